This design comes from an exercise in tuning for small area on the open sky130 flow, not from production work.
RTL that was checked went through simulation tests only; none was proved equivalent to the original.
Runs are listed by start time; runs that overlapped did not see each other's results, and the first one shown may already differ from the original design.
The series may have gaps, and a smaller design here may also do less where the tests do not look.
Function not checked in runs 4, 5, 15 and 16: the RTL went through the layout flow alone.
No driver is modelled on the clock port, so clocking that relies on it looks cheaper here than on a real chip.

==> flow/design.v <==
`default_nettype	none
module	debouncer(i_clk, i_rst, i_in, o_debounced, o_debug);
	parameter	NIN=16+5, LGWAIT=17;
	input	wire			i_clk;
	input	wire			i_rst;
	input	wire	[(NIN-1):0]	i_in;
	output	reg	[(NIN-1):0]	o_debounced;
	output	wire	[30:0]		o_debug;
	reg			different, ztimer;
	reg	[(NIN-1):0]	r_in, q_in, r_last;
	reg	[(LGWAIT-1):0]	timer;
	always @(posedge i_clk)
		if (i_rst)
			q_in <= 0;
		else
			q_in <= i_in;
	always @(posedge i_clk)
		if (i_rst)
			r_in <= 0;
		else
			r_in <= q_in;
	always @(posedge i_clk)
		if (i_rst)
			r_last <= 0;
		else
			r_last <= r_in;
	always @(posedge i_clk)
		if (i_rst)
		begin
			ztimer <= 1'b1;
			timer  <= 0;
		end else if ((ztimer)&&(different))
		begin
			timer  <= {(LGWAIT) {1'b1} };
			ztimer <= 1'b0;
		end else if (!ztimer)
		begin
			timer  <= timer - 1'b1;
			ztimer <= (timer[(LGWAIT-1):1] == 0);
		end else begin
			ztimer <= 1'b1;
			timer  <= 0;
		end
	always @(posedge i_clk)
		if (i_rst)
			different <= 1'b0;
		else
			different <= ((different)&&(!ztimer))||(r_in != o_debounced);
	always @(posedge i_clk)
		if (i_rst)
			o_debounced <= { (NIN) {1'b0} };
		else if (ztimer)
			o_debounced <= r_last;
	reg	trigger;
	always @(posedge i_clk)
		if (i_rst)
			trigger <= 1'b0;
		else
			trigger <= (!ztimer)&&(!different)&&(!(|i_in))
				&&(timer[(LGWAIT-1):2]==0)&&(timer[1]);
	wire	[30:0]	debug;
	assign	debug[30] = ztimer;
	assign	debug[29] = trigger;
	assign	debug[28] = 1'b0;
	generate
	if (NIN >= 14)
	begin
		assign debug[27:14] = o_debounced[13:0];
		assign debug[13: 0] = r_in[13:0];
	end else begin
		assign	debug[27 :(14+NIN)] = 0;
		assign	debug[(14+NIN-1):14] = o_debounced;
		assign	debug[13 :NIN] = 0;
		assign	debug[(NIN-1):0] = r_in;
	end endgenerate
	assign	o_debug = debug;
endmodule
`default_nettype wire
`timescale 1ns / 1ps
module Clock_Generator (
    input clk,   
    input rst,   
    input btnU,  
    input btnC,  
    input btnD,  
    output reg slow_clk,  
    output reg reset
);
    logic btnU_debounced;
    logic btnC_debounced;
    logic btnD_debounced;
    logic prev_btnU_debounced;
    logic prev_btnC_debounced;
    logic prev_btnD_debounced;
    debouncer # (.NIN(1), .LGWAIT(3)) debouncer_inst1
    (
        .i_clk(clk),
        .i_rst(rst),
        .i_in(btnU),
        .o_debounced(btnU_debounced),
        .o_debug()
    );
    debouncer # (.NIN(1), .LGWAIT(3)) debouncer_inst2
    (
        .i_clk(clk),
        .i_rst(rst),
        .i_in(btnC),
        .o_debounced(btnC_debounced),
        .o_debug()
    );
    debouncer # (.NIN(1), .LGWAIT(3)) debouncer_inst3
    (
        .i_clk(clk),
        .i_rst(rst),
        .i_in(btnD),
        .o_debounced(btnD_debounced),
        .o_debug()
    );
    parameter [31:0] speed_1 = 7, speed_2 = 3, speed_3 = 1, speed_4 = 0;
    logic [31:0] speed_selection;
    logic [1:0] i;
    logic [31:0] counter;
    always @ (*) begin
        case (i)
            2'd0: speed_selection = speed_1;
            2'd1: speed_selection = speed_2;
            2'd2: speed_selection = speed_3;
            default: speed_selection = speed_4;
        endcase
    end
    logic pause;
    always @ (posedge clk) begin
        if (rst) begin
            pause = 1'b0;
            i <= 2'd0;
            counter <= 32'd0;
            slow_clk <= 1'b0;
            reset <= 1'b0;
            prev_btnU_debounced <= 1'b0;
            prev_btnC_debounced <= 1'b0;
            prev_btnD_debounced <= 1'b0;
        end else begin
            if (btnC_debounced && !prev_btnC_debounced) begin  
                pause = ~pause;
            end
            if (!pause && btnU_debounced && !prev_btnU_debounced) begin  
                i <= i + 1'd1;  
                if (i == 2'd3) begin
                    i <= 2'd0;
                end
            end
            if (!pause && (counter >= speed_selection)) begin  
                counter <= 32'd0;
                slow_clk <= ~slow_clk;
            end else if (!pause) begin
                counter <= counter + 1;
            end else begin
                counter <= counter;
            end
            if (btnD_debounced && !prev_btnD_debounced) begin  
                i <= 2'd0;
                counter <= 32'd0;
                reset <= 1'b1;
            end else begin
                reset <= 1'b0;
            end
            prev_btnU_debounced <= btnU_debounced;
            prev_btnC_debounced <= btnC_debounced;
            prev_btnD_debounced <= btnD_debounced;
        end
    end
endmodule
`timescale 1ns / 1ps
module Counter(
    input clk,  
    input rst,  
    input slow_clk,  
    input reset,  
    output [31:0] data  
);
    logic [3:0] a0, a1;                            
    logic [3:0] b2, b3;                           
    logic [3:0] b4, b5;                           
    logic [3:0] b6, b7;                           
    logic prev_slow_clk;
    always @ (posedge clk) begin
        if (rst || reset) begin
            a0 <= 4'd0;
            a1 <= 4'd0;
            b2 <= 4'd0;
            b3 <= 4'd0;
            b4 <= 4'd0;
            b5 <= 4'd0;
            b6 <= 4'd0;
            b7 <= 4'd0;
        end else if (slow_clk && !prev_slow_clk) begin
            if (a0 == 4'd9) begin
                a0 <= 4'd0;
                a1 <= a1 + 1'd1;
            end else begin
                a0 <= a0 + 1'd1;  
            end
            if (a1 == 4'd9 && a0 == 4'd9) begin
                a1 <= 4'd0;
                b2 <= b2 + 1'd1;
            end
            if (b2 == 4'd9 && a1 == 4'd9 && a0 == 4'd9) begin
                b2 <= 4'd0;
                b3 <= b3 + 1'd1;
            end
            if (b3 == 4'd5 && b2 == 4'd9 && a1 == 4'd9 && a0 == 4'd9) begin
                b3 <= 4'd0;
                b4 <= b4 + 1'd1;
            end
            if (b4 == 4'd9 && b3 == 4'd5 && b2 == 4'd9 && a1 == 4'd9 && a0 == 4'd9) begin
                b4 <= 4'd0;
                b5 <= b5 + 1'd1;
            end
            if (b5 == 4'd5 && b4 == 4'd9 && b3 == 4'd5 && b2 == 4'd9 && a1 == 4'd9 && a0 == 4'd9) begin
                b5 <= 4'd0;
                b6 <= b6 + 1'd1;
            end
            if (b6 == 4'd9 && b5 == 4'd5 && b4 == 4'd9 && b3 == 4'd5 && b2 == 4'd9 && a1 == 4'd9 && a0 == 4'd9) begin
                b6 <= 4'd0;
                b7 <= b7 + 1'd1;
            end
            if (b7 == 4'd9 && b6 == 4'd9 && b5 == 4'd5 && b4 == 4'd9 && b3 == 4'd5 && b2 == 4'd9 && a1 == 4'd9 && a0 == 4'd9) begin
                b7 <= 4'd0;
            end
        end
        if (rst)
            prev_slow_clk <= 1'b0;
        else
            prev_slow_clk <= slow_clk;  
    end
    assign data = {b7, b6, b5, b4, b3, b2, a1, a0};
endmodule
`default_nettype wire
`timescale 1ns / 1ps
module Seven_Seg(
    input clk,   
    input rst,   
    input [31:0] data,    
    output reg [7:0] anode,  
    output reg dp,   
    output reg [6:0] cathode  
    );
    reg [7:0] enable;    
    reg [3:0] data_disp;  
    reg [16:0] count_fast;           
    reg seven_seg_enable;            
     always @(posedge clk) begin
         if (rst) begin
            count_fast <= 17'b0;
            seven_seg_enable <= 1'b0;
         end else begin
         count_fast <= count_fast+1;     
         if(count_fast == 17'd100) begin   
            seven_seg_enable <= 1'b1;    
            count_fast <= 17'b0;     
         end
         else seven_seg_enable <= 0;     
         end
     end
     always @(posedge clk) begin
         if (rst) begin
            anode <= 8'hFF;   
            enable <= 8'b00000001;    
         end else if(seven_seg_enable) begin  
            enable <= (enable == 8'h80)? 8'h01 : (enable << 1);  
            anode <= ~enable;    
         end
     end
      always @ (*) begin                       
        case (anode)     
            8'b11111110 : begin
                data_disp = data[3:0];
                dp = 1'b1;
            end
            8'b11111101 : begin 
                data_disp = data[7:4];
                dp = 1'b1;
            end
            8'b11111011 : begin 
                data_disp = data[11:8];
                dp = 1'b0;   
            end
            8'b11110111 : begin  
                data_disp = data[15:12];
                dp = 1'b1; 
            end
            8'b11101111 : begin
                data_disp = data[19:16];
                dp = 1'b0;   
            end
            8'b11011111 : begin  
                data_disp = data[23:20];
                dp = 1'b1;
            end
            8'b10111111 : begin 
                data_disp = data[27:24];
                dp = 1'b0;   
            end
            8'b01111111 : begin  
                data_disp = data[31:28];
                dp = 1'b1;
            end
            default : begin
                data_disp = 4'h0;
                dp = 1'b1;
            end
        endcase 
        case (data_disp)  
            4'h0 : cathode = 7'b1000000; 
            4'h1 : cathode = 7'b1111001;
            4'h2 : cathode = 7'b0100100;
            4'h3 : cathode = 7'b0110000;
            4'h4 : cathode = 7'b0011001;
            4'h5 : cathode = 7'b0010010;
            4'h6 : cathode = 7'b0000010;
            4'h7 : cathode = 7'b1111000;
            4'h8 : cathode = 7'b0000000;
            4'h9 : cathode = 7'b0010000;
            4'hA : cathode = 7'b0001000;
            4'hB : cathode = 7'b0000011;
            4'hC : cathode = 7'b1000110;
            4'hD : cathode = 7'b0100001;
            4'hE : cathode = 7'b0000110;
            4'hF : cathode = 7'b0001110;
         endcase
    end 
endmodule
`default_nettype wire
`timescale 1ns / 1ps
module Top(
    input clk,  			 
    input rst,               
    input btnU,              
    input btnC, 			 
    input btnD,              
    output dp,  			 
    output [7:0]SevenSegAn, 		 
    output [6:0]SevenSegCat  	 
);
    wire slow_clk;
    wire reset;
    Clock_Generator Clock_Generator_inst(.clk(clk), .rst(rst), .btnU(btnU), .btnC(btnC), .btnD(btnD), .slow_clk(slow_clk), .reset(reset));
    wire [31:0] data;    
    Counter Counter_inst(.clk(clk), .rst(rst), .slow_clk(slow_clk), .reset(reset), .data(data));
    Seven_Seg Seven_Seg_inst(.clk(clk), .rst(rst), .data(data), .anode(SevenSegAn), .dp(dp), .cathode(SevenSegCat));
endmodule
==> flow/run.sh <==
#!/bin/bash
# synth_recipe.tcl (not shown) runs the flow's synth.tcl, then flattens the netlist and writes it again
# the make line also repeats each setting of config.mk as NAME=value (left out here)
make -C /OpenROAD-flow-scripts/flow DESIGN_CONFIG=/design/flow/config.mk WORK_HOME=/design/flow/orfs CLKGATE_MAP_FILE= SYNTH_SCRIPT=/design/flow/synth_recipe.tcl finish
==> flow/config.mk <==
export PLATFORM = sky130hd
export DESIGN_NAME = Top
export DESIGN_NICKNAME = Top
export VERILOG_FILES = /design/flow/design.v
export SDC_FILE = /design/flow/constraint.sdc
export NUM_CORES = 4
export LEC_CHECK = 0
export CAP_MARGIN = 20
export CORE_MARGIN = 2
export CORE_UTILIZATION = 40
export SLEW_MARGIN = 20
==> flow/constraint.sdc <==
create_clock -name core_clock -period 10.0 [get_ports {clk}]
set_input_delay 2.0000 -clock core_clock [delete_from_list [all_inputs] [get_ports {clk}]]
set_output_delay 2.0000 -clock core_clock [all_outputs]
set_load 0.01 [all_outputs]
==> reports/qor.yml, run 1 <==
run_status:
  outcome: "no timing/DRC/antenna violations"
timing:
  fmax_mhz: 198
  rsz0062_at_grt: "false"
  fin_tns_setup_ns: 0
  skew_ns: 0.00577
  hold_viol_final: 0
  worst_slew_pin_slew_ns: 0.944
  period_needed_ns: 5.05
  slew_headroom_pct: 36.5
  drv_slew: 0
  setup_viol_count_final: 0
  timing.final.crit_share_pct: 50.5
clock_network:
  numCtsBuffers: 17
  clock_latency_ns: 0.42
  path_clk_slew_ns: 0.06
  cts_max_path_buffers: 2
  cts_root_buf: "clkbuf_16"
  cts_tree: "done"
  cts_hold_buf: 0
  cts.sinks: 134
  htree_levels: 4
  cts_resized: 0
  cts_setup_buffers: 0
logic_synthesis:
  synth_cells: 735
  synth.distinct_cells: 58
  yosysWarnings: 4
  synth_nets: 774
  synth_top_area_share_pct: 42.1
  avgSynthCellArea_um2: 8.67
  synth.area.top_cells: "dfxtp_1 (42%), ha_1 (6.7%), nor2_1 (6.4%)"
  synth_flop_cell: "dfxtp_1"
  synth.top_cells.by_count: "dfxtp_1 (134), nor2_1 (108), a21oi_1 (49)"
  async_flop_share_pct: 0
  synthesis.area_mm2: 0.00637
  synth_edf_count: 0
  yosysMostFrequentCell: "dfxtp_1"
  yosysSeqAreaShare_pct: 42.1
  ys_ff_latch: 134
  yosys.area.top_type: "dfxtp_1"
layout:
  syn_to_final_growth_pct: 14.2
  drive_gt1_share_pct: 6.47
  register_area_mm2: 0.00268
  fillers: 1511
  multiInputGateArea_mm2: 0.00340
  insertedDiodeCount: 0
  finalNetCount: 783
  design_area_mm2: 0.00728
job:
  maxCapViolCount: 0
die:
  io_pins: 21
  start_util_pct: 40.6
  fp.dieW_um: 130
  core_mm2: 0.0157
  die_y_um: 130
  die_area_mm2: 0.0170
  rows: 46
global_routing:
  met2_usage_pct: 27.2
  grtUsageTotal_pct: 16.1
  busiest_layer: "met2"
  grt_overflow: 0
  grt_max_degree: 52
  global_route.usage.met1_pct: 19.3
  grt_pass1_wl_mm: 21.8
  antenna_found_initial: 0
  grt_pass1_vias: 4723
  met3_usage_pct: 4.76
critical_path:
  crit_type: "flip-flop to output pin"
  crit_fanout: 15
  worstSetupStartpointType: "flip-flop"
  r2r_setup_slack_ns: 7.54
  cp.required_ns: 8.00
  worst_setup_path_end_kind: "output pin"
  cp_slowest_cell: "clkdlybuf4s50_1"
  cp_cell_sequence: "nand2_1 > or3_1 > nor2b_1 > a211o_1 > mux2i_1 > a21o_1 > clkdlybuf4s50_1"
  cp.arrival_ns: 3.05
  slowest_delay_ns: 0.53
worst_hold_path:
  hp-class: "flip-flop to flip-flop"
placed_design:
  place.gp.congestion: 0.922
  place_hpwl_mm: 8.84
  port_buffers: 20
  post_dp_cell_area_mm2: 0.00669
routing:
  wl_mm: 12.7
  vias: 5084
  firstDrtPassIters: 5
  wire_per_inst_um: 13.1
  drtIter0Drc: 300
  via_per_inst: 5.23
  drc: 0
  antenna_left: 0
[sequential cells by signal (all words and copies together) (netlist names), 2 cells and up]
| name | cells |
|---|---|
| Counter_inst.a1 | 4 |
| Counter_inst.b3 | 4 |
| Counter_inst.b4 | 4 |
| Seven_Seg_inst.anode | 8 |
| Counter_inst.b2 | 4 |
| Counter_inst.b7 | 4 |
| Seven_Seg_inst.count_fast | 17 |
| Counter_inst.a0 | 4 |
| Clock_Generator_inst.debouncer_inst1.timer | 3 |
| Counter_inst.b5 | 4 |
| Clock_Generator_inst.debouncer_inst2.timer | 3 |
| Clock_Generator_inst.debouncer_inst3.timer | 3 |
| Counter_inst.b6 | 4 |
| Seven_Seg_inst.enable | 8 |
| Clock_Generator_inst.counter | 32 |
| Clock_Generator_inst.i | 2 |
[stage by stage]
step                utilization, %  setup slack [ns]  hold slack (ns)  std cells
floorplan                        -              5.96            0.414        735
global route                  46.3              4.75            0.453        973
CTS                           46.3              4.97            0.439        973
finish                        46.3              4.95            0.436        973
global placement              42.6              5.50            0.423        941
detailed placement            42.6              5.43            0.426        941
[metal layers]
metal / up-vias / part of all wire [%]
met3: 14 / 4.0
met5: - / 0
met1: 2421 / 46
met4: 0 / 1.4
met2: 77 / 48
li1: 2572 / -
[cell type report]
cell class,instances,share of cell area [%]
Tap cell,216,3.71
Multi-Input combinational cell,535,46.8
Inverter,35,1.80
Timing Repair Buffer,21,2.78
Clock inverter,14,2.06
Clock buffer,18,6.03
Sequential cell,134,36.8
[worst max-delay path: cells and delay by family (launching register included)]
kind | cells | cell delay, ns
buf+inv | 1 | 0.53
flops | 1 | 0.38
compound gates | 2 | 0.66
simple gates | 3 | 0.81
mux | 1 | 0.26
[cells in the final DEF, fill, tap and decap left out, types with 6 or more instances in the layout]
cell type and instances:
dfxtp_1 134, nor2_1 108, a21oi_1 49, nand2_1 41
inv_1 35, ha_1 34, nor2b_1 28, nand2b_1 23
mux2i_1 20, o21ai_0 20, nor3_1 19, xnor2_1 19
xor2_1 19, clkdlybuf4s50_1 19, nand3_1 17, clkbuf_16 17
or3_1 16, a22oi_1 15, nand4_1 13, nor4_1 12
o22ai_1 10, a31oi_1 7, and3b_1 6
[path summary, 6_finish.rpt]
kind                                        startpoint                                   endpoint  depth (start not counted)
max                            Seven_Seg_inst.anode[2]                             SevenSegCat[4]                          7
min          Clock_Generator_inst.debouncer_inst1.q_in  Clock_Generator_inst.debouncer_inst1.r_in                          1
max reg2reg                         Counter_inst.a1[0]                         Counter_inst.b4[0]                          6
min reg2reg  Clock_Generator_inst.debouncer_inst1.q_in  Clock_Generator_inst.debouncer_inst1.r_in                          1
[cell families after synthesis]
family                     synth area share, %
and+or+nand+nor                           25.8
DFF                                       42.1
AOI/OAI and AO/OA                         12.6
buffers and inverters                     4.50
xor gates and xnor gates                  5.22
adders and majority gates                 6.67
muxes                                     3.14
Power of run 1 is not shown: the default activity estimate is doubtful for this run.
==> run 2, diff against run 1 <==
==> flow/design.v (replaced) <==
`default_nettype none
module debouncer(
    input  wire i_clk,
    input  wire i_rst,
    input  wire i_in,
    output wire o_rise
);
    reg q_in, r_in, r_last, different, o_deb, prev;
    reg [2:0] timer;
    wire ztimer = (timer == 3'd0);
    always @(posedge i_clk)
        if (i_rst) begin
            q_in <= 1'b0;
            r_in <= 1'b0;
            r_last <= 1'b0;
            different <= 1'b0;
            o_deb <= 1'b0;
            prev <= 1'b0;
            timer <= 3'd0;
        end else begin
            q_in <= i_in;
            r_in <= q_in;
            r_last <= r_in;
            timer <= ztimer ? {3{different}} : timer - 3'd1;
            different <= (different & ~ztimer) | (r_in ^ o_deb);
            if (ztimer)
                o_deb <= r_last;
            prev <= o_deb;
        end
    assign o_rise = o_deb & ~prev;
endmodule
`default_nettype wire
`default_nettype wire
module Clock_Generator (
    input  clk,
    input  rst,
    input  btnU,
    input  btnC,
    input  btnD,
    output reg tick,
    output reg reset
);
    wire eU, eC, eD;
    debouncer dU (.i_clk(clk), .i_rst(rst), .i_in(btnU), .o_rise(eU));
    debouncer dC (.i_clk(clk), .i_rst(rst), .i_in(btnC), .o_rise(eC));
    debouncer dD (.i_clk(clk), .i_rst(rst), .i_in(btnD), .o_rise(eD));
    reg pause;
    reg [1:0] i;
    reg [2:0] counter;
    reg slow_clk;
    wire pause_n = pause ^ eC;
    reg  ge;
    always @(*) begin
        case (i)
            2'd0: ge = (counter == 3'd7);
            2'd1: ge = (counter >= 3'd3);
            2'd2: ge = (counter != 3'd0);
            default: ge = 1'b1;
        endcase
    end
    wire toggle = ~pause_n & ge;
    always @(posedge clk) begin
        if (rst) begin
            pause <= 1'b0;
            i <= 2'd0;
            counter <= 3'd0;
            slow_clk <= 1'b0;
            tick <= 1'b0;
            reset <= 1'b0;
        end else begin
            pause <= pause_n;
            if (eD)
                i <= 2'd0;
            else if (~pause_n & eU)
                i <= i + 2'd1;
            if (eD | toggle)
                counter <= 3'd0;
            else if (~pause_n)
                counter <= counter + 3'd1;
            if (toggle)
                slow_clk <= ~slow_clk;
            tick <= toggle & ~slow_clk;
            reset <= eD;
        end
    end
endmodule
module Counter(
    input clk,
    input rst,
    input tick,
    input reset,
    output [31:0] data
);
    reg [3:0] a0, a1, b2, b4, b6, b7;
    reg [2:0] b3, b5;
    wire c0 = tick;
    wire c1 = c0 & (a0 == 4'd9);
    wire c2 = c1 & (a1 == 4'd9);
    wire c3 = c2 & (b2 == 4'd9);
    wire c4 = c3 & (b3 == 3'd5);
    wire c5 = c4 & (b4 == 4'd9);
    wire c6 = c5 & (b5 == 3'd5);
    wire c7 = c6 & (b6 == 4'd9);
    always @(posedge clk) begin
        if (rst | reset) begin
            a0 <= 4'd0; a1 <= 4'd0; b2 <= 4'd0; b3 <= 3'd0;
            b4 <= 4'd0; b5 <= 3'd0; b6 <= 4'd0; b7 <= 4'd0;
        end else begin
            if (c0) a0 <= (a0 == 4'd9) ? 4'd0 : a0 + 4'd1;
            if (c1) a1 <= (a1 == 4'd9) ? 4'd0 : a1 + 4'd1;
            if (c2) b2 <= (b2 == 4'd9) ? 4'd0 : b2 + 4'd1;
            if (c3) b3 <= (b3 == 3'd5) ? 3'd0 : b3 + 3'd1;
            if (c4) b4 <= (b4 == 4'd9) ? 4'd0 : b4 + 4'd1;
            if (c5) b5 <= (b5 == 3'd5) ? 3'd0 : b5 + 3'd1;
            if (c6) b6 <= (b6 == 4'd9) ? 4'd0 : b6 + 4'd1;
            if (c7) b7 <= (b7 == 4'd9) ? 4'd0 : b7 + 4'd1;
        end
    end
    assign data = {b7, b6, 1'b0, b5, b4, 1'b0, b3, b2, a1, a0};
endmodule
`default_nettype wire
module Seven_Seg(
    input clk,
    input rst,
    input [31:0] data,
    output [7:0] anode,
    output dp,
    output reg [6:0] cathode
);
    reg [6:0] lfsr;
    reg       step;    
    reg [2:0] idx;     
    reg       valid;   
    wire wrap = (lfsr == 7'd22);    
    always @(posedge clk) begin
        if (rst) begin
            lfsr <= 7'd0;
            step <= 1'b0;
            idx <= 3'd7;
            valid <= 1'b0;
        end else begin
            lfsr <= wrap ? 7'd0 : {lfsr[5:0], ~(lfsr[6] ^ lfsr[5])};
            step <= wrap;
            if (step) begin
                idx <= idx + 3'd1;
                valid <= 1'b1;
            end
        end
    end
    wire [7:0] sel = valid ? (8'd1 << idx) : 8'd0;
    assign anode = ~sel;
    assign dp = ~(sel[2] | sel[4] | sel[6]);
    wire [3:0] d = ({4{sel[0]}} & data[3:0])   | ({4{sel[1]}} & data[7:4])
                 | ({4{sel[2]}} & data[11:8])  | ({4{sel[3]}} & data[15:12])
                 | ({4{sel[4]}} & data[19:16]) | ({4{sel[5]}} & data[23:20])
                 | ({4{sel[6]}} & data[27:24]) | ({4{sel[7]}} & data[31:28]);
    always @(*) begin
        case (d)
            4'h0: cathode = 7'b1000000;
            4'h1: cathode = 7'b1111001;
            4'h2: cathode = 7'b0100100;
            4'h3: cathode = 7'b0110000;
            4'h4: cathode = 7'b0011001;
            4'h5: cathode = 7'b0010010;
            4'h6: cathode = 7'b0000010;
            4'h7: cathode = 7'b1111000;
            4'h8: cathode = 7'b0000000;
            4'h9: cathode = 7'b0010000;
            4'hA: cathode = 7'b0001000;
            4'hB: cathode = 7'b0000011;
            4'hC: cathode = 7'b1000110;
            4'hD: cathode = 7'b0100001;
            4'hE: cathode = 7'b0000110;
            default: cathode = 7'b0001110;
        endcase
    end
endmodule
`default_nettype wire
`timescale 1ns / 1ps
module Top(
    input clk,
    input rst,
    input btnU,
    input btnC,
    input btnD,
    output dp,
    output [7:0] SevenSegAn,
    output [6:0] SevenSegCat
);
    wire tick, reset;
    Clock_Generator Clock_Generator_inst(.clk(clk), .rst(rst), .btnU(btnU), .btnC(btnC), .btnD(btnD), .tick(tick), .reset(reset));
    wire [31:0] data;
    Counter Counter_inst(.clk(clk), .rst(rst), .tick(tick), .reset(reset), .data(data));
    Seven_Seg Seven_Seg_inst(.clk(clk), .rst(rst), .data(data), .anode(SevenSegAn), .dp(dp), .cathode(SevenSegCat));
endmodule
==> run 2 against run 1 <==
  * Still clean
  * Sequential cell count fell by 56
  * Global-route usage fell by 0.72 points
  * Register-to-register slack improved by 0.52 ns
  * Largest cell class unchanged
==> reports/qor.yml, run 2 <==
layout:
  layout_commonest_cell: "dfxtp_1"
  drive_gt1_share_pct: 5.32  # -1.2 points
  register_area_mm2: 0.00156  # -42%
  insertedDiodeCount: 0  # unchanged
  largest_reg_flops: 7  # -78%
  multiInputGateArea_mm2: 0.00215  # -37%
  top_register: "Seven_Seg_inst.lfsr"
  fillers: 993  # -34%
  final_cell_mix: "dfxtp_1 (78), nor2_1 (44), nor2b_1 (29), ha_1 (26), a21oi_1 (24)"
  finalNetCount: 477  # -39%
  syn_to_final_growth_pct: 12.3
die:
  fp.dieW_um: 103  # -21%
  rows: 36  # -22%
  die_area_mm2: 0.0106  # -38%
  io_pins: 21  # unchanged
  core_mm2: 0.00964  # -39%
  die_y_um: 103  # -21%
  start_util_pct: 40.5  # -0.078 points
routing:
  firstDrtPassIters: 5  # unchanged
  drc: 0  # unchanged
  vias: 2939  # -42%
  antenna_left: 0  # unchanged
  wl_mm: 7.52  # -41%
  wire_per_inst_um: 12.9  # -1.4%
  via_per_inst: 5.03  # -3.7%
  drtIter0Drc: 146  # -51%
logic_synthesis:
  avgSynthCellArea_um2: 9.01  # +3.9%
  ys_ff_latch: 78  # -42%
  synth_nets: 464  # -40%
  synth_cells: 433  # -41%
  synth.area.top_cells: "dfxtp_1 (40%), ha_1 (8.3%), mux2i_1 (5.4%)"
  synthesis.area_mm2: 0.00390  # -39%
  yosys.area.top_type: "dfxtp_1"
  synth_edf_count: 0  # unchanged
  async_flop_share_pct: 0  # unchanged
  synth.top_cells.by_count: "dfxtp_1 (78), nor2_1 (44), nor2b_1 (29)"
  yosysSeqAreaShare_pct: 40.0  # -2.1 points
  synth.distinct_cells: 57  # -1.7%
  synth_top_area_share_pct: 40.0  # -2.1 points
  synth_flop_cell: "dfxtp_1"
  yosysMostFrequentCell: "dfxtp_1"
  yosysWarnings: 4  # unchanged
placed_design:
  place_hpwl_mm: 5.28  # -40%
  port_buffers: 20  # unchanged
  place.gp.congestion: 0.895  # -2.9%
clock_network:
  cts_tree: "done"
  cts_setup_buffers: 0  # unchanged
  cts_max_path_buffers: 2  # unchanged
  cts.sinks: 78  # -42%
  cts_resized: 0  # unchanged
  numCtsBuffers: 9  # -8
  cts_hold_buf: 0  # unchanged
  htree_levels: 3  # -1
  cts_root_buf: "clkbuf_8"
  path_clk_slew_ns: 0.09  # +0.03 ns
  clock_latency_ns: 0.35  # -0.07 ns
worst_hold_path:
  worst_hold_path.endpoint: "Clock_Generator_inst.dD.timer[0]"
  hp-class: "flip-flop to flip-flop"
  min_path_cells: 1  # unchanged
  worstHoldStart: "Clock_Generator_inst.dD.timer[0]"
critical_path:
  r2r-end: "Counter_inst.b6[3]"
  cp_cell_sequence: "inv_1 > ha_1 > a22oi_1 > o21ai_0 > o21ai_1 > inv_1 > ha_1 > o31ai_1 > clkdlybuf4s50_1"
  cp_slowest_cell: "dfxtp_1"
  crit_fanout: 16  # +1
  slowest_delay_ns: 0.71  # +0.18 ns
  worstSetupStartpointType: "flip-flop"
  worst_setup_path_end_kind: "output pin"
  r2r-start: "Counter_inst.a0[0]"
  cp.required_ns: 8.00  # about the same
  reg2reg_depth: 5  # -1
  crit_type: "flip-flop to output pin"
  cp.arrival_ns: 3.45  # +0.40 ns
  r2r_setup_slack_ns: 8.06  # +0.52 ns
timing:
  worst_slew_pin_slew_ns: 0.963  # +0.0190 ns
  skew_ns: 0.00906  # +0.00329 ns
  period_needed_ns: 5.45  # +0.399 ns
  rsz0062_at_grt: "false"
  setup_viol_count_final: 0  # unchanged
  fmax_mhz: 184  # -7.3%
  fin_tns_setup_ns: 0  # unchanged
  hold_viol_final: 0  # unchanged
  timing.final.crit_share_pct: 54.5  # +4.0 points
  slew_headroom_pct: 35.8  # -0.68 points
  drv_slew: 0  # unchanged
global_routing:
  antenna_found_initial: 0  # unchanged
  met3_usage_pct: 4.07  # -0.69 points
  met2_usage_pct: 25.8  # -1.3 points
  grt_pass1_wl_mm: 12.7  # -42%
  grt_max_degree: 37  # -29%
  busiest_layer: "met2"
  grt_overflow: 0  # unchanged
  grt_pass1_vias: 2779  # -41%
  grtUsageTotal_pct: 15.4  # -0.72 points
  global_route.usage.met1_pct: 19.1  # -0.25 points
run_status:
  outcome: "no timing/DRC/antenna violations"
job:
  maxCapViolCount: 0  # unchanged
[run 2: worst max path at each step]
stage	start	end	slack [ns]	cells after the start
detailed placement	Seven_Seg_inst.idx[2]	SevenSegCat[2]	4.96	9
floorplan	Seven_Seg_inst.idx[0]	SevenSegCat[2]	5.86	9
finish	Seven_Seg_inst.idx[2]	SevenSegCat[2]	4.55	9
global placement	Seven_Seg_inst.idx[2]	SevenSegCat[2]	5.10	9
global route	Seven_Seg_inst.idx[2]	SevenSegCat[2]	4.25	9
CTS	Seven_Seg_inst.idx[2]	SevenSegCat[2]	4.57	9
[run 2: final cells by class]
type                    instances  area share, %
flip-flops and latches         78           35.6
clock buffers                   9           2.83
well taps                     133           3.80
repair buffers                 21           4.74
clock inverters                 7           1.86
inverters                      23           1.97
multi-input cells             313           49.2
[run 2: worst max-delay path: cells and delay by family, from the launching register on]
| kind | cells | cell delay [ns] |
|---|---|---|
| fa+ha+maj | 2 | 0.55 |
| compound gates | 4 | 0.98 |
| flops | 1 | 0.71 |
| buf+inv | 3 | 0.85 |
[run 2: stage by stage]
stage,util (%),setup slack (ns),cell area (um2),std cells,hold slack (ns)
finish,45.5,4.55,4380,584,0.433
global route,45.5,4.25,4380,584,0.462
CTS,45.5,4.57,4380,584,0.439
detailed placement,43.3,4.96,4180,568,0.426
global placement,43.3,5.10,4180,568,0.420
floorplan,-,5.86,3900,433,0.408
[run 2: layer usage]
metal | wire [um] | vias up
met5 | 0 | -
met4 | 119 | 0
met3 | 318 | 9
met2 | 3500 | 42
met1 | 3580 | 1368
li1 | - | 1520
[run 2: cells by family (layout without fill, tap and decap cells)]
logic type,after synthesis,in the layout,share of synthesized area [%]
compound gates,70,70,11.6
fa+ha+maj,26,26,8.34
xor+xnor,24,24,5.39
mux,21,21,5.39
flops,78,78,40.0
simple gates,172,172,24.5
buf+inv,42,60,4.78
Power of run 2 is not shown: the default activity estimate is doubtful for this run.
==> run 3, diff against run 2 <==
==> flow/flow/run.sh (new file) <==
#!/bin/bash
# Own layout flow: the standard synthesis, then an area re-mapping of its
# combinational logic (registers untouched), then the standard layout steps
# with small port buffers and a clock tree without dummy loads.
set -euo pipefail
W=$(pwd)
F=$W/flow
R=$W/orfs/results/$FLOW_PLATFORM/Top/base
YOSYS=${YOSYS_EXE:-$(command -v yosys || echo /OpenROAD-flow-scripts/tools/install/yosys/bin/yosys)}

bash standard.sh synth > $W/standard_synth.log 2>&1

cp $R/1_2_yosys.v $W/standard_synth_netlist.v
REMAP_LIB=$FLOW_HOME/platforms/sky130hd/lib/sky130_fd_sc_hd__tt_025C_1v80.lib \
REMAP_IN=$W/standard_synth_netlist.v REMAP_OUT=$W/remapped.v REMAP_ABC=$F/abc.script \
  $YOSYS -c $F/remap.tcl > $W/remap.log 2>&1
cp $W/remapped.v $R/1_2_yosys.v
rm -f $R/1_synth.odb

export BUFFER_PORTS_ARGS="-buffer_cell sky130_fd_sc_hd__buf_1"
export CTS_ARGS="-sink_clustering_enable -repair_clock_nets -dont_use_dummy_load"
bash standard.sh > $W/standard_layout.log 2>&1
==> flow/flow/abc.script (new file) <==
strash
dch
map -a
topo
==> flow/flow/remap.tcl (new file) <==
# Re-map the combinational logic of the standard synthesis netlist for area.
# The flip-flops stay as they are: same instances, names and cell types.
set lib $::env(REMAP_LIB)
yosys read_liberty -ignore_miss_func $lib
yosys blackbox sky130_fd_sc_hd__dfxtp_1
yosys read_verilog $::env(REMAP_IN)
yosys hierarchy -top $::env(FLOW_TOP)
yosys flatten
yosys opt_clean -purge
yosys abc -liberty $lib -dont_use *lpflow* -dont_use *probe* -script $::env(REMAP_ABC)
yosys opt_clean -purge
yosys hilomap -singleton -hicell sky130_fd_sc_hd__conb_1 HI -locell sky130_fd_sc_hd__conb_1 LO
yosys splitnets
yosys opt_clean -purge
yosys stat -liberty $lib
yosys write_verilog -noattr -nohex -nodec $::env(REMAP_OUT)
==> flow/standard.sh (new file) <==
#!/bin/bash
# synth_recipe.tcl (not shown) runs the flow's synth.tcl, then flattens the netlist and writes it again
# the make line also repeats each setting of config.mk as NAME=value (left out here)
make -C /OpenROAD-flow-scripts/flow DESIGN_CONFIG=/design/flow/config.mk WORK_HOME=/design/flow/orfs CLKGATE_MAP_FILE= SYNTH_SCRIPT=/design/flow/synth_recipe.tcl "${@:-finish}"
removed: flow/run.sh
==> run 3 against run 2 <==
  * Still clean on timing, DRC and antenna
  * Non-clock buffer count unchanged
  * Global-route usage rose by 1.3 points
  * Final area down 19%
  * Setup slack better by 0.33 ns
  * First-iteration DRC count down 29%
  * Die area is 17% lower
  * Fmax increased by 6.4%
  * Cell count is 3.3% lower
  * Worst hold slack worse by 0.045 ns
  * Utilization increased by 0.34 points
  * Critical path type unchanged
  * Critical endpoint is now SevenSegCat[3]
==> reports/qor.yml, run 3 <==
critical_path:
  slowest_delay_ns: 0.38  # -0.33 ns
  worstSetupStartpointType: "flip-flop"
  r2r_setup_slack_ns: 7.10  # -0.96 ns
  cp.required_ns: 8.00  # about the same
  r2r-end: "Counter_inst.b7[2]"
  cp_slowest_cell: "dfxtp_1"
  reg2reg_depth: 12  # +7
  cp.arrival_ns: 3.12  # -0.33 ns
  crit_type: "flip-flop to output pin"
  crit_fanout: 5  # -11
  cpMostUsedCell: "clkinv_1"
  cp_cell_sequence: "clkinv_1 > nor2_1 > clkinv_1 > o21ai_0 > a21oi_1 > a32oi_1 > clkinv_1 > nor2_1 > clkinv_1 > nor3_1 > o21ai_0 > o311ai_0 > buf_1"
  r2r-start: "Counter_inst.a0[3]"
  worst_setup_path_end_kind: "output pin"
  worst-path-buf-inv: 5  # +2
  cp_top_family: "buffers and inverters"
clock_network:
  path_clk_slew_ns: 0.08  # about the same
  cts_setup_buffers: 0  # unchanged
  cts_tree: "done"
  numCtsBuffers: 9  # unchanged
  clock_latency_ns: 0.34  # about the same
  cts_resized: 0  # unchanged
  cts_root_buf: "clkbuf_8"
  cts_hold_buf: 0  # unchanged
  cts.sinks: 78  # unchanged
  cts_max_path_buffers: 2  # unchanged
  htree_levels: 3  # unchanged
layout:
  layout_commonest_cell: "nor2_1"
  finalNetCount: 470  # -1.5%
  syn_to_final_growth_pct: 10.4
  drive_gt1_share_pct: 3.02  # -2.3 points
  largest_reg_flops: 7  # unchanged
  top_register: "Seven_Seg_inst.lfsr"
  final_cell_mix: "nor2_1 (85), dfxtp_1 (78), clkinv_1 (76), nand2_1 (41), a21oi_1 (38)"
  insertedDiodeCount: 0  # unchanged
global_routing:
  grt_pass1_vias: 2557  # -8.0%
  grt_max_degree: 30  # -19%
  grt_overflow: 0  # unchanged
  grtUsageTotal_pct: 16.7  # +1.3 points
  antenna_found_initial: 0  # unchanged
  grt_pass1_wl_mm: 11.7  # -8.0%
routing:
  antenna_left: 0  # unchanged
  via_per_inst: 4.99  # -0.89%
  wire_per_inst_um: 11.7  # -8.7%
  firstDrtPassIters: 4  # -1
  wl_mm: 6.64  # -12%
  drtIter0Drc: 104  # -29%
  vias: 2818  # -4.1%
  drc: 0  # unchanged
logic_synthesis:
  synthesis.area_mm2: 0.00322  # -17%
  avgSynthCellArea_um2: 7.44  # -17%
  synth_cells: 433  # unchanged
  synth_nets: 438  # -5.6%
  yosysWarnings: 4  # unchanged
die:
  fp.dieW_um: 93.8  # -8.8%
  io_pins: 21  # unchanged
  start_util_pct: 41.5  # +1.0 points
  rows: 32  # -11%
  die_y_um: 93.8  # -8.8%
  core_mm2: 0.00777  # -19%
  die_area_mm2: 0.00879  # -17%
timing:
  fmax_mhz: 195  # +6.4%
  skew_ns: 0.0300  # +0.0209 ns
  worst_slew_pin_slew_ns: 0.680  # -0.283 ns
  timing.final.crit_share_pct: 51.2  # -3.3 points
  hold_viol_final: 0  # unchanged
  slew_headroom_pct: 54.5  # +19 points
  worst_slack_ns: 4.88  # +0.328 ns
  drv_slew: 0  # unchanged
  setup_viol_count_final: 0  # unchanged
  rsz0062_at_grt: "false"
  fin_tns_setup_ns: 0  # unchanged
  period_needed_ns: 5.12  # -0.328 ns
placed_design:
  place_hpwl_mm: 4.97  # -6.0%
  post-place-ws_ns: 5.30  # +0.339 ns
  place.gp.congestion: 0.927  # +3.5%
  port_buffers: 20  # unchanged
worst_hold_path:
  min_path_cells: 2  # +1
  worst_hold_path.endpoint: "Clock_Generator_inst.dD.r_in"
  hp-class: "flip-flop to flip-flop"
  worstHoldStart: "Clock_Generator_inst.dD.q_in"
run_status:
  outcome: "no timing/DRC/antenna violations"
job:
  maxCapViolCount: 0  # unchanged
[run 3: cell types whose count changed in the layout (fill, tap and decap cells not counted), moves of 8 or more]
cell	previous run	this run
ha_1	26	0
clkinv_1	0	76
o21ai_0	11	32
nor2b_1	29	0
nor3_1	5	15
nor2_1	44	85
xor2_1	16	5
nand2_1	23	41
mux2i_1	21	0
a21oi_1	24	38
buf_1	0	20
nor4_1	0	8
clkdlybuf4s50_1	20	0
inv_1	23	0
[run 3: metal layers]
| layer | wire (um) | global-route usage (%) | part of all wire [%] |
|---|---|---|---|
| met5 | 0 | 0 | 0 |
| met3 | 308 | 3.13 | 4.6 |
| met2 | 2830 | 25.2 | 43 |
| met4 | 155 | 9.06 | 2.3 |
| met1 | 3350 | 22.5 | 50 |
[run 3: worst max path at each step]
stage	start	endpoint	slack, ns	depth (start not counted)
2_1_floorplan	Seven_Seg_inst.idx[0]	SevenSegCat[3]	5.73	12
4_1_cts	Seven_Seg_inst.idx[0]	SevenSegCat[3]	4.94	13
5_1_grt	Seven_Seg_inst.idx[0]	SevenSegCat[3]	4.60	13
3_5_place_dp	Seven_Seg_inst.idx[0]	SevenSegCat[3]	5.30	13
3_3_place_gp	Seven_Seg_inst.idx[0]	SevenSegCat[3]	5.50	13
6_report	Seven_Seg_inst.idx[0]	SevenSegCat[3]	4.88	13
[run 3: layout make-up]
cell class | instances | area (um2)
flip-flops and latches | 78 | 1560
well taps | 102 | 128
inverters | 76 | 285
multi-input cells | 279 | 1380
repair buffers | 21 | 82.6
clock buffers | 9 | 124
fillers | 804 | 4210
[run 3: worst register-to-register path, stage by stage (launching register included)]
cell	delay, ns
dfxtp_1	0.34
clkinv_1	0.11
nor3_1	0.27
nand3_1	0.16
clkinv_1	0.13
nand3_1	0.16
nor2_1	0.22
nand2_1	0.16
nor4_1	0.50
nand4_1	0.26
nor2_1	0.27
o21ai_0	0.11
a21oi_1	0.14
[run 3: metrics by stage]
| stage | hold WS [ns] | area (um2) | std cells | util (%) |
|---|---|---|---|---|
| floorplan | 0.383 | 3220 | 433 | - |
| global placement | 0.385 | 3430 | 556 | 44.2 |
| detailed placement | 0.390 | 3430 | 556 | 44.2 |
| CTS | 0.386 | 3560 | 565 | 45.8 |
| global route | 0.402 | 3560 | 565 | 45.8 |
| finish | 0.388 | 3560 | 565 | 45.8 |
Power of run 3 is not shown: the default activity estimate is doubtful for this run.
==> run 4, diff against run 3 <==
--- a/flow/design.v
+++ b/flow/design.v
@@ -166,12 +166,12 @@
             4'h7: cathode = 7'b1111000;
             4'h8: cathode = 7'b0000000;
             4'h9: cathode = 7'b0010000;
-            4'hA: cathode = 7'b0001000;
-            4'hB: cathode = 7'b0000011;
-            4'hC: cathode = 7'b1000110;
-            4'hD: cathode = 7'b0100001;
-            4'hE: cathode = 7'b0000110;
-            default: cathode = 7'b0001110;
+            4'hA: cathode = 7'b0100100;
+            4'hB: cathode = 7'b0110000;
+            4'hC: cathode = 7'b0011001;
+            4'hD: cathode = 7'b0010010;
+            4'hE: cathode = 7'b0000010;
+            default: cathode = 7'b1111000;
         endcase
     end
 endmodule
--- a/flow/flow/run.sh
+++ b/flow/flow/run.sh
@@ -18,5 +18,5 @@
 rm -f $R/1_synth.odb
 
 export BUFFER_PORTS_ARGS="-buffer_cell sky130_fd_sc_hd__buf_1"
-export CTS_ARGS="-sink_clustering_enable -repair_clock_nets -dont_use_dummy_load"
+export CTS_ARGS="$(cat $F/cts_args.txt)"
 bash standard.sh > $W/standard_layout.log 2>&1
==> flow/flow/abc.script (replaced) <==
strash
&get -n
&deepsyn -T 30
&put
dch -f
&get -n
&nf -a -R 1000
&put
topo
==> flow/flow/cts_args.txt (new file) <==
-sink_clustering_enable -repair_clock_nets -dont_use_dummy_load -buf_list sky130_fd_sc_hd__clkbuf_8 -root_buf sky130_fd_sc_hd__clkbuf_8 -sink_clustering_size 30 -sink_clustering_max_diameter 100 -sink_clustering_levels 1
==> run 4 against run 3 <==
  * Still clean on timing, DRC and antenna
  * Cell count decreased by 16%
  * Global-route usage fell by 2.5 points
  * Sequential share of layout area is 2.5 points higher
  * Utilization rose by 0.40 points
  * Fmax rose by 11%
  * Wire length decreased by 17%
  * Clock skew decreased by 0.0012 ns
  * Clock-buffer cell count unchanged
==> reports/qor.yml, run 4 <==
run_status:
  outcome: "no timing/DRC/antenna violations"
layout:
  drive_gt1_share_pct: 2.94  # -0.083 points
  layout_commonest_cell: "dfxtp_1"
  finalNetCount: 381  # -19%
  register_area_mm2: 0.00156  # unchanged
  multiInputGateArea_mm2: 0.00145  # +5.0%
  final_cell_mix: "dfxtp_1 (78), nor2_1 (44), nor3_1 (29), nand2_1 (27), a21oi_1 (24)"
  final_cells: 473  # -16%
  top_register: "Seven_Seg_inst.lfsr"
  fillers: 745  # -7.3%
  syn_to_final_growth_pct: 11.1
  insertedDiodeCount: 0  # unchanged
  largest_reg_flops: 7  # unchanged
placed_design:
  place_hpwl_mm: 4.00  # -20%
  port_buffers: 20  # unchanged
  place.gp.congestion: 0.875  # -5.5%
  dpl.cell_count: 463  # -17%
global_routing:
  grt_overflow: 0  # unchanged
  grt_pass1_wl_mm: 9.54  # -18%
  antenna_found_initial: 0  # unchanged
  grtUsageTotal_pct: 14.2  # -2.5 points
  grt_max_degree: 45  # +50%
  grt_pass1_vias: 2140  # -16%
timing:
  hold_viol_final: 0  # unchanged
  fin_tns_setup_ns: 0  # unchanged
  slew_headroom_pct: 45.5  # -9.0 points
  period_needed_ns: 4.60  # -0.517 ns
  skew_ns: 0.0287  # -0.00121 ns
  rsz0062_at_grt: "false"
  fmax_mhz: 217  # +11%
  timing.final.crit_share_pct: 46.0  # -5.2 points
  setup_viol_count_final: 0  # unchanged
  worst_slew_pin_slew_ns: 0.817  # +0.137 ns
  drv_slew: 0  # unchanged
routing:
  wire_per_inst_um: 11.6  # -1.2%
  vias: 2318  # -18%
  met3WireLength_um: 249  # -19%
  wl_mm: 5.49  # -17%
  wl_met1_mm: 2.73  # -18%
  via_per_inst: 4.90  # -1.7%
  drc: 0  # unchanged
  top_layer: "met4"
  firstDrtPassIters: 4  # unchanged
  antenna_left: 0  # unchanged
  drtIter0Drc: 85  # -18%
  dr_wl_met2_mm: 2.47  # -12%
critical_path:
  crit_fanout: 7  # +2
  worst_setup_path_end_kind: "flip-flop"
  cp.arrival_ns: 4.81  # +1.69 ns
  crit_type: "flip-flop to flip-flop"
  cp.required_ns: 10.21  # +2.21 ns
  worstSetupStartpointType: "flip-flop"
logic_synthesis:
  avgSynthCellArea_um2: 8.82  # +18%
  yosysWarnings: 4  # unchanged
  synthesis.area_mm2: 0.00303  # -5.9%
  synth_nets: 349  # -20%
  synth_cells: 344  # -21%
clock_network:
  clock_latency_ns: 0.35  # about the same
  cts_tree: "done"
  cts_root_buf: "clkbuf_8"
  cts_hold_buf: 0  # unchanged
  cts_resized: 0  # unchanged
  cts_max_path_buffers: 2  # unchanged
  htree_levels: 3  # unchanged
  path_clk_slew_ns: 0.09  # about the same
  cts_setup_buffers: 0  # unchanged
  cts.sinks: 78  # unchanged
  numCtsBuffers: 9  # unchanged
die:
  die_area_mm2: 0.00829  # -5.7%
  die_y_um: 91.1  # -2.9%
  rows: 31  # -3.1%
  core_mm2: 0.00729  # -6.1%
  fp.dieW_um: 91.1  # -2.9%
  io_pins: 21  # unchanged
  start_util_pct: 41.6  # +0.097 points
job:
  maxCapViolCount: 0  # unchanged
worst_hold_path:
  hp-class: "flip-flop to flip-flop"
==> run 4: path summary, 6_finish.rpt <==
| kind | from | endpoint | slack (ns) | cells past startpoint |
|---|---|---|---|---|
| max | Clock_Generator_inst.tick | Counter_inst.b7[1] | 5.40 | 22 |
| min | Clock_Generator_inst.dD.prev | Clock_Generator_inst.reset | 0.44 | 1 |
| max reg2reg | Clock_Generator_inst.tick | Counter_inst.b7[1] | 5.40 | 22 |
| min reg2reg | Clock_Generator_inst.dD.prev | Clock_Generator_inst.reset | 0.44 | 1 |
==> run 4: metrics by stage <==
stage	worst slack, ns	hold WS (ns)	cell area, um2	utilization, %
global route	4.75	0.450	3370	46.2
floorplan	5.99	0.389	3030	-
CTS	5.42	0.441	3360	46.0
global placement	5.63	0.408	3230	44.3
detailed placement	5.45	0.404	3230	44.3
finish	5.40	0.437	3370	46.2
==> run 4: routing by layer <==
| layer | vias to the layer above | track usage (%) |
|---|---|---|
| met1 | 1023 | 18.1 |
| met4 | 0 | 4.04 |
| met3 | 2 | 5.56 |
| met2 | 40 | 22.5 |
| li1 | 1253 | - |
| met5 | - | 0 |
==> run 4: final cells by class <==
cell class,instances,area share (%)
tap,99,3.68
inverter,7,0.780
clock buffer,9,3.68
multi-input combinational,259,42.9
sequential,78,46.4
timing repair buffer,21,2.60
==> run 4: critical path, cell delays in order, from the launching register on <==
cell,delay [ns]
dfxtp_1,0.34
and3_1,0.23
nor3_1,0.27
and2_0,0.30
a21oi_1,0.12
and2_0,0.23
nand3_1,0.12
nor2_1,0.09
nor3_1,0.28
and2_0,0.28
nand2_1,0.10
nor2_1,0.13
and2_0,0.30
a21oi_1,0.14
and3_1,0.26
nand2_1,0.10
nor2_1,0.05
and2_0,0.24
a21oi_1,0.20
and2_0,0.24
nand2_1,0.14
o21ai_0,0.25
nor2_1,0.07
Power of run 4 is not shown: the default activity estimate is doubtful for this run.
==> run 5, diff against run 4 <==
==> flow/flow/cts_args.txt (replaced) <==
-sink_clustering_enable -repair_clock_nets -dont_use_dummy_load -buf_list sky130_fd_sc_hd__clkbuf_4 -root_buf sky130_fd_sc_hd__clkbuf_8
==> run 5 against run 4 <==
  * Fmax unchanged
  * Setup slack did not move
  * Worst hold slack did not move
  * Sequential cell count unchanged
  * Sequential share of layout area is the same
  * Clock skew unchanged
  * Cell count unchanged
  * Wire length stayed put
  * Largest cell class unchanged
==> reports/qor.yml, run 5 <==
worst_hold_path:
  hp-class: "flip-flop to flip-flop"
  worstHoldStart: "Clock_Generator_inst.dD.prev"
  min_path_cells: 1  # unchanged
  worst_hold_path.endpoint: "Clock_Generator_inst.reset"
die:
  die_area_mm2: 0.00829  # unchanged
  rows: 31  # unchanged
  fp.dieW_um: 91.1  # unchanged
  io_pins: 21  # unchanged
  core_mm2: 0.00729  # unchanged
  start_util_pct: 41.6  # unchanged
  die_y_um: 91.1  # unchanged
clock_network:
  path_clk_slew_ns: 0.09  # about the same
  clock_latency_ns: 0.35  # about the same
  cts.sinks: 78  # unchanged
  cts_root_buf: "clkbuf_8"
  cts_max_path_buffers: 2  # unchanged
  cts_setup_buffers: 0  # unchanged
  numCtsBuffers: 9  # unchanged
  cts_resized: 0  # unchanged
  htree_levels: 3  # unchanged
  cts_tree: "done"
  cts_hold_buf: 0  # unchanged
logic_synthesis:
  synth_nets: 349  # unchanged
  synthesis.area_mm2: 0.00303  # unchanged
  synth_cells: 344  # unchanged
  avgSynthCellArea_um2: 8.82  # unchanged
  yosysWarnings: 4  # unchanged
layout:
  register_area_mm2: 0.00156  # unchanged
  top_register: "Seven_Seg_inst.lfsr"
  fillers: 745  # unchanged
  finalNetCount: 381  # unchanged
  largest_reg_flops: 7  # unchanged
  multiInputGateArea_mm2: 0.00145  # unchanged
  drive_gt1_share_pct: 2.94  # unchanged
  layout_commonest_cell: "dfxtp_1"
  insertedDiodeCount: 0  # unchanged
  syn_to_final_growth_pct: 11.1  # unchanged
  final_cell_mix: "dfxtp_1 (78), nor2_1 (44), nor3_1 (29), nand2_1 (27), a21oi_1 (24)"
routing:
  drtIter0Drc: 85  # unchanged
  drc: 0  # unchanged
  firstDrtPassIters: 4  # unchanged
  wire_per_inst_um: 11.6  # unchanged
  vias: 2318  # unchanged
  via_per_inst: 4.90  # unchanged
  antenna_left: 0  # unchanged
  wl_mm: 5.49  # unchanged
critical_path:
  r2r_setup_slack_ns: 5.40  # about the same
  worst-path-buf-inv: 0  # unchanged
  worst_setup_path_end_kind: "flip-flop"
  r2r-end: "Counter_inst.b7[1]"
  cp_top_family: "simple AND/OR/NAND/NOR gates"
  r2r-start: "Clock_Generator_inst.tick"
  cp.arrival_ns: 4.81  # about the same
  cp_slowest_cell: "dfxtp_1"
  crit_fanout: 7  # unchanged
  slowest_delay_ns: 0.34  # about the same
  worstSetupStartpointType: "flip-flop"
  cpMostUsedCell: "and2_0"
  crit_type: "flip-flop to flip-flop"
  cp_cell_sequence: "and3_1 > nor3_1 > and2_0 > a21oi_1 > and2_0 > nand3_1 > nor2_1 > nor3_1 > and2_0 > nand2_1 > nor2_1 > and2_0 > a21oi_1 > and3_1 > nand2_1 > nor2_1 > and2_0 > a21oi_1 > and2_0 > nand2_1 > o21ai_0 > nor2_1"
  reg2reg_depth: 22  # unchanged
  cp.required_ns: 10.21  # about the same
global_routing:
  grt_pass1_wl_mm: 9.54  # unchanged
  grt_max_degree: 45  # unchanged
  grt_pass1_vias: 2140  # unchanged
  antenna_found_initial: 0  # unchanged
  grtUsageTotal_pct: 14.2  # unchanged
  grt_overflow: 0  # unchanged
placed_design:
  place_hpwl_mm: 4.00  # unchanged
  post-place-ws_ns: 5.45  # unchanged
  port_buffers: 20  # unchanged
  place.gp.congestion: 0.875  # unchanged
timing:
  rsz0062_at_grt: "false"
  whs_ns: 0.437  # unchanged
  period_needed_ns: 4.60  # unchanged
  setup_viol_count_final: 0  # unchanged
  skew_ns: 0.0287  # unchanged
  fin_tns_setup_ns: 0  # unchanged
  slew_headroom_pct: 45.5  # unchanged
  worst_slack_ns: 5.40  # unchanged
  hold_viol_final: 0  # unchanged
  worst_slew_pin_slew_ns: 0.817  # unchanged
  timing.final.crit_share_pct: 46.0  # unchanged
  drv_slew: 0  # unchanged
  fmax_mhz: 217  # unchanged
run_status:
  outcome: "no timing/DRC/antenna violations"
job:
  maxCapViolCount: 0  # unchanged
run 5: how the worst max path moves through the flow:
| stage | end | depth (start not counted) | start |
|---|---|---|---|
| after floorplan | Counter_inst.b7[1] | 22 | Clock_Generator_inst.tick |
| after global placement | Counter_inst.b7[1] | 22 | Clock_Generator_inst.tick |
| after detailed placement | Counter_inst.b7[1] | 22 | Counter_inst.a0[0] |
| after CTS | Counter_inst.b7[1] | 22 | Clock_Generator_inst.tick |
| after global routing | Counter_inst.b7[1] | 22 | Counter_inst.a0[0] |
| final | Counter_inst.b7[1] | 22 | Clock_Generator_inst.tick |
run 5: per-layer routing:
| metal | part of all wire [%] | up-vias | global-route usage [%] | routed length [um] |
|---|---|---|---|---|
| li1 | - | 1253 | - | - |
| met3 | 4.5 | 2 | 5.56 | 249 |
| met1 | 50 | 1023 | 18.1 | 2730 |
| met4 | 0.56 | 0 | 4.04 | 31 |
| met2 | 45 | 40 | 22.5 | 2470 |
| met5 | 0 | - | 0 | 0 |
run 5: stage by stage:
| stage | cells | util (%) | area, um2 |
|---|---|---|---|
| after global routing | 473 | 46.2 | 3370 |
| after CTS | 472 | 46.0 | 3360 |
| after detailed placement | 463 | 44.3 | 3230 |
| final | 473 | 46.2 | 3370 |
| after floorplan | 344 | - | 3030 |
| after global placement | 463 | 44.3 | 3230 |
run 5: layout make-up:
type | instances | share of cell area (%)
inverter | 7 | 0.780
clock buffer | 9 | 3.68
timing repair buffer | 21 | 2.60
sequential | 78 | 46.4
multi-input combinational | 259 | 42.9
tap | 99 | 3.68
Power of run 5 is not shown: the default activity estimate is doubtful for this run.
==> run 6, diff against run 5 <==
--- a/flow/design.v
+++ b/flow/design.v
@@ -5,7 +5,7 @@
     input  wire i_in,
     output wire o_rise
 );
-    reg q_in, r_in, r_last, different, o_deb, prev;
+    reg q_in, r_in, r_last, different, o_deb;
     reg [2:0] timer;
     wire ztimer = (timer == 3'd0);
     always @(posedge i_clk)
@@ -15,7 +15,6 @@
             r_last <= 1'b0;
             different <= 1'b0;
             o_deb <= 1'b0;
-            prev <= 1'b0;
             timer <= 3'd0;
         end else begin
             q_in <= i_in;
@@ -25,9 +24,8 @@
             different <= (different & ~ztimer) | (r_in ^ o_deb);
             if (ztimer)
                 o_deb <= r_last;
-            prev <= o_deb;
         end
-    assign o_rise = o_deb & ~prev;
+    assign o_rise = o_deb & (timer == 3'd7) & ~(different ^ r_last);
 endmodule
 `default_nettype wire
 `default_nettype wire
==> flow/flow/cts_args.txt (replaced) <==
-sink_clustering_enable -repair_clock_nets -dont_use_dummy_load -buf_list sky130_fd_sc_hd__clkbuf_4 -root_buf sky130_fd_sc_hd__clkbuf_16
==> run 6 against run 5 <==
  * First-iteration DRC count increased by 4.7%
  * Synthesized cell count grew 0.29%
  * Final area rose by 1.7%
  * Setup slack worse by 0.079 ns
  * Non-clock buffer count down 1
  * Sequential cell count fell by 3
  * Clock skew shrank 0.016 ns
  * Largest cell class unchanged
  * Register-to-register slack improved by 0.34 ns
  * Die area shrank 1.0%
  * Via count increased by 3.9%
==> reports/qor.yml, run 6 <==
run_status:
  outcome: "no timing/DRC/antenna violations"
critical_path:
  r2r-end: "Counter_inst.b7[3]"
  worstSetupStartpointType: "flip-flop"
  crit_fanout: 11  # +4
  r2r_setup_slack_ns: 5.74  # +0.34 ns
  crit_type: "flip-flop to output pin"
  cp.required_ns: 8.00  # -2.21 ns
  cp.arrival_ns: 2.68  # -2.13 ns
  r2r-start: "Counter_inst.a0[0]"
  worst_setup_path_end_kind: "output pin"
  reg2reg_depth: 21  # -4.5%
clock_network:
  cts_hold_buf: 0  # unchanged
  clock_latency_ns: 0.32  # -0.03 ns
  cts_tree: "done"
  cts_max_path_buffers: 2  # unchanged
  htree_levels: 3  # unchanged
  path_clk_slew_ns: 0.06  # -0.03 ns
  cts.sinks: 75  # -3.8%
  numCtsBuffers: 9  # unchanged
  cts_resized: 0  # unchanged
  cts_root_buf: "clkbuf_16"
  cts_setup_buffers: 0  # unchanged
placed_design:
  place.gp.congestion: 0.826  # -5.6%
  port_buffers: 20  # unchanged
  place_hpwl_mm: 4.07  # +1.8%
worst_hold_path:
  worstHoldStart: "Clock_Generator_inst.dD.q_in"
  hp-class: "flip-flop to flip-flop"
  worst_hold_path.endpoint: "Clock_Generator_inst.dD.r_in"
  min_path_cells: 1  # unchanged
die:
  die_area_mm2: 0.00821  # -1.0%
  die_y_um: 90.6  # -0.52%
  core_mm2: 0.00725  # -0.53%
  fp.dieW_um: 90.6  # -0.52%
  rows: 31  # unchanged
  io_pins: 21  # unchanged
  start_util_pct: 41.4  # -0.23 points
routing:
  wire_per_inst_um: 12.0  # +3.7%
  via_per_inst: 5.09  # +3.9%
  wl_mm: 5.69  # +3.7%
  firstDrtPassIters: 4  # unchanged
  vias: 2409  # +3.9%
  drtIter0Drc: 89  # +4.7%
  drc: 0  # unchanged
  antenna_left: 0  # unchanged
global_routing:
  met2_usage_pct: 23.4  # +0.91 points
  global_route.usage.met1_pct: 18.1  # -0.048 points
  grt_pass1_vias: 2198  # +2.7%
  grt_pass1_wl_mm: 9.78  # +2.5%
  grt_overflow: 0  # unchanged
  met3_usage_pct: 5.09  # -0.47 points
  grt_max_degree: 43  # -4.4%
  busiest_layer: "met2"
  antenna_found_initial: 0  # unchanged
  grtUsageTotal_pct: 14.5  # +0.25 points
layout:
  layout_commonest_cell: "dfxtp_1"
  syn_to_final_growth_pct: 14.2
  final_cell_mix: "dfxtp_1 (75), nor2_1 (45), nand2_1 (40), a21oi_1 (26), nor3_1 (25)"
  top_register: "Seven_Seg_inst.lfsr"
  finalNetCount: 381  # unchanged
  fillers: 733  # -1.6%
  drive_gt1_share_pct: 2.67  # -0.27 points
  insertedDiodeCount: 0  # unchanged
  register_area_mm2: 0.00150  # -3.8%
  multiInputGateArea_mm2: 0.00148  # +2.4%
  largest_reg_flops: 7  # unchanged
timing:
  timing.final.crit_share_pct: 46.8  # +0.79 points
  skew_ns: 0.0132  # -0.0155 ns
  period_needed_ns: 4.68  # +0.0793 ns
  rsz0062_at_grt: "false"
  drv_slew: 0  # unchanged
  setup_viol_count_final: 0  # unchanged
  fmax_mhz: 214  # -1.7%
  hold_viol_final: 0  # unchanged
  slew_headroom_pct: 37.0  # -8.6 points
  fin_tns_setup_ns: 0  # unchanged
  worst_slew_pin_slew_ns: 0.946  # +0.128 ns
logic_synthesis:
  avgSynthCellArea_um2: 8.70  # -1.4%
  synth_nets: 350  # +0.29%
  yosysWarnings: 4  # unchanged
  synthesis.area_mm2: 0.00300  # -1.1%
  synth_cells: 345  # +0.29%
job:
  maxCapViolCount: 0  # unchanged
[run 6: cell type report]
class / instances / share of cell area, %
sequential: 75 / 43.8
multi-input combinational: 265 / 43.2
clock buffer: 9 / 6.57
tap: 99 / 3.62
timing repair buffer: 20 / 2.23
inverter: 5 / 0.548
[run 6: per-stage QoR]
stage                     setup slack (ns)  hold slack [ns]  util, %  cells  area (um2)
after floorplan                       5.97            0.405        -    345        3000
after global placement                5.65            0.423     44.1    464        3200
after detailed placement              5.70            0.423     44.1    464        3200
after CTS                             5.36            0.437     47.2    473        3430
after global routing                  5.07            0.468     47.2    473        3430
final                                 5.32            0.436     47.2    473        3430
[run 6: worst max-delay path by stage]
stage	from	endpoint	slack, ns	depth (start not counted)
floorplan	Seven_Seg_inst.idx[0]	SevenSegCat[0]	5.97	7
finish	Seven_Seg_inst.idx[1]	SevenSegCat[0]	5.32	8
CTS	Seven_Seg_inst.idx[1]	SevenSegCat[0]	5.36	8
global route	Counter_inst.a0[0]	Counter_inst.b7[3]	5.07	21
detailed placement	Seven_Seg_inst.valid	SevenSegCat[0]	5.70	8
global placement	Seven_Seg_inst.idx[1]	SevenSegCat[0]	5.65	8
[run 6: layer usage]
layer  vias to the layer above  wire [um]
li1                       1274          -
met3                         6        240
met4                         0         69
met1                      1089       2850
met2                        40       2540
met5                         -          0
[run 6: critical path: stages, from the launching register on]
cell     delay (ns)
dfxtp_1        0.53
nor2b_1        0.56
a22oi_1        0.17
nand2_1        0.11
a22o_1         0.23
xor2_1         0.23
mux2i_1        0.24
nor2b_1        0.14
buf_1          0.16
Power of run 6 is not shown: the default activity estimate is doubtful for this run.
==> run 7, diff against run 6 <==
==> flow/flow/cts_args.txt (replaced) <==
-sink_clustering_enable -repair_clock_nets -dont_use_dummy_load -buf_list {sky130_fd_sc_hd__clkbuf_4 sky130_fd_sc_hd__clkbuf_8}
==> run 7 against run 6 <==
  * Wire length down 1.6%
  * Synthesized cell count unchanged
  * Global-route usage down 0.10 points
  * Final area down 3.0%
  * Via count down 0.50%
  * Synthesized area unchanged
  * Worst hold slack better by 0.0017 ns
  * Sequential share of layout area up 1.3 points
  * Register-to-register slack about the same
  * Still clean
  * Sequential cell count unchanged
==> reports/qor.yml, run 7 <==
die:
  start_util_pct: 41.4  # unchanged
  io_pins: 21  # unchanged
  core_mm2: 0.00725  # unchanged
  die_area_mm2: 0.00821  # unchanged
  die_y_um: 90.6  # unchanged
  rows: 31  # unchanged
  fp.dieW_um: 90.6  # unchanged
routing:
  wire_per_inst_um: 11.8  # -1.6%
  drc: 0  # unchanged
  via_per_inst: 5.07  # -0.50%
  drtIter0Drc: 98  # +10%
  firstDrtPassIters: 4  # unchanged
  vias: 2397  # -0.50%
  antenna_left: 0  # unchanged
  wl_mm: 5.60  # -1.6%
critical_path:
  r2r-end: "Counter_inst.b7[3]"
  reg2reg_depth: 21  # unchanged
  r2r_setup_slack_ns: 5.75  # about the same
  worst_setup_path_end_kind: "output pin"
  crit_start: "Seven_Seg_inst.idx[1]"
  crit_type: "flip-flop to output pin"
  worstSetupStartpointType: "flip-flop"
  cp_cell_sequence: "nor2b_1 > a22oi_1 > nand2_1 > a22o_1 > xor2_1 > mux2i_1 > nor2b_1 > buf_1"
  slowest_delay_ns: 0.56  # about the same
  cp.arrival_ns: 2.68  # about the same
  cp.required_ns: 8.00  # about the same
  cp_slowest_cell: "nor2b_1"
  r2r-start: "Counter_inst.a0[0]"
  crit_fanout: 11  # unchanged
  crit_end: "SevenSegCat[0]"
  cpMostUsedCell: "nor2b_1"
run_status:
  outcome: "no timing/DRC/antenna violations"
clock_network:
  cts_hold_buf: 0  # unchanged
  cts_resized: 0  # unchanged
  cts_max_path_buffers: 2  # unchanged
  path_clk_slew_ns: 0.07  # about the same
  clock_latency_ns: 0.33  # about the same
  cts_setup_buffers: 0  # unchanged
  htree_levels: 3  # unchanged
  cts_root_buf: "clkbuf_8"
  numCtsBuffers: 9  # unchanged
  cts.sinks: 75  # unchanged
  cts_tree: "done"
placed_design:
  place.gp.congestion: 0.826  # unchanged
  post_dp_cell_area_mm2: 0.00320  # unchanged
  place_hpwl_mm: 4.07  # unchanged
  port_buffers: 20  # unchanged
layout:
  post-route-util_pct: 45.8  # -1.4 points
  largest_reg_flops: 7  # unchanged
  layout_commonest_cell: "dfxtp_1"
  design_area_mm2: 0.00332  # -3.0%
  final_cell_mix: "dfxtp_1 (75), nor2_1 (45), nand2_1 (40), a21oi_1 (26), nor3_1 (25)"
  finalNetCount: 381  # unchanged
  drive_gt1_share_pct: 2.67  # unchanged
  top_register: "Seven_Seg_inst.lfsr"
  insertedDiodeCount: 0  # unchanged
  fillers: 749  # +2.2%
  syn_to_final_growth_pct: 10.8
timing:
  slew_headroom_pct: 38.1  # +1.2 points
  whs_ns: 0.438  # +0.00165 ns
  fmax_mhz: 214  # about the same
  skew_ns: 0.0151  # +0.00187 ns
  rsz0062_at_grt: "false"
  timing.final.crit_share_pct: 46.8  # about the same
  period_needed_ns: 4.68  # +0.00125 ns
  drv_slew: 0  # unchanged
  worst_slew_pin_slew_ns: 0.928  # -0.0178 ns
  fin_tns_setup_ns: 0  # unchanged
  setup_viol_count_final: 0  # unchanged
  hold_viol_final: 0  # unchanged
global_routing:
  grt_max_degree: 43  # unchanged
  grtUsageTotal_pct: 14.4  # -0.10 points
  grt_pass1_vias: 2167  # -1.4%
  grt_pass1_wl_mm: 9.69  # -0.92%
  antenna_found_initial: 0  # unchanged
  grt_overflow: 0  # unchanged
logic_synthesis:
  synth_nets: 350  # unchanged
  yosysWarnings: 4  # unchanged
  synth_cells: 345  # unchanged
  avgSynthCellArea_um2: 8.70  # unchanged
  synthesis.area_mm2: 0.00300  # unchanged
worst_hold_path:
  hp-class: "flip-flop to flip-flop"
  min_path_cells: 1  # unchanged
job:
  maxCapViolCount: 0  # unchanged
[run 7: cell count changes in the layout (fill, tap and decap cells not counted)]
cell	previous run	this run
clkbuf_16	9	0
clkbuf_8	0	9
[run 7: area by class of cell]
| type | instances | area [um2] | share of cell area, % |
|---|---|---|---|
| well taps | 99 | 124 | 3.73 |
| flip-flops and latches | 75 | 1500 | 45.2 |
| clock buffers | 9 | 124 | 3.73 |
| multi-input cells | 265 | 1480 | 44.5 |
| repair buffers | 20 | 76.3 | 2.30 |
| inverters | 5 | 18.8 | 0.565 |
[run 7: how the worst min path moves through the flow]
stage                                        startpoint                            to
after floorplan           Clock_Generator_inst.slow_clk     Clock_Generator_inst.tick
after global placement     Clock_Generator_inst.dD.q_in  Clock_Generator_inst.dD.r_in
after detailed placement   Clock_Generator_inst.dD.q_in  Clock_Generator_inst.dD.r_in
after CTS                  Clock_Generator_inst.dD.q_in  Clock_Generator_inst.dD.r_in
after global routing       Clock_Generator_inst.dD.q_in  Clock_Generator_inst.dD.r_in
final                     Clock_Generator_inst.slow_clk     Clock_Generator_inst.tick
[run 7: per-layer routing]
metal / wire length [um] / up-vias / share of wire [%] / GRT usage, %
li1: - / 1275 / - / -
met1: 2800 / 1076 / 50 / 17.8
met2: 2480 / 39 / 44 / 23.6
met3: 242 / 7 / 4.3 / 5.34
met4: 74 / 0 / 1.3 / 3.85
met5: 0 / - / 0 / 0
[run 7: stage by stage]
stage,instances,setup slack (ns)
final,473,5.32
after global routing,473,5.05
after CTS,473,5.34
after detailed placement,464,5.70
after global placement,464,5.65
after floorplan,345,5.97
[run 7: worst max-delay path: cells and delay by family, from the launching register on]
family	cells	cell delay, ns
compound gates	2	0.40
simple gates	3	0.81
flops	1	0.53
xor+xnor	1	0.23
buf+inv	1	0.16
mux	1	0.24
Power of run 7 is not shown: the default activity estimate is doubtful for this run.
==> run 8, diff against run 7 <==
==> flow/flow/cts_args.txt (replaced) <==
-sink_clustering_enable -repair_clock_nets -dont_use_dummy_load -buf_list sky130_fd_sc_hd__clkbuf_4 -root_buf sky130_fd_sc_hd__clkbuf_4 -tree_buf sky130_fd_sc_hd__clkbuf_4 -sink_clustering_size 10 -sink_clustering_max_diameter 40
==> run 8 against run 7 <==
  * Still clean
  * Critical path depth unchanged
  * Wire length decreased by 0.30%
  * Clock-buffer cell count unchanged
  * Final area decreased by 1.7%
  * Cell count unchanged
  * Worst hold slack improved by 0.0053 ns
  * Largest cell class unchanged
==> reports/qor.yml, run 8 <==
run_status:
  outcome: "no timing/DRC/antenna violations"
clock_network:
  clock_latency_ns: 0.39  # +0.06 ns
  cts_max_path_buffers: 2  # unchanged
  cts_setup_buffers: 0  # unchanged
  path_clk_slew_ns: 0.11  # +0.04 ns
  cts_resized: 0  # unchanged
  cts_tree: "done"
  cts_hold_buf: 0  # unchanged
  numCtsBuffers: 9  # unchanged
  cts.sinks: 75  # unchanged
  htree_levels: 3  # unchanged
  cts_root_buf: "clkbuf_4"
routing:
  firstDrtPassIters: 4  # unchanged
  antenna_left: 0  # unchanged
  drtIter0Drc: 95  # -3.1%
  top_layer: "met4"
  vias: 2407  # +0.42%
  wl_mm: 5.58  # -0.30%
  met3WireLength_um: 243  # +0.41%
  via_per_inst: 5.09  # +0.42%
  wl_met1_mm: 2.78  # -0.71%
  wire_per_inst_um: 11.8  # -0.30%
  drc: 0  # unchanged
  dr_wl_met2_mm: 2.49  # +0.12%
die:
  io_pins: 21  # unchanged
  fp.dieW_um: 90.6  # unchanged
  rows: 31  # unchanged
  core_mm2: 0.00725  # unchanged
  die_y_um: 90.6  # unchanged
  start_util_pct: 41.4  # unchanged
  die_area_mm2: 0.00821  # unchanged
placed_design:
  place.gp.congestion: 0.826  # unchanged
  port_buffers: 20  # unchanged
  place_hpwl_mm: 4.07  # unchanged
  post_dp_cell_area_mm2: 0.00320  # unchanged
worst_hold_path:
  hp-class: "flip-flop to flip-flop"
critical_path:
  cpMostUsedCell: "nor2b_1"
  cp.required_ns: 8.00  # about the same
  crit_type: "flip-flop to output pin"
  worst_setup_path_end_kind: "output pin"
  crit_fanout: 11  # unchanged
  cp_slowest_cell: "dfxtp_1"
  slowest_delay_ns: 0.54  # -0.02 ns
  cp_cell_sequence: "nor2b_1 > a22oi_1 > nand2_1 > a22o_1 > xor2_1 > mux2i_1 > nor2b_1 > buf_1"
  worstSetupStartpointType: "flip-flop"
  cp.arrival_ns: 2.71  # +0.03 ns
layout:
  finalNetCount: 381  # unchanged
  top_register: "Seven_Seg_inst.lfsr"
  final_cell_mix: "dfxtp_1 (75), nor2_1 (45), nand2_1 (40), a21oi_1 (26), nor3_1 (25)"
  layout_commonest_cell: "dfxtp_1"
  largest_reg_flops: 7  # unchanged
  design_area_mm2: 0.00327  # -1.7%
  fillers: 759  # +1.3%
  post-route-util_pct: 45.1  # -0.78 points
  drive_gt1_share_pct: 2.67  # unchanged
  syn_to_final_growth_pct: 8.92
  insertedDiodeCount: 0  # unchanged
timing:
  setup_viol_count_final: 0  # unchanged
  rsz0062_at_grt: "false"
  timing.final.crit_share_pct: 47.1  # +0.31 points
  drv_slew: 0  # unchanged
  fin_tns_setup_ns: 0  # unchanged
  period_needed_ns: 4.71  # +0.0313 ns
  hold_viol_final: 0  # unchanged
  worst_slew_pin_slew_ns: 0.942  # +0.0140 ns
  skew_ns: 0.0257  # +0.0106 ns
  fmax_mhz: 212  # -0.66%
  slew_headroom_pct: 37.2  # -0.93 points
global_routing:
  grt_max_degree: 43  # unchanged
  grt_pass1_vias: 2153  # -0.65%
  grt_overflow: 0  # unchanged
  grtUsageTotal_pct: 14.3  # -0.053 points
  antenna_found_initial: 0  # unchanged
  grt_pass1_wl_mm: 9.63  # -0.57%
logic_synthesis:
  avgSynthCellArea_um2: 8.70  # unchanged
  yosysWarnings: 4  # unchanged
  synth_nets: 350  # unchanged
  synth_cells: 345  # unchanged
  synthesis.area_mm2: 0.00300  # unchanged
job:
  maxCapViolCount: 0  # unchanged
==> run 8: path summary, 6_finish.rpt <==
kind / depth (start not counted) / from / end / slack, ns
worst max register to register: 21 / Counter_inst.a0[0] / Counter_inst.b7[3] / 5.71
worst max-delay path: 8 / Seven_Seg_inst.idx[1] / SevenSegCat[0] / 5.29
worst min register to register: 1 / Clock_Generator_inst.slow_clk / Clock_Generator_inst.tick / 0.44
worst min-delay path: 1 / Clock_Generator_inst.slow_clk / Clock_Generator_inst.tick / 0.44
==> run 8: metrics by stage <==
| stage | instances | setup WS [ns] | hold slack (ns) |
|---|---|---|---|
| finish | 473 | 5.29 | 0.443 |
| global placement | 464 | 5.65 | 0.423 |
| floorplan | 345 | 5.97 | 0.405 |
| global route | 473 | 4.98 | 0.473 |
| detailed placement | 464 | 5.70 | 0.423 |
| CTS | 473 | 5.27 | 0.452 |
==> run 8: layout make-up <==
cell class | instances | area [um2] | area share, %
Clock buffer | 9 | 67.6 | 2.07
Sequential cell | 75 | 1500 | 45.9
Multi-Input combinational cell | 265 | 1480 | 45.3
Inverter | 5 | 18.8 | 0.574
Timing Repair Buffer | 20 | 76.3 | 2.34
Tap cell | 99 | 124 | 3.79
==> run 8: critical path: cells and delay by family (launching register included) <==
family	cells	cell delay (ns)
AOI/OAI and AO/OA	2	0.39
muxes	1	0.24
buffers and inverters	1	0.16
xor gates and xnor gates	1	0.23
DFF	1	0.54
and+or+nand+nor	3	0.79
==> run 8: routing by layer <==
metal,up-vias,track usage [%]
met4,0,3.85
met1,1082,17.6
met3,7,5.34
met2,42,23.6
li1,1276,-
met5,-,0
Power of run 8 is not shown: the default activity estimate is doubtful for this run.
==> run 9, diff against run 8 <==
==> flow/flow/cts_args.txt (replaced) <==
-sink_clustering_enable -repair_clock_nets -dont_use_dummy_load -buf_list sky130_fd_sc_hd__clkbuf_4 -root_buf sky130_fd_sc_hd__clkbuf_8 -tree_buf sky130_fd_sc_hd__clkbuf_4
==> run 9 against run 8 <==
  * Non-clock buffer count unchanged
  * First-iteration DRC count rose by 3.2%
  * Critical endpoint unchanged
  * Synthesized area unchanged
  * Wire length increased by 0.30%
  * Critical path depth unchanged
  * Clock-buffer cell count unchanged
  * Highest routed layer unchanged
  * Still clean on timing, DRC and antenna
==> reports/qor.yml, run 9 <==
critical_path:
  worst_setup_path_end_kind: "output pin"
  cp_slowest_cell: "nor2b_1"
  cpMostUsedCell: "nor2b_1"
  crit_fanout: 11  # unchanged
  crit_type: "flip-flop to output pin"
  worstSetupStartpointType: "flip-flop"
  slowest_delay_ns: 0.56  # +0.02 ns
  cp_cell_sequence: "nor2b_1 > a22oi_1 > nand2_1 > a22o_1 > xor2_1 > mux2i_1 > nor2b_1 > buf_1"
  cp.required_ns: 8.00  # about the same
  r2r_setup_slack_ns: 5.75  # +0.04 ns
  cp.arrival_ns: 2.68  # -0.03 ns
timing:
  period_needed_ns: 4.68  # -0.0313 ns
  slew_headroom_pct: 38.1  # +0.93 points
  worst_slew_pin_slew_ns: 0.928  # -0.0140 ns
  fin_tns_setup_ns: 0  # unchanged
  hold_viol_final: 0  # unchanged
  timing.final.crit_share_pct: 46.8  # -0.31 points
  rsz0062_at_grt: "false"
  drv_slew: 0  # unchanged
  fmax_mhz: 214  # +0.67%
  skew_ns: 0.0151  # -0.0106 ns
  setup_viol_count_final: 0  # unchanged
die:
  core_mm2: 0.00725  # unchanged
  rows: 31  # unchanged
  fp.dieW_um: 90.6  # unchanged
  die_area_mm2: 0.00821  # unchanged
  io_pins: 21  # unchanged
  die_y_um: 90.6  # unchanged
  start_util_pct: 41.4  # unchanged
global_routing:
  antenna_found_initial: 0  # unchanged
  grt_overflow: 0  # unchanged
  grt_max_degree: 43  # unchanged
  grt_pass1_wl_mm: 9.69  # +0.57%
  grt_pass1_vias: 2167  # +0.65%
  grtUsageTotal_pct: 14.4  # +0.053 points
logic_synthesis:
  synth_cells: 345  # unchanged
  synth_nets: 350  # unchanged
  yosysWarnings: 4  # unchanged
  avgSynthCellArea_um2: 8.70  # unchanged
  synthesis.area_mm2: 0.00300  # unchanged
routing:
  wl_mm: 5.60  # +0.30%
  firstDrtPassIters: 4  # unchanged
  drtIter0Drc: 98  # +3.2%
  wire_per_inst_um: 11.8  # +0.30%
  via_per_inst: 5.07  # -0.42%
  drc: 0  # unchanged
  antenna_left: 0  # unchanged
  vias: 2397  # -0.42%
placed_design:
  place.gp.congestion: 0.826  # unchanged
  place_hpwl_mm: 4.07  # unchanged
  post_dp_cell_area_mm2: 0.00320  # unchanged
  port_buffers: 20  # unchanged
clock_network:
  numCtsBuffers: 9  # unchanged
  cts_tree: "done"
  cts_resized: 0  # unchanged
  cts_root_buf: "clkbuf_8"
  htree_levels: 3  # unchanged
  cts_setup_buffers: 0  # unchanged
  clock_latency_ns: 0.33  # -0.06 ns
  path_clk_slew_ns: 0.07  # -0.04 ns
  cts_max_path_buffers: 2  # unchanged
  cts.sinks: 75  # unchanged
  cts_hold_buf: 0  # unchanged
layout:
  design_area_mm2: 0.00332  # +1.7%
  syn_to_final_growth_pct: 10.8
  largest_reg_flops: 7  # unchanged
  drive_gt1_share_pct: 2.67  # unchanged
  insertedDiodeCount: 0  # unchanged
  layout_commonest_cell: "dfxtp_1"
  finalNetCount: 381  # unchanged
  fillers: 749  # -1.3%
  final_cell_mix: "dfxtp_1 (75), nor2_1 (45), nand2_1 (40), a21oi_1 (26), nor3_1 (25)"
  top_register: "Seven_Seg_inst.lfsr"
worst_hold_path:
  hp-class: "flip-flop to flip-flop"
run_status:
  outcome: "no timing/DRC/antenna violations"
job:
  maxCapViolCount: 0  # unchanged
[run 9: stage by stage]
step                hold WS [ns]  setup WS (ns)  util [%]  cells
floorplan                  0.405           5.97         -    345
global placement           0.423           5.65      44.1    464
detailed placement         0.423           5.70      44.1    464
CTS                        0.441           5.34      45.8    473
global route               0.472           5.05      45.8    473
finish                     0.438           5.32      45.8    473
[run 9: worst max-delay path: cells and delay by family, from the launching register on]
family	cells	cell delay [ns]
multiplexers	1	0.24
XOR/XNOR	1	0.23
AND/OR/NAND/NOR	3	0.81
flip-flops	1	0.53
AO/OA/AOI/OAI	2	0.40
buffers and inverters	1	0.16
[run 9: final timing paths]
path,start,to,cells past startpoint
setup / recovery,Seven_Seg_inst.idx[1],SevenSegCat[0],8
hold / removal,Clock_Generator_inst.slow_clk,Clock_Generator_inst.tick,1
setup reg to reg,Counter_inst.a0[0],Counter_inst.b7[3],21
hold reg to reg,Clock_Generator_inst.slow_clk,Clock_Generator_inst.tick,1
[run 9: per-layer routing]
metal,global-route usage (%),vias to the layer above,share of wire [%]
met5,0,-,0
met4,3.85,0,1.3
met3,5.34,7,4.3
met2,23.6,39,44
met1,17.8,1076,50
li1,-,1275,-
[run 9: final cells by class]
class | instances | area (um2) | area share [%]
clock buffer | 9 | 124 | 3.73
inverter | 5 | 18.8 | 0.565
multi-input combinational | 265 | 1480 | 44.5
sequential | 75 | 1500 | 45.2
tap | 99 | 124 | 3.73
timing repair buffer | 20 | 76.3 | 2.30
Power of run 9 is not shown: the default activity estimate is doubtful for this run.
==> run 10, diff against run 9 <==
==> flow/flow/run.sh (replaced) <==
#!/bin/bash
# Own layout flow: the standard synthesis, then an area re-mapping of its
# combinational logic (registers untouched: same instances, names and cell
# types), then the standard layout steps with small port buffers and a clock
# tree without dummy loads. Each tool writes its own log in this folder.
set -euo pipefail
W=$(pwd)
F=$W/flow
R=$W/orfs/results/$FLOW_PLATFORM/Top/base
YOSYS=${YOSYS_EXE:-$(command -v yosys || echo /OpenROAD-flow-scripts/tools/install/yosys/bin/yosys)}
LIB=$FLOW_HOME/platforms/sky130hd/lib/sky130_fd_sc_hd__tt_025C_1v80.lib

bash standard.sh synth > $W/standard_synth.log 2>&1
cp $R/1_2_yosys.v $W/standard_synth_netlist.v

# Several re-mappings with different seeds; keep the smallest.
pids=()
for s in $(cat $F/seeds.txt); do
  sed "s/@SEED@/$s/" $F/abc.script > $W/abc_$s.script
  REMAP_LIB=$LIB REMAP_IN=$W/standard_synth_netlist.v REMAP_OUT=$W/remapped_$s.v \
  REMAP_ABC=$W/abc_$s.script $YOSYS -c $F/remap.tcl > $W/remap_$s.log 2>&1 &
  pids+=($!)
done
for p in "${pids[@]}"; do wait $p || true; done
nff=$(grep -c 'sky130_fd_sc_hd__dfxtp_1 ' $W/standard_synth_netlist.v)
best=""; bestA=""
for s in $(cat $F/seeds.txt); do
  [[ -f $W/remapped_$s.v ]] || continue
  grep -q "ERROR" $W/remap_$s.log && continue
  [[ $(grep -c 'sky130_fd_sc_hd__dfxtp_1 ' $W/remapped_$s.v) == $nff ]] || continue
  a=$(grep "Chip area for module" $W/remap_$s.log | tail -1 | awk '{print $NF}')
  # a mapping that lost its logic is not a candidate
  awk -v a=$a -v n=$nff 'BEGIN{exit !(a > n*20.02*1.3)}' || continue
  if [[ -z $best ]] || awk -v a=$a -v b=$bestA 'BEGIN{exit !(a < b)}'; then best=$s; bestA=$a; fi
done
echo "remap: seed $best area $bestA" > $W/remap_choice.log
if [[ -n $best ]]; then
  cp $W/remapped_$best.v $R/1_2_yosys.v
  rm -f $R/1_synth.odb
fi

export BUFFER_PORTS_ARGS="-buffer_cell sky130_fd_sc_hd__buf_1"
export CTS_ARGS="$(cat $F/cts_args.txt)"
bash standard.sh > $W/standard_layout.log 2>&1
==> flow/flow/abc.script (replaced) <==
strash
&get -n
&deepsyn -T 40 -S @SEED@
&put
dch -f
&get -n
&nf -a -R 1000
&put
topo
==> flow/flow/cts_args.txt (replaced) <==
-sink_clustering_enable -repair_clock_nets -dont_use_dummy_load -buf_list sky130_fd_sc_hd__clkbuf_4 -root_buf sky130_fd_sc_hd__clkbuf_4 -tree_buf sky130_fd_sc_hd__clkbuf_4 -sink_clustering_size 10 -sink_clustering_max_diameter 40
==> flow/flow/seeds.txt (new file) <==
1 2 3 4
==> run 10 against run 9 <==
  * Worst hold slack better by 0.0087 ns
  * Critical path depth is 1 higher
  * Sequential share of layout area is 1.1 points higher
  * Fmax is 1.8% lower
  * Global-route usage hardly changed
  * First-iteration DRC count is 23% higher
  * Still clean on timing, DRC and antenna
  * Via count is 2.1% lower
  * Synthesized cell count is 0.87% lower
  * Register-to-register slack worse by 0.51 ns
==> reports/qor.yml, run 10 <==
routing:
  via_per_inst: 4.98  # -1.7%
  wl_mm: 5.60  # about the same
  drc: 0  # unchanged
  antenna_left: 0  # unchanged
  firstDrtPassIters: 4  # unchanged
  vias: 2347  # -2.1%
  drtIter0Drc: 121  # +23%
  wire_per_inst_um: 11.9  # +0.33%
clock_network:
  path_clk_slew_ns: 0.12  # +0.05 ns
  cts_hold_buf: 0  # unchanged
  cts_tree: "done"
  cts_setup_buffers: 0  # unchanged
  numCtsBuffers: 9  # unchanged
  clock_latency_ns: 0.41  # +0.08 ns
  cts_max_path_buffers: 2  # unchanged
  cts_resized: 0  # unchanged
  cts_root_buf: "clkbuf_4"
  cts.sinks: 75  # unchanged
  htree_levels: 3  # unchanged
critical_path:
  crit_type: "flip-flop to output pin"
  crit_start: "Seven_Seg_inst.idx[0]"
  reg2reg_depth: 22  # +4.8%
  worst_setup_path_end_kind: "output pin"
  cp.arrival_ns: 2.77  # +0.09 ns
  cp.required_ns: 8.00  # about the same
  crit_fanout: 13  # +2
  worstSetupStartpointType: "flip-flop"
  r2r-start: "Counter_inst.a0[0]"
placed_design:
  post-place-ws_ns: 5.31  # -0.387 ns
  place.gp.congestion: 0.838  # +1.5%
  port_buffers: 20  # unchanged
  dpl.cell_count: 462  # -0.43%
  place_hpwl_mm: 4.00  # -1.8%
layout:
  finalNetCount: 379  # -0.52%
  insertedDiodeCount: 0  # unchanged
  layout_commonest_cell: "dfxtp_1"
  syn_to_final_growth_pct: 9.23
  final_cell_mix: "dfxtp_1 (75), nor2_1 (49), nor3_1 (32), nand2_1 (28), a21oi_1 (26)"
  drive_gt1_share_pct: 2.69  # +0.014 points
  register_area_mm2: 0.00150  # unchanged
  largest_reg_flops: 7  # unchanged
  top_register: "Seven_Seg_inst.lfsr"
  fillers: 734  # -2.0%
  final_cells: 471  # -0.42%
  multiInputGateArea_mm2: 0.00145  # -2.4%
  post-route-util_pct: 45.0  # -0.88 points
timing:
  fin_tns_setup_ns: 0  # unchanged
  hold_viol_final: 0  # unchanged
  setup_viol_count_final: 0  # unchanged
  period_needed_ns: 4.77  # +0.0867 ns
  worst_slack_ns: 5.23  # -0.0867 ns
  drv_slew: 0  # unchanged
  skew_ns: 0.0355  # +0.0204 ns
  timing.final.crit_share_pct: 47.7  # +0.87 points
  fmax_mhz: 210  # -1.8%
  rsz0062_at_grt: "false"
  worst_slew_pin_slew_ns: 0.900  # -0.0283 ns
  slew_headroom_pct: 40.0  # +1.9 points
job:
  maxCapViolCount: 0  # unchanged
global_routing:
  grt_overflow: 0  # unchanged
  grt_pass1_wl_mm: 9.42  # -2.8%
  grt_max_degree: 42  # -2.3%
  grt_pass1_vias: 2045  # -5.6%
  grtUsageTotal_pct: 14.4  # -0.032 points
  antenna_found_initial: 0  # unchanged
logic_synthesis:
  yosysWarnings: 4  # unchanged
  synth_nets: 347  # -0.86%
  synth_cells: 342  # -0.87%
  avgSynthCellArea_um2: 8.68  # -0.17%
  synthesis.area_mm2: 0.00297  # -1.0%
die:
  fp.dieW_um: 90.2  # -0.50%
  io_pins: 21  # unchanged
  start_util_pct: 41.2  # -0.21 points
  core_mm2: 0.00721  # -0.53%
  die_y_um: 90.2  # -0.50%
  rows: 31  # unchanged
  die_area_mm2: 0.00813  # -0.99%
worst_hold_path:
  min_path_cells: 1  # unchanged
  worstHoldStart: "Clock_Generator_inst.dD.q_in"
  hp-class: "flip-flop to flip-flop"
run_status:
  outcome: "no timing/DRC/antenna violations"
-- run 10: final cells by class --
class	count	share of cell area (%)
well taps	99	3.82
multi-input cells	261	44.6
inverters	6	0.694
clock buffers	9	2.08
flip-flops and latches	75	46.3
repair buffers	21	2.55
-- run 10: final timing paths --
| check | endpoint | slack (ns) |
|---|---|---|
| max | SevenSegCat[0] | 5.23 |
| min | Clock_Generator_inst.dD.r_in | 0.45 |
| max reg2reg | Counter_inst.b7[1] | 5.24 |
| min reg2reg | Clock_Generator_inst.dD.r_in | 0.45 |
-- run 10: routing by layer --
layer	share of wire, %	global-route usage (%)
met1	51	18.2
met2	43	22.7
met4	1.0	4.23
met5	0	0
met3	4.5	5.62
-- run 10: critical path, stage by stage, from the launching register on --
cell and delay [ns]:
dfxtp_1 0.62, nand2b_1 0.30, nor2_1 0.12, a32oi_1 0.18, nand4_1 0.25, or2_0 0.30
nand2_1 0.12, and3_1 0.19, nor2b_1 0.13, buf_1 0.16
-- run 10: metrics by stage --
step	hold slack [ns]	cell area (um2)
after floorplan	0.405	2970
after global placement	0.417	3180
after detailed placement	0.427	3180
after CTS	0.455	3240
after global routing	0.459	3240
final	0.447	3240
Power of run 10 is not shown: the default activity estimate is doubtful for this run.
==> run 11, diff against run 10 <==
--- a/flow/design.v
+++ b/flow/design.v
@@ -7,7 +7,10 @@
 );
     reg q_in, r_in, r_last, different, o_deb;
     reg [2:0] timer;
-    wire ztimer = (timer == 3'd0);
+    wire ztimer = (timer == 3'b000);
+    wire first  = (timer == 3'b001);
+    wire fb     = ztimer ? different
+                : ((~timer[2] & timer[0]) | (timer[2] & timer[1] & ~timer[0]));
     always @(posedge i_clk)
         if (i_rst) begin
             q_in <= 1'b0;
@@ -15,17 +18,17 @@
             r_last <= 1'b0;
             different <= 1'b0;
             o_deb <= 1'b0;
-            timer <= 3'd0;
+            timer <= 3'b000;
         end else begin
             q_in <= i_in;
             r_in <= q_in;
             r_last <= r_in;
-            timer <= ztimer ? {3{different}} : timer - 3'd1;
+            timer <= {timer[1:0], fb};
             different <= (different & ~ztimer) | (r_in ^ o_deb);
             if (ztimer)
                 o_deb <= r_last;
         end
-    assign o_rise = o_deb & (timer == 3'd7) & ~(different ^ r_last);
+    assign o_rise = o_deb & first & ~(different ^ r_last);
 endmodule
 `default_nettype wire
 `default_nettype wire
@@ -129,7 +132,7 @@
     reg       step;    
     reg [2:0] idx;     
     reg       valid;   
-    wire wrap = (lfsr == 7'd22);    
+    wire wrap = lfsr[6] & (lfsr[3:0] == 4'd0);    
     always @(posedge clk) begin
         if (rst) begin
             lfsr <= 7'd0;
@@ -137,7 +140,7 @@
             idx <= 3'd7;
             valid <= 1'b0;
         end else begin
-            lfsr <= wrap ? 7'd0 : {lfsr[5:0], ~(lfsr[6] ^ lfsr[5])};
+            lfsr <= wrap ? 7'd0 : {lfsr[5:0], ~(lfsr[6] ^ lfsr[3])};
             step <= wrap;
             if (step) begin
                 idx <= idx + 3'd1;
--- a/flow/flow/run.sh
+++ b/flow/flow/run.sh
@@ -20,8 +20,12 @@
   REMAP_LIB=$LIB REMAP_IN=$W/standard_synth_netlist.v REMAP_OUT=$W/remapped_$s.v \
   REMAP_ABC=$W/abc_$s.script $YOSYS -c $F/remap.tcl > $W/remap_$s.log 2>&1 &
   pids+=($!)
+  if (( ${#pids[@]} >= 4 )); then
+    for p in "${pids[@]}"; do wait $p || true; done
+    pids=()
+  fi
 done
-for p in "${pids[@]}"; do wait $p || true; done
+for p in "${pids[@]+"${pids[@]}"}"; do wait $p || true; done
 nff=$(grep -c 'sky130_fd_sc_hd__dfxtp_1 ' $W/standard_synth_netlist.v)
 best=""; bestA=""
 for s in $(cat $F/seeds.txt); do
==> flow/flow/abc.script (replaced) <==
strash
&get -n
&deepsyn -T 15 -S @SEED@
&put
dch -f
&get -n
&nf -a -R 1000
&put
topo
==> flow/flow/seeds.txt (replaced) <==
1 2 3 4 5 6 7 8 9 10 11 12
==> run 11 against run 10 <==
  * Final area fell by 0.27%
  * Fmax fell by 2.4%
  * Global-route usage increased by 0.28 points
  * Via count shrank 0.43%
  * Utilization fell by 0.12 points
  * Cell count fell by 2.5%
  * Non-clock buffer count grew 1
  * Clock-buffer cell count did not move
==> reports/qor.yml, run 11 <==
die:
  core_mm2: 0.00721  # unchanged
  rows: 31  # unchanged
  die_area_mm2: 0.00808  # -0.56%
  start_util_pct: 40.9  # -0.24 points
  die_y_um: 89.9  # -0.28%
  fp.dieW_um: 89.9  # -0.28%
  io_pins: 21  # unchanged
global_routing:
  met3_usage_pct: 4.53  # -1.1 points
  grt_overflow: 0  # unchanged
  grt_pass1_wl_mm: 9.57  # +1.6%
  antenna_found_initial: 0  # unchanged
  grt_pass1_vias: 2114  # +3.4%
  global_route.usage.met1_pct: 19.4  # +1.2 points
  met2_usage_pct: 22.3  # -0.33 points
  busiest_layer: "met2"
  grt_max_degree: 43  # +2.4%
  grtUsageTotal_pct: 14.6  # +0.28 points
critical_path:
  cp.arrival_ns: 2.89  # +0.12 ns
  crit_type: "flip-flop to output pin"
  worstSetupStartpointType: "flip-flop"
  crit_fanout: 9  # -4
  worst_setup_path_end_kind: "output pin"
  cp.required_ns: 8.00  # about the same
logic_synthesis:
  avgSynthCellArea_um2: 8.97  # +3.3%
  yosysWarnings: 4  # unchanged
  synth_cells: 329  # -3.8%
  synth_nets: 334  # -3.7%
  synthesis.area_mm2: 0.00295  # -0.59%
layout:
  largest_reg_flops: 7  # unchanged
  insertedDiodeCount: 0  # unchanged
  finalNetCount: 367  # -3.2%
  final_cells: 459  # -2.5%
  layout_commonest_cell: "dfxtp_1"
  final_cell_mix: "dfxtp_1 (75), nor2_1 (43), nor2b_1 (28), nand2_1 (28), nor3_1 (22)"
  drive_gt1_share_pct: 3.33  # +0.65 points
  syn_to_final_growth_pct: 9.58
  design_area_mm2: 0.00323  # -0.27%
  post-route-util_pct: 44.8  # -0.12 points
  fillers: 715  # -2.6%
  top_register: "Seven_Seg_inst.lfsr"
timing:
  fmax_mhz: 205  # -2.4%
  period_needed_ns: 4.89  # +0.117 ns
  slew_headroom_pct: 48.0  # +8.0 points
  worst_slew_pin_slew_ns: 0.779  # -0.121 ns
  setup_viol_count_final: 0  # unchanged
  drv_slew: 0  # unchanged
  fin_tns_setup_ns: 0  # unchanged
  hold_viol_final: 0  # unchanged
  timing.final.crit_share_pct: 48.9  # +1.2 points
  rsz0062_at_grt: "false"
  skew_ns: 0.0388  # +0.00331 ns
placed_design:
  place.gp.congestion: 0.761  # -9.2%
  port_buffers: 20  # unchanged
  dpl.cell_count: 450  # -2.6%
  place_hpwl_mm: 3.83  # -4.2%
  post_dp_cell_area_mm2: 0.00317  # -0.28%
run_status:
  outcome: "no timing/DRC/antenna violations"
clock_network:
  cts_root_buf: "clkbuf_4"
  cts_max_path_buffers: 2  # unchanged
  cts_hold_buf: 0  # unchanged
  cts_resized: 0  # unchanged
  clock_latency_ns: 0.42  # about the same
  cts_tree: "done"
  path_clk_slew_ns: 0.09  # -0.03 ns
  cts_setup_buffers: 0  # unchanged
  cts.sinks: 75  # unchanged
  numCtsBuffers: 9  # unchanged
  htree_levels: 3  # unchanged
routing:
  drc: 0  # unchanged
  antenna_left: 0  # unchanged
  wire_per_inst_um: 12.2  # +2.6%
  drtIter0Drc: 109  # -9.9%
  via_per_inst: 5.09  # +2.2%
  firstDrtPassIters: 5  # +1
  vias: 2337  # -0.43%
  wl_mm: 5.59  # about the same
job:
  maxCapViolCount: 0  # unchanged
worst_hold_path:
  hp-class: "flip-flop to flip-flop"
## run 11: through the flow
step	hold WS (ns)	worst slack, ns
after detailed placement	0.423	5.42
after global placement	0.414	5.54
final	0.432	5.11
after CTS	0.434	5.11
after floorplan	0.405	5.91
after global routing	0.457	4.64
## run 11: cell type report
| type | count | area, um2 | share of cell area, % |
|---|---|---|---|
| clock buffer | 9 | 67.6 | 2.09 |
| sequential | 75 | 1500 | 46.4 |
| inverter | 4 | 15.0 | 0.464 |
| tap | 99 | 124 | 3.83 |
| multi-input combinational | 250 | 1440 | 44.4 |
| timing repair buffer | 22 | 91.3 | 2.82 |
## run 11: layer usage
metal  vias to the layer above  part of all wire [%]
met1                      1047                    50
met2                        53                    44
met5                         -                     0
met3                         9                   5.1
met4                         0                   1.6
li1                       1228                     -
## run 11: final timing paths
check | cells after the start | to | slack, ns | startpoint
worst max-delay path | 11 | SevenSegCat[0] | 5.11 | Seven_Seg_inst.idx[0]
worst max register to register | 20 | Counter_inst.b7[1] | 5.40 | Counter_inst.a0[0]
worst min register to register | 1 | Clock_Generator_inst.tick | 0.43 | Clock_Generator_inst.slow_clk
worst min-delay path | 1 | Clock_Generator_inst.tick | 0.43 | Clock_Generator_inst.slow_clk
## run 11: worst max-delay path, cell delays in order, from the launching register on
cell	delay, ns
dfxtp_1	0.44
clkinv_1	0.11
nor2_1	0.55
a222oi_1	0.19
nand2_1	0.14
nand3_1	0.16
nor2_1	0.18
a21oi_1	0.07
a21oi_1	0.18
o21a_1	0.14
and2_0	0.15
buf_1	0.16
Power of run 11 is not shown: the default activity estimate is doubtful for this run.
==> run 12, diff against run 11 <==
--- a/flow/design.v
+++ b/flow/design.v
@@ -94,27 +94,38 @@
 );
     reg [3:0] a0, a1, b2, b4, b6, b7;
     reg [2:0] b3, b5;
+    function [3:0] inc10(input [3:0] d, input c);
+        inc10 = d ^ {c & ((d[3] & d[0]) | (d[2] & d[1] & d[0])),
+                     c & d[1] & d[0],
+                     c & d[0] & ~d[3],
+                     c};
+    endfunction
+    function [2:0] inc6(input [2:0] d, input c);
+        inc6 = d ^ {c & d[0] & (d[2] | d[1]),
+                    c & d[0] & ~d[2],
+                    c};
+    endfunction
     wire c0 = tick;
-    wire c1 = c0 & (a0 == 4'd9);
-    wire c2 = c1 & (a1 == 4'd9);
-    wire c3 = c2 & (b2 == 4'd9);
-    wire c4 = c3 & (b3 == 3'd5);
-    wire c5 = c4 & (b4 == 4'd9);
-    wire c6 = c5 & (b5 == 3'd5);
-    wire c7 = c6 & (b6 == 4'd9);
+    wire c1 = c0 & a0[3] & a0[0];
+    wire c2 = c1 & a1[3] & a1[0];
+    wire c3 = c2 & b2[3] & b2[0];
+    wire c4 = c3 & b3[2] & b3[0];
+    wire c5 = c4 & b4[3] & b4[0];
+    wire c6 = c5 & b5[2] & b5[0];
+    wire c7 = c6 & b6[3] & b6[0];
     always @(posedge clk) begin
         if (rst | reset) begin
             a0 <= 4'd0; a1 <= 4'd0; b2 <= 4'd0; b3 <= 3'd0;
             b4 <= 4'd0; b5 <= 3'd0; b6 <= 4'd0; b7 <= 4'd0;
         end else begin
-            if (c0) a0 <= (a0 == 4'd9) ? 4'd0 : a0 + 4'd1;
-            if (c1) a1 <= (a1 == 4'd9) ? 4'd0 : a1 + 4'd1;
-            if (c2) b2 <= (b2 == 4'd9) ? 4'd0 : b2 + 4'd1;
-            if (c3) b3 <= (b3 == 3'd5) ? 3'd0 : b3 + 3'd1;
-            if (c4) b4 <= (b4 == 4'd9) ? 4'd0 : b4 + 4'd1;
-            if (c5) b5 <= (b5 == 3'd5) ? 3'd0 : b5 + 3'd1;
-            if (c6) b6 <= (b6 == 4'd9) ? 4'd0 : b6 + 4'd1;
-            if (c7) b7 <= (b7 == 4'd9) ? 4'd0 : b7 + 4'd1;
+            a0 <= inc10(a0, c0);
+            a1 <= inc10(a1, c1);
+            b2 <= inc10(b2, c2);
+            b3 <= inc6(b3, c3);
+            b4 <= inc10(b4, c4);
+            b5 <= inc6(b5, c5);
+            b6 <= inc10(b6, c6);
+            b7 <= inc10(b7, c7);
         end
     end
     assign data = {b7, b6, 1'b0, b5, b4, 1'b0, b3, b2, a1, a0};
==> run 12 against run 11 <==
  * Global-route usage is 0.55 points higher
  * Sequential cell count unchanged
  * Fmax fell by 3.7%
  * Wire length fell by 0.25%
  * Clock skew increased by 0.0010 ns
  * First-iteration DRC count up 44%
  * Via count is 0.26% higher
  * Highest routed layer unchanged
==> reports/qor.yml, run 12 <==
routing:
  dr_wl_met2_mm: 2.43  # -0.53%
  wl_mm: 5.58  # -0.25%
  via_per_inst: 5.14  # +0.92%
  drtIter0Drc: 157  # +44%
  met3WireLength_um: 255  # -11%
  antenna_left: 0  # unchanged
  vias: 2343  # +0.26%
  wl_met1_mm: 2.81  # +1.6%
  drc: 0  # unchanged
  top_layer: "met4"
  firstDrtPassIters: 5  # unchanged
  wire_per_inst_um: 12.2  # +0.41%
layout:
  largest_reg_flops: 7  # unchanged
  syn_to_final_growth_pct: 9.48  # about the same
  drive_gt1_share_pct: 3.08  # -0.25 points
  final_cell_mix: "dfxtp_1 (75), a21oi_1 (38), nor2_1 (33), nor2b_1 (27), nor3_1 (27)"
  top_register: "Seven_Seg_inst.lfsr"
  finalNetCount: 364  # -0.82%
  insertedDiodeCount: 0  # unchanged
  layout_commonest_cell: "dfxtp_1"
timing:
  fmax_mhz: 197  # -3.7%
  timing.final.crit_share_pct: 50.7  # +1.9 points
  fin_tns_setup_ns: 0  # unchanged
  setup_viol_count_final: 0  # unchanged
  worst_slew_pin_slew_ns: 0.843  # +0.0641 ns
  slew_headroom_pct: 43.8  # -4.2 points
  rsz0062_at_grt: "false"
  skew_ns: 0.0399  # +0.00103 ns
  period_needed_ns: 5.07  # +0.186 ns
  drv_slew: 0  # unchanged
  hold_viol_final: 0  # unchanged
clock_network:
  cts_tree: "done"
  htree_levels: 3  # unchanged
  cts_setup_buffers: 0  # unchanged
  cts_hold_buf: 0  # unchanged
  cts_max_path_buffers: 2  # unchanged
  cts_root_buf: "clkbuf_4"
  cts.sinks: 75  # unchanged
  clock_latency_ns: 0.41  # about the same
  cts_resized: 0  # unchanged
  numCtsBuffers: 9  # unchanged
  path_clk_slew_ns: 0.12  # +0.03 ns
die:
  die_area_mm2: 0.00796  # -1.5%
  die_y_um: 89.2  # -0.77%
  core_mm2: 0.00714  # -1.1%
  io_pins: 21  # unchanged
  fp.dieW_um: 89.2  # -0.77%
  rows: 31  # unchanged
  start_util_pct: 40.7  # -0.22 points
logic_synthesis:
  synth_nets: 332  # -0.60%
  yosysWarnings: 4  # unchanged
  synthesis.area_mm2: 0.00290  # -1.6%
  avgSynthCellArea_um2: 8.88  # -1.0%
  synth_cells: 327  # -0.61%
job:
  maxCapViolCount: 0  # unchanged
critical_path:
  cp.arrival_ns: 3.07  # +0.18 ns
  r2r_setup_slack_ns: 6.94  # +1.54 ns
  worst_setup_path_end_kind: "output pin"
  crit_fanout: 10  # +1
  r2r-end: "Counter_inst.b7[1]"
  crit_type: "flip-flop to output pin"
  cp.required_ns: 8.00  # about the same
  r2r-start: "Counter_inst.a0[0]"
  worstSetupStartpointType: "flip-flop"
  reg2reg_depth: 11  # -45%
worst_hold_path:
  min_path_cells: 1  # unchanged
  worstHoldStart: "Seven_Seg_inst.lfsr[4]"
  hp-class: "flip-flop to flip-flop"
  worst_hold_path.endpoint: "Seven_Seg_inst.lfsr[5]"
global_routing:
  grt_pass1_wl_mm: 9.28  # -3.0%
  grt_overflow: 0  # unchanged
  grt_pass1_vias: 1983  # -6.2%
  grtUsageTotal_pct: 15.2  # +0.55 points
  grt_max_degree: 43  # unchanged
  antenna_found_initial: 0  # unchanged
placed_design:
  port_buffers: 20  # unchanged
  place.gp.congestion: 0.833  # +9.4%
  place_hpwl_mm: 3.91  # +2.1%
run_status:
  outcome: "no timing/DRC/antenna violations"
run 12: cell type report:
class                   instances  area (um2)
fillers                       721        3960
flip-flops and latches         75        1500
multi-input cells             245        1380
well taps                      99         124
repair buffers                 21        83.8
clock buffers                   9        67.6
inverters                       7        26.3
run 12: metrics by stage:
stage / hold WS, ns / setup slack [ns] / std cells / instance area (um2) / utilization (%)
2_1_floorplan: 0.405 / 5.58 / 327 / 2900 / -
3_3_place_gp: 0.411 / 5.54 / 447 / 3110 / 43.6
3_5_place_dp: 0.428 / 5.38 / 447 / 3110 / 43.6
4_1_cts: 0.443 / 4.94 / 456 / 3180 / 44.5
5_1_grt: 0.465 / 4.61 / 456 / 3180 / 44.5
6_report: 0.436 / 4.93 / 456 / 3180 / 44.5
run 12: layer usage:
metal | GRT usage (%) | vias to the layer above
met3 | 6.09 | 7
li1 | - | 1237
met1 | 20.7 | 1064
met4 | 4.88 | 0
met2 | 22.0 | 35
met5 | 0 | -
run 12: worst max path at each step:
stage | from | slack (ns) | depth (start not counted) | end
finish | Seven_Seg_inst.idx[0] | 4.93 | 10 | SevenSegCat[0]
global route | Seven_Seg_inst.idx[0] | 4.61 | 10 | SevenSegCat[0]
CTS | Seven_Seg_inst.idx[0] | 4.94 | 10 | SevenSegCat[0]
detailed placement | Seven_Seg_inst.idx[0] | 5.38 | 10 | SevenSegCat[0]
global placement | Seven_Seg_inst.idx[0] | 5.54 | 10 | SevenSegCat[0]
floorplan | Seven_Seg_inst.idx[0] | 5.58 | 9 | SevenSegCat[0]
run 12: worst max-delay path, stage by stage (launching register included):
cell      delay (ns)
dfxtp_1         0.46
clkinv_1        0.18
nor2_1          0.53
a222oi_1        0.23
a32oi_1         0.40
a21oi_1         0.15
nor2_1          0.16
clkinv_1        0.10
o22ai_1         0.21
and2_0          0.14
buf_1           0.14
Power of run 12 is not shown: the default activity estimate is doubtful for this run.
==> run 13, diff against run 12 <==
==> flow/flow/cts_args.txt (replaced) <==
-sink_clustering_enable -repair_clock_nets -dont_use_dummy_load -buf_list sky130_fd_sc_hd__clkbuf_4 -root_buf sky130_fd_sc_hd__clkbuf_4 -tree_buf sky130_fd_sc_hd__clkbuf_4 -sink_clustering_size 6 -sink_clustering_max_diameter 25
==> run 13 against run 12 <==
  * Worst hold slack unchanged
  * Clock-buffer cell count unchanged
  * Fmax unchanged
  * Setup slack unchanged
  * Critical path depth unchanged
  * Critical endpoint unchanged
==> reports/qor.yml, run 13 <==
run_status:
  outcome: "no timing/DRC/antenna violations"
worst_hold_path:
  worstHoldStart: "Seven_Seg_inst.lfsr[4]"
  hp-class: "flip-flop to flip-flop"
  min_path_cells: 1  # unchanged
  worst_hold_path.endpoint: "Seven_Seg_inst.lfsr[5]"
die:
  die_y_um: 89.2  # unchanged
  core_mm2: 0.00714  # unchanged
  io_pins: 21  # unchanged
  fp.dieW_um: 89.2  # unchanged
  rows: 31  # unchanged
  start_util_pct: 40.7  # unchanged
  die_area_mm2: 0.00796  # unchanged
critical_path:
  cp.required_ns: 8.00  # about the same
  worst-path-buf-inv: 3  # unchanged
  cp.arrival_ns: 3.07  # about the same
  r2r-end: "Counter_inst.b7[1]"
  cp_cell_sequence: "clkinv_1 > nor2_1 > a222oi_1 > a32oi_1 > a21oi_1 > nor2_1 > clkinv_1 > o22ai_1 > and2_0 > buf_1"
  r2r-start: "Counter_inst.a0[0]"
  reg2reg_depth: 11  # unchanged
  cp_top_family: "compound AO/OA/AOI/OAI gates"
  r2r_setup_slack_ns: 6.94  # about the same
  crit_fanout: 10  # unchanged
  worst_setup_path_end_kind: "output pin"
  crit_start: "Seven_Seg_inst.idx[0]"
  slowest_delay_ns: 0.53  # about the same
  worstSetupStartpointType: "flip-flop"
  crit_type: "flip-flop to output pin"
  cp_slowest_cell: "nor2_1"
timing:
  slew_headroom_pct: 43.8  # unchanged
  skew_ns: 0.0399  # unchanged
  worst_slew_pin_slew_ns: 0.843  # unchanged
  drv_slew: 0  # unchanged
  whs_ns: 0.436  # unchanged
  period_needed_ns: 5.07  # unchanged
  rsz0062_at_grt: "false"
  timing.final.crit_share_pct: 50.7  # unchanged
  fin_tns_setup_ns: 0  # unchanged
  hold_viol_final: 0  # unchanged
  fmax_mhz: 197  # unchanged
  setup_viol_count_final: 0  # unchanged
clock_network:
  cts.sinks: 75  # unchanged
  cts_root_buf: "clkbuf_4"
  cts_hold_buf: 0  # unchanged
  path_clk_slew_ns: 0.12  # about the same
  clock_latency_ns: 0.41  # about the same
  cts_max_path_buffers: 2  # unchanged
  cts_tree: "done"
  numCtsBuffers: 9  # unchanged
  htree_levels: 3  # unchanged
  cts_resized: 0  # unchanged
  cts_setup_buffers: 0  # unchanged
logic_synthesis:
  synth_nets: 332  # unchanged
  synthesis.area_mm2: 0.00290  # unchanged
  avgSynthCellArea_um2: 8.88  # unchanged
  yosysWarnings: 4  # unchanged
  synth_cells: 327  # unchanged
global_routing:
  grt_overflow: 0  # unchanged
  grt_pass1_vias: 1983  # unchanged
  antenna_found_initial: 0  # unchanged
  grt_pass1_wl_mm: 9.28  # unchanged
  grt_max_degree: 43  # unchanged
  grtUsageTotal_pct: 15.2  # unchanged
routing:
  dr_wl_met2_mm: 2.43  # unchanged
  antenna_left: 0  # unchanged
  drc: 0  # unchanged
  drtIter0Drc: 157  # unchanged
  vias: 2343  # unchanged
  firstDrtPassIters: 5  # unchanged
  top_layer: "met4"
  wl_mm: 5.58  # unchanged
  met3WireLength_um: 255  # unchanged
  via_per_inst: 5.14  # unchanged
  wl_met1_mm: 2.81  # unchanged
  wire_per_inst_um: 12.2  # unchanged
placed_design:
  place_hpwl_mm: 3.91  # unchanged
  port_buffers: 20  # unchanged
  place.gp.congestion: 0.833  # unchanged
layout:
  final_cell_mix: "dfxtp_1 (75), a21oi_1 (38), nor2_1 (33), nor2b_1 (27), nor3_1 (27)"
  insertedDiodeCount: 0  # unchanged
  finalNetCount: 364  # unchanged
  drive_gt1_share_pct: 3.08  # unchanged
  syn_to_final_growth_pct: 9.48  # unchanged
  register_area_mm2: 0.00150  # unchanged
  layout_commonest_cell: "dfxtp_1"
  fillers: 721  # unchanged
  multiInputGateArea_mm2: 0.00138  # unchanged
  largest_reg_flops: 7  # unchanged
  top_register: "Seven_Seg_inst.lfsr"
job:
  maxCapViolCount: 0  # unchanged
==> run 13: through the flow <==
stage | std cells | worst slack (ns) | utilization, % | cell area, um2
2_1_floorplan | 327 | 5.58 | - | 2900
3_3_place_gp | 447 | 5.54 | 43.6 | 3110
3_5_place_dp | 447 | 5.38 | 43.6 | 3110
4_1_cts | 456 | 4.94 | 44.5 | 3180
5_1_grt | 456 | 4.61 | 44.5 | 3180
6_report | 456 | 4.93 | 44.5 | 3180
==> run 13: worst reg2reg max path: stages (launching register included) <==
cell     delay, ns
dfxtp_1       0.39
and3_1        0.24
and3_1        0.21
and2_0        0.37
and3_1        0.25
and3_1        0.25
and3_1        0.24
and3_1        0.32
and3_1        0.27
nor2b_1       0.18
a21oi_1       0.08
o21a_1        0.14
==> run 13: per-layer routing <==
layer	up-vias	track usage (%)
li1	1237	-
met1	1064	20.7
met2	35	22.0
met3	7	6.09
met4	0	4.88
met5	-	0
==> run 13: how the worst max path moves through the flow <==
stage,to,slack [ns],cells after the start
after global placement,SevenSegCat[0],5.54,10
after floorplan,SevenSegCat[0],5.58,9
after global routing,SevenSegCat[0],4.61,10
after CTS,SevenSegCat[0],4.94,10
final,SevenSegCat[0],4.93,10
after detailed placement,SevenSegCat[0],5.38,10
==> run 13: final cells by class <==
type	instances	share of cell area [%]
inverter	7	0.826
clock buffer	9	2.13
multi-input combinational	245	43.3
sequential	75	47.2
tap	99	3.90
timing repair buffer	21	2.64
Power of run 13 is not shown: the default activity estimate is doubtful for this run.
==> run 14, diff against run 13 <==
==> flow/flow/cts_args.txt (replaced) <==
-sink_clustering_enable -repair_clock_nets -dont_use_dummy_load -buf_list sky130_fd_sc_hd__clkbuf_4 -root_buf sky130_fd_sc_hd__clkbuf_4 -tree_buf sky130_fd_sc_hd__clkbuf_4 -sink_clustering_size 8 -sink_clustering_max_diameter 30
==> run 14 against run 13 <==
  * Non-clock buffer count stayed put
  * Via count unchanged
  * Fmax unchanged
  * Global-route usage did not move
  * Final area stayed put
  * Die area unchanged
  * Critical endpoint unchanged
  * First-iteration DRC count stayed put
  * Clock-buffer cell count stayed put
  * Clock skew did not move
  * Wire length unchanged
  * Setup slack stayed put
  * Critical path depth stayed put
==> reports/qor.yml, run 14 <==
clock_network:
  cts_tree: "done"
  cts_resized: 0  # unchanged
  numCtsBuffers: 9  # unchanged
  cts_hold_buf: 0  # unchanged
  cts_max_path_buffers: 2  # unchanged
  cts_setup_buffers: 0  # unchanged
  cts_root_buf: "clkbuf_4"
  htree_levels: 3  # unchanged
  path_clk_slew_ns: 0.12  # about the same
  cts.sinks: 75  # unchanged
  clock_latency_ns: 0.41  # about the same
placed_design:
  place_hpwl_mm: 3.91  # unchanged
  post_dp_cell_area_mm2: 0.00311  # unchanged
  place.gp.congestion: 0.833  # unchanged
  port_buffers: 20  # unchanged
timing:
  fmax_mhz: 197  # unchanged
  slew_headroom_pct: 43.8  # unchanged
  drv_slew: 0  # unchanged
  worst_slew_pin_slew_ns: 0.843  # unchanged
  rsz0062_at_grt: "false"
  setup_viol_count_final: 0  # unchanged
  period_needed_ns: 5.07  # unchanged
  hold_viol_final: 0  # unchanged
  skew_ns: 0.0399  # unchanged
  timing.final.crit_share_pct: 50.7  # unchanged
  fin_tns_setup_ns: 0  # unchanged
critical_path:
  crit_type: "flip-flop to output pin"
  crit_fanout: 10  # unchanged
  worst_setup_path_end_kind: "output pin"
  worstSetupStartpointType: "flip-flop"
  cp.required_ns: 8.00  # about the same
  cp.arrival_ns: 3.07  # about the same
run_status:
  outcome: "no timing/DRC/antenna violations"
routing:
  vias: 2343  # unchanged
  drc: 0  # unchanged
  via_per_inst: 5.14  # unchanged
  wl_mm: 5.58  # unchanged
  antenna_left: 0  # unchanged
  drtIter0Drc: 157  # unchanged
  firstDrtPassIters: 5  # unchanged
  wire_per_inst_um: 12.2  # unchanged
logic_synthesis:
  yosysWarnings: 4  # unchanged
  synth_cells: 327  # unchanged
  synth_nets: 332  # unchanged
  synthesis.area_mm2: 0.00290  # unchanged
  avgSynthCellArea_um2: 8.88  # unchanged
layout:
  final_cell_mix: "dfxtp_1 (75), a21oi_1 (38), nor2_1 (33), nor2b_1 (27), nor3_1 (27)"
  largest_reg_flops: 7  # unchanged
  design_area_mm2: 0.00318  # unchanged
  syn_to_final_growth_pct: 9.48  # unchanged
  drive_gt1_share_pct: 3.08  # unchanged
  fillers: 721  # unchanged
  layout_commonest_cell: "dfxtp_1"
  top_register: "Seven_Seg_inst.lfsr"
  insertedDiodeCount: 0  # unchanged
  finalNetCount: 364  # unchanged
global_routing:
  antenna_found_initial: 0  # unchanged
  grt_overflow: 0  # unchanged
  grt_max_degree: 43  # unchanged
  grt_pass1_wl_mm: 9.28  # unchanged
  grt_pass1_vias: 1983  # unchanged
  grtUsageTotal_pct: 15.2  # unchanged
die:
  io_pins: 21  # unchanged
  start_util_pct: 40.7  # unchanged
  rows: 31  # unchanged
  die_y_um: 89.2  # unchanged
  fp.dieW_um: 89.2  # unchanged
  core_mm2: 0.00714  # unchanged
  die_area_mm2: 0.00796  # unchanged
job:
  maxCapViolCount: 0  # unchanged
worst_hold_path:
  hp-class: "flip-flop to flip-flop"
-- run 14: critical path, stage by stage (launching register included) --
cell,delay (ns)
dfxtp_1,0.46
clkinv_1,0.18
nor2_1,0.53
a222oi_1,0.23
a32oi_1,0.40
a21oi_1,0.15
nor2_1,0.16
clkinv_1,0.10
o22ai_1,0.21
and2_0,0.14
buf_1,0.14
-- run 14: layout make-up --
cell class | count | area (um2) | area share, %
sequential | 75 | 1500 | 47.2
inverter | 7 | 26.3 | 0.826
timing repair buffer | 21 | 83.8 | 2.64
clock buffer | 9 | 67.6 | 2.13
multi-input combinational | 245 | 1380 | 43.3
tap | 99 | 124 | 3.90
-- run 14: path summary, 6_finish.rpt --
kind	start	slack, ns	cells after the start	endpoint
worst max-delay path	Seven_Seg_inst.idx[0]	4.93	10	SevenSegCat[0]
worst min-delay path	Seven_Seg_inst.lfsr[4]	0.44	1	Seven_Seg_inst.lfsr[5]
worst max register to register	Counter_inst.a0[0]	6.94	11	Counter_inst.b7[1]
worst min register to register	Seven_Seg_inst.lfsr[4]	0.44	1	Seven_Seg_inst.lfsr[5]
-- run 14: metal layers --
layer	vias up	GRT usage [%]	share of wire, %
met5	-	0	0
met4	0	4.88	1.4
met3	7	6.09	4.6
met2	35	22.0	44
met1	1064	20.7	50
li1	1237	-	-
-- run 14: through the flow --
step | util [%] | worst slack, ns | hold slack (ns) | cells
2_1_floorplan | - | 5.58 | 0.405 | 327
3_3_place_gp | 43.6 | 5.54 | 0.411 | 447
3_5_place_dp | 43.6 | 5.38 | 0.428 | 447
4_1_cts | 44.5 | 4.94 | 0.443 | 456
5_1_grt | 44.5 | 4.61 | 0.465 | 456
6_report | 44.5 | 4.93 | 0.436 | 456
Power of run 14 is not shown: the default activity estimate is doubtful for this run.
==> run 15, diff against run 14 <==
--- a/flow/design.v
+++ b/flow/design.v
@@ -148,13 +148,12 @@
         if (rst) begin
             lfsr <= 7'd0;
             step <= 1'b0;
-            idx <= 3'd7;
             valid <= 1'b0;
         end else begin
             lfsr <= wrap ? 7'd0 : {lfsr[5:0], ~(lfsr[6] ^ lfsr[3])};
             step <= wrap;
             if (step) begin
-                idx <= idx + 3'd1;
+                idx <= valid ? idx + 3'd1 : 3'd0;
                 valid <= 1'b1;
             end
         end
==> flow/flow/cts_args.txt (replaced) <==
-sink_clustering_enable -repair_clock_nets -dont_use_dummy_load -buf_list sky130_fd_sc_hd__clkbuf_4 -root_buf sky130_fd_sc_hd__clkbuf_4 -tree_buf sky130_fd_sc_hd__clkbuf_4 -sink_clustering_size 10 -sink_clustering_max_diameter 40
--- a/flow/config.mk
+++ b/flow/config.mk
@@ -7,5 +7,6 @@
 export LEC_CHECK = 0
 export CAP_MARGIN = 20
 export CORE_MARGIN = 2
-export CORE_UTILIZATION = 40
+export CORE_UTILIZATION = 70
+export PLACE_DENSITY = 0.8
 export SLEW_MARGIN = 20
==> run 15 against run 14 <==
  * The flow now stops in netlist read-in after synthesis (1_synth)
==> reports/qor.yml, run 15 <==
run_status:
  toolErrorMsg: "[ERROR STA-0171] /design/flow/orfs/results/sky130hd/Top/base/1_2_yosys.v line 269, syntax error"
  outcome: "aborted with a tool error"
  lastStage: "netlist read-in after synthesis (1_synth)"
logic_synthesis:
  yosysWarnings: 4  # unchanged
==> run 16, diff against run 15 <==
--- a/flow/config.mk
+++ b/flow/config.mk
@@ -7,6 +7,5 @@
 export LEC_CHECK = 0
 export CAP_MARGIN = 20
 export CORE_MARGIN = 2
-export CORE_UTILIZATION = 70
-export PLACE_DENSITY = 0.8
+export CORE_UTILIZATION = 60
 export SLEW_MARGIN = 20
==> run 16 against run 15 <==
  * The run again fails in netlist read-in after synthesis (1_synth)
==> reports/qor.yml, run 16 <==
run_status:
  outcome: "aborted with a tool error"
  lastStage: "netlist read-in after synthesis (1_synth)"
  toolErrorMsg: "[ERROR STA-0171] /design/flow/orfs/results/sky130hd/Top/base/1_2_yosys.v line 269, syntax error"
logic_synthesis:
  yosysWarnings: 4  # unchanged
==> run 17, diff against run 16 <==
--- a/flow/design.v
+++ b/flow/design.v
@@ -148,12 +148,13 @@
         if (rst) begin
             lfsr <= 7'd0;
             step <= 1'b0;
+            idx <= 3'd7;
             valid <= 1'b0;
         end else begin
             lfsr <= wrap ? 7'd0 : {lfsr[5:0], ~(lfsr[6] ^ lfsr[3])};
             step <= wrap;
             if (step) begin
-                idx <= valid ? idx + 3'd1 : 3'd0;
+                idx <= idx + 3'd1;
                 valid <= 1'b1;
             end
         end
--- a/flow/flow/run.sh
+++ b/flow/flow/run.sh
@@ -26,12 +26,12 @@
   fi
 done
 for p in "${pids[@]+"${pids[@]}"}"; do wait $p || true; done
-nff=$(grep -c 'sky130_fd_sc_hd__dfxtp_1 ' $W/standard_synth_netlist.v)
+nff=$(grep -cE 'sky130_fd_sc_hd__[a-z]*df[a-z0-9_]* ' $W/standard_synth_netlist.v)
 best=""; bestA=""
 for s in $(cat $F/seeds.txt); do
   [[ -f $W/remapped_$s.v ]] || continue
   grep -q "ERROR" $W/remap_$s.log && continue
-  [[ $(grep -c 'sky130_fd_sc_hd__dfxtp_1 ' $W/remapped_$s.v) == $nff ]] || continue
+  [[ $(grep -cE 'sky130_fd_sc_hd__[a-z]*df[a-z0-9_]* ' $W/remapped_$s.v) == $nff ]] || continue
   a=$(grep "Chip area for module" $W/remap_$s.log | tail -1 | awk '{print $NF}')
   # a mapping that lost its logic is not a candidate
   awk -v a=$a -v n=$nff 'BEGIN{exit !(a > n*20.02*1.3)}' || continue
--- a/flow/flow/remap.tcl
+++ b/flow/flow/remap.tcl
@@ -2,7 +2,7 @@
 # The flip-flops stay as they are: same instances, names and cell types.
 set lib $::env(REMAP_LIB)
 yosys read_liberty -ignore_miss_func $lib
-yosys blackbox sky130_fd_sc_hd__dfxtp_1
+yosys blackbox sky130_fd_sc_hd__*df* sky130_fd_sc_hd__*dl*
 yosys read_verilog $::env(REMAP_IN)
 yosys hierarchy -top $::env(FLOW_TOP)
 yosys flatten
==> run 17 against run 16 <==
  * The run now finishes clean
==> reports/qor.yml, run 17 <==
run_status:
  outcome: "no timing/DRC/antenna violations"
global_routing:
  grt_pass1_wl_mm: 8.63
  grt_pass1_vias: 1937
  grtUsageTotal_pct: 20.9
  grt_max_degree: 43
  antenna_found_initial: 0
  grt_overflow: 0
clock_network:
  cts_hold_buf: 0
  clock_latency_ns: 0.40
  cts.sinks: 75
  cts_resized: 0
  cts_root_buf: "clkbuf_4"
  path_clk_slew_ns: 0.10
  htree_levels: 3
  cts_tree: "done"
  cts_max_path_buffers: 2
  numCtsBuffers: 9
  cts_setup_buffers: 0
layout:
  insertedDiodeCount: 0
  drive_gt1_share_pct: 3.08
  top_register: "Seven_Seg_inst.lfsr"
  syn_to_final_growth_pct: 7.54
  post-route-util_pct: 66.6
  largest_reg_flops: 7
  final_cell_mix: "dfxtp_1 (75), a21oi_1 (38), nor2_1 (33), nor2b_1 (27), nor3_1 (27)"
  finalNetCount: 364
  layout_commonest_cell: "dfxtp_1"
critical_path:
  cp.required_ns: 8.00
  r2r-start: "Counter_inst.a0[3]"
  crit_fanout: 10
  worstSetupStartpointType: "flip-flop"
  crit_type: "flip-flop to output pin"
  worst_setup_path_end_kind: "output pin"
  cp.arrival_ns: 3.05
  crit_start: "Seven_Seg_inst.idx[0]"
routing:
  dr_wl_met2_mm: 2.39
  vias: 2329
  drc: 0
  via_per_inst: 5.67
  top_layer: "met4"
  wl_mm: 5.28
  drtIter0Drc: 90
  wl_met1_mm: 2.58
  met3WireLength_um: 197
  antenna_left: 0
  firstDrtPassIters: 5
  wire_per_inst_um: 12.8
logic_synthesis:
  synthesis.area_mm2: 0.00290
  synth_cells: 327
  avgSynthCellArea_um2: 8.88
  synth_nets: 332
  yosysWarnings: 4  # unchanged
timing:
  drv_slew: 0
  setup_viol_count_final: 0
  worst_slew_pin_slew_ns: 0.783
  skew_ns: 0.0272
  fin_tns_setup_ns: 0
  hold_viol_final: 0
  fmax_mhz: 198
  timing.final.crit_share_pct: 50.5
  rsz0062_at_grt: "false"
  period_needed_ns: 5.05
  slew_headroom_pct: 47.8
placed_design:
  place.gp.congestion: 0.849
  place_hpwl_mm: 3.80
  port_buffers: 20
die:
  start_util_pct: 61.9
  die_area_mm2: 0.00541
  rows: 25
  io_pins: 21
  core_mm2: 0.00469
  die_y_um: 73.6
  fp.dieW_um: 73.6
worst_hold_path:
  worstHoldStart: "Seven_Seg_inst.lfsr[4]"
  hp-class: "flip-flop to flip-flop"
job:
  maxCapViolCount: 0
[run 17: worst max-delay path, cell delays in order, from the launching register on]
cell	delay, ns
dfxtp_1	0.45
clkinv_1	0.18
nor2_1	0.52
a222oi_1	0.23
a32oi_1	0.37
a21oi_1	0.15
nor2_1	0.17
clkinv_1	0.10
o22ai_1	0.20
and2_0	0.14
buf_1	0.14
[run 17: path summary, 6_finish.rpt]
| kind | to | slack (ns) | cells after the start |
|---|---|---|---|
| setup / recovery | SevenSegCat[0] | 4.95 | 10 |
| hold / removal | Seven_Seg_inst.lfsr[5] | 0.44 | 1 |
| setup reg to reg | Counter_inst.b7[1] | 6.95 | 11 |
| hold reg to reg | Seven_Seg_inst.lfsr[5] | 0.44 | 1 |
[run 17: stage by stage]
stage / instance area [um2] / setup WS [ns] / cells / hold WS (ns)
after floorplan: 2900 / 5.58 / 327 / 0.405
after global placement: 3060 / 5.57 / 402 / 0.413
after detailed placement: 3060 / 5.42 / 402 / 0.420
after CTS: 3120 / 4.99 / 411 / 0.445
after global routing: 3120 / 4.64 / 411 / 0.450
final: 3120 / 4.95 / 411 / 0.441
[run 17: area by class of cell]
cell class	count	area [um2]
Sequential cell	75	1500
Timing Repair Buffer	21	83.8
Inverter	7	26.3
Multi-Input combinational cell	245	1380
Clock buffer	9	67.6
Tap cell	54	67.6
Fill cell	383	1570
[run 17: layer usage]
layer  GRT usage, %  vias to the layer above
met1           26.9                     1048
met2           32.4                       47
met4           11.5                        0
li1               -                     1222
met3           4.94                       12
met5              0                        -
Power of run 17 is not shown: the default activity estimate is doubtful for this run.
==> run 18, diff against run 17 <==
--- a/flow/config.mk
+++ b/flow/config.mk
@@ -7,5 +7,6 @@
 export LEC_CHECK = 0
 export CAP_MARGIN = 20
 export CORE_MARGIN = 2
-export CORE_UTILIZATION = 60
+export CORE_UTILIZATION = 70
+export PLACE_DENSITY = 0.8
 export SLEW_MARGIN = 20
==> run 18 against run 17 <==
  * Setup slack lost 0.010 ns
  * Clock skew grew 0.0073 ns
  * Clock-buffer cell count is the same
  * First-iteration DRC count grew 140%
  * Die area shrank 14%
  * Sequential cell count is the same
  * Utilization grew 12 points
  * Critical path depth is the same
  * Fmax shrank 0.21%
  * Sequential share of layout area is essentially flat
  * Critical endpoint unchanged
==> reports/qor.yml, run 18 <==
routing:
  dr_wl_met2_mm: 2.70  # +13%
  antenna_left: 0  # unchanged
  top_layer: "met4"
  via_per_inst: 5.90  # +4.2%
  wire_per_inst_um: 13.9  # +8.2%
  drtIter0Drc: 219  # +140%
  drc: 0  # unchanged
  firstDrtPassIters: 4  # -1
  wl_met1_mm: 2.53  # -1.7%
  wl_mm: 5.67  # +7.4%
  met3WireLength_um: 295  # +50%
  vias: 2409  # +3.4%
critical_path:
  worst-path-buf-inv: 3  # unchanged
  crit_type: "flip-flop to output pin"
  cp_cell_sequence: "clkinv_1 > nor2_1 > a222oi_1 > a32oi_1 > a21oi_1 > nor2_1 > clkinv_1 > o22ai_1 > and2_0 > buf_1"
  cp.arrival_ns: 3.06  # about the same
  slowest_delay_ns: 0.50  # -0.02 ns
  cp_slowest_cell: "nor2_1"
  worstSetupStartpointType: "flip-flop"
  worst_setup_path_end_kind: "output pin"
  cp_top_family: "compound AO/OA/AOI/OAI gates"
  cp.required_ns: 8.00  # about the same
  crit_fanout: 10  # unchanged
timing:
  worst_slew_pin_slew_ns: 0.626  # -0.157 ns
  fmax_mhz: 197  # -0.21%
  skew_ns: 0.0345  # +0.00735 ns
  setup_viol_count_final: 0  # unchanged
  drv_slew: 0  # unchanged
  rsz0062_at_grt: "false"
  fin_tns_setup_ns: 0  # unchanged
  period_needed_ns: 5.06  # +0.0105 ns
  timing.final.crit_share_pct: 50.6  # +0.10 points
  hold_viol_final: 0  # unchanged
  slew_headroom_pct: 58.1  # +10 points
clock_network:
  cts_hold_buf: 0  # unchanged
  numCtsBuffers: 9  # unchanged
  htree_levels: 3  # unchanged
  path_clk_slew_ns: 0.10  # about the same
  cts_max_path_buffers: 2  # unchanged
  cts_resized: 0  # unchanged
  cts_tree: "done"
  cts_root_buf: "clkbuf_4"
  cts_setup_buffers: 0  # unchanged
  clock_latency_ns: 0.41  # about the same
  cts.sinks: 75  # unchanged
global_routing:
  grt_pass1_wl_mm: 9.40  # +8.9%
  grtUsageTotal_pct: 27.4  # +6.4 points
  grt_max_degree: 42  # -2.3%
  antenna_found_initial: 0  # unchanged
  grt_pass1_vias: 2157  # +11%
  grt_overflow: 0  # unchanged
die:
  start_util_pct: 72.6  # +11 points
  io_pins: 21  # unchanged
  die_y_um: 68.4  # -7.0%
  die_area_mm2: 0.00468  # -14%
  fp.dieW_um: 68.4  # -7.0%
  rows: 23  # -8.0%
  core_mm2: 0.00400  # -15%
logic_synthesis:
  synth_cells: 327  # unchanged
  synth_nets: 332  # unchanged
  yosysWarnings: 4  # unchanged
  synthesis.area_mm2: 0.00290  # unchanged
  avgSynthCellArea_um2: 8.88  # unchanged
layout:
  largest_reg_flops: 7  # unchanged
  top_register: "Seven_Seg_inst.lfsr"
  finalNetCount: 365  # +0.27%
  final_cell_mix: "dfxtp_1 (75), a21oi_1 (38), nor2_1 (33), nor2b_1 (27), nor3_1 (27)"
  layout_commonest_cell: "dfxtp_1"
  drive_gt1_share_pct: 3.07  # -0.0086 points
  syn_to_final_growth_pct: 7.58  # about the same
  insertedDiodeCount: 0  # unchanged
  design_area_mm2: 0.00312  # about the same
job:
  maxCapViolCount: 0  # unchanged
worst_hold_path:
  hp-class: "flip-flop to flip-flop"
placed_design:
  place_hpwl_mm: 4.02  # +5.7%
  place.gp.congestion: 0.869  # +2.3%
  post_dp_cell_area_mm2: 0.00306  # about the same
  port_buffers: 20  # unchanged
run_status:
  outcome: "no timing/DRC/antenna violations"
## run 18: area by class of cell
cell class,count,area (um2)
Clock buffer,9,67.6
Fill cell,302,876
Inverter,7,26.3
Sequential cell,75,1500
Multi-Input combinational cell,245,1380
Timing Repair Buffer,22,90.1
Tap cell,50,62.6
## run 18: metal layers
layer	vias to the layer above	global-route usage (%)
met5	-	0
li1	1231	-
met4	0	13.5
met1	1092	33.1
met2	72	45.3
met3	14	6.58
## run 18: final timing paths
path	start	to	slack, ns	cells past startpoint
hold reg to reg	Seven_Seg_inst.lfsr[4]	Seven_Seg_inst.lfsr[5]	0.44	1
setup reg to reg	Counter_inst.a0[3]	Counter_inst.b7[1]	6.89	11
setup / recovery	Seven_Seg_inst.idx[0]	SevenSegCat[0]	4.94	10
hold / removal	Seven_Seg_inst.lfsr[4]	Seven_Seg_inst.lfsr[5]	0.44	1
## run 18: metrics by stage
stage / std cells / hold WS [ns] / setup WS [ns] / util [%]
final: 408 / 0.441 / 4.94 / 78.1
after global routing: 408 / 0.457 / 4.67 / 78.1
after CTS: 408 / 0.443 / 5.01 / 78.1
after detailed placement: 399 / 0.417 / 5.46 / 76.4
after global placement: 399 / 0.413 / 5.59 / 76.4
after floorplan: 327 / 0.405 / 5.58 / -
Power of run 18 is not shown: the default activity estimate is doubtful for this run.
==> run 19, diff against run 18 <==
--- a/flow/flow/run.sh
+++ b/flow/flow/run.sh
@@ -45,4 +45,5 @@
 
 export BUFFER_PORTS_ARGS="-buffer_cell sky130_fd_sc_hd__buf_1"
 export CTS_ARGS="$(cat $F/cts_args.txt)"
+export POST_CTS_TCL=$F/post_cts.tcl
 bash standard.sh > $W/standard_layout.log 2>&1
==> flow/flow/post_cts.tcl (new file) <==
# Upsize the clock tree's root buffer, then legalise the placement again.
set root [get_cells -quiet clkbuf_0_clk]
if { [llength $root] == 1 } {
  replace_cell $root sky130_fd_sc_hd__clkbuf_8
  detailed_placement
  check_placement -verbose
}
--- a/flow/config.mk
+++ b/flow/config.mk
@@ -7,6 +7,5 @@
 export LEC_CHECK = 0
 export CAP_MARGIN = 20
 export CORE_MARGIN = 2
-export CORE_UTILIZATION = 70
-export PLACE_DENSITY = 0.8
+export CORE_UTILIZATION = 40
 export SLEW_MARGIN = 20
==> run 19 against run 18 <==
  * Synthesized cell count stayed put
  * Die area up 70%
  * Non-clock buffer count shrank 1
  * Sequential cell count did not move
  * Highest routed layer unchanged
  * Register-to-register slack improved by 0.06 ns
  * Clock skew grew 0.0054 ns
  * Synthesized area stayed put
==> reports/qor.yml, run 19 <==
global_routing:
  antenna_found_initial: 0  # unchanged
  met3_usage_pct: 6.09  # -0.48 points
  grt_max_degree: 43  # +2.4%
  busiest_layer: "met2"
  grtUsageTotal_pct: 15.2  # -12 points
  grt_overflow: 0  # unchanged
  grt_pass1_vias: 1983  # -8.1%
  grt_pass1_wl_mm: 9.28  # -1.2%
  met2_usage_pct: 22.0  # -23 points
  global_route.usage.met1_pct: 20.7  # -12 points
layout:
  finalNetCount: 364  # -0.27%
  insertedDiodeCount: 0  # unchanged
  layout_commonest_cell: "dfxtp_1"
  final_cell_mix: "dfxtp_1 (75), a21oi_1 (38), nor2_1 (33), nor2b_1 (27), nor3_1 (27)"
  final_cells: 456  # +12%
  fillers: 721  # +140%
  drive_gt1_share_pct: 3.08  # +0.0086 points
  syn_to_final_growth_pct: 9.69
  top_register: "Seven_Seg_inst.lfsr"
  largest_reg_flops: 7  # unchanged
clock_network:
  clock_latency_ns: 0.35  # -0.06 ns
  cts_tree: "done"
  path_clk_slew_ns: 0.12  # +0.02 ns
  cts.sinks: 75  # unchanged
die:
  fp.dieW_um: 89.2  # +30%
  die_area_mm2: 0.00796  # +70%
  die_y_um: 89.2  # +30%
  start_util_pct: 40.7  # -32 points
  rows: 31  # +35%
  core_mm2: 0.00714  # +78%
  io_pins: 21  # unchanged
critical_path:
  crit_type: "flip-flop to output pin"
  cp.required_ns: 8.00  # about the same
  slowest_delay_ns: 0.52  # +0.02 ns
  worst_setup_path_end_kind: "output pin"
  crit_fanout: 10  # unchanged
  cp_top_family: "compound AO/OA/AOI/OAI gates"
  cp.arrival_ns: 3.01  # -0.05 ns
  worstSetupStartpointType: "flip-flop"
  worst-path-buf-inv: 3  # unchanged
  cp_slowest_cell: "nor2_1"
  cp_cell_sequence: "clkinv_1 > nor2_1 > a222oi_1 > a32oi_1 > a21oi_1 > nor2_1 > clkinv_1 > o22ai_1 > and2_0 > buf_1"
routing:
  vias: 2340  # -2.9%
  drc: 0  # unchanged
  drtIter0Drc: 165  # -25%
  antenna_left: 0  # unchanged
  via_per_inst: 5.13  # -13%
  wire_per_inst_um: 12.2  # -12%
  firstDrtPassIters: 5  # +1
  wl_mm: 5.57  # -1.8%
timing:
  slew_headroom_pct: 44.7  # -13 points
  worst_slack_ns: 4.99  # +0.0547 ns
  fin_tns_setup_ns: 0  # unchanged
  fmax_mhz: 200  # +1.1%
  drv_slew: 0  # unchanged
  setup_viol_count_final: 0  # unchanged
  timing.final.crit_share_pct: 50.1  # -0.55 points
  skew_ns: 0.0399  # +0.00538 ns
  hold_viol_final: 0  # unchanged
  period_needed_ns: 5.01  # -0.0547 ns
  worst_slew_pin_slew_ns: 0.829  # +0.203 ns
  rsz0062_at_grt: "false"
logic_synthesis:
  synthesis.area_mm2: 0.00290  # unchanged
  synth_nets: 332  # unchanged
  synth_cells: 327  # unchanged
  avgSynthCellArea_um2: 8.88  # unchanged
  yosysWarnings: 4  # unchanged
placed_design:
  dpl.cell_count: 447  # +12%
  place_hpwl_mm: 3.91  # -2.7%
  port_buffers: 20  # unchanged
  place.gp.congestion: 0.833  # -4.1%
  post-place-ws_ns: 5.38  # -0.0810 ns
job:
  maxCapViolCount: 0  # unchanged
worst_hold_path:
  hp-class: "flip-flop to flip-flop"
run_status:
  outcome: "no timing/DRC/antenna violations"
## run 19: per-layer routing
metal	vias to the layer above	part of all wire, %
li1	1237	-
met1	1063	50
met2	33	44
met3	7	4.2
met4	0	1.4
met5	-	0
## run 19: through the flow
| step | area, um2 | utilization, % | hold slack (ns) |
|---|---|---|---|
| final | 3190 | 44.6 | 0.436 |
| after global routing | 3190 | 44.6 | 0.465 |
| after detailed placement | 3110 | 43.6 | 0.428 |
| after global placement | 3110 | 43.6 | 0.411 |
| after floorplan | 2900 | - | 0.405 |
## run 19: final cells by class
class                      count  area [um2]  share of cell area (%)
timing repair buffer          21        83.8                    2.63
sequential                    75        1500                    47.1
tap                           99         124                    3.89
inverter                       7        26.3                   0.825
multi-input combinational    245        1380                    43.2
clock buffer                   9        73.8                    2.32
## run 19: worst paths after layout
check	from	to	slack (ns)	cells after the start
min reg2reg	Seven_Seg_inst.lfsr[4]	Seven_Seg_inst.lfsr[5]	0.44	1
min	Seven_Seg_inst.lfsr[4]	Seven_Seg_inst.lfsr[5]	0.44	1
max reg2reg	Counter_inst.a0[0]	Counter_inst.b7[1]	6.95	11
max	Seven_Seg_inst.idx[0]	SevenSegCat[0]	4.99	10
Power of run 19 is not shown: the default activity estimate is doubtful for this run.
==> run 20, diff against run 19 <==
--- a/flow/design.v
+++ b/flow/design.v
@@ -5,29 +5,30 @@
     input  wire i_in,
     output wire o_rise
 );
-    reg q_in, r_in, r_last, different, o_deb;
-    reg [2:0] timer;
+    localparam [7:0] POL = 8'b0100_1010;
+    reg  [7:0] s;
+    wire [7:0] v = s ^ POL;
+    wire       q_in      = v[7];
+    wire       r_in      = v[6];
+    wire       r_last    = v[5];
+    wire       different = v[4];
+    wire [2:0] timer     = v[3:1];
+    wire       o_deb     = v[0];
     wire ztimer = (timer == 3'b000);
     wire first  = (timer == 3'b001);
     wire fb     = ztimer ? different
                 : ((~timer[2] & timer[0]) | (timer[2] & timer[1] & ~timer[0]));
+    wire [7:0] nv = {i_in,                                   
+                     q_in,                                   
+                     r_in,                                   
+                     (different & ~ztimer) | (r_in ^ o_deb), 
+                     timer[1:0], fb,                         
+                     ztimer ? r_last : o_deb};               
     always @(posedge i_clk)
-        if (i_rst) begin
-            q_in <= 1'b0;
-            r_in <= 1'b0;
-            r_last <= 1'b0;
-            different <= 1'b0;
-            o_deb <= 1'b0;
-            timer <= 3'b000;
-        end else begin
-            q_in <= i_in;
-            r_in <= q_in;
-            r_last <= r_in;
-            timer <= {timer[1:0], fb};
-            different <= (different & ~ztimer) | (r_in ^ o_deb);
-            if (ztimer)
-                o_deb <= r_last;
-        end
+        if (i_rst)
+            s <= POL;         
+        else
+            s <= nv ^ POL;
     assign o_rise = o_deb & first & ~(different ^ r_last);
 endmodule
 `default_nettype wire
--- a/flow/flow/run.sh
+++ b/flow/flow/run.sh
@@ -45,5 +45,4 @@
 
 export BUFFER_PORTS_ARGS="-buffer_cell sky130_fd_sc_hd__buf_1"
 export CTS_ARGS="$(cat $F/cts_args.txt)"
-export POST_CTS_TCL=$F/post_cts.tcl
 bash standard.sh > $W/standard_layout.log 2>&1
==> flow/flow/seeds.txt (replaced) <==
1 2 3 4 5 6 7 8 9 10 11 12 13 14 15 16
removed: flow/flow/post_cts.tcl
==> run 20 against run 19 <==
  * Clock skew decreased by 0.0012 ns
  * Utilization about the same
  * Die area hardly changed
  * Final area hardly changed
  * Still clean
  * Sequential share of layout area about the same
==> reports/qor.yml, run 20 <==
layout:
  final_cell_mix: "dfxtp_1 (75), a21oi_1 (39), nor2_1 (36), nand2_1 (26), nor3_1 (25)"
  final_cells: 462  # +1.3%
  insertedDiodeCount: 0  # unchanged
  finalNetCount: 370  # +1.6%
  drive_gt1_share_pct: 3.03  # -0.051 points
  post-route-util_pct: 44.6  # about the same
  syn_to_final_growth_pct: 9.70  # about the same
  layout_commonest_cell: "dfxtp_1"
  largestRegisters: "Clock_Generator_inst.dC.s x8, Clock_Generator_inst.dD.s x8, Clock_Generator_inst.dU.s x8"
worst_hold_path:
  hp-class: "flip-flop to flip-flop"
critical_path:
  cp_slowest_cell: "dfxtp_1"
  worst_setup_path_end_kind: "output pin"
  cp_cell_sequence: "nor2b_1 > and2_0 > a32oi_1 > o2111ai_1 > nor2_1 > nor2_1 > nand2_1 > nand2_1 > and2_0 > buf_1"
  slowest_delay_ns: 0.52  # about the same
  crit_fanout: 10  # unchanged
  cp.required_ns: 8.00  # about the same
  worst-path-buf-inv: 1  # -2
  crit_type: "flip-flop to output pin"
  cp.arrival_ns: 2.79  # -0.22 ns
  cp_top_family: "simple AND/OR/NAND/NOR gates"
  worstSetupStartpointType: "flip-flop"
clock_network:
  cts_setup_buffers: 0
  cts_hold_buf: 0
  cts.sinks: 75  # unchanged
  cts_max_path_buffers: 2
  htree_levels: 3
  cts_root_buf: "clkbuf_4"
  cts_tree: "done"
  clock_latency_ns: 0.41  # +0.06 ns
  numCtsBuffers: 9
  cts_resized: 0
  path_clk_slew_ns: 0.11  # about the same
logic_synthesis:
  synthesis.area_mm2: 0.00290  # about the same
  avgSynthCellArea_um2: 8.74  # -1.5%
  synth_cells: 332  # +1.5%
  synth_nets: 337  # +1.5%
  yosysWarnings: 4  # unchanged
timing:
  rsz0062_at_grt: "false"
  slew_headroom_pct: 65.8  # +21 points
  fin_tns_setup_ns: 0  # unchanged
  worst_slew_pin_slew_ns: 0.511  # -0.318 ns
  fmax_mhz: 209  # +4.6%
  period_needed_ns: 4.79  # -0.222 ns
  drv_slew: 0  # unchanged
  setup_viol_count_final: 0  # unchanged
  skew_ns: 0.0387  # -0.00123 ns
  hold_viol_final: 0  # unchanged
  timing.final.crit_share_pct: 47.9  # -2.2 points
global_routing:
  grt_pass1_wl_mm: 9.21  # -0.74%
  grt_max_degree: 43  # unchanged
  grtUsageTotal_pct: 15.0  # -0.17 points
  grt_overflow: 0  # unchanged
  antenna_found_initial: 0  # unchanged
  grt_pass1_vias: 2076  # +4.7%
die:
  die_area_mm2: 0.00795  # about the same
  rows: 31  # unchanged
  core_mm2: 0.00714  # unchanged
  die_y_um: 89.2  # about the same
  fp.dieW_um: 89.2  # about the same
  io_pins: 21  # unchanged
  start_util_pct: 40.7  # about the same
routing:
  drc: 0  # unchanged
  firstDrtPassIters: 4  # -1
  antenna_left: 0  # unchanged
  vias: 2394  # +2.3%
  drtIter0Drc: 133  # -19%
  wire_per_inst_um: 12.3  # +0.53%
  via_per_inst: 5.18  # +0.98%
  wl_mm: 5.67  # +1.8%
placed_design:
  place.gp.congestion: 0.883  # +5.9%
  place_hpwl_mm: 4.01  # +2.7%
  port_buffers: 20  # unchanged
  dpl.cell_count: 453  # +1.3%
run_status:
  outcome: "no timing/DRC/antenna violations"
job:
  maxCapViolCount: 0  # unchanged
run 20: metrics by stage:
step                      worst slack, ns  cell area, um2  hold slack (ns)
after CTS                            5.26            3180            0.395
after detailed placement             5.72            3120            0.362
after global placement               5.77            3120            0.362
after global routing                 4.91            3180            0.406
final                                5.21            3180            0.391
after floorplan                      5.90            2900            0.355
run 20: routing by layer:
metal / up-vias / global-route usage [%] / share of wire (%)
met5: - / 0 / 0
met4: 0 / 4.88 / 1.9
met3: 10 / 6.28 / 4.7
met2: 41 / 22.4 / 45
met1: 1111 / 19.7 / 48
li1: 1232 / - / -
run 20: cell type report:
type	count	area (um2)
fill	735	3950
sequential	75	1500
multi-input combinational	247	1360
tap	99	124
timing repair buffer	22	90.1
clock buffer	9	67.6
inverter	10	37.5
run 20: path summary, 6_finish.rpt:
path	from	to	slack (ns)	depth (start not counted)
hold / removal	Clock_Generator_inst.dU.s[7]	Clock_Generator_inst.dU.s[6]	0.39	1
setup reg to reg	Counter_inst.a0[3]	Counter_inst.b7[3]	6.97	11
setup / recovery	Seven_Seg_inst.valid	SevenSegCat[0]	5.21	10
hold reg to reg	Clock_Generator_inst.dU.s[7]	Clock_Generator_inst.dU.s[6]	0.39	1
Power of run 20 is not shown: the default activity estimate is doubtful for this run.
==> run 21, diff against run 20 <==
==> flow/flow/cts_args.txt (replaced) <==
-sink_clustering_enable -repair_clock_nets -dont_use_dummy_load -buf_list sky130_fd_sc_hd__clkbuf_8 -sink_clustering_size 40 -sink_clustering_max_diameter 200 -balance_levels
==> flow/flow/seeds.txt (replaced) <==
1 2 3 4
==> run 21 against run 20 <==
  * First-iteration DRC count down 9.0%
  * Synthesized cell count unchanged
  * Final area up 1.7%
  * Wire length up 2.1%
  * Clock skew down 0.010 ns
  * Fmax up 0.92%
  * Worst hold slack worse by 0.018 ns
  * Critical path depth unchanged
  * Synthesized area about the same
  * Via count down 0.50%
  * Sequential share of layout area down 0.80 points
  * Critical path type unchanged
==> reports/qor.yml, run 21 <==
clock_network:
  cts_root_buf: "clkbuf_8"
  htree_levels: 3  # unchanged
  numCtsBuffers: 9  # unchanged
  cts_max_path_buffers: 2  # unchanged
  cts_setup_buffers: 0  # unchanged
  cts.sinks: 75  # unchanged
  path_clk_slew_ns: 0.08  # -0.03 ns
  clock_latency_ns: 0.35  # -0.06 ns
  cts_resized: 0  # unchanged
  cts_hold_buf: 0  # unchanged
  cts_tree: "done"
logic_synthesis:
  synth_nets: 337  # unchanged
  yosysWarnings: 4  # unchanged
  avgSynthCellArea_um2: 8.74  # about the same
  synthesis.area_mm2: 0.00290  # about the same
  synth_cells: 332  # unchanged
timing:
  worst_slew_pin_slew_ns: 0.556  # +0.0444 ns
  fmax_mhz: 211  # +0.92%
  drv_slew: 0  # unchanged
  slew_headroom_pct: 62.9  # -3.0 points
  rsz0062_at_grt: "false"
  fin_tns_setup_ns: 0  # unchanged
  worst_slack_ns: 5.26  # +0.0434 ns
  skew_ns: 0.0285  # -0.0102 ns
  hold_viol_final: 0  # unchanged
  setup_viol_count_final: 0  # unchanged
  period_needed_ns: 4.74  # -0.0434 ns
  whs_ns: 0.373  # -0.0181 ns
  timing.final.crit_share_pct: 47.4  # -0.43 points
die:
  rows: 31  # unchanged
  fp.dieW_um: 89.2  # about the same
  core_mm2: 0.00714  # unchanged
  start_util_pct: 40.7  # about the same
  io_pins: 21  # unchanged
  die_area_mm2: 0.00795  # about the same
  die_y_um: 89.2  # about the same
placed_design:
  port_buffers: 20  # unchanged
  place.gp.congestion: 0.801  # -9.2%
  place_hpwl_mm: 4.10  # +2.3%
  post_dp_cell_area_mm2: 0.00312  # about the same
  post-place-ws_ns: 5.66  # -0.0622 ns
layout:
  design_area_mm2: 0.00324  # +1.7%
  drive_gt1_share_pct: 3.03  # unchanged
  fillers: 749  # +1.9%
  syn_to_final_growth_pct: 11.6
  largestRegisters: "Clock_Generator_inst.dC.s x8, Clock_Generator_inst.dD.s x8, Clock_Generator_inst.dU.s x8"
  multiInputGateArea_mm2: 0.00137  # +0.46%
  register_area_mm2: 0.00150  # unchanged
  finalNetCount: 370  # unchanged
  layout_commonest_cell: "dfxtp_1"
  final_cell_mix: "dfxtp_1 (75), nand2_1 (39), a21oi_1 (36), nor2_1 (30), nor3_1 (23)"
  insertedDiodeCount: 0  # unchanged
routing:
  drtIter0Drc: 121  # -9.0%
  antenna_left: 0  # unchanged
  firstDrtPassIters: 4  # unchanged
  via_per_inst: 5.16  # -0.50%
  wire_per_inst_um: 12.5  # +2.1%
  drc: 0  # unchanged
  wl_mm: 5.79  # +2.1%
  vias: 2382  # -0.50%
global_routing:
  grt_pass1_wl_mm: 9.77  # +6.1%
  grt_pass1_vias: 2189  # +5.4%
  grt_max_degree: 31  # -28%
  grtUsageTotal_pct: 16.0  # +1.0 points
  antenna_found_initial: 0  # unchanged
  grt_overflow: 0  # unchanged
critical_path:
  crit_fanout: 9  # -1
  cp.required_ns: 8.00  # about the same
  worstSetupStartpointType: "flip-flop"
  r2r_setup_slack_ns: 7.00  # +0.03 ns
  reg2reg_depth: 11  # unchanged
  crit_type: "flip-flop to output pin"
  worst_setup_path_end_kind: "output pin"
  cp.arrival_ns: 2.74  # -0.05 ns
run_status:
  outcome: "no timing/DRC/antenna violations"
job:
  maxCapViolCount: 0  # unchanged
worst_hold_path:
  min_path_cells: 1  # unchanged
  hp-class: "flip-flop to flip-flop"
## run 21: worst paths after layout
kind / start / end
setup / recovery: Seven_Seg_inst.idx[0] / SevenSegCat[0]
hold / removal: Clock_Generator_inst.dD.s[7] / Clock_Generator_inst.dD.s[6]
setup reg to reg: Counter_inst.a0[0] / Counter_inst.b7[3]
hold reg to reg: Clock_Generator_inst.dD.s[7] / Clock_Generator_inst.dD.s[6]
## run 21: final cells by class
class                   instances  area share (%)
flip-flops and latches         75            46.3
multi-input cells             249            42.3
clock buffers                   9            3.82
well taps                      99            3.82
repair buffers                 22            2.78
inverters                       8           0.927
## run 21: per-stage QoR
| step | util (%) | std cells |
|---|---|---|
| finish | 45.4 | 462 |
| detailed placement | 43.7 | 453 |
| CTS | 45.4 | 462 |
| global route | 45.4 | 462 |
| global placement | 43.7 | 453 |
| floorplan | - | 332 |
## run 21: worst max-delay path, stage by stage (launching register included)
cell and delay [ns]:
dfxtp_1 0.46, nor2b_1 0.51, nand2_1 0.11, a311o_1 0.37
o221ai_1 0.12, or2_0 0.23, o21a_1 0.17, nand2b_1 0.08
nand2_1 0.08, and2_0 0.12, buf_1 0.14
## run 21: layer usage
metal / vias to the layer above / track usage [%] / part of all wire, %
met5: - / 0 / 0
met4: 0 / 5.56 / 1.1
met3: 8 / 5.45 / 4.4
met2: 45 / 27.3 / 48
met1: 1092 / 18.8 / 47
li1: 1237 / - / -
Power of run 21 is not shown: the default activity estimate is doubtful for this run.
==> run 22, diff against run 21 <==
==> flow/flow/cts_args.txt (replaced) <==
-repair_clock_nets -dont_use_dummy_load -buf_list sky130_fd_sc_hd__clkbuf_8
==> run 22 against run 21 <==
  * Synthesized cell count stayed put
  * First-iteration DRC count stayed put
  * Wire length stayed put
  * Die area stayed put
  * Clock skew stayed put
  * Critical endpoint unchanged
==> reports/qor.yml, run 22 <==
timing:
  setup_viol_count_final: 0  # unchanged
  rsz0062_at_grt: "false"
  fmax_mhz: 211  # unchanged
  worst_slew_pin_slew_ns: 0.556  # unchanged
  slew_headroom_pct: 62.9  # unchanged
  hold_viol_final: 0  # unchanged
  timing.final.crit_share_pct: 47.4  # unchanged
  drv_slew: 0  # unchanged
  skew_ns: 0.0285  # unchanged
  fin_tns_setup_ns: 0  # unchanged
  period_needed_ns: 4.74  # unchanged
clock_network:
  cts.sinks: 75  # unchanged
  numCtsBuffers: 9  # unchanged
  path_clk_slew_ns: 0.08  # about the same
  cts_max_path_buffers: 2  # unchanged
  htree_levels: 3  # unchanged
  clock_latency_ns: 0.35  # about the same
  cts_tree: "done"
  cts_setup_buffers: 0  # unchanged
  cts_hold_buf: 0  # unchanged
  cts_resized: 0  # unchanged
  cts_root_buf: "clkbuf_8"
die:
  rows: 31  # unchanged
  fp.dieW_um: 89.2  # unchanged
  core_mm2: 0.00714  # unchanged
  io_pins: 21  # unchanged
  die_area_mm2: 0.00795  # unchanged
  die_y_um: 89.2  # unchanged
  start_util_pct: 40.7  # unchanged
critical_path:
  worstSetupStartpointType: "flip-flop"
  slowest_delay_ns: 0.51  # about the same
  crit_fanout: 9  # unchanged
  cp_cell_sequence: "nor2b_1 > nand2_1 > a311o_1 > o221ai_1 > or2_0 > o21a_1 > nand2b_1 > nand2_1 > and2_0 > buf_1"
  crit_type: "flip-flop to output pin"
  cpMostUsedCell: "nand2_1"
  worst_setup_path_end_kind: "output pin"
  cp_slowest_cell: "nor2b_1"
  cp_top_family: "simple AND/OR/NAND/NOR gates"
  cp.required_ns: 8.00  # about the same
  cp.arrival_ns: 2.74  # about the same
  worst-path-buf-inv: 1  # unchanged
routing:
  vias: 2382  # unchanged
  via_per_inst: 5.16  # unchanged
  wire_per_inst_um: 12.5  # unchanged
  drtIter0Drc: 121  # unchanged
  firstDrtPassIters: 4  # unchanged
  antenna_left: 0  # unchanged
  drc: 0  # unchanged
  wl_mm: 5.79  # unchanged
layout:
  final_cell_mix: "dfxtp_1 (75), nand2_1 (39), a21oi_1 (36), nor2_1 (30), nor3_1 (23)"
  largestRegisters: "Clock_Generator_inst.dC.s x8, Clock_Generator_inst.dD.s x8, Clock_Generator_inst.dU.s x8"
  fillers: 749  # unchanged
  drive_gt1_share_pct: 3.03  # unchanged
  layout_commonest_cell: "dfxtp_1"
  finalNetCount: 370  # unchanged
  insertedDiodeCount: 0  # unchanged
  syn_to_final_growth_pct: 11.6  # unchanged
global_routing:
  met2_usage_pct: 27.3  # unchanged
  busiest_layer: "met2"
  global_route.usage.met1_pct: 18.8  # unchanged
  grtUsageTotal_pct: 16.0  # unchanged
  grt_pass1_vias: 2189  # unchanged
  grt_pass1_wl_mm: 9.77  # unchanged
  grt_overflow: 0  # unchanged
  antenna_found_initial: 0  # unchanged
  grt_max_degree: 31  # unchanged
  met3_usage_pct: 5.45  # unchanged
logic_synthesis:
  synth_nets: 337  # unchanged
  synth_cells: 332  # unchanged
  avgSynthCellArea_um2: 8.74  # unchanged
  synthesis.area_mm2: 0.00290  # unchanged
  yosysWarnings: 4  # unchanged
placed_design:
  place.gp.congestion: 0.801  # unchanged
  port_buffers: 20  # unchanged
  place_hpwl_mm: 4.10  # unchanged
worst_hold_path:
  hp-class: "flip-flop to flip-flop"
job:
  maxCapViolCount: 0  # unchanged
run_status:
  outcome: "no timing/DRC/antenna violations"
==> run 22: cell counts in the layout (fill, tap and decap cells not counted) <==
No cell type changed its count.
==> run 22: cell type report <==
cell class / count / area (um2) / share of cell area [%]
sequential: 75 / 1500 / 46.3
inverter: 8 / 30.0 / 0.927
clock buffer: 9 / 124 / 3.82
tap: 99 / 124 / 3.82
timing repair buffer: 22 / 90.1 / 2.78
multi-input combinational: 249 / 1370 / 42.3
==> run 22: worst paths after layout <==
kind,cells after the start,to,slack (ns),start
worst max-delay path,10,SevenSegCat[0],5.26,Seven_Seg_inst.idx[0]
worst min-delay path,1,Clock_Generator_inst.dD.s[6],0.37,Clock_Generator_inst.dD.s[7]
worst max register to register,11,Counter_inst.b7[3],7.00,Counter_inst.a0[0]
worst min register to register,1,Clock_Generator_inst.dD.s[6],0.37,Clock_Generator_inst.dD.s[7]
==> run 22: metrics by stage <==
stage / instances / worst slack [ns] / hold WS [ns] / area (um2) / util, %
floorplan: 332 / 5.88 / 0.352 / 2900 / -
global placement: 453 / 5.74 / 0.353 / 3120 / 43.7
detailed placement: 453 / 5.66 / 0.363 / 3120 / 43.7
CTS: 462 / 5.25 / 0.380 / 3240 / 45.4
global route: 462 / 4.90 / 0.397 / 3240 / 45.4
finish: 462 / 5.26 / 0.373 / 3240 / 45.4
==> run 22: layer usage <==
layer / wire [um] / share of wire (%) / vias to the layer above
met1: 2700 / 47 / 1092
li1: - / - / 1237
met2: 2770 / 48 / 45
met3: 257 / 4.4 / 8
met5: 0 / 0 / -
met4: 62 / 1.1 / 0
Power of run 22 is not shown: the default activity estimate is doubtful for this run.
==> run 23, diff against run 22 <==
--- a/flow/design.v
+++ b/flow/design.v
@@ -5,30 +5,29 @@
     input  wire i_in,
     output wire o_rise
 );
-    localparam [7:0] POL = 8'b0100_1010;
-    reg  [7:0] s;
-    wire [7:0] v = s ^ POL;
-    wire       q_in      = v[7];
-    wire       r_in      = v[6];
-    wire       r_last    = v[5];
-    wire       different = v[4];
-    wire [2:0] timer     = v[3:1];
-    wire       o_deb     = v[0];
+    reg q_in, r_in, r_last, different, o_deb;
+    reg [2:0] timer;
     wire ztimer = (timer == 3'b000);
     wire first  = (timer == 3'b001);
     wire fb     = ztimer ? different
                 : ((~timer[2] & timer[0]) | (timer[2] & timer[1] & ~timer[0]));
-    wire [7:0] nv = {i_in,                                   
-                     q_in,                                   
-                     r_in,                                   
-                     (different & ~ztimer) | (r_in ^ o_deb), 
-                     timer[1:0], fb,                         
-                     ztimer ? r_last : o_deb};               
     always @(posedge i_clk)
-        if (i_rst)
-            s <= POL;         
-        else
-            s <= nv ^ POL;
+        if (i_rst) begin
+            q_in <= 1'b0;
+            r_in <= 1'b0;
+            r_last <= 1'b0;
+            different <= 1'b0;
+            o_deb <= 1'b0;
+            timer <= 3'b000;
+        end else begin
+            q_in <= i_in;
+            r_in <= q_in;
+            r_last <= r_in;
+            timer <= {timer[1:0], fb};
+            different <= (different & ~ztimer) | (r_in ^ o_deb);
+            if (ztimer)
+                o_deb <= r_last;
+        end
     assign o_rise = o_deb & first & ~(different ^ r_last);
 endmodule
 `default_nettype wire
==> flow/flow/run.sh (replaced) <==
#!/bin/bash
# Own layout flow: the standard synthesis, then an area re-mapping of its
# combinational logic (registers untouched: same instances, names and cell
# types), then the standard layout steps with small port buffers and a clock
# tree without dummy loads. Each tool writes its own log in this folder.
set -euo pipefail
W=$(pwd)
F=$W/flow
R=$W/orfs/results/$FLOW_PLATFORM/Top/base
YOSYS=${YOSYS_EXE:-$(command -v yosys || echo /OpenROAD-flow-scripts/tools/install/yosys/bin/yosys)}
LIB=$FLOW_HOME/platforms/sky130hd/lib/sky130_fd_sc_hd__tt_025C_1v80.lib
FF_RE='sky130_fd_sc_hd__[a-z]*df[a-z0-9_]* '

bash standard.sh synth > $W/standard_synth.log 2>&1
cp $R/1_2_yosys.v $W/standard_synth_netlist.v
nff=$(grep -cE "$FF_RE" $W/standard_synth_netlist.v)

# One round: re-map netlist $1 with each seed in $3 (4 at a time), tagged $2;
# prints "area file" of the smallest valid result.
remap_round() {
  local in=$1 tag=$2 seeds=$3 pids=() s a best="" bestA=""
  for s in $seeds; do
    sed "s/@SEED@/$s/" $F/abc.script > $W/abc_${tag}_$s.script
    REMAP_LIB=$LIB REMAP_IN=$in REMAP_OUT=$W/remapped_${tag}_$s.v \
    REMAP_ABC=$W/abc_${tag}_$s.script $YOSYS -c $F/remap.tcl > $W/remap_${tag}_$s.log 2>&1 &
    pids+=($!)
    if (( ${#pids[@]} >= 4 )); then
      for p in "${pids[@]}"; do wait $p || true; done
      pids=()
    fi
  done
  for p in "${pids[@]+"${pids[@]}"}"; do wait $p || true; done
  for s in $seeds; do
    [[ -f $W/remapped_${tag}_$s.v ]] || continue
    grep -q "ERROR" $W/remap_${tag}_$s.log && continue
    [[ $(grep -cE "$FF_RE" $W/remapped_${tag}_$s.v) == $nff ]] || continue
    a=$(grep "Chip area for module" $W/remap_${tag}_$s.log | tail -1 | awk '{print $NF}')
    # a mapping that lost its logic is not a candidate
    awk -v a=$a -v n=$nff 'BEGIN{exit !(a > n*20.02*1.3)}' || continue
    if [[ -z $best ]] || awk -v a=$a -v b=$bestA 'BEGIN{exit !(a < b)}'; then
      best=$W/remapped_${tag}_$s.v; bestA=$a
    fi
  done
  echo "$bestA $best"
}

# Several rounds, each starting from the best netlist so far.
cur=$W/standard_synth_netlist.v; curA=999999
round=0
for seeds in "$(cat $F/seeds.txt)" "21 22 23 24 25 26 27 28" "31 32 33 34 35 36 37 38"; do
  round=$((round+1))
  read -r a f <<< "$(remap_round $cur r$round "$seeds")"
  echo "round $round: best ${a:-none} ${f:-}" >> $W/remap_choice.log
  if [[ -n "${f:-}" ]] && awk -v a=$a -v b=$curA 'BEGIN{exit !(a < b)}'; then
    cur=$f; curA=$a
  fi
done
echo "chosen: $curA $cur" >> $W/remap_choice.log
if [[ $cur != $W/standard_synth_netlist.v ]]; then
  cp $cur $R/1_2_yosys.v
  rm -f $R/1_synth.odb
fi

export BUFFER_PORTS_ARGS="-buffer_cell sky130_fd_sc_hd__buf_1"
export CTS_ARGS="$(cat $F/cts_args.txt)"
export POST_CTS_TCL=$F/post_cts.tcl
bash standard.sh > $W/standard_layout.log 2>&1
==> flow/flow/cts_args.txt (replaced) <==
-sink_clustering_enable -repair_clock_nets -dont_use_dummy_load -buf_list sky130_fd_sc_hd__clkbuf_4 -root_buf sky130_fd_sc_hd__clkbuf_4 -tree_buf sky130_fd_sc_hd__clkbuf_4 -sink_clustering_size 10 -sink_clustering_max_diameter 40
==> flow/flow/post_cts.tcl (new file) <==
set slew_limit 0.110
set changed 0
for {set iter 0} {$iter < 6} {incr iter} {
  estimate_parasitics -placement
  set worst_inst ""
  set worst 0
  foreach inst [get_cells clkbuf_*] {
    if { [get_property $inst ref_name] == "sky130_fd_sc_hd__clkbuf_8" } { continue }
    set out [get_pins -of_objects $inst -filter "direction == output"]
    set net [get_nets -of_objects $out]
    foreach l [get_pins -of_objects $net -filter "direction == input"] {
      set s [get_property $l slew_max]
      if { $s > $worst } { set worst $s; set worst_inst $inst }
    }
  }
  puts "post_cts: worst clock load slew $worst at [expr {$worst_inst eq "" ? "-" : [get_full_name $worst_inst]}]"
  if { $worst <= $slew_limit || $worst_inst eq "" } { break }
  replace_cell $worst_inst sky130_fd_sc_hd__clkbuf_8
  puts "post_cts: upsized [get_full_name $worst_inst] to clkbuf_8"
  set changed 1
}
if { $changed } {
  detailed_placement
  check_placement -verbose
  estimate_parasitics -placement
}
==> flow/flow/seeds.txt (replaced) <==
1 2 3 4 5 6 7 8 9 10 11 12
==> run 23 against run 22 <==
  * Worst hold slack better by 0.048 ns
  * Wire length down 9.2%
  * Synthesized area down 0.13%
  * Sequential share of layout area up 0.60 points
  * Largest cell class unchanged
==> reports/qor.yml, run 23 <==
clock_network:
  cts.sinks: 75  # unchanged
  path_clk_slew_ns: 0.08  # about the same
  cts_tree: "done"
  clock_latency_ns: 0.34  # about the same
timing:
  drv_slew: 0  # unchanged
  skew_ns: 0.0273  # -0.00121 ns
  fin_tns_setup_ns: 0  # unchanged
  period_needed_ns: 5.04  # +0.302 ns
  setup_viol_count_final: 0  # unchanged
  fmax_mhz: 198  # -6.0%
  timing.final.crit_share_pct: 50.4  # +3.0 points
  hold_viol_final: 0  # unchanged
  worst_slew_pin_slew_ns: 0.654  # +0.0985 ns
  rsz0062_at_grt: "false"
  slew_headroom_pct: 56.2  # -6.7 points
routing:
  antenna_left: 0  # unchanged
  wl_mm: 5.26  # -9.2%
  vias: 2321  # -2.6%
  drc: 0  # unchanged
  drtIter0Drc: 140  # +16%
  via_per_inst: 5.08  # -1.5%
  firstDrtPassIters: 4  # unchanged
  wire_per_inst_um: 11.5  # -8.2%
global_routing:
  antenna_found_initial: 0  # unchanged
  grtUsageTotal_pct: 14.4  # -1.6 points
  grt_overflow: 0  # unchanged
  grt_pass1_wl_mm: 8.85  # -9.5%
  grt_max_degree: 41  # +32%
  grt_pass1_vias: 1945  # -11%
placed_design:
  port_buffers: 20  # unchanged
  place_hpwl_mm: 3.68  # -10%
  place.gp.congestion: 0.850  # +6.1%
critical_path:
  worstSetupStartpointType: "flip-flop"
  crit_type: "flip-flop to output pin"
  worst-path-buf-inv: 2  # +1
  cp.arrival_ns: 3.04  # +0.30 ns
  cp_cell_sequence: "clkinv_1 > nor2_1 > a222oi_1 > a32oi_1 > a21oi_1 > a31oi_1 > nand3_1 > o21ai_0 > nor2b_1 > buf_1"
  cp_top_family: "compound AO/OA/AOI/OAI gates"
  slowest_delay_ns: 0.53  # +0.02 ns
  cp_slowest_cell: "nor2_1"
  worst_setup_path_end_kind: "output pin"
  cp.required_ns: 8.00  # about the same
  crit_fanout: 10  # +1
layout:
  largest_reg_flops: 7
  finalNetCount: 365  # -1.4%
  insertedDiodeCount: 0  # unchanged
  final_cell_mix: "dfxtp_1 (75), a21oi_1 (34), nor2_1 (32), nor3_1 (29)"
  drive_gt1_share_pct: 3.07  # +0.042 points
  layout_commonest_cell: "dfxtp_1"
  top_register: "Seven_Seg_inst.lfsr"
  syn_to_final_growth_pct: 10.4
logic_synthesis:
  synth_nets: 332  # -1.5%
  yosysWarnings: 4  # unchanged
  synth_cells: 327  # -1.5%
  synthesis.area_mm2: 0.00290  # -0.13%
  avgSynthCellArea_um2: 8.86  # +1.4%
die:
  rows: 31  # unchanged
  fp.dieW_um: 89.1  # about the same
  start_util_pct: 40.6  # -0.053 points
  io_pins: 21  # unchanged
  die_y_um: 89.1  # about the same
  die_area_mm2: 0.00794  # -0.12%
  core_mm2: 0.00714  # unchanged
run_status:
  outcome: "no timing/DRC/antenna violations"
worst_hold_path:
  hp-class: "flip-flop to flip-flop"
job:
  maxCapViolCount: 0  # unchanged
run 23: cell types whose count changed in the layout (fill, tap and decap cells not counted), sizes merged, moves of 4 or more:
cell,previous run,this run
and2,10,5
a31oi,0,4
clkinv,8,14
nor3,23,29
nand2,39,23
run 23: area by class of cell:
class | count | area (um2)
repair buffers | 22 | 90.1
clock buffers | 9 | 86.3
multi-input cells | 238 | 1340
fillers | 751 | 3940
flip-flops and latches | 75 | 1500
well taps | 99 | 124
inverters | 14 | 52.6
run 23: metrics by stage:
step / area [um2] / utilization (%) / setup slack (ns) / hold slack, ns / cells
6_report: 3200 / 44.8 / 4.96 / 0.421 / 457
5_1_grt: 3200 / 44.8 / 4.66 / 0.449 / 457
3_5_place_dp: 3110 / 43.6 / 5.36 / 0.420 / 448
3_3_place_gp: 3110 / 43.6 / 5.56 / 0.412 / 448
2_1_floorplan: 2900 / - / 5.61 / 0.404 / 327
run 23: metal layers:
layer | part of all wire [%] | global-route usage (%) | up-vias
li1 | - | - | 1235
met1 | 49 | 18.2 | 1027
met2 | 44 | 22.3 | 53
met3 | 4.9 | 6.37 | 6
met4 | 1.5 | 4.48 | 0
met5 | 0 | 0 | -
run 23: worst reg2reg max path, cell delays in order (launching register included):
cell and delay [ns]:
dfxtp_1 0.46, and3_1 0.25, and2_0 0.33, and3_1 0.36, and3_1 0.25, and3_1 0.29
and3_1 0.23, and3_1 0.29, and3_1 0.30, and3_1 0.20, nor2_1 0.04, a211oi_1 0.19
run 23: worst paths after layout:
check                          from                     end  slack [ns]  depth (start not counted)
max           Seven_Seg_inst.idx[0]          SevenSegCat[0]        4.96                         10
min reg2reg  Seven_Seg_inst.lfsr[4]  Seven_Seg_inst.lfsr[5]        0.42                          1
max reg2reg      Counter_inst.a0[0]      Counter_inst.b7[3]        6.72                         11
min          Seven_Seg_inst.lfsr[4]  Seven_Seg_inst.lfsr[5]        0.42                          1
Power of run 23 is not shown: the default activity estimate is doubtful for this run.
==> run 24, diff against run 23 <==
==> flow/flow/post_cts.tcl (replaced) <==
set slew_limit 0.115
set changed 0
for {set iter 0} {$iter < 6} {incr iter} {
  estimate_parasitics -placement
  set worst 0
  set worst_pin ""
  foreach pin [get_pins -of_objects [all_registers] -filter "name == CLK"] {
    set s [get_property $pin slew_max]
    if { $s > $worst } { set worst $s; set worst_pin $pin }
  }
  puts "post_cts: worst flip-flop clock pin slew $worst"
  if { $worst <= $slew_limit || $worst_pin eq "" } { break }
  set net [get_nets -of_objects $worst_pin]
  set drv [get_cells -of_objects [get_pins -of_objects $net -filter "direction == output"]]
  if { [get_property $drv ref_name] == "sky130_fd_sc_hd__clkbuf_8" } {
    set drv [get_cells clkbuf_0_clk]
    if { [get_property $drv ref_name] == "sky130_fd_sc_hd__clkbuf_8" } { break }
  }
  replace_cell $drv sky130_fd_sc_hd__clkbuf_8
  puts "post_cts: upsized [get_full_name $drv] to clkbuf_8"
  set changed 1
}
if { $changed } {
  detailed_placement
  check_placement -verbose
  estimate_parasitics -placement
}
==> run 24 against run 23 <==
  * Still clean on timing, DRC and antenna
  * Die area unchanged
  * Wire length about the same
  * First-iteration DRC count down 10%
  * Synthesized cell count unchanged
  * Register-to-register slack about the same
  * Sequential cell count unchanged
  * Fmax down 0.93%
  * Global-route usage down 0.077 points
  * Non-clock buffer count unchanged
  * Via count down 0.17%
  * Cell count unchanged
  * Clock skew about the same
  * Critical path type unchanged
  * Largest cell class unchanged
==> reports/qor.yml, run 24 <==
placed_design:
  post_dp_cell_area_mm2: 0.00311  # unchanged
  place.gp.congestion: 0.850  # unchanged
  port_buffers: 20  # unchanged
  post-place-ws_ns: 5.36  # unchanged
  place_hpwl_mm: 3.68  # unchanged
layout:
  largest_reg_flops: 7  # unchanged
  design_area_mm2: 0.00319  # -0.20%
  top_register: "Seven_Seg_inst.lfsr"
  insertedDiodeCount: 0  # unchanged
  syn_to_final_growth_pct: 10.1
  finalNetCount: 365  # unchanged
  final_cell_mix: "dfxtp_1 (75), a21oi_1 (34), nor2_1 (32), nor3_1 (29)"
  drive_gt1_share_pct: 3.07  # unchanged
  post-route-util_pct: 44.7  # -0.088 points
  layout_commonest_cell: "dfxtp_1"
logic_synthesis:
  synthesis.area_mm2: 0.00290  # unchanged
  avgSynthCellArea_um2: 8.86  # unchanged
  yosysWarnings: 4  # unchanged
  synth_nets: 332  # unchanged
  synth_cells: 327  # unchanged
die:
  io_pins: 21  # unchanged
  rows: 31  # unchanged
  start_util_pct: 40.6  # unchanged
  die_y_um: 89.1  # unchanged
  core_mm2: 0.00714  # unchanged
  die_area_mm2: 0.00794  # unchanged
  fp.dieW_um: 89.1  # unchanged
global_routing:
  busiest_layer: "met2"
  met2_usage_pct: 22.2  # -0.067 points
  grt_max_degree: 41  # unchanged
  grt_pass1_vias: 1936  # -0.46%
  grt_pass1_wl_mm: 8.85  # unchanged
  antenna_found_initial: 0  # unchanged
  grt_overflow: 0  # unchanged
  met3_usage_pct: 6.09  # -0.28 points
  global_route.usage.met1_pct: 18.2  # unchanged
  grtUsageTotal_pct: 14.3  # -0.077 points
timing:
  worst_slew_pin_slew_ns: 0.636  # -0.0183 ns
  timing.final.crit_share_pct: 50.9  # +0.47 points
  rsz0062_at_grt: "false"
  setup_viol_count_final: 0  # unchanged
  drv_slew: 0  # unchanged
  fmax_mhz: 196  # -0.93%
  period_needed_ns: 5.09  # +0.0474 ns
  hold_viol_final: 0  # unchanged
  slew_headroom_pct: 57.4  # +1.2 points
  fin_tns_setup_ns: 0  # unchanged
  worst_slack_ns: 4.91  # -0.0474 ns
  skew_ns: 0.0272  # -0.000129 ns
routing:
  firstDrtPassIters: 5  # +1
  drtIter0Drc: 126  # -10%
  wl_mm: 5.26  # about the same
  wire_per_inst_um: 11.5  # about the same
  via_per_inst: 5.07  # -0.17%
  antenna_left: 0  # unchanged
  drc: 0  # unchanged
  vias: 2317  # -0.17%
critical_path:
  cp.arrival_ns: 3.09  # +0.05 ns
  crit_fanout: 10  # unchanged
  cp_cell_sequence: "clkinv_1 > nor2_1 > a222oi_1 > a32oi_1 > a21oi_1 > a31oi_1 > nand3_1 > o21ai_0 > nor2b_1 > buf_1"
  crit_type: "flip-flop to output pin"
  worstSetupStartpointType: "flip-flop"
  cp_slowest_cell: "nor2_1"
  worst-path-buf-inv: 2  # unchanged
  slowest_delay_ns: 0.52  # about the same
  worst_setup_path_end_kind: "output pin"
  cp.required_ns: 8.00  # about the same
  cp_top_family: "compound AO/OA/AOI/OAI gates"
run_status:
  outcome: "no timing/DRC/antenna violations"
clock_network:
  clock_latency_ns: 0.40  # +0.06 ns
  cts_tree: "done"
  path_clk_slew_ns: 0.08  # about the same
  cts.sinks: 75  # unchanged
job:
  maxCapViolCount: 0  # unchanged
worst_hold_path:
  hp-class: "flip-flop to flip-flop"
## run 24: cell type report
cell class / instances / area (um2)
tap: 99 / 124
sequential: 75 / 1500
clock buffer: 9 / 80.1
fill: 753 / 3950
timing repair buffer: 22 / 90.1
multi-input combinational: 238 / 1340
inverter: 14 / 52.6
## run 24: routing by layer
layer	vias to the layer above	routed length (um)	share of wire (%)
met5	-	0	0
met4	0	87	1.7
met3	7	253	4.8
met2	46	2350	45
met1	1029	2570	49
li1	1235	-	-
## run 24: path summary, 6_finish.rpt
check	startpoint	endpoint	slack, ns	cells after the start
setup / recovery	Seven_Seg_inst.idx[0]	SevenSegCat[0]	4.91	10
hold / removal	Seven_Seg_inst.lfsr[4]	Seven_Seg_inst.lfsr[5]	0.42	1
setup reg to reg	Counter_inst.a0[0]	Counter_inst.b7[3]	6.73	11
hold reg to reg	Seven_Seg_inst.lfsr[4]	Seven_Seg_inst.lfsr[5]	0.42	1
## run 24: metrics by stage
step,cells,hold slack [ns]
after floorplan,327,0.404
after global routing,457,0.449
after detailed placement,448,0.420
final,457,0.422
after global placement,448,0.412
Power of run 24 is not shown: the default activity estimate is doubtful for this run.
==> run 25, diff against run 24 <==
--- a/flow/design.v
+++ b/flow/design.v
@@ -5,29 +5,30 @@
     input  wire i_in,
     output wire o_rise
 );
-    reg q_in, r_in, r_last, different, o_deb;
-    reg [2:0] timer;
+    localparam [7:0] POL = 8'b0100_1010;
+    reg  [7:0] s;
+    wire [7:0] v = s ^ POL;
+    wire       q_in      = v[7];
+    wire       r_in      = v[6];
+    wire       r_last    = v[5];
+    wire       different = v[4];
+    wire [2:0] timer     = v[3:1];
+    wire       o_deb     = v[0];
     wire ztimer = (timer == 3'b000);
     wire first  = (timer == 3'b001);
     wire fb     = ztimer ? different
                 : ((~timer[2] & timer[0]) | (timer[2] & timer[1] & ~timer[0]));
+    wire [7:0] nv = {i_in,                                   
+                     q_in,                                   
+                     r_in,                                   
+                     (different & ~ztimer) | (r_in ^ o_deb), 
+                     timer[1:0], fb,                         
+                     ztimer ? r_last : o_deb};               
     always @(posedge i_clk)
-        if (i_rst) begin
-            q_in <= 1'b0;
-            r_in <= 1'b0;
-            r_last <= 1'b0;
-            different <= 1'b0;
-            o_deb <= 1'b0;
-            timer <= 3'b000;
-        end else begin
-            q_in <= i_in;
-            r_in <= q_in;
-            r_last <= r_in;
-            timer <= {timer[1:0], fb};
-            different <= (different & ~ztimer) | (r_in ^ o_deb);
-            if (ztimer)
-                o_deb <= r_last;
-        end
+        if (i_rst)
+            s <= POL;         
+        else
+            s <= nv ^ POL;
     assign o_rise = o_deb & first & ~(different ^ r_last);
 endmodule
 `default_nettype wire
==> run 25 against run 24 <==
  * Still clean
  * Synthesized cell count is 0.61% higher
  * Synthesized area increased by 0.30%
  * Setup slack gained 0.28 ns
  * Sequential share of layout area fell by 0.13 points
  * Final area grew 0.27%
  * Clock skew decreased by 0.0014 ns
  * Worst hold slack worse by 0.063 ns
  * First-iteration DRC count fell by 16%
  * Wire length rose by 9.6%
  * Global-route usage rose by 1.2 points
  * Via count is 1.6% higher
==> reports/qor.yml, run 25 <==
job:
  maxCapViolCount: 0  # unchanged
placed_design:
  post-place-ws_ns: 5.67  # +0.307 ns
  port_buffers: 20  # unchanged
  place.gp.congestion: 0.777  # -8.6%
  place_hpwl_mm: 4.00  # +8.7%
worst_hold_path:
  hp-class: "flip-flop to flip-flop"
timing:
  skew_ns: 0.0258  # -0.00139 ns
  rsz0062_at_grt: "false"
  drv_slew: 0  # unchanged
  slew_headroom_pct: 61.7  # +4.3 points
  fmax_mhz: 208  # +5.8%
  worst_slack_ns: 5.19  # +0.280 ns
  timing.final.crit_share_pct: 48.1  # -2.8 points
  setup_viol_count_final: 0  # unchanged
  period_needed_ns: 4.81  # -0.280 ns
  fin_tns_setup_ns: 0  # unchanged
  worst_slew_pin_slew_ns: 0.570  # -0.0655 ns
  hold_viol_final: 0  # unchanged
global_routing:
  met3_usage_pct: 3.79  # -2.3 points
  grt_pass1_wl_mm: 9.43  # +6.6%
  grtUsageTotal_pct: 15.6  # +1.2 points
  global_route.usage.met1_pct: 21.5  # +3.3 points
  grt_max_degree: 42  # +2.4%
  busiest_layer: "met2"
  grt_pass1_vias: 2052  # +6.0%
  grt_overflow: 0  # unchanged
  met2_usage_pct: 22.1  # -0.13 points
  antenna_found_initial: 0  # unchanged
die:
  rows: 31  # unchanged
  die_y_um: 89.2  # +0.14%
  io_pins: 21  # unchanged
  core_mm2: 0.00714  # unchanged
  die_area_mm2: 0.00796  # +0.28%
  start_util_pct: 40.7  # +0.12 points
  fp.dieW_um: 89.2  # +0.14%
logic_synthesis:
  synthesis.area_mm2: 0.00291  # +0.30%
  synth_nets: 334  # +0.60%
  synth_cells: 329  # +0.61%
  avgSynthCellArea_um2: 8.83  # -0.31%
  yosysWarnings: 4  # unchanged
layout:
  largestRegisters: "Clock_Generator_inst.dC.s x8, Clock_Generator_inst.dD.s x8, Clock_Generator_inst.dU.s x8"
  insertedDiodeCount: 0  # unchanged
  drive_gt1_share_pct: 3.33  # +0.26 points
  final_cell_mix: "dfxtp_1 (75), nor2_1 (36), a21oi_1 (36), nand2_1 (23), nor3_1 (22)"
  finalNetCount: 367  # +0.55%
  syn_to_final_growth_pct: 10.1  # about the same
  layout_commonest_cell: "dfxtp_1"
  fillers: 724  # -3.9%
critical_path:
  worstSetupStartpointType: "flip-flop"
  cp_cell_sequence: "nor2b_1 > a222oi_1 > a32oi_1 > a21o_1 > clkinv_1 > o22a_1 > nor2_1 > o21a_1 > and2_0 > buf_1"
  worst_setup_path_end_kind: "output pin"
  cp_slowest_cell: "dfxtp_1"
  crit_fanout: 9  # -1
  slowest_delay_ns: 0.49  # -0.03 ns
  cp.required_ns: 8.00  # about the same
  crit_type: "flip-flop to output pin"
  cp.arrival_ns: 2.81  # -0.28 ns
routing:
  wire_per_inst_um: 12.6  # +9.1%
  drc: 0  # unchanged
  drtIter0Drc: 106  # -16%
  vias: 2354  # +1.6%
  via_per_inst: 5.13  # +1.2%
  wl_mm: 5.76  # +9.6%
  firstDrtPassIters: 4  # -1
  antenna_left: 0  # unchanged
clock_network:
  cts.sinks: 75  # unchanged
  cts_tree: "done"
  path_clk_slew_ns: 0.10  # +0.02 ns
  clock_latency_ns: 0.42  # +0.02 ns
run_status:
  outcome: "no timing/DRC/antenna violations"
## run 25: layer usage
| layer | routed length [um] | vias to the layer above |
|---|---|---|
| li1 | - | 1224 |
| met4 | 89 | 0 |
| met1 | 2990 | 1082 |
| met2 | 2410 | 40 |
| met5 | 0 | - |
| met3 | 270 | 8 |
## run 25: worst paths after layout
path	start	to	slack [ns]	depth (start not counted)
max	Seven_Seg_inst.idx[0]	SevenSegCat[0]	5.19	10
min	Clock_Generator_inst.dC.s[7]	Clock_Generator_inst.dC.s[6]	0.36	1
max reg2reg	Counter_inst.a0[0]	Counter_inst.b7[3]	6.66	11
min reg2reg	Clock_Generator_inst.dC.s[7]	Clock_Generator_inst.dC.s[6]	0.36	1
## run 25: cell type report
type / instances / area, um2 / share of cell area [%]
flip-flops and latches: 75 / 1500 / 46.9
multi-input cells: 240 / 1350 / 42.3
well taps: 99 / 124 / 3.87
repair buffers: 22 / 90.1 / 2.81
clock buffers: 9 / 80.1 / 2.50
inverters: 14 / 52.6 / 1.64
## run 25: per-stage QoR
step	area [um2]	hold slack (ns)	std cells	utilization (%)
after floorplan	2910	0.355	329	-
after global placement	3120	0.358	450	43.7
after detailed placement	3120	0.363	450	43.7
after global routing	3200	0.388	459	44.8
final	3200	0.358	459	44.8
## run 25: critical path: cells and delay by family (launching register included)
family | cells | cell delay [ns]
buffers and inverters | 2 | 0.25
DFF | 1 | 0.49
AOI/OAI and AO/OA | 5 | 0.93
and+or+nand+nor | 3 | 0.72
Power of run 25 is not shown: the default activity estimate is doubtful for this run.
==> run 26, diff against run 25 <==
--- a/flow/design.v
+++ b/flow/design.v
@@ -5,30 +5,29 @@
     input  wire i_in,
     output wire o_rise
 );
-    localparam [7:0] POL = 8'b0100_1010;
-    reg  [7:0] s;
-    wire [7:0] v = s ^ POL;
-    wire       q_in      = v[7];
-    wire       r_in      = v[6];
-    wire       r_last    = v[5];
-    wire       different = v[4];
-    wire [2:0] timer     = v[3:1];
-    wire       o_deb     = v[0];
+    reg q_in, r_in, r_last, different, o_deb;
+    reg [2:0] timer;
     wire ztimer = (timer == 3'b000);
     wire first  = (timer == 3'b001);
     wire fb     = ztimer ? different
                 : ((~timer[2] & timer[0]) | (timer[2] & timer[1] & ~timer[0]));
-    wire [7:0] nv = {i_in,                                   
-                     q_in,                                   
-                     r_in,                                   
-                     (different & ~ztimer) | (r_in ^ o_deb), 
-                     timer[1:0], fb,                         
-                     ztimer ? r_last : o_deb};               
     always @(posedge i_clk)
-        if (i_rst)
-            s <= POL;         
-        else
-            s <= nv ^ POL;
+        if (i_rst) begin
+            q_in <= 1'b0;
+            r_in <= 1'b0;
+            r_last <= 1'b0;
+            different <= 1'b0;
+            o_deb <= 1'b0;
+            timer <= 3'b000;
+        end else begin
+            q_in <= i_in;
+            r_in <= q_in;
+            r_last <= r_in;
+            timer <= {timer[1:0], fb};
+            different <= (different & ~ztimer) | (r_in ^ o_deb);
+            if (ztimer)
+                o_deb <= r_last;
+        end
     assign o_rise = o_deb & first & ~(different ^ r_last);
 endmodule
 `default_nettype wire
--- a/flow/flow/run.sh
+++ b/flow/flow/run.sh
@@ -47,7 +47,7 @@
 # Several rounds, each starting from the best netlist so far.
 cur=$W/standard_synth_netlist.v; curA=999999
 round=0
-for seeds in "$(cat $F/seeds.txt)" "21 22 23 24 25 26 27 28" "31 32 33 34 35 36 37 38"; do
+for seeds in "$(cat $F/seeds.txt)" "21 22 23 24 25 26 27 28" "31 32 33 34 35 36 37 38" "41 42 43 44 45 46 47 48" "51 52 53 54 55 56 57 58"; do
   round=$((round+1))
   read -r a f <<< "$(remap_round $cur r$round "$seeds")"
   echo "round $round: best ${a:-none} ${f:-}" >> $W/remap_choice.log
==> run 26 against run 25 <==
  * Setup slack got worse by 0.28 ns
  * Global-route usage decreased by 1.2 points
  * Wire length decreased by 8.8%
  * Critical path depth unchanged
  * Register-to-register slack improved by 0.07 ns
  * Clock skew increased by 0.0014 ns
  * Cell count decreased by 0.44%
  * Synthesized area decreased by 0.30%
  * Die area decreased by 0.28%
  * Clock-buffer cell count unchanged
  * Fmax decreased by 5.5%
  * Via count decreased by 1.6%
==> reports/qor.yml, run 26 <==
layout:
  syn_to_final_growth_pct: 10.1  # about the same
  final_cell_mix: "dfxtp_1 (75), a21oi_1 (34), nor2_1 (32), nor3_1 (29)"
  post-route-util_pct: 44.7  # -0.12 points
  multiInputGateArea_mm2: 0.00134  # -0.65%
  insertedDiodeCount: 0  # unchanged
  register_area_mm2: 0.00150  # unchanged
  fillers: 753  # +4.0%
  largest_reg_flops: 7
  layout_commonest_cell: "dfxtp_1"
  finalNetCount: 365  # -0.54%
  drive_gt1_share_pct: 3.07  # -0.26 points
  top_register: "Seven_Seg_inst.lfsr"
die:
  start_util_pct: 40.6  # -0.12 points
  io_pins: 21  # unchanged
  fp.dieW_um: 89.1  # -0.14%
  core_mm2: 0.00714  # unchanged
  die_y_um: 89.1  # -0.14%
  die_area_mm2: 0.00794  # -0.28%
  rows: 31  # unchanged
routing:
  firstDrtPassIters: 5  # +1
  wl_mm: 5.26  # -8.8%
  drc: 0  # unchanged
  drtIter0Drc: 126  # +19%
  via_per_inst: 5.07  # -1.1%
  wire_per_inst_um: 11.5  # -8.4%
  vias: 2317  # -1.6%
  antenna_left: 0  # unchanged
timing:
  fin_tns_setup_ns: 0  # unchanged
  drv_slew: 0  # unchanged
  fmax_mhz: 196  # -5.5%
  worst_slack_ns: 4.91  # -0.280 ns
  worst_slew_pin_slew_ns: 0.636  # +0.0655 ns
  skew_ns: 0.0272  # +0.00139 ns
  rsz0062_at_grt: "false"
  timing.final.crit_share_pct: 50.9  # +2.8 points
  whs_ns: 0.422  # +0.0633 ns
  period_needed_ns: 5.09  # +0.280 ns
  hold_viol_final: 0  # unchanged
  setup_viol_count_final: 0  # unchanged
  slew_headroom_pct: 57.4  # -4.3 points
logic_synthesis:
  synthesis.area_mm2: 0.00290  # -0.30%
  synth_nets: 332  # -0.60%
  synth_cells: 327  # -0.61%
  yosysWarnings: 4  # unchanged
  avgSynthCellArea_um2: 8.86  # +0.31%
global_routing:
  grt_pass1_wl_mm: 8.85  # -6.2%
  antenna_found_initial: 0  # unchanged
  met2_usage_pct: 22.2  # +0.13 points
  grtUsageTotal_pct: 14.3  # -1.2 points
  met3_usage_pct: 6.09  # +2.3 points
  grt_pass1_vias: 1936  # -5.7%
  busiest_layer: "met2"
  grt_max_degree: 41  # -2.4%
  grt_overflow: 0  # unchanged
  global_route.usage.met1_pct: 18.2  # -3.3 points
clock_network:
  cts.sinks: 75  # unchanged
  path_clk_slew_ns: 0.08  # -0.02 ns
  cts_tree: "done"
  clock_latency_ns: 0.40  # -0.02 ns
placed_design:
  place.gp.congestion: 0.850  # +9.4%
  port_buffers: 20  # unchanged
  place_hpwl_mm: 3.68  # -8.0%
  post-place-ws_ns: 5.36  # -0.307 ns
run_status:
  outcome: "no timing/DRC/antenna violations"
critical_path:
  crit_fanout: 10  # +1
  cp_slowest_cell: "nor2_1"
  cp.arrival_ns: 3.09  # +0.28 ns
  worstSetupStartpointType: "flip-flop"
  crit_type: "flip-flop to output pin"
  cp.required_ns: 8.00  # about the same
  worst_setup_path_end_kind: "output pin"
  cp_cell_sequence: "clkinv_1 > nor2_1 > a222oi_1 > a32oi_1 > a21oi_1 > a31oi_1 > nand3_1 > o21ai_0 > nor2b_1 > buf_1"
  slowest_delay_ns: 0.52  # +0.03 ns
job:
  maxCapViolCount: 0  # unchanged
worst_hold_path:
  hp-class: "flip-flop to flip-flop"
## run 26: area by class of cell
cell class | instances | area share [%]
flip-flops and latches | 75 | 47.0
multi-input cells | 238 | 42.1
well taps | 99 | 3.88
repair buffers | 22 | 2.82
clock buffers | 9 | 2.51
inverters | 14 | 1.65
## run 26: worst paths after layout
path	end	slack (ns)	depth (start not counted)	startpoint
min reg2reg	Seven_Seg_inst.lfsr[5]	0.42	1	Seven_Seg_inst.lfsr[4]
min	Seven_Seg_inst.lfsr[5]	0.42	1	Seven_Seg_inst.lfsr[4]
max	SevenSegCat[0]	4.91	10	Seven_Seg_inst.idx[0]
max reg2reg	Counter_inst.b7[3]	6.73	11	Counter_inst.a0[0]
## run 26: through the flow
stage	cells	area, um2
5_1_grt	457	3190
3_5_place_dp	448	3110
2_1_floorplan	327	2900
6_report	457	3190
3_3_place_gp	448	3110
## run 26: layer usage
metal	vias to the layer above	part of all wire, %
met5	-	0
met4	0	1.7
met3	7	4.8
met2	46	45
met1	1029	49
li1	1235	-
## run 26: critical path: cells and delay by family, from the launching register on
kind                   cells  cell delay [ns]
DFF                        1             0.44
AOI/OAI and AO/OA          5             1.15
and+or+nand+nor            3             0.79
buffers and inverters      2             0.33
Power of run 26 is not shown: the default activity estimate is doubtful for this run.

==> what the ideal ports hide <==
Ports are ideal in the flow. The routed layouts listed here were re-timed in OpenROAD.
Step 1 (the two cells are an assumption about what drives the block):
set clk [get_ports {clk}]
set_driving_cell -lib_cell sky130_fd_sc_hd__clkbuf_16 $clk
set_driving_cell -lib_cell sky130_fd_sc_hd__buf_2 [delete_from_list [all_inputs] $clk]
Step 2 also shifts input and output timing later by t, the mid clock arrival at the registers, as if the neighbouring blocks saw the same clock.
Three values: ideal, step 1, step 2; two values: the first two.
run | t (ns) | slack for setup (ns) | clock arrival spread, ns | pins driven straight from the clock port
run 1 | 0.455 | 4.951 / 4.911 / 5.366 | 0.006 / 0.006 | 1
run 2 | 0.377 | 4.553 / 4.520 / 4.897 | 0.010 / 0.010 | 1
run 3 | 0.359 | 4.880 / 4.848 / 5.207 | 0.031 / 0.031 | 1
run 4 | 0.360 | 5.397 / 5.397 / 5.397 | 0.029 / 0.029 | 1
run 5 | 0.360 | 5.397 / 5.397 / 5.397 | 0.029 / 0.029 | 1
run 6 | 0.348 | 5.318 / 5.284 / 5.632 | 0.013 / 0.013 | 1
run 7 | 0.351 | 5.317 / 5.288 / 5.639 | 0.018 / 0.018 | 1
run 8 | 0.402 | 5.286 / 5.259 / 5.661 | 0.030 / 0.031 | 1
run 9 | 0.351 | 5.317 / 5.288 / 5.639 | 0.018 / 0.018 | 1
run 10 | 0.414 | 5.230 / 5.203 / 5.243 | 0.035 / 0.035 | 1
run 11 | 0.424 | 5.114 / 5.088 / 5.400 | 0.039 / 0.039 | 1
run 12 | 0.421 | 4.928 / 4.900 / 5.321 | 0.040 / 0.040 | 1
run 13 | 0.421 | 4.928 / 4.900 / 5.321 | 0.040 / 0.040 | 1
run 14 | 0.421 | 4.928 / 4.900 / 5.321 | 0.040 / 0.040 | 1
run 17 | 0.415 | 4.947 / 4.922 / 5.337 | 0.027 / 0.028 | 1
run 18 | 0.417 | 4.936 / 4.912 / 5.329 | 0.034 / 0.035 | 1
run 19 | 0.362 | 4.991 / 4.961 / 5.323 | 0.040 / 0.040 | 1
run 20 | 0.415 | 5.214 / 5.187 / 5.602 | 0.039 / 0.040 | 1
run 21 | 0.362 | 5.257 / 5.229 / 5.591 | 0.030 / 0.030 | 1
run 22 | 0.362 | 5.257 / 5.229 / 5.591 | 0.030 / 0.030 | 1
run 23 | 0.351 | 4.955 / 4.928 / 5.279 | 0.028 / 0.027 | 1
run 24 | 0.416 | 4.908 / 4.883 / 5.299 | 0.028 / 0.028 | 1
run 25 | 0.439 | 5.188 / 5.159 / 5.598 | 0.026 / 0.026 | 1
run 26 | 0.416 | 4.908 / 4.883 / 5.299 | 0.028 / 0.028 | 1
After both steps every run listed still meets setup and hold.
